What follows belongs to an exercise in optimizing a design on an open flow for small area, a short achievable clock period and few clock cycles; a production flow would make more cautious choices.
In this exercise RTL edits were held to simulation tests only and were not proved equivalent to the original.
Order is by start time. A run may have started before the one above it ended, and the first run may already hold edits.
Not every run is shown, and edits may drop behaviour that the tests do not exercise.

$ cat flow/design.v
module STA(
	rst_n,
	clk,
	in_valid,
	delay,
	source,
	destination,
	out_valid,
	worst_delay,
	path
);
input				rst_n, clk, in_valid;
input		[3:0]	delay;
input		[3:0]	source;
input		[3:0]	destination;
output reg			out_valid;
output reg	[7:0]	worst_delay;
output reg	[3:0]	path;
localparam IDLE = 4'd0,
		   INPUT = 4'd1,
		   READ_QUEUE = 4'd2,
		   FIND_ZERO_IN_DEGREE = 4'd3,
		   FIND_WORST_DELAY = 4'd4,
		   FIND_LONGEST_PATH = 4'd5,
		   OUTPUT_STATE = 4'd6;
reg [3:0] c_state;
reg [3:0] n_state;
reg 	  no_indegree_is_0;
reg [3:0] node_delay [0:15];
reg [3:0] delay_ff;
reg [3:0] destination_ff;
reg [3:0] source_ff;
reg 	  connection [0:15][0:15];
reg [3:0] input_count;
reg 	  delay_input_done;
reg [3:0] in_degree [1:15];
reg       in_degree_is_0 [1:15];
reg [3:0] scan_count;
reg [3:0] topo_fifo [0:15];
reg [3:0] wrt_ptr;
reg [3:0] rd_ptr;
reg [3:0] wr_data;
reg [3:0] rd_data;
reg		  wr_en;
reg		  rd_en;
reg [7:0] node_value [0:15];
reg [3:0] longest_path [0:15];
reg       path_get;
reg [3:0] depth;
reg [7:0] out_temp;
reg [3:0] path_temp;
reg 	  worst_delay_out_done;
reg go_next_node;
reg [3:0] current_node;
reg can_write_to_fifo[2:15];
reg in_fifo[2:15];
genvar i, j;
integer k;
integer kk;
wire [255:0] conn_flat;                
wire [3:0]   rq_node  = topo_fifo[rd_ptr];
wire [3:0]   tq_node  = topo_fifo[input_count];
wire [15:0]  cur_row  = conn_flat[{current_node, 4'd0} +: 16];
wire [15:0]  rq_row   = conn_flat[{rq_node, 4'd0} +: 16];
wire [15:0]  tq_row   = conn_flat[{tq_node, 4'd0} +: 16];
wire [3:0]   tq_delay = node_delay[tq_node];
wire [7:0]   tq_value = node_value[tq_node];
wire [7:0]   tq_sum   = tq_delay + tq_value;
wire [3:0]   lp_cur   = longest_path[input_count];
wire [7:0]   lp_value = node_value[lp_cur];
reg          pred_found;
reg [3:0]    pred_node;
reg          fifo_sel_found;
reg [3:0]    fifo_sel_node;
generate
	for (i = 0; i < 16; i = i + 1) begin : conn_flat_row
		for (j = 0; j < 16; j = j + 1) begin : conn_flat_col
			assign conn_flat[16 * i + j] = connection[i][j];
		end
	end
endgenerate
always @(*) begin
	pred_found = 1'b0;
	pred_node = 4'd0;
	if (conn_flat[lp_cur] && (node_delay[0] == lp_value)) begin
		pred_found = 1'b1;
		pred_node = 4'd0;
	end
	else begin
		for (kk = 15; kk >= 2; kk = kk - 1) begin
			if (conn_flat[{kk[3:0], lp_cur}] && (node_value[kk] + node_delay[kk] == lp_value)) begin
				pred_found = 1'b1;
				pred_node = kk[3:0];
			end
		end
	end
end
always @(*) begin
	fifo_sel_found = 1'b0;
	fifo_sel_node = 4'd0;
	for (kk = 15; kk >= 2; kk = kk - 1) begin
		if (can_write_to_fifo[kk]) begin
			fifo_sel_found = 1'b1;
			fifo_sel_node = kk[3:0];
		end
	end
end
always @(posedge clk or negedge rst_n) begin
	if (!rst_n)
		c_state <= IDLE;
	else
		c_state <= n_state;
end
always @(*) begin
	case (c_state)
		IDLE : if (in_valid) 
			   		n_state = INPUT;
			   else
					n_state = IDLE;
		INPUT : if (!in_valid)
					n_state = READ_QUEUE;
				else
					n_state = INPUT;
		READ_QUEUE : n_state = FIND_ZERO_IN_DEGREE;
		FIND_ZERO_IN_DEGREE : if (wrt_ptr == 15)
								  n_state = FIND_WORST_DELAY;
							  else if (go_next_node)
							  	  n_state = READ_QUEUE;
							  else
							  	  n_state = FIND_ZERO_IN_DEGREE;
		FIND_WORST_DELAY :  if (input_count == 15)
							   n_state = FIND_LONGEST_PATH;
							else
								n_state = FIND_WORST_DELAY;
		FIND_LONGEST_PATH : if (path_get)
								n_state = OUTPUT_STATE;
							else
								n_state = FIND_LONGEST_PATH;
		OUTPUT_STATE	  : if (depth == 0)
								n_state = IDLE;
							else
								n_state = OUTPUT_STATE;
		default: n_state = IDLE;
	endcase
end
always @(posedge clk or negedge rst_n) begin
	if (!rst_n)
		delay_ff <= 'd0;
	else if (in_valid)
		delay_ff <= delay;
	else
		delay_ff <= 0;
end
always @(posedge clk or negedge rst_n) begin
	if (!rst_n)
		delay_input_done <= 1'b0;
	else if (c_state == IDLE)
		delay_input_done <= 'd0;
	else if ((c_state == INPUT) && (input_count == 15))
		delay_input_done <= 1'b1;
	else
		delay_input_done <= delay_input_done;
end
always @(posedge clk or negedge rst_n) begin
	if (!rst_n)
		destination_ff <= 'd0;
	else if (in_valid)
		destination_ff <= destination;
	else
		destination_ff <= 'd0;
end
always @(posedge clk or negedge rst_n) begin
	if (!rst_n)
		source_ff <= 'd0;
	else if (in_valid)
		source_ff <= source;
	else
		source_ff <= 'd0;
end
always @(posedge clk or negedge rst_n) begin
	if (!rst_n)
		input_count <= 0;
	else if (c_state == IDLE)
		input_count <= 0;
	else if ((c_state == INPUT) || (c_state == FIND_WORST_DELAY) || (c_state == FIND_LONGEST_PATH)) begin
		input_count <= input_count + 1;
	end
	else
		input_count <= input_count;	
end
generate
	for (i = 0; i < 16; i = i + 1) begin:input_loop
		always @(posedge clk or negedge rst_n) begin
			if (!rst_n)
				node_delay[i] <= 'd0;
			else if (c_state == IDLE)
				node_delay[i] <= 'd0;
			else if ((input_count == i) && (c_state == INPUT) && !delay_input_done)
				node_delay[i] <= delay_ff;
			else
				node_delay[i] <= node_delay[i];
		end
	end
endgenerate
generate
	for (i = 0; i < 16; i = i + 1) begin
		for (j = 0; j < 16; j = j + 1) begin
			always @(posedge clk or negedge rst_n) begin
				if (!rst_n)
					connection[i][j] <= 1'b0;
				else if (c_state == IDLE)
					connection[i][j] <= 1'b0;
				else if (c_state == INPUT) begin
					if ((source_ff == i) && (destination_ff == j))
						connection[i][j] <= 1'b1;
					else
						connection[i][j] <= connection[i][j];
				end
				else
					connection[i][j] <= connection[i][j];
			end
		end
	end
endgenerate
always @(posedge clk or negedge rst_n) begin
	if (!rst_n)
		rd_ptr <= 0;
	else if (c_state == IDLE)
		rd_ptr <= 0;
	else if (c_state == READ_QUEUE)
		rd_ptr <= rd_ptr + 1;
	else
		rd_ptr <= rd_ptr;
end
always @(posedge clk or negedge rst_n) begin
	if (!rst_n)
		current_node <= 0;
	else if (c_state == IDLE)
		current_node <= 0;
	else if (c_state ==READ_QUEUE)
		current_node <= rq_node;
	else 
		current_node <= current_node;
end
always @(posedge clk or negedge rst_n) begin
	if (!rst_n)
		go_next_node <= 0;
	else if (c_state == READ_QUEUE)
		go_next_node <= 0;
	else if (c_state == FIND_ZERO_IN_DEGREE) begin
		if (!can_write_to_fifo[2] && !can_write_to_fifo[3] && !can_write_to_fifo[4] && !can_write_to_fifo[5] && !can_write_to_fifo[6] && !can_write_to_fifo[7] && !can_write_to_fifo[8] && !can_write_to_fifo[9] && !can_write_to_fifo[10] && !can_write_to_fifo[11] && !can_write_to_fifo[12] && !can_write_to_fifo[13] && !can_write_to_fifo[14] && !can_write_to_fifo[15])
			go_next_node <= 1;
		else
			go_next_node <= 0;
	end
	else
		go_next_node <= 0;
end
generate
	for (i = 2; i < 16; i = i + 1) begin
		assign can_write_to_fifo[i] = cur_row[i] && (in_degree[i] == 0) && !in_fifo[i];
	end
endgenerate
always @(posedge clk or negedge rst_n) begin
	if (!rst_n) begin
		for (k = 0; k < 15; k = k + 1) begin
			topo_fifo[k] <= 0;
		end
		for (k = 2; k < 16; k = k + 1) begin
			in_fifo[k] <= 0;
		end
		topo_fifo[15] <= 1;
		wrt_ptr <= 1;
	end
	else if (c_state == IDLE) begin
		for (k = 0; k < 15; k = k + 1) begin
			topo_fifo[k] <= 0;
		end
		for (k = 2; k < 16; k = k + 1) begin
			in_fifo[k] <= 0;
		end
		topo_fifo[15] <= 1;
		wrt_ptr <= 1;
	end
	else if (c_state == FIND_ZERO_IN_DEGREE) begin
		if (fifo_sel_found) begin
			topo_fifo[wrt_ptr] <= fifo_sel_node;
			wrt_ptr <= wrt_ptr + 1;
			in_fifo[fifo_sel_node] <= 1;
		end
	end
end
generate
    for (i = 1; i < 16; i = i + 1) begin
		always @(posedge clk or negedge rst_n) begin
			if (!rst_n)
				in_degree[i] <= 'd0;
			else if (c_state == IDLE)
				in_degree[i] <= 'd0;
			else if ((c_state == INPUT) && (destination_ff == i))
				in_degree[i] <= in_degree[i] + 'd1;
			else if ((c_state == READ_QUEUE)) begin
				if (rq_row[i]) begin
					if (in_degree[i] == 0)
						in_degree[i] <= in_degree[i];
					else	
						in_degree[i] <= in_degree[i] - 'd1;
				end
				else
					in_degree[i] <= in_degree[i];
			end
			else
				in_degree[i] <= in_degree[i];
		end
	end
endgenerate
generate
	for (i = 0; i < 16; i = i + 1) begin
		always @(posedge clk or negedge rst_n) begin
			if (!rst_n)
				node_value[i] <= 'd0;
			else if (c_state == IDLE)
				node_value[i] <= 'd0;
			else if (c_state == FIND_WORST_DELAY) begin
				if (tq_row[i]) begin
					if (tq_sum > node_value[i])
						node_value[i] <= tq_sum;
					else
						node_value[i] <= node_value[i];
				end
			end 
			else
				node_value[i] <= node_value[i];
		end
	end
endgenerate
assign longest_path[0] = 'd1;
generate
	for (i = 2; i < 16; i = i + 1) begin
		always @(posedge clk or negedge rst_n) begin
			if (!rst_n)
				longest_path[i] <= 0;
			else if (c_state == IDLE)
				longest_path[i] <= 0;
			else if ((c_state == FIND_LONGEST_PATH) && (input_count == i - 1)) begin
				if (pred_found)
					longest_path[i] <= pred_node;
				else
					longest_path[i] <= longest_path[i];
			end
			else
				longest_path[i] <= longest_path[i];
		end
	end
endgenerate
always @(posedge clk or negedge rst_n) begin
	if (!rst_n)
		longest_path[1] <= 0;
	else if (c_state == IDLE)
		longest_path[1] <= 0;
	else if ((c_state == FIND_LONGEST_PATH) && (input_count == 0)) begin
		if (pred_found)
			longest_path[1] <= pred_node;
		else
			longest_path[1] <= longest_path[1];
	end
	else
		longest_path[1] <= longest_path[1];
end
always @(*) begin
	if ((c_state == FIND_LONGEST_PATH)) begin
		if (((input_count == 1) && (longest_path[1] == 0)) || ((input_count == 2) && (longest_path[2] == 0)) || ((input_count == 3) && (longest_path[3] == 0)) || ((input_count == 4) && (longest_path[4] == 0)) || ((input_count == 5) && (longest_path[5] == 0)) || ((input_count == 6) && (longest_path[6] == 0)) || ((input_count == 7) && (longest_path[7] == 0)) || ((input_count == 8) && (longest_path[8] == 0)) || ((input_count == 9) && (longest_path[9] == 0)) || ((input_count == 10) && (longest_path[10] == 0)) || ((input_count == 11) && (longest_path[11] == 0)) || ((input_count == 12) && (longest_path[12] == 0)) || ((input_count == 13) && (longest_path[13] == 0)) || ((input_count == 14) && (longest_path[14] == 0)) || ((input_count == 15) && (longest_path[15] == 0)))
			path_get <= 1'b1;
		else
			path_get <= 1'b0;
	end
	else
		path_get <= 1'b0;
end
always @(posedge clk or negedge rst_n) begin
	if (!rst_n)
		depth <= 'd0;
	else if (c_state == IDLE)
		depth <= 'd0;
	else if ((c_state == FIND_LONGEST_PATH) && path_get)
			depth <= input_count;
	else if (c_state == OUTPUT_STATE) begin
		if (depth == 0)
			depth <= depth;
		else
			depth <= depth - 1;
	end
	else
		depth <= depth; 
end
always @(posedge clk or negedge rst_n) begin
	if (!rst_n)
		worst_delay_out_done <= 1'b0;
	else if (c_state == IDLE)
		worst_delay_out_done <= 1'b0;
	else if (c_state == OUTPUT_STATE)
		worst_delay_out_done <= 1'b1;
	else
		worst_delay_out_done <= worst_delay_out_done;
end
always @(posedge clk or negedge rst_n) begin
	if (!rst_n)
		out_valid <= 1'b0;
	else if (c_state == IDLE)
		out_valid <= 1'b0;
	else if (c_state == OUTPUT_STATE)
		out_valid <= 1'b1;
	else 
		out_valid <= 1'b0; 
end
always @(posedge clk or negedge rst_n) begin
	if (!rst_n)
		path <= 'd0;
	else if (c_state == OUTPUT_STATE)
		path <= longest_path[depth];
	else
		path <= 'd0;
end
always @(posedge clk or negedge rst_n) begin
	if (!rst_n)
		worst_delay <= 'd0;
	else if (c_state == OUTPUT_STATE && !worst_delay_out_done)
		worst_delay <= node_value[1] + node_delay[1];
	else
		worst_delay <= 'd0;
end
endmodule
$ cat flow/constraint.sdc
create_clock -name core_clock -period 12.0 [get_ports {clk}]
set_input_delay 2.4000 -clock core_clock [delete_from_list [all_inputs] [get_ports {clk}]]
set_output_delay 2.4000 -clock core_clock [all_outputs]
set_load 0.01 [all_outputs]
$ cat flow/run.sh
#!/bin/bash
# synth_recipe.tcl (not shown) runs the flow's synth.tcl, then flattens the netlist and writes it again
# the make line also repeats each setting of config.mk as NAME=value (left out here)
make -C /OpenROAD-flow-scripts/flow DESIGN_CONFIG=/design/flow/config.mk WORK_HOME=/design/flow/orfs CLKGATE_MAP_FILE= SYNTH_SCRIPT=/design/flow/synth_recipe.tcl finish
$ cat flow/config.mk
export PLATFORM = sky130hd
export DESIGN_NAME = STA
export DESIGN_NICKNAME = STA
export VERILOG_FILES = /design/flow/design.v
export SDC_FILE = /design/flow/constraint.sdc
export NUM_CORES = 4
export LEC_CHECK = 0
export CAP_MARGIN = 20
export CORE_MARGIN = 2
export CORE_UTILIZATION = 25
export SLEW_MARGIN = 20
==> results.py, run 1 <==
metrics = {
    "sta": {
        "period_needed_ps": 8640,
        "hold_viol_final": 0,
        "setup_viol_count_final": 0,
        "maxSlewHeadroom": 0.176,
        "tns_ps": 0,
        "fmax_mhz": 116,
        "hold_ws_ps": 484,
        "clock_skew_ps": 39.3,
        "drv_slew": 0,
        "tightest_slew_ps": 1240,
        "fin_crit_sh": 0.720,
        "rsz0062_at_grt": "no",
    },
    "clock_network": {
        "clk_latency_ps": 730,
        "cts_tree": "done",
        "ctsResizeCount": 0,
        "postCtsSetupRepairBufs": 0,
        "clkTransAtPathRegs_ps": 60,
        "cts.htree.levels": 3,
        "cts_hold_repair.buffers": 0,
        "clock-sinks": 693,
        "cts_buffer_depth": 3,
        "cts_root_buf": "clkbuf_16",
        "numCtsBuffers": 83,
    },
    "finish": {
        "fin_util": 0.283,
        "finalNetCount": 5435,
        "layout-drive-gt1-share": 0.138,
        "syn_to_final_growth_pct": 12.4,
    },
    "place": {
        "numPortBuffers": 27,
        "dpl.hpwl_um": 165000,
        "gp_congestion": 1.08,
    },
    "hold_path": {
        "holdPathStages": 1,
        "min_from": "in_degree[3][3]",
        "hold_path_class": "register to register",
        "holdPathEnd": "in_degree[3][3]",
    },
    "global_route": {
        "grt_first_pass_wirelength_um": 332000,
        "antenna_found_initial": 11,
        "grtUsageTotal": 0.221,
        "gr-total-overflow": 0,
        "grt_pass1_vias": 43866,
        "grt_max_degree": 162,
    },
    "logic_synthesis": {
        "ys.flop_type": "dfrtp_1",
        "yosys.area.top_type": "dfrtp_1",
        "syn-num-nets": 5560,
        "ys_types": 111,
        "ys_ff_latch": 693,
        "ys_warn_count": 24,
        "syn_inst": 5278,
        "yosysTopAreaCellShare": 0.344,
        "synth_area_um2": 50200,
        "ys_seq_area_frac": 0.345,
        "synthArstFlopShare": 1.00,
        "synth_area_leaders": "dfrtp_1 (34%), mux4_2 (6.9%), ha_1 (5.9%)",
        "synth_edf_count": 0,
        "synth_area_per_cell_um2": 9.52,
    },
    "critical_path": {
        "critical-path-max-stage-delay_ps": 890,
        "worstPathArrival_ps": 9230,
        "crit_fanout": 59,
        "critPathLaunchType": "register",
        "r2r_cells": 26,
        "r2r-start": "input_count[3]",
        "critPathSlowestCell": "xnor2_4",
        "critPathTopFamily": "simple AND/OR/NAND/NOR gates",
        "crit_path_end_kind": "register",
        "critPathMostFrequentCell": "nand2_1",
        "crit_required_ps": 12590,
        "crit_type": "register to register",
        "r2r_slack_ps": 3360,
        "reg2reg_to": "node_value[1][3]",
        "path_buf_inv": 3,
    },
    "drt": {
        "vias": 45995,
        "viasPerCell": 5.84,
        "drtPass1Iterations": 9,
        "met1_length_um": 94000,
        "antenna_left": 0,
        "wirelength_um": 232000,
        "dr_wl_met2_um": 98000,
        "top_layer_used": "met5",
        "drt_iter0_markers": 6682,
        "route.detailed.drc": 0,
        "wl_per_cell_um": 29.5,
        "met3_length_um": 25300,
    },
    "floorplan": {
        "fp.dieArea_um2": 205000,
        "pin_count": 28,
        "core_um2": 200000,
        "row_count": 164,
        "dieHeight_um": 452,
        "dieWidth_um": 452,
        "start_util": 0.252,
    },
    "status": {
        "status": "finished clean",
    },
    "flow_run": {
        "drv_cap": 0,
    },
}
==> cell usage after synthesis, drive strengths merged (46+ instances only) <==
cell and instances:
dfrtp 691, a31oi 52, nor2 586, o21ai 157, clkbuf 255, a22o 49, ha 237, xnor2 134
and3 49, nand2 378, inv 192, a221oi 54, nand3 158, a311oi 46, nor2b 100, nand4 49
mux4 154, a21oi 468, a22oi 98, mux2i 283, mux2 170, a211oi 99, a21o 73, buf 127
nor3 59
==> worst register-to-register path, delay by kind of cell (launching register included) <==
kind	cells	cell delay [ps]
multiplexers	1	430
AO/OA/AOI/OAI	9	1440
XOR/XNOR	1	890
adder cells (fa/ha/maj)	3	940
buffers and inverters	3	1130
AND/OR/NAND/NOR	9	3320
flip-flops	1	380
==> through the flow <==
step | worst slack (ps) | area [um2] | std cells
floorplan | 5170 | 50200 | 5278
CTS | 3460 | 56400 | 7873
finish | 3360 | 56500 | 7877
global route | 2950 | 56400 | 7874
detailed placement | 3500 | 53700 | 7723
global placement | 3450 | 53600 | 7721
==> layer usage <==
metal  vias up  track usage
met1     23121        0.294
met2      2874        0.327
met3       725       0.0578
met5         -            0
li1      19261            -
met4        14        0.120
==> cells by family (layout without fill, tap and decap cells) <==
logic type	after synthesis	after routing	share of synthesized area
AO/OA/AOI/OAI	1389	1389	0.195
XOR/XNOR	178	178	0.0310
adder cells (fa/ha/maj)	267	267	0.0710
buffers and inverters	576	516	0.0488
flip-flops	693	693	0.345
multiplexers	607	607	0.164
other	0	3	0
AND/OR/NAND/NOR	1568	1568	0.146
==> cells in the final DEF (no fill, tap or decap), types with 95 or more instances in the layout <==
| cell type | n |
|---|---|
| dfrtp_1 | 686 |
| buf_4 | 141 |
| inv_1 | 192 |
| nor2_1 | 574 |
| nand3_1 | 158 |
| xnor2_1 | 130 |
| mux2_2 | 156 |
| nand2_1 | 375 |
| o21ai_0 | 150 |
| mux4_2 | 154 |
| a21oi_1 | 465 |
| a211oi_1 | 95 |
| nor2b_1 | 100 |
| ha_1 | 236 |
| mux2i_1 | 282 |
| a22oi_1 | 96 |
==> layout make-up <==
class,count,area (um2)
Inverter,194,728
Tap cell,2656,3320
Timing Repair Buffer,172,1420
Clock inverter,29,347
Antenna cell,3,7.51
Sequential cell,693,17400
Fill cell,20917,143000
Multi-Input combinational cell,4009,30800
Clock buffer,121,2420
==> sequential cells by signal, summed over array words and instances, names as in the netlist, 8 cells and up <==
register	cells
worst_delay	8
connection	256
node_value	128
node_delay	64
topo_fifo	64
longest_path	60
in_degree	56
in_fifo	14
==> worst max path at each step <==
stage	to	depth (start not counted)	start	slack [ps]
global route	node_value[10][1]	26	input_count[2]	2950
finish	node_value[1][3]	26	input_count[3]	3360
CTS	node_value[10][4]	28	input_count[0]	3460
floorplan	node_value[10][0]	32	input_count[1]	5170
global placement	node_value[10][1]	28	input_count[0]	3450
detailed placement	node_value[10][4]	25	input_count[2]	3500
Testbench counts, summed over its fixed seeds: cycles 145,312.
Power of run 1 is not shown: the default activity estimate is doubtful for this run.
==> inputs of run 2 (changes only) <==
==> flow/design.v (replaced) <==
module STA(
	rst_n,
	clk,
	in_valid,
	delay,
	source,
	destination,
	out_valid,
	worst_delay,
	path
);
input			rst_n, clk, in_valid;
input	[3:0]	delay;
input	[3:0]	source;
input	[3:0]	destination;
output reg			out_valid;
output reg	[7:0]	worst_delay;
output reg	[3:0]	path;
localparam S_IDLE = 2'd0, S_IN = 2'd1, S_COMP = 2'd2, S_OUT = 2'd3;
reg  [1:0]  state;
reg  [4:0]  cnt;
reg  [15:0] adj [0:15];
reg  [7:0]  val [0:15];
reg  [15:0] done;
reg         busy;
reg  [3:0]  cur;
reg  [15:0] rem;
reg  [7:0]  acc;
reg  [3:0]  best;
reg         wr_valid;
reg  [3:0]  wr_cur;
reg  [7:0]  wr_acc;
reg  [3:0]  wr_best;
reg  [15:0] optr;
integer u, v;
wire first = (state == S_IDLE) && in_valid;
wire [15:0] vsel = rem & (~rem + 16'd1);
reg  [7:0]  hv;
reg  [3:0]  venc;
always @(*) begin
	hv = 8'd0;
	venc = 4'd0;
	for (v = 0; v < 16; v = v + 1) begin
		hv = hv | ({8{vsel[v]}} & val[v]);
		venc = venc | ({4{vsel[v]}} & v[3:0]);
	end
end
wire        take   = (hv >= acc);
wire [7:0]  acc_n  = take ? hv : acc;
wire [3:0]  best_n = take ? venc : best;
wire [15:0] rem_n  = rem & ~vsel;
wire        last   = busy && (rem_n == 16'd0);
reg  [15:0] wr_dec;
reg  [15:0] cur_dec;
always @(*) begin
	for (u = 0; u < 16; u = u + 1) begin
		wr_dec[u]  = wr_valid && (wr_cur == u);
		cur_dec[u] = busy && (cur == u);
	end
end
wire [15:0] donex = done | wr_dec | 16'h0002;
reg  [15:0] ready;
always @(*) begin
	for (u = 0; u < 16; u = u + 1)
		ready[u] = !donex[u] && !cur_dec[u] && ((adj[u] & ~donex) == 16'd0);
end
wire [15:0] psel  = ready & (~ready + 16'd1);
wire        pick  = (state == S_COMP) && (!busy || last) && (ready != 16'd0);
reg  [3:0]  penc;
always @(*) begin
	penc = 4'd0;
	for (u = 0; u < 16; u = u + 1)
		penc = penc | ({4{psel[u]}} & u[3:0]);
end
wire [15:0] rsel = (state == S_COMP) ? psel : optr;
reg  [15:0] row;
always @(*) begin
	row = 16'd0;
	for (u = 0; u < 16; u = u + 1)
		row = row | ({16{rsel[u]}} & adj[u]);
end
reg  [3:0] dcur;
always @(*) begin
	dcur = 4'd0;
	for (u = 0; u < 16; u = u + 1)
		dcur = dcur | ({4{wr_dec[u]}} & val[u][3:0]);
end
wire [7:0] hsum = wr_acc + {4'd0, dcur};
reg  [15:0] best_dec;
always @(*) begin
	for (v = 0; v < 16; v = v + 1)
		best_dec[v] = (wr_best == v);
end
wire fin0 = wr_valid && (wr_cur == 4'd0);
always @(posedge clk or negedge rst_n) begin
	if (!rst_n) begin
		state <= S_IDLE;
		cnt <= 5'd0;
		busy <= 1'b0;
		wr_valid <= 1'b0;
		out_valid <= 1'b0;
		worst_delay <= 8'd0;
		path <= 4'd0;
	end else begin
		wr_valid <= last;
		case (state)
		S_IDLE: begin
			cnt <= 5'd0;
			if (in_valid) begin
				state <= S_IN;
				cnt <= 5'd1;
			end
		end
		S_IN: begin
			cnt <= cnt + 5'd1;
			if (cnt == 5'd31) state <= S_COMP;
		end
		S_COMP: begin
			if (pick) busy <= 1'b1;
			else if (last) busy <= 1'b0;
			if (fin0) begin
				state <= S_OUT;
				out_valid <= 1'b1;
				worst_delay <= hsum;
				path <= 4'd0;
			end
		end
		S_OUT: begin
			worst_delay <= 8'd0;
			if (path == 4'd1) begin
				out_valid <= 1'b0;
				path <= 4'd0;
				state <= S_IDLE;
			end else begin
				path <= penc_o;
			end
		end
		endcase
	end
end
reg [3:0] penc_o;
always @(*) begin
	penc_o = 4'd0;
	for (u = 0; u < 16; u = u + 1)
		penc_o = penc_o | ({4{optr[u]}} & u[3:0]);
end
always @(posedge clk) begin
	if (busy) begin
		acc <= acc_n;
		best <= best_n;
		rem <= rem_n;
	end
	if (pick) begin
		cur <= penc;
		rem <= row;
		acc <= 8'd0;
	end
	if (last) begin
		wr_cur <= cur;
		wr_acc <= acc_n;
		wr_best <= best_n;
	end
	if (fin0) optr <= best_dec;
	else if (state == S_OUT) optr <= row;
end
always @(posedge clk) begin
	for (u = 0; u < 16; u = u + 1) begin
		if (first) done[u] <= 1'b0;
		else if (wr_dec[u]) done[u] <= 1'b1;
	end
end
always @(posedge clk) begin
	for (u = 0; u < 16; u = u + 1) begin
		for (v = 0; v < 16; v = v + 1) begin
			if (u != 1 && v != 0 && u != v) begin
				if (in_valid && source == u && destination == v)
					adj[u][v] <= 1'b1;
				else if (first || (wr_dec[u] && !best_dec[v]))
					adj[u][v] <= 1'b0;
			end else
				adj[u][v] <= 1'b0;
		end
	end
end
always @(posedge clk) begin
	for (u = 0; u < 16; u = u + 1) begin
		if (in_valid && !cnt[4] && cnt[3:0] == u)
			val[u] <= {4'd0, delay};
		else if (wr_dec[u] && u != 0 && u != 1)
			val[u] <= hsum;
	end
end
endmodule
==> run 2 against run 1 <==
Net effect: synthesized cell count shrank 53%; setup slack better by 2300 ps; core utilization increased by 0.46 points; cell area down 54%; critical path depth decreased by 3; worst hold slack got worse by 5.6 ps; flip-flop and latch count down 262; area after synthesis fell by 55%; register-to-register slack gained 2300 ps; die area shrank 54%; critical endpoint is now acc[0].
==> results.py, run 2 <==
metrics = {
    "logic_synthesis": {
        "ys_warn_count": 3,
        "synth_area_um2": 22800,
        "synth_area_leaders": "dfxtp_1 (25%), edfxtp_1 (16%), a32o_1 (9.4%)",
        "ys_types": 93,
        "yosysTopAreaCellShare": 0.255,
        "ys_ff_latch": 431,
        "synth_edf_count": 119,
        "ys.flop_type": "dfxtp_1",
        "synth_most_common_cell": "nand2_1",
        "ys_seq_area_frac": 0.436,
        "syn-num-nets": 2494,
        "synth_common_cells": "nand2_1 (388), dfxtp_1 (290), a32o_1 (214)",
        "synthArstFlopShare": 0.0510,
        "synth_area_per_cell_um2": 9.27,
        "syn_inst": 2457,
        "yosys.area.top_type": "dfxtp_1",
    },
    "global_route": {
        "antenna_found_initial": 5,
        "grtUsageTotal": 0.228,
        "grt_first_pass_wirelength_um": 156000,
        "gr-total-overflow": 0,
        "grt_pass1_vias": 20716,
        "grt_max_degree": 98,
    },
    "place": {
        "dpl.hpwl_um": 78900,
        "postPlaceCellArea_um2": 24400,
        "gp_congestion": 1.06,
        "numPortBuffers": 27,
    },
    "finish": {
        "syn_to_final_growth_pct": 13.7,
        "postLayoutCellArea_um2": 25900,
        "finalNetCount": 2424,
        "layout-drive-gt1-share": 0.106,
        "nFillCells": 9405,
        "reg_top3": "adj x211, val x120, optr x16",
        "largest_reg_flops": 211,
        "top_register": "adj",
        "final_cell_mix": "nand2_1 (387), dfxtp_1 (290), a32o_1 (214), nor2_1 (138), a22oi_1 (130)",
        "mostFrequentLayoutCell": "nand2_1",
        "fin_util": 0.287,
    },
    "drt": {
        "route.detailed.drc": 0,
        "wirelength_um": 111000,
        "drt_iter0_markers": 3766,
        "vias": 22525,
        "viasPerCell": 6.26,
        "antenna_left": 0,
        "wl_per_cell_um": 30.7,
        "drtPass1Iterations": 6,
    },
    "hold_path": {
        "hold_path_class": "register to register",
    },
    "critical_path": {
        "critPathLaunchType": "register",
        "worstPathArrival_ps": 6790,
        "crit_required_ps": 12450,
        "crit_path_end_kind": "register",
        "crit_fanout": 23,
        "crit_type": "register to register",
    },
    "sta": {
        "fmax_mhz": 158,
        "hold_ws_ps": 479,
        "rsz0062_at_grt": "no",
        "hold_viol_final": 0,
        "period_needed_ps": 6350,
        "drv_slew": 0,
        "tightest_slew_ps": 1240,
        "maxSlewHeadroom": 0.175,
        "fin_crit_sh": 0.529,
        "tns_ps": 0,
        "clock_skew_ps": 35.7,
        "setup_viol_count_final": 0,
    },
    "floorplan": {
        "dieHeight_um": 306,
        "fp.dieArea_um2": 93500,
        "pin_count": 28,
        "core_um2": 90100,
        "start_util": 0.253,
        "dieWidth_um": 306,
        "row_count": 110,
    },
    "flow_run": {
        "drv_cap": 0,
    },
    "clock_network": {
        "cts_hold_repair.buffers": 0,
        "clkTransAtPathRegs_ps": 60,
        "numCtsBuffers": 45,
        "clk_latency_ps": 620,
        "cts_root_buf": "clkbuf_16",
        "cts_tree": "done",
        "postCtsSetupRepairBufs": 0,
        "ctsResizeCount": 0,
        "cts.htree.levels": 2,
        "cts_buffer_depth": 3,
        "clock-sinks": 431,
    },
    "status": {
        "status": "finished clean",
    },
}
[run 2: changes by cell type after synthesis, sizes merged, moves of 119 or more]
cell / before / now
nor2: 586 / 164
edfxtp: 0 / 119
nand3: 158 / 34
mux2i: 283 / 35
mux4: 154 / 0
a32o: 4 / 214
xnor2: 134 / 0
mux2: 170 / 16
a21oi: 468 / 86
inv: 192 / 42
ha: 237 / 21
dfxtp: 0 / 290
dfrtp: 691 / 22
[run 2: cells by family (layout without fill, tap and decap cells)]
group | after synthesis | after routing | share of synthesized area
buf+inv | 258 | 225 | 0.0458
xor+xnor | 6 | 6 | 0.00231
mux | 51 | 51 | 0.0233
other cells | 0 | 1 | 0
flops | 431 | 431 | 0.436
simple gates | 842 | 842 | 0.179
compound gates | 844 | 844 | 0.300
fa+ha+maj | 25 | 25 | 0.0138
[run 2: final timing paths]
check / cells past startpoint / endpoint / start / slack, ps
worst max-delay path: 23 / acc[0] / rem[1] / 5650
worst min-delay path: 2 / val[5][4] / val[5][4] / 480
worst min register to register: 2 / val[5][4] / val[5][4] / 480
min in group asynchronous: 2 / busy / rst_n / 2240
worst max register to register: 23 / acc[0] / rem[1] / 5650
max in group asynchronous: 2 / worst_delay[6] / rst_n / 9400
[run 2: area by class of cell]
cell class | count | area, um2 | area share
multi-input combinational | 1768 | 12100 | 0.465
sequential | 431 | 9930 | 0.383
tap | 1176 | 1470 | 0.0568
clock buffer | 67 | 1290 | 0.0498
timing repair buffer | 99 | 837 | 0.0323
clock inverter | 17 | 165 | 0.00638
inverter | 42 | 158 | 0.00609
antenna | 1 | 2.50 | 0.0000966
[run 2: metrics by stage]
| stage | worst slack, ps | std cells |
|---|---|---|
| floorplan | 6610 | 2457 |
| global placement | 5810 | 3512 |
| detailed placement | 5670 | 3513 |
| CTS | 5650 | 3597 |
| global route | 5280 | 3601 |
| finish | 5650 | 3601 |
[run 2: worst max-delay path, cell delays in order (launching register included)]
cell	delay (ps)
edfxtp_1	660
or4_1	690
or3_1	420
nand2b_4	200
or3_1	350
nor2_1	170
nand2_1	160
nor3b_2	620
nand2_1	120
nand3_1	140
inv_1	60
ha_1	260
nand2b_1	140
a21o_1	170
a21o_1	170
a21o_1	170
a21o_1	170
a21o_1	170
a21o_1	170
a21oi_1	150
buf_4	260
nand2b_1	480
mux2i_1	240
nor2_1	60
[run 2: routing by layer]
metal  global-route usage  share of wire  vias up
met2                0.337           0.42     1583
met3               0.0614           0.12      373
met4                0.121          0.062        2
met1                0.302           0.40    11173
li1                     -              -     9394
met5                    0        0.00033        -
Testbench counts for the RTL of run 2, summed over its fixed seeds: cycles 94,490.
Power of run 2 is not shown: the default activity estimate is doubtful for this run.
==> inputs of run 3 (changes only) <==
==> flow/design.v (replaced) <==
module STA(
	rst_n,
	clk,
	in_valid,
	delay,
	source,
	destination,
	out_valid,
	worst_delay,
	path
);
input			rst_n, clk, in_valid;
input	[3:0]	delay;
input	[3:0]	source;
input	[3:0]	destination;
output reg			out_valid;
output reg	[7:0]	worst_delay;
output reg	[3:0]	path;
localparam S_IDLE = 2'd0, S_IN = 2'd1, S_COMP = 2'd2, S_OUT = 2'd3;
integer u, v;
reg  [1:0]  state;
reg  [4:0]  cnt;		 
reg  [15:0] adj [0:15];
reg  [7:0]  val [0:15];
reg  [15:0] rdone;		 
reg  [15:0] picked;		 
reg         busy;
reg  [3:0]  cur;
reg  [15:0] rem;
reg         a_first;
reg         b_valid;
reg         b_first;
reg         b_last;
reg  [3:0]  b_cur;
reg  [3:0]  b_d;
reg  [15:0] b_lo;
reg  [15:0] b_hi;
reg  [7:0]  acc;
reg  [3:0]  best;
reg         wr_valid;
reg  [3:0]  wr_cur;
reg  [3:0]  wr_d;
reg  [7:0]  wr_acc;
reg  [3:0]  wr_best;
reg  [15:0] optr;
reg         iv_r;
reg  [3:0]  src_r;
reg  [3:0]  dst_r;
reg  [3:0]  dly_r;
always @(posedge clk or negedge rst_n) begin
	if (!rst_n) iv_r <= 1'b0;
	else        iv_r <= in_valid;
end
always @(posedge clk) begin
	src_r <= source;
	dst_r <= destination;
	dly_r <= delay;
end
wire idle = (state == S_IDLE);
reg  [15:0] rem_rev;
reg  [15:0] hi;
always @(*) begin
	for (v = 0; v < 16; v = v + 1)
		rem_rev[v] = rem[15 - v];
end
wire [15:0] hi_rev = rem_rev & (~rem_rev + 16'd1);
always @(*) begin
	for (v = 0; v < 16; v = v + 1)
		hi[v] = hi_rev[15 - v];
end
wire [15:0] lo     = rem & (~rem + 16'd1);
wire [15:0] rem_n  = rem & ~lo & ~hi;
wire        a_last = busy && (rem_n == 16'd0);
reg  [15:0] cur_dec;
reg  [3:0]  a_d;
always @(*) begin
	a_d = 4'd0;
	for (u = 0; u < 16; u = u + 1) begin
		cur_dec[u] = (cur == u);
		a_d = a_d | ({4{cur_dec[u]}} & val[u][3:0]);
	end
end
reg  [7:0]  hv1, hv2;
reg  [3:0]  e1, e2;
always @(*) begin
	hv1 = 8'd0;
	hv2 = 8'd0;
	e1 = 4'd0;
	e2 = 4'd0;
	for (v = 0; v < 16; v = v + 1) begin
		hv1 = hv1 | ({8{b_lo[v]}} & val[v]);
		hv2 = hv2 | ({8{b_hi[v]}} & val[v]);
		e1 = e1 | ({4{b_lo[v]}} & v[3:0]);
		e2 = e2 | ({4{b_hi[v]}} & v[3:0]);
	end
end
wire        c12    = (hv1 >= hv2);
wire        c1a    = b_first || (hv1 >= acc);
wire        c2a    = b_first || (hv2 >= acc);
wire        t1     = c12 && c1a;
wire        t2     = !c12 && c2a;
wire [7:0]  acc_n  = t1 ? hv1 : t2 ? hv2 : acc;
wire [3:0]  best_n = t1 ? e1 : t2 ? e2 : best;
wire        last   = b_valid && b_last;
wire [15:0] donex = rdone | 16'h0002;
reg  [15:0] ready;
always @(*) begin
	for (u = 0; u < 16; u = u + 1)
		ready[u] = (u != 1) && !picked[u] && ((adj[u] & ~donex) == 16'd0);
end
wire [15:0] psel = ready & (~ready + 16'd1);
wire        pick = (state == S_COMP) && (!busy || a_last) && (ready != 16'd0);
reg  [3:0]  penc;
always @(*) begin
	penc = 4'd0;
	for (u = 0; u < 16; u = u + 1)
		penc = penc | ({4{psel[u]}} & u[3:0]);
end
wire [15:0] rsel = (state == S_COMP) ? psel : optr;
reg  [15:0] row;
always @(*) begin
	row = 16'd0;
	for (u = 0; u < 16; u = u + 1)
		row = row | ({16{rsel[u]}} & adj[u]);
end
reg  [3:0] row_enc;
always @(*) begin
	row_enc = 4'd0;
	for (u = 0; u < 16; u = u + 1)
		row_enc = row_enc | ({4{row[u]}} & u[3:0]);
end
wire [7:0]  hsum = wr_acc + {4'd0, wr_d};
reg  [15:0] wr_dec;
reg  [15:0] best_dec;
always @(*) begin
	for (u = 0; u < 16; u = u + 1) begin
		wr_dec[u]   = wr_valid && (wr_cur == u);
		best_dec[u] = (wr_best == u);
	end
end
wire fin0 = wr_valid && (wr_cur == 4'd0);
always @(posedge clk or negedge rst_n) begin
	if (!rst_n) begin
		state <= S_IDLE;
		cnt <= 5'd0;
		busy <= 1'b0;
		b_valid <= 1'b0;
		wr_valid <= 1'b0;
		out_valid <= 1'b0;
		worst_delay <= 8'd0;
		path <= 4'd0;
	end else begin
		b_valid <= busy;
		wr_valid <= last;
		case (state)
		S_IDLE: begin
			cnt <= 5'd0;
			if (iv_r) begin
				state <= S_IN;
				cnt <= 5'd1;
			end
		end
		S_IN: begin
			cnt <= cnt + 5'd1;
			if (cnt == 5'd31) state <= S_COMP;
		end
		S_COMP: begin
			if (pick) busy <= 1'b1;
			else if (a_last) busy <= 1'b0;
			if (fin0) begin
				state <= S_OUT;
				out_valid <= 1'b1;
				worst_delay <= hsum;
				path <= 4'd0;
			end
		end
		S_OUT: begin
			worst_delay <= 8'd0;
			if (path == 4'd1) begin
				out_valid <= 1'b0;
				path <= 4'd0;
				state <= S_IDLE;
			end else begin
				path <= row_enc;
			end
		end
		endcase
	end
end
always @(posedge clk) begin
	rem <= pick ? row : rem_n;
	b_lo <= lo;
	b_hi <= hi;
	b_last <= a_last;
	b_cur <= cur;
	b_d <= a_d;
	b_first <= a_first;
	a_first <= pick;
	if (pick) cur <= penc;
	acc <= acc_n;
	best <= best_n;
	wr_cur <= b_cur;
	wr_d <= b_d;
	wr_acc <= acc_n;
	wr_best <= best_n;
	if (fin0) optr <= 16'd1;
	else if (state == S_OUT) optr <= row;
end
always @(posedge clk) begin
	for (u = 0; u < 16; u = u + 1) begin
		if (idle) begin
			rdone[u] <= 1'b0;
			picked[u] <= 1'b0;
		end else begin
			if (a_last && cur_dec[u]) rdone[u] <= 1'b1;
			if (pick && psel[u]) picked[u] <= 1'b1;
		end
	end
end
always @(posedge clk) begin
	for (u = 0; u < 16; u = u + 1) begin
		for (v = 0; v < 16; v = v + 1) begin
			if (u != 1 && v != 0 && u != v) begin
				if (iv_r && src_r == u && dst_r == v)
					adj[u][v] <= 1'b1;
				else if (idle || (wr_dec[u] && !best_dec[v]))
					adj[u][v] <= 1'b0;
			end else
				adj[u][v] <= 1'b0;
		end
	end
end
always @(posedge clk) begin
	for (u = 0; u < 16; u = u + 1) begin
		if ((idle && u == 0) || (state == S_IN && !cnt[4] && cnt[3:0] == u))
			val[u] <= {4'd0, dly_r};
		else if (wr_dec[u] && u != 0 && u != 1)
			val[u] <= hsum;
	end
end
endmodule
--- a/flow/config.mk
+++ b/flow/config.mk
@@ -5,7 +5,8 @@
 export SDC_FILE = /design/flow/constraint.sdc
 export NUM_CORES = 4
 export LEC_CHECK = 0
+export ABC_AREA = 1
 export CAP_MARGIN = 20
 export CORE_MARGIN = 2
-export CORE_UTILIZATION = 25
+export CORE_UTILIZATION = 40
 export SLEW_MARGIN = 20
==> run 3 against run 2 <==
Net effect: global-route usage increased by 9.8 points; non-clock buffer count decreased by 34; first-iteration DRC count decreased by 8.0%; critical path type unchanged.
==> results.py, run 3 <==
metrics = {
    "critical_path": {
        "path_cells": "inv_1 -> o22ai_1 -> a2111oi_0 -> buf_4 -> and2_1 -> ha_1 -> a21boi_0 -> o21a_1 -> o21ai_0 -> nand2_1 -> nand3_1 -> nand2_1 -> a21oi_1 -> o21bai_1 -> nand2_1 -> inv_1 -> nor3_1 -> a31oi_1",
        "critPathMostFrequentCell": "nand2_1",
        "path_buf_inv": 3,
        "critPathTopFamily": "compound AO/OA/AOI/OAI gates",
        "crit_path_end_kind": "register",
        "crit_type": "register to register",
        "critPathLaunchType": "register",
        "crit_required_ps": 12330,
        "critPathSlowestCell": "a2111oi_0",
        "critical-path-max-stage-delay_ps": 950,
        "worstPathArrival_ps": 4690,
        "crit_fanout": 20,
        "r2r_slack_ps": 7640,
    },
    "clock_network": {
        "cts_root_buf": "clkbuf_16",
        "cts_tree": "done",
        "cts_buffer_depth": 3,
        "clkTransAtPathRegs_ps": 60,
        "postCtsSetupRepairBufs": 0,
        "clk_latency_ps": 650,
        "ctsResizeCount": 0,
        "numCtsBuffers": 54,
        "clock-sinks": 491,
        "cts_hold_repair.buffers": 0,
        "cts.htree.levels": 2,
    },
    "logic_synthesis": {
        "synth_area_um2": 25100,
        "syn_inst": 3365,
        "ys_seq_area_frac": 0.429,
        "synth_common_cells": "nand2_1 (999), dfxtp_1 (387), nor2_1 (316)",
        "yosys.area.top_type": "dfxtp_1",
        "synth_edf_count": 80,
        "yosysTopAreaCellShare": 0.309,
        "ys_ff_latch": 491,
        "ys.flop_type": "dfxtp_1",
        "ys_types": 65,
        "synth_area_leaders": "dfxtp_1 (31%), nand2_1 (15%), edfxtp_1 (9.6%)",
        "synthArstFlopShare": 0.0489,
        "syn-num-nets": 3418,
        "synth_most_common_cell": "nand2_1",
        "ys_warn_count": 3,
        "synth_area_per_cell_um2": 7.45,
    },
    "finish": {
        "syn_to_final_growth_pct": 11.0,
        "final_cell_mix": "nand2_1 (999), dfxtp_1 (387), inv_1 (300), nor2_1 (296), a32o_1 (211)",
        "finalNetCount": 3359,
        "top_register": "adj",
        "largest_reg_flops": 211,
        "seq_area_um2": 10800,
        "nFillCells": 6268,
        "reg_top3": "adj x211, val x120",
        "diodes": 0,
        "layout-drive-gt1-share": 0.0805,
        "multi_input_area_um2": 12400,
        "mostFrequentLayoutCell": "nand2_1",
        "postLayoutCellArea_um2": 27800,
    },
    "drt": {
        "viasPerCell": 5.99,
        "route.detailed.drc": 0,
        "wirelength_um": 107000,
        "vias": 25095,
        "antenna_left": 0,
        "wl_per_cell_um": 25.5,
        "drtPass1Iterations": 8,
        "drt_iter0_markers": 3463,
    },
    "global_route": {
        "antenna_found_initial": 2,
        "gr-total-overflow": 0,
        "grtUsageTotal": 0.326,
        "grt_pass1_vias": 22892,
        "grt_first_pass_wirelength_um": 155000,
        "grt_max_degree": 127,
    },
    "sta": {
        "fmax_mhz": 229,
        "maxSlewHeadroom": 0.204,
        "hold_viol_final": 0,
        "rsz0062_at_grt": "no",
        "tns_ps": 0,
        "tightest_slew_ps": 1190,
        "setup_viol_count_final": 0,
        "fin_crit_sh": 0.363,
        "clock_skew_ps": 34.3,
        "period_needed_ps": 4360,
        "drv_slew": 0,
        "hold_ws_ps": 327,
    },
    "status": {
        "status": "finished clean",
    },
    "floorplan": {
        "dieWidth_um": 254,
        "core_um2": 61800,
        "pin_count": 28,
        "fp.dieArea_um2": 64700,
        "start_util": 0.406,
        "dieHeight_um": 254,
        "row_count": 91,
    },
    "place": {
        "gp_congestion": 1.00,
        "numPortBuffers": 27,
        "dpl.hpwl_um": 77300,
        "postPlaceCellArea_um2": 25900,
    },
    "flow_run": {
        "drv_cap": 0,
    },
    "hold_path": {
        "hold_path_class": "register to register",
    },
}
[run 3: path summary, 6_finish.rpt]
kind                               start  cells after the start             end
worst max-delay path             b_hi[3]                     18         best[0]
worst min-delay path            b_cur[0]                      0       wr_cur[0]
worst max register to register   b_hi[3]                     18         best[0]
worst min register to register  b_cur[0]                      0       wr_cur[0]
max in group asynchronous          rst_n                      2         b_valid
min in group asynchronous          rst_n                      2  worst_delay[0]
[run 3: cell type report]
class | count | area share
Sequential cell | 491 | 0.386
Multi-Input combinational cell | 2362 | 0.444
Inverter | 332 | 0.0449
Tap cell | 837 | 0.0376
Clock inverter | 33 | 0.0132
Clock buffer | 69 | 0.0545
Timing Repair Buffer | 65 | 0.0201
[run 3: cells by family after synthesis]
kind of cell,count (synthesis),synth area share
xor+xnor,5,0.00175
flops,491,0.429
simple gates,1658,0.278
buf+inv,512,0.0818
fa+ha+maj,38,0.0193
compound gates,661,0.191
[run 3: layer usage]
layer  global-route usage  up-vias  part of all wire  wire [um]
met2                0.456     1594              0.40      43200
met5                    0        -          0.000075          8
li1                     -    11290                 -          -
met3               0.0797      264              0.12      12700
met4                0.131        2             0.043       4600
met1                0.475    11945              0.43      46200
[run 3: stage by stage]
stage / utilization / setup slack, ps / std cells
after global placement: 0.419 / 7710 / 4086
after floorplan: - / 8270 / 3365
after global routing: 0.450 / 7460 / 4189
after detailed placement: 0.420 / 7670 / 4087
after CTS: 0.450 / 7650 / 4189
final: 0.450 / 7640 / 4189
Testbench counts for the RTL of run 3, summed over its fixed seeds: cycles 83,426.
Power of run 3 is not shown: the default activity estimate is doubtful for this run.
==> inputs of run 4 (changes only) <==
--- a/flow/design.v
+++ b/flow/design.v
@@ -23,7 +23,6 @@
 reg  [15:0] adj [0:15];
 reg  [7:0]  val [0:15];
 reg  [15:0] rdone;		 
-reg  [15:0] picked;		 
 reg         busy;
 reg  [3:0]  cur;
 reg  [15:0] rem;
@@ -42,7 +41,6 @@
 reg  [3:0]  wr_d;
 reg  [7:0]  wr_acc;
 reg  [3:0]  wr_best;
-reg  [15:0] optr;
 reg         iv_r;
 reg  [3:0]  src_r;
 reg  [3:0]  dst_r;
@@ -106,7 +104,7 @@
 reg  [15:0] ready;
 always @(*) begin
 	for (u = 0; u < 16; u = u + 1)
-		ready[u] = (u != 1) && !picked[u] && ((adj[u] & ~donex) == 16'd0);
+		ready[u] = (u != 1) && !rdone[u] && !(busy && cur_dec[u]) && ((adj[u] & ~donex) == 16'd0);
 end
 wire [15:0] psel = ready & (~ready + 16'd1);
 wire        pick = (state == S_COMP) && (!busy || a_last) && (ready != 16'd0);
@@ -116,7 +114,7 @@
 	for (u = 0; u < 16; u = u + 1)
 		penc = penc | ({4{psel[u]}} & u[3:0]);
 end
-wire [15:0] rsel = (state == S_COMP) ? psel : optr;
+wire [15:0] rsel = (state == S_COMP) ? psel : rem;
 reg  [15:0] row;
 always @(*) begin
 	row = 16'd0;
@@ -188,7 +186,7 @@
 	end
 end
 always @(posedge clk) begin
-	rem <= pick ? row : rem_n;
+	rem <= (pick || state == S_OUT) ? row : fin0 ? 16'd1 : rem_n;
 	b_lo <= lo;
 	b_hi <= hi;
 	b_last <= a_last;
@@ -203,18 +201,11 @@
 	wr_d <= b_d;
 	wr_acc <= acc_n;
 	wr_best <= best_n;
-	if (fin0) optr <= 16'd1;
-	else if (state == S_OUT) optr <= row;
-end
-always @(posedge clk) begin
-	for (u = 0; u < 16; u = u + 1) begin
-		if (idle) begin
-			rdone[u] <= 1'b0;
-			picked[u] <= 1'b0;
-		end else begin
-			if (a_last && cur_dec[u]) rdone[u] <= 1'b1;
-			if (pick && psel[u]) picked[u] <= 1'b1;
-		end
+end
+always @(posedge clk) begin
+	for (u = 0; u < 16; u = u + 1) begin
+		if (idle) rdone[u] <= 1'b0;
+		else if (a_last && cur_dec[u]) rdone[u] <= 1'b1;
 	end
 end
 always @(posedge clk) begin
==> flow/flow/run.sh (new file) <==
#!/bin/bash
# Standard layout (standard.sh, unchanged synthesis and flow), with
# ORFS's timing repair asked to leave more setup slack than the 12 ns clock
# needs, so that it sizes up the critical paths. Constraints are unchanged.
set -euo pipefail
bash standard.sh SETUP_SLACK_MARGIN=8.4 finish > standard_flow.log 2>&1
==> flow/standard.sh (new file) <==
#!/bin/bash
# synth_recipe.tcl (not shown) runs the flow's synth.tcl, then flattens the netlist and writes it again
# the make line also repeats each setting of config.mk as NAME=value (left out here)
make -C /OpenROAD-flow-scripts/flow DESIGN_CONFIG=/design/flow/config.mk WORK_HOME=/design/flow/orfs CLKGATE_MAP_FILE= SYNTH_SCRIPT=/design/flow/synth_recipe.tcl "${@:-finish}"
removed: flow/run.sh
==> run 4 against run 3 <==
Net effect: still clean; count of clock-buffer cells in the layout did not move; via count rose by 1.6%; area after synthesis fell by 2.2%; critical path type is now register to output pin; largest cell class unchanged.
==> results.py, run 4 <==
metrics = {
    "status": {
        "status": "finished clean",
    },
    "drt": {
        "dr_wl_met2_um": 48600,
        "vias": 25485,
        "route.detailed.drc": 0,
        "wl_per_cell_um": 27.0,
        "drt_iter0_markers": 3438,
        "met3_length_um": 11300,
        "antenna_left": 0,
        "viasPerCell": 6.12,
        "met1_length_um": 43200,
        "wirelength_um": 112000,
        "drtPass1Iterations": 6,
        "top_layer_used": "met4",
    },
    "logic_synthesis": {
        "yosys.area.top_type": "dfxtp_1",
        "synth_area_leaders": "dfxtp_1 (29%), nand2_1 (15%), edfxtp_1 (9.8%)",
        "ys.flop_type": "dfxtp_1",
        "synth_edf_count": 80,
        "syn-num-nets": 3391,
        "synthArstFlopShare": 0.0516,
        "synth_area_um2": 24500,
        "ys_warn_count": 3,
        "yosysTopAreaCellShare": 0.295,
        "ys_seq_area_frac": 0.417,
        "synth_common_cells": "nand2_1 (996), dfxtp_1 (361), nor2_1 (345)",
        "syn_inst": 3338,
        "ys_types": 54,
        "ys_ff_latch": 465,
        "synth_most_common_cell": "nand2_1",
        "synth_area_per_cell_um2": 7.35,
    },
    "place": {
        "place_ws_ps": 8060,
        "numPortBuffers": 27,
        "gp_congestion": 1.03,
        "dpl.hpwl_um": 79900,
    },
    "finish": {
        "finalNetCount": 3397,
        "syn_to_final_growth_pct": 12.8,
        "layout-drive-gt1-share": 0.107,
        "top_register": "adj",
        "diodes": 0,
        "largest_reg_flops": 211,
        "reg_top3": "adj x211, val x120",
        "final_cell_mix": "nand2_1 (989), dfxtp_1 (356), nor2_1 (324), inv_1 (272), nand3_1 (257)",
        "mostFrequentLayoutCell": "nand2_1",
    },
    "hold_path": {
        "hold_path_class": "register to register",
        "holdPathEnd": "wr_cur[3]",
        "holdPathStages": 0,
        "min_from": "b_cur[3]",
    },
    "critical_path": {
        "crit_fanout": 2,
        "critical-path-max-stage-delay_ps": 410,
        "critPathLaunchType": "register",
        "r2r-start": "cur[0]",
        "critPathTopFamily": "flip-flops",
        "critPathSlowestCell": "dfrtp_1",
        "reg2reg_to": "path[0]",
        "path_buf_inv": 1,
        "crit_type": "register to output pin",
        "r2r_slack_ps": 8420,
        "crit_required_ps": 9600,
        "crit_path_end_kind": "output pin",
        "path_cells": "buf_2",
        "r2r_cells": 22,
        "worstPathArrival_ps": 1190,
    },
    "sta": {
        "tns_ps": 0,
        "drv_slew": 0,
        "clock_skew_ps": 45.8,
        "hold_viol_final": 0,
        "hold_ws_ps": 326,
        "fin_crit_sh": 0.299,
        "tightest_slew_ps": 1240,
        "setup_viol_count_final": 0,
        "maxSlewHeadroom": 0.173,
        "setup_ws_ps": 8410,
        "rsz0062_at_grt": "yes",
        "fmax_mhz": 278,
        "period_needed_ps": 3590,
    },
    "clock_network": {
        "cts_root_buf": "clkbuf_16",
        "cts_tree": "done",
        "cts.htree.levels": 2,
        "cts_buffer_depth": 3,
        "numCtsBuffers": 52,
        "clk_latency_ps": 640,
        "cts_hold_repair.buffers": 0,
        "clock-sinks": 465,
        "clkTransAtPathRegs_ps": 60,
    },
    "global_route": {
        "grt_pass1_vias": 23629,
        "antenna_found_initial": 1,
        "grtUsageTotal": 0.346,
        "grt_first_pass_wirelength_um": 162000,
        "grt_max_degree": 81,
        "gr-total-overflow": 0,
    },
    "floorplan": {
        "dieHeight_um": 252,
        "core_um2": 60500,
        "start_util": 0.406,
        "fp.dieArea_um2": 63300,
        "dieWidth_um": 252,
        "pin_count": 28,
        "row_count": 90,
    },
    "flow_run": {
        "drv_cap": 0,
    },
}
## run 4: cell types whose count changed in the layout (fill, tap and decap cells not counted), moves of 28 or more
cell	delta
a21oi_1	-32
buf_4	+43
dfxtp_1	-31
inv_1	-28
nand3_1	+63
nor2_1	+28
## run 4: stage by stage
stage	util	area [um2]	std cells
global route	0.457	27700	4167
CTS	0.452	27300	4148
finish	0.457	27700	4167
global placement	0.420	25400	4027
floorplan	-	24500	3338
detailed placement	0.420	25400	4027
## run 4: worst max path at each step
stage               from      end  slack (ps)  cells past startpoint
3_5_place_dp    b_lo[15]   acc[1]        8060                     16
3_3_place_gp   val[1][1]   acc[1]        8040                     15
6_report         path[1]  path[1]        8410                      1
2_1_floorplan   b_lo[15]   acc[0]        8440                     16
5_1_grt        val[0][0]   acc[1]        8300                     19
4_1_cts          b_lo[7]   acc[1]        8380                     15
## run 4: layout make-up
class,instances,area [um2]
repair buffers,115,910
inverters,306,1190
clock buffers,69,1500
multi-input cells,2402,12600
fillers,6139,32800
repair inverters,2,12.5
clock inverters,26,200
well taps,782,978
flip-flops and latches,465,10200
## run 4: routing by layer
metal  vias to the layer above  GRT usage
met5                         -          0
met4                         0      0.239
met3                       427     0.0605
met2                      1599      0.533
met1                     12059      0.442
li1                      11400          -
## run 4: cells by family after synthesis
| group | Yosys count | share of synthesized area |
|---|---|---|
| adder cells (fa/ha/maj) | 38 | 0.0197 |
| XOR/XNOR | 4 | 0.00143 |
| AND/OR/NAND/NOR | 1746 | 0.300 |
| flip-flops | 465 | 0.417 |
| buffers and inverters | 471 | 0.0777 |
| AO/OA/AOI/OAI | 614 | 0.184 |
## run 4: repair_timing
action                                  CTS  global route
pin swaps                                 4            16
endpoints found under the hold margin     0             0
resized for setup                        76            72
gates cloned                              1             1
setup buffers                            25            16
endpoints found under the setup margin   39            36
Testbench counts for the RTL of run 4, summed over its fixed seeds: cycles 83,426.
Power of run 4 is not shown: the default activity estimate is doubtful for this run.
==> inputs of run 5 (changes only) <==
--- a/flow/design.v
+++ b/flow/design.v
@@ -31,16 +31,12 @@
 reg         b_first;
 reg         b_last;
 reg  [3:0]  b_cur;
-reg  [3:0]  b_d;
-reg  [15:0] b_lo;
-reg  [15:0] b_hi;
+reg  [7:0]  b_h1;
+reg  [7:0]  b_h2;
+reg  [3:0]  b_e1;
+reg  [3:0]  b_e2;
 reg  [7:0]  acc;
 reg  [3:0]  best;
-reg         wr_valid;
-reg  [3:0]  wr_cur;
-reg  [3:0]  wr_d;
-reg  [7:0]  wr_acc;
-reg  [3:0]  wr_best;
 reg         iv_r;
 reg  [3:0]  src_r;
 reg  [3:0]  dst_r;
@@ -71,35 +67,45 @@
 wire        a_last = busy && (rem_n == 16'd0);
 reg  [15:0] cur_dec;
 reg  [3:0]  a_d;
+reg  [7:0]  h1, h2;
+reg  [3:0]  e1, e2;
 always @(*) begin
 	a_d = 4'd0;
+	h1 = 8'd0;
+	h2 = 8'd0;
+	e1 = 4'd0;
+	e2 = 4'd0;
 	for (u = 0; u < 16; u = u + 1) begin
 		cur_dec[u] = (cur == u);
 		a_d = a_d | ({4{cur_dec[u]}} & val[u][3:0]);
-	end
-end
-reg  [7:0]  hv1, hv2;
-reg  [3:0]  e1, e2;
-always @(*) begin
-	hv1 = 8'd0;
-	hv2 = 8'd0;
-	e1 = 4'd0;
-	e2 = 4'd0;
-	for (v = 0; v < 16; v = v + 1) begin
-		hv1 = hv1 | ({8{b_lo[v]}} & val[v]);
-		hv2 = hv2 | ({8{b_hi[v]}} & val[v]);
-		e1 = e1 | ({4{b_lo[v]}} & v[3:0]);
-		e2 = e2 | ({4{b_hi[v]}} & v[3:0]);
-	end
-end
-wire        c12    = (hv1 >= hv2);
-wire        c1a    = b_first || (hv1 >= acc);
-wire        c2a    = b_first || (hv2 >= acc);
+		h1 = h1 | ({8{lo[u]}} & val[u]);
+		h2 = h2 | ({8{hi[u]}} & val[u]);
+	end
+	h1 = h1 + {4'd0, a_d};
+	h2 = h2 + {4'd0, a_d};
+	for (u = 0; u < 16; u = u + 1) begin
+		e1 = e1 | ({4{lo[u]}} & u[3:0]);
+		e2 = e2 | ({4{hi[u]}} & u[3:0]);
+	end
+end
+wire        c12    = (b_h1 >= b_h2);
+wire        c1a    = b_first || (b_h1 >= acc);
+wire        c2a    = b_first || (b_h2 >= acc);
 wire        t1     = c12 && c1a;
 wire        t2     = !c12 && c2a;
-wire [7:0]  acc_n  = t1 ? hv1 : t2 ? hv2 : acc;
-wire [3:0]  best_n = t1 ? e1 : t2 ? e2 : best;
+wire [7:0]  acc_n  = t1 ? b_h1 : t2 ? b_h2 : acc;
+wire [3:0]  best_n = t1 ? b_e1 : t2 ? b_e2 : best;
 wire        last   = b_valid && b_last;
+wire [7:0]  hsum   = acc_n;
+reg  [15:0] wr_dec;
+reg  [15:0] best_dec;
+always @(*) begin
+	for (u = 0; u < 16; u = u + 1) begin
+		wr_dec[u]   = last && (b_cur == u);
+		best_dec[u] = (best_n == u);
+	end
+end
+wire fin0 = last && (b_cur == 4'd0);
 wire [15:0] donex = rdone | 16'h0002;
 reg  [15:0] ready;
 always @(*) begin
@@ -127,29 +133,17 @@
 	for (u = 0; u < 16; u = u + 1)
 		row_enc = row_enc | ({4{row[u]}} & u[3:0]);
 end
-wire [7:0]  hsum = wr_acc + {4'd0, wr_d};
-reg  [15:0] wr_dec;
-reg  [15:0] best_dec;
-always @(*) begin
-	for (u = 0; u < 16; u = u + 1) begin
-		wr_dec[u]   = wr_valid && (wr_cur == u);
-		best_dec[u] = (wr_best == u);
-	end
-end
-wire fin0 = wr_valid && (wr_cur == 4'd0);
 always @(posedge clk or negedge rst_n) begin
 	if (!rst_n) begin
 		state <= S_IDLE;
 		cnt <= 5'd0;
 		busy <= 1'b0;
 		b_valid <= 1'b0;
-		wr_valid <= 1'b0;
 		out_valid <= 1'b0;
 		worst_delay <= 8'd0;
 		path <= 4'd0;
 	end else begin
 		b_valid <= busy;
-		wr_valid <= last;
 		case (state)
 		S_IDLE: begin
 			cnt <= 5'd0;
@@ -187,20 +181,17 @@
 end
 always @(posedge clk) begin
 	rem <= (pick || state == S_OUT) ? row : fin0 ? 16'd1 : rem_n;
-	b_lo <= lo;
-	b_hi <= hi;
+	b_h1 <= h1;
+	b_h2 <= h2;
+	b_e1 <= e1;
+	b_e2 <= e2;
 	b_last <= a_last;
 	b_cur <= cur;
-	b_d <= a_d;
 	b_first <= a_first;
 	a_first <= pick;
 	if (pick) cur <= penc;
 	acc <= acc_n;
 	best <= best_n;
-	wr_cur <= b_cur;
-	wr_d <= b_d;
-	wr_acc <= acc_n;
-	wr_best <= best_n;
 end
 always @(posedge clk) begin
 	for (u = 0; u < 16; u = u + 1) begin
==> run 5 against run 4 <==
Net effect: still clean; cell area increased by 4.2%; first-iteration DRC count decreased by 3.6%; clock skew decreased by 25 ps; die area increased by 3.0%; via count increased by 4.6%; critical path depth unchanged; largest cell class unchanged; highest routed layer unchanged.
==> results.py, run 5 <==
metrics = {
    "flow_run": {
        "drv_cap": 0,
    },
    "logic_synthesis": {
        "synthArstFlopShare": 0.0518,
        "syn-num-nets": 3951,
        "synth_area_per_cell_um2": 6.49,
        "ys_ff_latch": 444,
        "synth_area_um2": 25300,
        "synth_common_cells": "nand2_1 (1,409), nor2_1 (469), inv_1 (414)",
        "yosys.area.top_type": "dfxtp_1",
        "ys_types": 56,
        "synth_most_common_cell": "nand2_1",
        "yosysTopAreaCellShare": 0.280,
        "ys_warn_count": 3,
        "syn_inst": 3893,
        "synth_area_leaders": "dfxtp_1 (28%), nand2_1 (21%), edfxtp_1 (8.1%)",
        "synth_edf_count": 68,
        "ys_seq_area_frac": 0.383,
        "ys.flop_type": "dfxtp_1",
    },
    "drt": {
        "viasPerCell": 5.55,
        "drtPass1Iterations": 6,
        "drt_iter0_markers": 3314,
        "top_layer_used": "met4",
        "wl_per_cell_um": 23.5,
        "route.detailed.drc": 0,
        "vias": 26667,
        "wirelength_um": 113000,
        "antenna_left": 0,
        "met3_length_um": 13200,
        "met1_length_um": 50700,
        "dr_wl_met2_um": 45700,
    },
    "critical_path": {
        "critPathLaunchType": "register",
        "critPathSlowestCell": "dfrtp_1",
        "crit_type": "register to output pin",
        "crit_path_end_kind": "output pin",
        "critPathTopFamily": "flip-flops",
        "path_buf_inv": 1,
        "crit_required_ps": 9600,
        "worstPathArrival_ps": 1200,
        "path_cells": "buf_2",
        "critical-path-max-stage-delay_ps": 420,
        "crit_fanout": 3,
    },
    "sta": {
        "clock_skew_ps": 20.8,
        "drv_slew": 0,
        "fmax_mhz": 278,
        "hold_viol_final": 0,
        "period_needed_ps": 3600,
        "tightest_slew_ps": 1220,
        "rsz0062_at_grt": "yes",
        "maxSlewHeadroom": 0.167,
        "setup_viol_count_final": 0,
        "fin_crit_sh": 0.300,
        "tns_ps": 0,
    },
    "floorplan": {
        "dieWidth_um": 255,
        "row_count": 92,
        "core_um2": 62700,
        "fp.dieArea_um2": 65200,
        "pin_count": 28,
        "dieHeight_um": 255,
        "start_util": 0.403,
    },
    "global_route": {
        "antenna_found_initial": 2,
        "gr-total-overflow": 0,
        "grt_pass1_vias": 24133,
        "grt_max_degree": 80,
        "grt_first_pass_wirelength_um": 164000,
        "grtUsageTotal": 0.336,
    },
    "finish": {
        "syn_to_final_growth_pct": 14.0,
        "diodes": 0,
        "final_cell_mix": "nand2_1 (1,392), nor2_1 (435), inv_1 (406), dfxtp_1 (343), nand3_1 (335)",
        "mostFrequentLayoutCell": "nand2_1",
        "finalNetCount": 3979,
        "top_register": "adj",
        "reg_top3": "adj x211, val x120, rem x16",
        "layout-drive-gt1-share": 0.0997,
        "largest_reg_flops": 211,
    },
    "clock_network": {
        "clk_latency_ps": 620,
        "cts.htree.levels": 2,
        "cts_root_buf": "clkbuf_16",
        "clock-sinks": 444,
        "cts_tree": "done",
        "cts_hold_repair.buffers": 0,
        "numCtsBuffers": 52,
        "cts_buffer_depth": 3,
        "clkTransAtPathRegs_ps": 60,
    },
    "status": {
        "status": "finished clean",
    },
    "hold_path": {
        "hold_path_class": "register to register",
    },
    "place": {
        "numPortBuffers": 27,
        "gp_congestion": 1.02,
        "dpl.hpwl_um": 85400,
    },
}
-- run 5: changes by cell type after synthesis, sizes merged, moves of 16 or more --
cell    previous run  this run
clkbuf           116        74
inv              303       442
nand2           1028      1443
nand3            268       351
o221ai             2        18
buf               49        68
o21ai            165       224
nor2             378       498
a32o             211         0
a21oi             85        68
o22ai             67        36
-- run 5: cell type report --
type | count | area (um2)
tap | 846 | 1060
timing repair inverter | 1 | 7.51
fill | 6584 | 33900
sequential | 444 | 9700
inverter | 451 | 1730
clock inverter | 23 | 231
timing repair buffer | 115 | 982
clock buffer | 72 | 1520
multi-input combinational | 2856 | 13600
-- run 5: path summary, 6_finish.rpt --
check / from / to / slack, ps / depth (start not counted)
setup / recovery: path[1] / path[1] / 8400 / 1
hold / removal: a_first / b_first / 330 / 0
setup reg to reg: rdone[13] / path[2] / 8500 / 20
hold reg to reg: a_first / b_first / 330 / 0
max in group asynchronous: rst_n / busy / 9430 / 2
min in group asynchronous: rst_n / worst_delay[2] / 2200 / 2
-- run 5: metrics by stage --
step	worst slack, ps	hold WS, ps	std cells	util	cell area [um2]
6_report	8400	333	4808	0.459	28800
5_1_grt	8310	342	4808	0.459	28800
2_1_floorplan	9030	310	3893	-	25300
4_1_cts	8270	334	4779	0.449	28200
3_3_place_gp	7860	314	4672	0.419	26300
3_5_place_dp	7830	320	4672	0.419	26300
-- run 5: cell families (layout without fill, tap and decap cells) --
group,count (synthesis),after routing,share of synthesized area
xor+xnor,10,10,0.00346
fa+ha+maj,43,43,0.0219
buf+inv,593,662,0.0945
simple gates,2359,2359,0.391
compound gates,444,444,0.106
flops,444,444,0.383
-- run 5: timing repair --
item                       4_1_cts  5_1_grt
resized for setup               77       92
setup endpoints to repair      175      229
pin swaps                        0       10
cloned                           0        1
buffers inserted                12       28
-- run 5: layer usage --
layer  vias to the layer above  GRT usage
li1                      12484          -
met1                     12494      0.508
met2                      1500      0.478
met3                       189     0.0663
met4                         0     0.0961
met5                         -          0
Testbench counts for the RTL of run 5, summed over its fixed seeds: cycles 82,226.
Power of run 5 is not shown: the default activity estimate is doubtful for this run.
==> inputs of run 6 (changes only) <==
==> flow/design.v: back to that of run 4 <==
==> flow/flow/run.sh (replaced) <==
#!/bin/bash
# Standard layout (standard.sh, unchanged synthesis and flow), with
# ORFS's timing repair asked to leave more setup slack than the 12 ns clock
# needs, so that it sizes up the critical paths. Constraints are unchanged.
set -euo pipefail
bash standard.sh SETUP_SLACK_MARGIN=8.8 finish > standard_flow.log 2>&1
==> run 6 against run 5 <==
Net effect: critical path depth is the same; core utilization up 1.8 points; flip-flop and latch count increased by 21; wire length increased by 1.7%; non-clock buffer count up 46; clock skew is 5.7 ps higher; via count fell by 3.1%; fmax down 0.89%; still clean on timing, DRC and antenna; sequential share of layout area increased by 1.9 points; register-to-register slack better by 50 ps; count of clock-buffer cells in the layout shrank 1; die area fell by 2.9%.
==> results.py, run 6 <==
metrics = {
    "finish": {
        "syn_to_final_growth_pct": 17.7,
        "final_cell_mix": "nand2_1 (973), dfxtp_1 (347), nor2_1 (290), inv_1 (266), nand3_1 (242)",
        "nFillCells": 6085,
        "finalNetCount": 3446,
        "multi_input_area_um2": 13200,
        "mostFrequentLayoutCell": "nand2_1",
        "reg_top3": "adj x211, val x120",
        "seq_area_um2": 10300,
        "top_register": "adj",
        "largest_reg_flops": 211,
        "layout-drive-gt1-share": 0.149,
    },
    "clock_network": {
        "cts_hold_repair.buffers": 0,
        "cts_root_buf": "clkbuf_16",
        "numCtsBuffers": 54,
        "clkTransAtPathRegs_ps": 70,
        "clock-sinks": 465,
        "cts.htree.levels": 2,
        "cts_buffer_depth": 3,
        "cts_tree": "done",
        "clk_latency_ps": 640,
    },
    "status": {
        "status": "finished clean",
    },
    "critical_path": {
        "r2r_slack_ps": 8550,
        "critPathSlowestCell": "dfrtp_1",
        "crit_required_ps": 9600,
        "worstPathArrival_ps": 1230,
        "r2r_cells": 16,
        "critical_path_depth": 1,
        "crit_fanout": 2,
        "path_cells": "buf_2",
        "path_buf_inv": 1,
        "r2r-start": "val[12][0]",
        "reg2reg_to": "acc[6]",
        "crit_path_end_kind": "output pin",
        "critPathTopFamily": "flip-flops",
        "crit_type": "register to output pin",
        "critical-path-max-stage-delay_ps": 430,
        "crit_start": "path[2]",
        "critPathLaunchType": "register",
        "endpoint": "path[2]",
    },
    "drt": {
        "vias": 25838,
        "drt_iter0_markers": 3358,
        "route.detailed.drc": 0,
        "antenna_left": 0,
        "wl_per_cell_um": 27.2,
        "drtPass1Iterations": 6,
        "wirelength_um": 115000,
        "viasPerCell": 6.12,
    },
    "logic_synthesis": {
        "ys_warn_count": 3,
        "syn-num-nets": 3391,
        "synthArstFlopShare": 0.0516,
        "synth_area_per_cell_um2": 7.35,
        "synth_edf_count": 80,
        "synth_common_cells": "nand2_1 (996), dfxtp_1 (361), nor2_1 (345)",
        "ys_ff_latch": 465,
        "syn_inst": 3338,
        "yosys.area.top_type": "dfxtp_1",
        "yosysTopAreaCellShare": 0.295,
        "synth_area_um2": 24500,
        "synth_most_common_cell": "nand2_1",
        "ys.flop_type": "dfxtp_1",
        "ys_types": 54,
        "synth_area_leaders": "dfxtp_1 (29%), nand2_1 (15%), edfxtp_1 (9.8%)",
        "ys_seq_area_frac": 0.417,
    },
    "floorplan": {
        "row_count": 90,
        "dieWidth_um": 252,
        "dieHeight_um": 252,
        "start_util": 0.406,
        "pin_count": 28,
        "core_um2": 60500,
        "fp.dieArea_um2": 63300,
    },
    "place": {
        "gp_congestion": 1.07,
        "numPortBuffers": 27,
        "dpl.hpwl_um": 81100,
    },
    "global_route": {
        "grt_pass1_vias": 24114,
        "grt_max_degree": 87,
        "gr-total-overflow": 0,
        "antenna_found_initial": 0,
        "grtUsageTotal": 0.353,
        "grt_first_pass_wirelength_um": 164000,
    },
    "sta": {
        "drv_slew": 0,
        "setup_viol_count_final": 0,
        "fmax_mhz": 276,
        "period_needed_ps": 3630,
        "hold_viol_final": 0,
        "tns_ps": 0,
        "fin_crit_sh": 0.302,
        "rsz0062_at_grt": "yes",
        "maxSlewHeadroom": 0.142,
        "tightest_slew_ps": 1290,
        "clock_skew_ps": 26.5,
    },
    "hold_path": {
        "hold_path_class": "register to register",
    },
    "flow_run": {
        "drv_cap": 0,
    },
}
run 6: changes by cell type after synthesis, moves of 11 or more:
| cell | before | now |
|---|---|---|
| a21oi_1 | 68 | 85 |
| a32o_1 | 0 | 211 |
| buf_2 | 38 | 18 |
| clkbuf_1 | 74 | 116 |
| edfxtp_1 | 68 | 80 |
| inv_1 | 414 | 286 |
| inv_2 | 28 | 17 |
| nand2_1 | 1409 | 996 |
| nand3_1 | 339 | 260 |
| nor2_1 | 469 | 345 |
| o21ai_0 | 182 | 154 |
| o21ai_1 | 41 | 11 |
| o221ai_1 | 18 | 2 |
| o22ai_1 | 36 | 67 |
run 6: stage by stage:
stage	cell area (um2)	worst slack [ps]	instances	util	hold WS (ps)
3_3_place_gp	25400	8200	4028	0.420	310
6_report	28900	8370	4221	0.478	326
3_5_place_dp	25400	8160	4028	0.421	312
4_1_cts	27900	8360	4171	0.462	325
5_1_grt	28900	8360	4220	0.477	332
2_1_floorplan	24600	8820	3338	-	310
run 6: kinds of logic (layout without fill, tap and decap cells):
group           Yosys count  after routing  share of synthesized area
flops                   465            465                      0.417
xor+xnor                  4              4                    0.00143
compound gates          614            614                      0.184
buf+inv                 471            570                     0.0777
fa+ha+maj                38             38                     0.0197
simple gates           1746           1747                      0.300
other cells               0              1                          0
run 6: worst min-delay path by stage:
stage / startpoint / slack [ps] / depth (start not counted) / end
final: b_cur[2] / 330 / 0 / wr_cur[2]
after global placement: b_d[2] / 310 / 0 / wr_d[2]
after detailed placement: b_cur[0] / 310 / 0 / wr_cur[0]
after floorplan: a_first / 310 / 0 / b_first
after CTS: b_cur[2] / 330 / 0 / wr_cur[2]
after global routing: b_cur[2] / 330 / 0 / wr_cur[2]
run 6: final cells by class:
type / count / share of cell area
inverters: 306 / 0.0416
repair buffers: 161 / 0.0473
clock buffers: 71 / 0.0525
multi-input cells: 2403 / 0.457
diodes: 1 / 0.0000867
well taps: 782 / 0.0339
clock inverters: 30 / 0.0122
repair inverters: 2 / 0.000520
flip-flops and latches: 465 / 0.355
run 6: what timing repair did:
action / CTS / global route
resized for setup: 164 / 154
pin swaps: 26 / 40
setup endpoints to repair: 63 / 83
cloned: 4 / 2
hold endpoints to repair: 0 / 0
buffers inserted: 38 / 47
run 6: layer usage:
metal,up-vias,wire length [um],track usage
li1,11534,-,-
met1,12110,42700,0.437
met2,1721,50300,0.551
met3,473,12500,0.0723
met4,0,9160,0.242
met5,-,0,0
Testbench counts for the RTL of run 6, summed over its fixed seeds: cycles 83,426.
Power of run 6 is not shown: the default activity estimate is doubtful for this run.
==> inputs of run 7 (changes only) <==
--- a/flow/design.v
+++ b/flow/design.v
@@ -31,16 +31,12 @@
 reg         b_first;
 reg         b_last;
 reg  [3:0]  b_cur;
-reg  [3:0]  b_d;
-reg  [15:0] b_lo;
-reg  [15:0] b_hi;
+reg  [7:0]  b_h1;
+reg  [7:0]  b_h2;
+reg  [3:0]  b_e1;
+reg  [3:0]  b_e2;
 reg  [7:0]  acc;
 reg  [3:0]  best;
-reg         wr_valid;
-reg  [3:0]  wr_cur;
-reg  [3:0]  wr_d;
-reg  [7:0]  wr_acc;
-reg  [3:0]  wr_best;
 reg         iv_r;
 reg  [3:0]  src_r;
 reg  [3:0]  dst_r;
@@ -71,35 +67,45 @@
 wire        a_last = busy && (rem_n == 16'd0);
 reg  [15:0] cur_dec;
 reg  [3:0]  a_d;
+reg  [7:0]  h1, h2;
+reg  [3:0]  e1, e2;
 always @(*) begin
 	a_d = 4'd0;
+	h1 = 8'd0;
+	h2 = 8'd0;
+	e1 = 4'd0;
+	e2 = 4'd0;
 	for (u = 0; u < 16; u = u + 1) begin
 		cur_dec[u] = (cur == u);
 		a_d = a_d | ({4{cur_dec[u]}} & val[u][3:0]);
-	end
-end
-reg  [7:0]  hv1, hv2;
-reg  [3:0]  e1, e2;
-always @(*) begin
-	hv1 = 8'd0;
-	hv2 = 8'd0;
-	e1 = 4'd0;
-	e2 = 4'd0;
-	for (v = 0; v < 16; v = v + 1) begin
-		hv1 = hv1 | ({8{b_lo[v]}} & val[v]);
-		hv2 = hv2 | ({8{b_hi[v]}} & val[v]);
-		e1 = e1 | ({4{b_lo[v]}} & v[3:0]);
-		e2 = e2 | ({4{b_hi[v]}} & v[3:0]);
-	end
-end
-wire        c12    = (hv1 >= hv2);
-wire        c1a    = b_first || (hv1 >= acc);
-wire        c2a    = b_first || (hv2 >= acc);
+		h1 = h1 | ({8{lo[u]}} & val[u]);
+		h2 = h2 | ({8{hi[u]}} & val[u]);
+	end
+	h1 = h1 + {4'd0, a_d};
+	h2 = h2 + {4'd0, a_d};
+	for (u = 0; u < 16; u = u + 1) begin
+		e1 = e1 | ({4{lo[u]}} & u[3:0]);
+		e2 = e2 | ({4{hi[u]}} & u[3:0]);
+	end
+end
+wire        c12    = (b_h1 >= b_h2);
+wire        c1a    = b_first || (b_h1 >= acc);
+wire        c2a    = b_first || (b_h2 >= acc);
 wire        t1     = c12 && c1a;
 wire        t2     = !c12 && c2a;
-wire [7:0]  acc_n  = t1 ? hv1 : t2 ? hv2 : acc;
-wire [3:0]  best_n = t1 ? e1 : t2 ? e2 : best;
+wire [7:0]  acc_n  = t1 ? b_h1 : t2 ? b_h2 : acc;
+wire [3:0]  best_n = t1 ? b_e1 : t2 ? b_e2 : best;
 wire        last   = b_valid && b_last;
+wire [7:0]  hsum   = acc_n;
+reg  [15:0] wr_dec;
+reg  [15:0] best_dec;
+always @(*) begin
+	for (u = 0; u < 16; u = u + 1) begin
+		wr_dec[u]   = last && (b_cur == u);
+		best_dec[u] = (best_n == u);
+	end
+end
+wire fin0 = last && (b_cur == 4'd0);
 wire [15:0] donex = rdone | 16'h0002;
 reg  [15:0] ready;
 always @(*) begin
@@ -127,29 +133,17 @@
 	for (u = 0; u < 16; u = u + 1)
 		row_enc = row_enc | ({4{row[u]}} & u[3:0]);
 end
-wire [7:0]  hsum = wr_acc + {4'd0, wr_d};
-reg  [15:0] wr_dec;
-reg  [15:0] best_dec;
-always @(*) begin
-	for (u = 0; u < 16; u = u + 1) begin
-		wr_dec[u]   = wr_valid && (wr_cur == u);
-		best_dec[u] = (wr_best == u);
-	end
-end
-wire fin0 = wr_valid && (wr_cur == 4'd0);
 always @(posedge clk or negedge rst_n) begin
 	if (!rst_n) begin
 		state <= S_IDLE;
 		cnt <= 5'd0;
 		busy <= 1'b0;
 		b_valid <= 1'b0;
-		wr_valid <= 1'b0;
 		out_valid <= 1'b0;
 		worst_delay <= 8'd0;
 		path <= 4'd0;
 	end else begin
 		b_valid <= busy;
-		wr_valid <= last;
 		case (state)
 		S_IDLE: begin
 			cnt <= 5'd0;
@@ -187,20 +181,17 @@
 end
 always @(posedge clk) begin
 	rem <= (pick || state == S_OUT) ? row : fin0 ? 16'd1 : rem_n;
-	b_lo <= lo;
-	b_hi <= hi;
+	b_h1 <= h1;
+	b_h2 <= h2;
+	b_e1 <= e1;
+	b_e2 <= e2;
 	b_last <= a_last;
 	b_cur <= cur;
-	b_d <= a_d;
 	b_first <= a_first;
 	a_first <= pick;
 	if (pick) cur <= penc;
 	acc <= acc_n;
 	best <= best_n;
-	wr_cur <= b_cur;
-	wr_d <= b_d;
-	wr_acc <= acc_n;
-	wr_best <= best_n;
 end
 always @(posedge clk) begin
 	for (u = 0; u < 16; u = u + 1) begin
@@ -208,25 +199,33 @@
 		else if (a_last && cur_dec[u]) rdone[u] <= 1'b1;
 	end
 end
+reg  [15:0] rw_sel, cl_sel, rw_keep;
+always @(*) begin
+	for (u = 0; u < 16; u = u + 1) begin
+		rw_sel[u]  = (state == S_COMP) ? wr_dec[u] : (iv_r && src_r == u);
+		cl_sel[u]  = (state == S_COMP) ? best_dec[u] : (dst_r == u);
+		rw_keep[u] = !idle && !wr_dec[u];
+	end
+end
 always @(posedge clk) begin
 	for (u = 0; u < 16; u = u + 1) begin
 		for (v = 0; v < 16; v = v + 1) begin
-			if (u != 1 && v != 0 && u != v) begin
-				if (iv_r && src_r == u && dst_r == v)
-					adj[u][v] <= 1'b1;
-				else if (idle || (wr_dec[u] && !best_dec[v]))
-					adj[u][v] <= 1'b0;
-			end else
+			if (u != 1 && v != 0 && u != v)
+				adj[u][v] <= (rw_sel[u] && cl_sel[v]) || (rw_keep[u] && adj[u][v]);
+			else
 				adj[u][v] <= 1'b0;
 		end
 	end
 end
-always @(posedge clk) begin
-	for (u = 0; u < 16; u = u + 1) begin
-		if ((idle && u == 0) || (state == S_IN && !cnt[4] && cnt[3:0] == u))
-			val[u] <= {4'd0, dly_r};
-		else if (wr_dec[u] && u != 0 && u != 1)
-			val[u] <= hsum;
-	end
+wire [7:0]  vw_data = (state == S_COMP) ? hsum : {4'd0, dly_r};
+reg  [15:0] vw_en;
+always @(*) begin
+	for (u = 0; u < 16; u = u + 1)
+		vw_en[u] = (state == S_COMP) ? (wr_dec[u] && u != 0 && u != 1)
+		                             : ((idle && u == 0) || (state == S_IN && !cnt[4] && cnt[3:0] == u));
+end
+always @(posedge clk) begin
+	for (u = 0; u < 16; u = u + 1)
+		if (vw_en[u]) val[u] <= vw_data;
 end
 endmodule
==> flow/flow/run.sh (replaced) <==
#!/bin/bash
# Standard layout (standard.sh, unchanged synthesis and flow), with
# ORFS's timing repair asked to leave more setup slack than the 12 ns clock
# needs, so that it sizes up the critical paths. Constraints are unchanged.
set -euo pipefail
bash standard.sh SETUP_SLACK_MARGIN=8.4 finish > standard_flow.log 2>&1
--- a/flow/config.mk
+++ b/flow/config.mk
@@ -9,4 +9,6 @@
 export CAP_MARGIN = 20
 export CORE_MARGIN = 2
 export CORE_UTILIZATION = 40
+export CTS_CLUSTER_DIAMETER = 100
+export CTS_CLUSTER_SIZE = 20
 export SLEW_MARGIN = 20
==> run 7 against run 6 <==
Net effect: worst hold slack better by 17 ps; wire length is 15% lower; cell area is 9.5% lower; register-to-register slack worse by 60 ps; flip-flop and latch count is 13 lower; via count is 7.0% lower; sequential share of layout area is 4.6 points higher; critical path type unchanged; setup slack better by 4.9 ps.
==> results.py, run 7 <==
metrics = {
    "sta": {
        "maxSlewHeadroom": 0.191,
        "period_needed_ps": 3620,
        "fmax_mhz": 276,
        "drv_slew": 0,
        "fin_crit_sh": 0.302,
        "tightest_slew_ps": 1210,
        "tns_ps": 0,
        "setup_viol_count_final": 0,
        "clock_skew_ps": 55.1,
        "hold_viol_final": 0,
        "rsz0062_at_grt": "yes",
    },
    "logic_synthesis": {
        "ys_seq_area_frac": 0.434,
        "synth_common_cells": "nand2_1 (1,130), nand3_1 (489), inv_1 (330)",
        "synthArstFlopShare": 0.0509,
        "synth_most_common_cell": "nand2_1",
        "yosys.area.top_type": "dfxtp_1",
        "ys_types": 61,
        "syn_inst": 3393,
        "ys.flop_type": "dfxtp_1",
        "ys_ff_latch": 452,
        "ys_warn_count": 3,
        "yosysTopAreaCellShare": 0.246,
        "synth_area_leaders": "dfxtp_1 (25%), nand2_1 (18%), edfxtp_1 (16%)",
        "synth_area_um2": 24100,
        "synth_area_per_cell_um2": 7.12,
        "syn-num-nets": 3451,
        "synth_edf_count": 132,
    },
    "drt": {
        "wl_per_cell_um": 23.5,
        "dr_wl_met2_um": 40000,
        "viasPerCell": 5.77,
        "drtPass1Iterations": 6,
        "met1_length_um": 43000,
        "vias": 24019,
        "met3_length_um": 11600,
        "drt_iter0_markers": 3348,
        "antenna_left": 0,
        "route.detailed.drc": 0,
        "top_layer_used": "met5",
        "wirelength_um": 97800,
    },
    "hold_path": {
        "holdPathEnd": "b_first",
        "holdPathStages": 0,
        "min_from": "a_first",
        "hold_path_class": "register to register",
    },
    "global_route": {
        "grtUsageTotal": 0.304,
        "antenna_found_initial": 1,
        "grt_pass1_vias": 21547,
        "grt_first_pass_wirelength_um": 144000,
        "gr-total-overflow": 0,
        "grt_max_degree": 61,
    },
    "finish": {
        "final_cell_mix": "nand2_1 (1,126), nand3_1 (488), inv_1 (325), nor2_1 (302), dfxtp_1 (289)",
        "diodes": 0,
        "top_register": "adj",
        "mostFrequentLayoutCell": "nand2_1",
        "layout-drive-gt1-share": 0.0790,
        "nFillCells": 6242,
        "finalNetCount": 3426,
        "syn_to_final_growth_pct": 8.23,
        "seq_area_um2": 10500,
        "largest_reg_flops": 211,
        "reg_top3": "adj x211, val x128, rem x16",
        "multi_input_area_um2": 11800,
    },
    "critical_path": {
        "r2r_slack_ps": 8490,
        "worstPathArrival_ps": 1220,
        "path_cells": "buf_6",
        "critPathLaunchType": "register",
        "critPathTopFamily": "flip-flops",
        "crit_required_ps": 9600,
        "crit_path_end_kind": "output pin",
        "path_buf_inv": 1,
        "r2r-start": "rem[7]",
        "r2r_cells": 16,
        "crit_fanout": 3,
        "critical-path-max-stage-delay_ps": 440,
        "critPathSlowestCell": "dfrtp_1",
        "critical_path_depth": 1,
        "reg2reg_to": "b_h1[7]",
        "crit_type": "register to output pin",
    },
    "clock_network": {
        "cts_root_buf": "clkbuf_16",
        "cts_buffer_depth": 3,
        "clkTransAtPathRegs_ps": 90,
        "cts_tree": "done",
        "clock-sinks": 452,
        "clk_latency_ps": 630,
        "cts.htree.levels": 1,
        "numCtsBuffers": 27,
    },
    "place": {
        "dpl.hpwl_um": 70800,
        "numPortBuffers": 27,
        "gp_congestion": 1.01,
    },
    "floorplan": {
        "fp.dieArea_um2": 62400,
        "core_um2": 60000,
        "row_count": 90,
        "start_util": 0.402,
        "dieWidth_um": 250,
        "dieHeight_um": 250,
        "pin_count": 28,
    },
    "flow_run": {
        "drv_cap": 0,
    },
    "status": {
        "status": "finished clean",
    },
}
## run 7: changes by cell type after synthesis, moves of 22 or more
cell      previous run  this run
a32o_1             211         0
nor2_1             345       318
clkbuf_1           116        53
inv_1              286       330
nand2_1            996      1130
buf_2               18        40
dfxtp_1            361       297
o21ai_0            154        78
nand3_1            260       489
edfxtp_1            80       132
a21oi_1             85        62
## run 7: layer usage
metal / vias to the layer above / GRT usage
li1: 11043 / -
met1: 11250 / 0.457
met2: 1506 / 0.438
met3: 218 / 0.0554
met4: 2 / 0.0919
met5: - / 0
## run 7: what timing repair did
item | CTS | global route
resized for setup | 70 | 58
endpoints found under the setup margin | 235 | 302
hold buffers | 0 | 0
buffers inserted | 5 | 11
pin swaps | 0 | 2
## run 7: worst max path at each step
stage,start,end
after floorplan,b_h2[7],val[0][1]
after global placement,b_h2[5],val[0][2]
after detailed placement,rem[0],b_h1[7]
after CTS,path[3],path[3]
after global routing,rem[7],b_h1[7]
final,path[0],path[0]
## run 7: stage by stage
step	hold slack, ps	util	worst slack, ps	instances	cell area (um2)
5_1_grt	354	0.435	8360	4163	26100
2_1_floorplan	310	-	8960	3393	24100
3_3_place_gp	321	0.417	8190	4104	25000
4_1_cts	343	0.431	8230	4152	25900
3_5_place_dp	318	0.417	8130	4105	25000
6_report	344	0.435	8380	4163	26100
## run 7: area by class of cell
cell class | count | area share
Inverter | 355 | 0.0517
Clock inverter | 5 | 0.00182
Clock buffer | 37 | 0.0281
Multi-Input combinational cell | 2452 | 0.453
Tap cell | 782 | 0.0374
Sequential cell | 452 | 0.402
Timing Repair Buffer | 80 | 0.0263
## run 7: logic make-up (layout without fill, tap and decap cells)
kind of cell / Yosys count / count (layout) / synth area share
AO/OA/AOI/OAI: 314 / 314 / 0.0817
adder cells (fa/ha/maj): 43 / 43 / 0.0229
buffers and inverters: 489 / 477 / 0.0862
AND/OR/NAND/NOR: 2084 / 2084 / 0.371
flip-flops: 452 / 452 / 0.434
XOR/XNOR: 11 / 11 / 0.00399
Testbench counts for the RTL of run 7, summed over its fixed seeds: cycles 82,226.
Power of run 7 is not shown: the default activity estimate is doubtful for this run.
==> inputs of run 8 (changes only) <==
==> flow/flow/run.sh (replaced) <==
#!/bin/bash
# Standard layout (standard.sh, unchanged synthesis and flow), with
# ORFS's timing repair asked to leave more setup slack than the 12 ns clock
# needs, so that it sizes up the critical paths. Constraints are unchanged.
set -euo pipefail
bash standard.sh SETUP_SLACK_MARGIN=8.0 finish > standard_flow.log 2>&1
==> run 8 against run 7 <==
Net effect: count of clock-buffer cells in the layout stayed put; critical path depth stayed put; area after synthesis stayed put; global-route usage is 0.059 points lower; fmax is 8.8% lower; via count hardly changed; worst hold slack better by 1.3 ps; critical path type unchanged; critical endpoint is now worst_delay[3].
==> results.py, run 8 <==
metrics = {
    "drt": {
        "drtPass1Iterations": 6,
        "vias": 24018,
        "viasPerCell": 5.79,
        "drt_iter0_markers": 3573,
        "wirelength_um": 97600,
        "route.detailed.drc": 0,
        "antenna_left": 0,
        "wl_per_cell_um": 23.5,
    },
    "logic_synthesis": {
        "synth_common_cells": "nand2_1 (1,130), nand3_1 (489), inv_1 (330)",
        "synth_edf_count": 132,
        "synth_area_per_cell_um2": 7.12,
        "ys_ff_latch": 452,
        "yosys.area.top_type": "dfxtp_1",
        "synth_area_leaders": "dfxtp_1 (25%), nand2_1 (18%), edfxtp_1 (16%)",
        "yosysTopAreaCellShare": 0.246,
        "ys_types": 61,
        "ys_seq_area_frac": 0.434,
        "synth_area_um2": 24100,
        "syn-num-nets": 3451,
        "synthArstFlopShare": 0.0509,
        "synth_most_common_cell": "nand2_1",
        "syn_inst": 3393,
        "ys.flop_type": "dfxtp_1",
        "ys_warn_count": 3,
    },
    "hold_path": {
        "min_from": "a_first",
        "holdPathEnd": "b_first",
        "holdPathStages": 0,
        "hold_path_class": "register to register",
    },
    "finish": {
        "finalNetCount": 3411,
        "postLayoutCellArea_um2": 25900,
        "final_cell_mix": "nand2_1 (1,130), nand3_1 (489), inv_1 (329), nor2_1 (312), dfxtp_1 (297)",
        "top_register": "adj",
        "post_layout_nonfiller_instances": 4148,
        "layout-drive-gt1-share": 0.0606,
        "syn_to_final_growth_pct": 7.21,
        "diodes": 0,
        "largest_reg_flops": 211,
        "mostFrequentLayoutCell": "nand2_1",
        "reg_top3": "adj x211, val x128, rem x16",
    },
    "place": {
        "postPlaceCellArea_um2": 25000,
        "place_ws_ps": 8130,
        "dpl.hpwl_um": 70800,
        "dpl.cell_count": 4105,
        "gp_congestion": 1.01,
        "numPortBuffers": 27,
    },
    "global_route": {
        "antenna_found_initial": 1,
        "grt_first_pass_wirelength_um": 143000,
        "grtUsageTotal": 0.303,
        "grt_max_degree": 61,
        "gr-total-overflow": 0,
        "grt_pass1_vias": 21489,
    },
    "critical_path": {
        "r2r_cells": 16,
        "crit_fanout": 2,
        "r2r_slack_ps": 8110,
        "crit_type": "register to output pin",
        "critPathLaunchType": "register",
        "reg2reg_to": "b_h1[6]",
        "crit_required_ps": 9600,
        "critPathSlowestCell": "clkdlybuf4s50_1",
        "path_buf_inv": 1,
        "path_cells": "clkdlybuf4s50_1",
        "crit_path_end_kind": "output pin",
        "critPathTopFamily": "buffers and inverters",
        "critical-path-max-stage-delay_ps": 580,
        "worstPathArrival_ps": 1570,
        "r2r-start": "rem[2]",
    },
    "clock_network": {
        "cts.htree.levels": 1,
        "cts_hold_repair.buffers": 0,
        "cts_buffer_depth": 3,
        "cts_root_buf": "clkbuf_16",
        "clock-sinks": 452,
        "clkTransAtPathRegs_ps": 90,
        "numCtsBuffers": 27,
        "cts_tree": "done",
        "clk_latency_ps": 630,
    },
    "sta": {
        "hold_viol_final": 0,
        "maxSlewHeadroom": 0.215,
        "rsz0062_at_grt": "yes",
        "setup_viol_count_final": 0,
        "period_needed_ps": 3970,
        "drv_slew": 0,
        "fmax_mhz": 252,
        "tightest_slew_ps": 1180,
        "setup_ws_ps": 8030,
        "clock_skew_ps": 49.6,
        "tns_ps": 0,
        "fin_crit_sh": 0.331,
    },
    "floorplan": {
        "core_um2": 60000,
        "start_util": 0.402,
        "pin_count": 28,
        "row_count": 90,
        "dieWidth_um": 250,
        "fp.dieArea_um2": 62400,
        "dieHeight_um": 250,
    },
    "status": {
        "status": "finished clean",
    },
    "flow_run": {
        "drv_cap": 0,
    },
}
[run 8: cell counts after synthesis]
Identical to the previous run, type by type.
[run 8: logic make-up (layout without fill, tap and decap cells)]
logic type                 Yosys count  in the layout  share of synthesized area
AOI/OAI and AO/OA                  314            314                     0.0817
xor gates and xnor gates            11             11                    0.00399
adders and majority gates           43             43                     0.0229
buffers and inverters              489            462                     0.0862
DFF                                452            452                      0.434
and+or+nand+nor                   2084           2084                      0.371
[run 8: area by class of cell]
type,instances,area [um2]
Sequential cell,452,10500
Timing Repair Buffer,65,567
Clock buffer,37,733
Tap cell,782,978
Clock inverter,5,47.5
Inverter,355,1330
Fill cell,6277,34100
Multi-Input combinational cell,2452,11700
[run 8: worst max-delay path by stage]
stage / startpoint / to / slack [ps] / cells after the start
5_1_grt: rem[0] / b_h1[7] / 7940 / 19
6_report: worst_delay[3] / worst_delay[3] / 8030 / 1
3_3_place_gp: b_h2[5] / val[0][2] / 8190 / 12
3_5_place_dp: rem[0] / b_h1[7] / 8130 / 19
4_1_cts: path[3] / path[3] / 7980 / 1
2_1_floorplan: b_h2[7] / val[0][1] / 8960 / 16
[run 8: layer usage]
layer	track usage	up-vias	routed length (um)
li1	-	11012	-
met1	0.456	11326	43000
met2	0.439	1478	40000
met3	0.0543	200	11400
met4	0.0912	2	3160
met5	0	-	11
[run 8: worst register-to-register path: cells and delay by family (launching register included)]
family                   cells  cell delay (ps)
AND/OR/NAND/NOR              8             1490
AO/OA/AOI/OAI                2              650
adder cells (fa/ha/maj)      2              660
flip-flops                   1              470
buffers and inverters        3              400
XOR/XNOR                     1              140
[run 8: timing repair]
action                                  CTS  global route
endpoints found under the setup margin    5           138
buffers inserted                          1             0
resized for setup                         4             9
[run 8: per-stage QoR]
step,hold slack [ps],utilization
floorplan,310,-
global placement,321,0.417
detailed placement,318,0.417
CTS,343,0.430
global route,354,0.431
finish,345,0.431
Power of run 8 is not shown: the default activity estimate is doubtful for this run.
==> inputs of run 9 (changes only) <==
--- a/flow/design.v
+++ b/flow/design.v
@@ -31,12 +31,18 @@
 reg         b_first;
 reg         b_last;
 reg  [3:0]  b_cur;
-reg  [7:0]  b_h1;
-reg  [7:0]  b_h2;
-reg  [3:0]  b_e1;
-reg  [3:0]  b_e2;
+reg  [3:0]  b_d;
+reg  [15:0] b_lo;
+reg  [15:0] b_hi;
+reg         b_fw1;		 
+reg         b_fw2;
 reg  [7:0]  acc;
 reg  [3:0]  best;
+reg         wr_valid;
+reg  [3:0]  wr_cur;
+reg  [3:0]  wr_d;
+reg  [7:0]  wr_acc;
+reg  [3:0]  wr_best;
 reg         iv_r;
 reg  [3:0]  src_r;
 reg  [3:0]  dst_r;
@@ -51,66 +57,68 @@
 	dly_r <= delay;
 end
 wire idle = (state == S_IDLE);
+wire        last   = b_valid && b_last;
+reg  [15:0] bl_dec;		 
+always @(*) begin
+	for (u = 0; u < 16; u = u + 1)
+		bl_dec[u] = last && (b_cur == u);
+end
+wire [15:0] eff    = rem;
+wire        issue  = busy;
 reg  [15:0] rem_rev;
 reg  [15:0] hi;
 always @(*) begin
 	for (v = 0; v < 16; v = v + 1)
-		rem_rev[v] = rem[15 - v];
+		rem_rev[v] = eff[15 - v];
 end
 wire [15:0] hi_rev = rem_rev & (~rem_rev + 16'd1);
 always @(*) begin
 	for (v = 0; v < 16; v = v + 1)
 		hi[v] = hi_rev[15 - v];
 end
-wire [15:0] lo     = rem & (~rem + 16'd1);
+wire [15:0] lo     = eff & (~eff + 16'd1);
 wire [15:0] rem_n  = rem & ~lo & ~hi;
 wire        a_last = busy && (rem_n == 16'd0);
 reg  [15:0] cur_dec;
 reg  [3:0]  a_d;
-reg  [7:0]  h1, h2;
+always @(*) begin
+	a_d = 4'd0;
+	for (u = 0; u < 16; u = u + 1) begin
+		cur_dec[u] = (cur == u);
+		a_d = a_d | ({4{cur_dec[u]}} & val[u][3:0]);
+	end
+end
+wire [4:0]  hs_lo  = {1'b0, wr_acc[3:0]} + {1'b0, wr_d};
+wire [3:0]  hs_hi1 = wr_acc[7:4] + 4'd1;
+wire [7:0]  hsum   = {hs_lo[4] ? hs_hi1 : wr_acc[7:4], hs_lo[3:0]};
+reg  [7:0]  hv1, hv2;
 reg  [3:0]  e1, e2;
 always @(*) begin
-	a_d = 4'd0;
-	h1 = 8'd0;
-	h2 = 8'd0;
+	hv1 = 8'd0;
+	hv2 = 8'd0;
 	e1 = 4'd0;
 	e2 = 4'd0;
-	for (u = 0; u < 16; u = u + 1) begin
-		cur_dec[u] = (cur == u);
-		a_d = a_d | ({4{cur_dec[u]}} & val[u][3:0]);
-		h1 = h1 | ({8{lo[u]}} & val[u]);
-		h2 = h2 | ({8{hi[u]}} & val[u]);
-	end
-	h1 = h1 + {4'd0, a_d};
-	h2 = h2 + {4'd0, a_d};
-	for (u = 0; u < 16; u = u + 1) begin
-		e1 = e1 | ({4{lo[u]}} & u[3:0]);
-		e2 = e2 | ({4{hi[u]}} & u[3:0]);
-	end
-end
-wire        c12    = (b_h1 >= b_h2);
-wire        c1a    = b_first || (b_h1 >= acc);
-wire        c2a    = b_first || (b_h2 >= acc);
+	for (v = 0; v < 16; v = v + 1) begin
+		hv1 = hv1 | ({8{b_lo[v]}} & val[v]);
+		hv2 = hv2 | ({8{b_hi[v]}} & val[v]);
+		e1 = e1 | ({4{b_lo[v]}} & v[3:0]);
+		e2 = e2 | ({4{b_hi[v]}} & v[3:0]);
+	end
+end
+wire [7:0]  hx1    = b_fw1 ? hsum : hv1;
+wire [7:0]  hx2    = b_fw2 ? hsum : hv2;
+wire        c12    = (hx1 >= hx2);
+wire        c1a    = b_first || (hx1 >= acc);
+wire        c2a    = b_first || (hx2 >= acc);
 wire        t1     = c12 && c1a;
 wire        t2     = !c12 && c2a;
-wire [7:0]  acc_n  = t1 ? b_h1 : t2 ? b_h2 : acc;
-wire [3:0]  best_n = t1 ? b_e1 : t2 ? b_e2 : best;
-wire        last   = b_valid && b_last;
-wire [7:0]  hsum   = acc_n;
-reg  [15:0] wr_dec;
-reg  [15:0] best_dec;
-always @(*) begin
-	for (u = 0; u < 16; u = u + 1) begin
-		wr_dec[u]   = last && (b_cur == u);
-		best_dec[u] = (best_n == u);
-	end
-end
-wire fin0 = last && (b_cur == 4'd0);
+wire [7:0]  acc_n  = t1 ? hx1 : t2 ? hx2 : acc;
+wire [3:0]  best_n = t1 ? e1 : t2 ? e2 : best;
 wire [15:0] donex = rdone | 16'h0002;
 reg  [15:0] ready;
 always @(*) begin
 	for (u = 0; u < 16; u = u + 1)
-		ready[u] = (u != 1) && !rdone[u] && !(busy && cur_dec[u]) && ((adj[u] & ~donex) == 16'd0);
+		ready[u] = (u != 1) && !rdone[u] && ((adj[u] & ~donex) == 16'd0);
 end
 wire [15:0] psel = ready & (~ready + 16'd1);
 wire        pick = (state == S_COMP) && (!busy || a_last) && (ready != 16'd0);
@@ -133,17 +141,28 @@
 	for (u = 0; u < 16; u = u + 1)
 		row_enc = row_enc | ({4{row[u]}} & u[3:0]);
 end
+reg  [15:0] wr_dec;
+reg  [15:0] best_dec;
+always @(*) begin
+	for (u = 0; u < 16; u = u + 1) begin
+		wr_dec[u]   = wr_valid && (wr_cur == u);
+		best_dec[u] = (wr_best == u);
+	end
+end
+wire fin0 = wr_valid && (wr_cur == 4'd0);
 always @(posedge clk or negedge rst_n) begin
 	if (!rst_n) begin
 		state <= S_IDLE;
 		cnt <= 5'd0;
 		busy <= 1'b0;
 		b_valid <= 1'b0;
+		wr_valid <= 1'b0;
 		out_valid <= 1'b0;
 		worst_delay <= 8'd0;
 		path <= 4'd0;
 	end else begin
-		b_valid <= busy;
+		b_valid <= issue;
+		wr_valid <= last;
 		case (state)
 		S_IDLE: begin
 			cnt <= 5'd0;
@@ -181,22 +200,28 @@
 end
 always @(posedge clk) begin
 	rem <= (pick || state == S_OUT) ? row : fin0 ? 16'd1 : rem_n;
-	b_h1 <= h1;
-	b_h2 <= h2;
-	b_e1 <= e1;
-	b_e2 <= e2;
+	b_lo <= lo;
+	b_hi <= hi;
+	b_fw1 <= ((lo & bl_dec) != 16'd0);
+	b_fw2 <= ((hi & bl_dec) != 16'd0);
 	b_last <= a_last;
 	b_cur <= cur;
+	b_d <= a_d;
 	b_first <= a_first;
-	a_first <= pick;
+	if (pick) a_first <= 1'b1;
+	else if (issue) a_first <= 1'b0;
 	if (pick) cur <= penc;
 	acc <= acc_n;
 	best <= best_n;
+	wr_cur <= b_cur;
+	wr_d <= b_d;
+	wr_acc <= acc_n;
+	wr_best <= best_n;
 end
 always @(posedge clk) begin
 	for (u = 0; u < 16; u = u + 1) begin
 		if (idle) rdone[u] <= 1'b0;
-		else if (a_last && cur_dec[u]) rdone[u] <= 1'b1;
+		else if (pick && psel[u]) rdone[u] <= 1'b1;
 	end
 end
 reg  [15:0] rw_sel, cl_sel, rw_keep;
==> flow/flow/run.sh (replaced) <==
#!/bin/bash
# Standard layout (standard.sh, unchanged synthesis and flow), with
# ORFS's timing repair asked to leave more setup slack than the 12 ns clock
# needs, so that it sizes up the critical paths. Constraints are unchanged.
set -euo pipefail
bash standard.sh SETUP_SLACK_MARGIN=8.4 finish > standard_flow.log 2>&1
==> run 9 against run 8 <==
Net effect: first-iteration DRC count is 24% lower; highest routed layer is now met4; largest cell class is now flip-flops and latches; setup slack improved by 410 ps; still clean on timing, DRC and antenna; cell area down 1.6%; critical path type is now register to register; area after synthesis decreased by 3.0%; core utilization grew 0.91 points.
==> results.py, run 9 <==
metrics = {
    "drt": {
        "vias": 22507,
        "drtPass1Iterations": 6,
        "wl_per_cell_um": 25.9,
        "wirelength_um": 98100,
        "viasPerCell": 5.94,
        "drt_iter0_markers": 2699,
        "route.detailed.drc": 0,
        "antenna_left": 0,
    },
    "logic_synthesis": {
        "synth_area_leaders": "dfxtp_1 (26%), edfxtp_1 (18%), nand2_1 (11%)",
        "ys_seq_area_frac": 0.473,
        "syn-num-nets": 3109,
        "ys_types": 55,
        "syn_inst": 3055,
        "yosysTopAreaCellShare": 0.262,
        "ys.flop_type": "dfxtp_1",
        "yosys.area.top_type": "dfxtp_1",
        "synth_common_cells": "nand2_1 (707), nand3_1 (375), dfxtp_1 (307)",
        "ys_ff_latch": 475,
        "synth_area_um2": 23400,
        "synth_most_common_cell": "nand2_1",
        "synthArstFlopShare": 0.0505,
        "synth_area_per_cell_um2": 7.67,
        "ys_warn_count": 3,
        "synth_edf_count": 144,
    },
    "sta": {
        "tightest_slew_ps": 1140,
        "maxSlewHeadroom": 0.238,
        "period_needed_ps": 3560,
        "fmax_mhz": 281,
        "setup_viol_count_final": 0,
        "drv_slew": 0,
        "fin_crit_sh": 0.297,
        "tns_ps": 0,
        "hold_viol_final": 0,
        "clock_skew_ps": 51.8,
        "rsz0062_at_grt": "yes",
    },
    "floorplan": {
        "dieWidth_um": 246,
        "start_util": 0.405,
        "fp.dieArea_um2": 60500,
        "core_um2": 57800,
        "pin_count": 28,
        "row_count": 88,
        "dieHeight_um": 246,
    },
    "place": {
        "gp_congestion": 1.03,
        "dpl.hpwl_um": 70700,
        "numPortBuffers": 27,
    },
    "critical_path": {
        "critPathSlowestCell": "edfxtp_1",
        "critical-path-max-stage-delay_ps": 460,
        "crit_path_end_kind": "register",
        "path_cells": "nand2_1 -> o21ai_0 -> a21oi_1 -> nand4_1 -> o21ai_0 -> ha_1 -> o21a_1 -> o21a_1 -> o211ai_1 -> nand2_1 -> a21oi_2 -> o21bai_2 -> nand2_4 -> clkinvlp_4 -> buf_6 -> o31ai_1 -> o21ai_0",
        "r2r_cells": 17,
        "crit_type": "register to register",
        "reg2reg_to": "best[3]",
        "worstPathArrival_ps": 3890,
        "r2r-start": "val[13][2]",
        "critPathLaunchType": "register",
        "path_buf_inv": 2,
        "critPathTopFamily": "compound AO/OA/AOI/OAI gates",
        "crit_required_ps": 12330,
        "critPathMostFrequentCell": "o21ai_0",
        "r2r_slack_ps": 8440,
        "crit_fanout": 5,
    },
    "finish": {
        "nFillCells": 5881,
        "syn_to_final_growth_pct": 8.70,
        "final_cell_mix": "nand2_1 (685), nand3_1 (373), inv_1 (282), dfxtp_1 (282), nor2_1 (274)",
        "finalNetCount": 3065,
        "mostFrequentLayoutCell": "nand2_1",
        "top_register": "adj",
        "largest_reg_flops": 211,
        "reg_top3": "adj x211, val x128",
        "layout-drive-gt1-share": 0.100,
    },
    "hold_path": {
        "min_from": "b_d[2]",
        "hold_path_class": "register to register",
        "holdPathEnd": "wr_d[2]",
        "holdPathStages": 0,
    },
    "clock_network": {
        "numCtsBuffers": 27,
        "cts_root_buf": "clkbuf_16",
        "cts_tree": "done",
        "cts.htree.levels": 1,
        "cts_hold_repair.buffers": 0,
        "clk_latency_ps": 640,
        "cts_buffer_depth": 3,
        "clock-sinks": 475,
        "clkTransAtPathRegs_ps": 90,
    },
    "global_route": {
        "antenna_found_initial": 1,
        "grtUsageTotal": 0.319,
        "gr-total-overflow": 0,
        "grt_pass1_vias": 21637,
        "grt_first_pass_wirelength_um": 142000,
        "grt_max_degree": 71,
    },
    "status": {
        "status": "finished clean",
    },
    "flow_run": {
        "drv_cap": 0,
    },
}
run 9: cell type report:
class | instances | area, um2 | share of cell area
Tap cell | 765 | 957 | 0.0376
Sequential cell | 475 | 11100 | 0.436
Timing Repair Buffer | 72 | 582 | 0.0228
Inverter | 319 | 1230 | 0.0483
Multi-Input combinational cell | 2116 | 10800 | 0.426
Clock inverter | 2 | 16.3 | 0.000639
Clock buffer | 41 | 728 | 0.0286
Antenna cell | 1 | 2.50 | 0.0000983
run 9: cells by family after synthesis:
family | Yosys count | share of synthesized area
buffers and inverters | 464 | 0.0816
and+or+nand+nor | 1523 | 0.283
AOI/OAI and AO/OA | 549 | 0.139
adders and majority gates | 39 | 0.0212
xor gates and xnor gates | 5 | 0.00187
DFF | 475 | 0.473
run 9: repair_timing:
| action | in CTS | in global routing |
|---|---|---|
| setup buffers | 12 | 9 |
| gates cloned | 0 | 0 |
| resized for setup | 88 | 106 |
| setup endpoints to repair | 197 | 176 |
| pin swaps | 3 | 15 |
run 9: worst register-to-register path, cell delays in order, from the launching register on:
cell	delay (ps)
edfxtp_1	460
nand2_1	240
o21ai_0	150
a21oi_1	340
nand4_1	240
o21ai_0	230
ha_1	300
o21a_1	100
o21a_1	160
o211ai_1	160
nand2_1	120
a21oi_2	170
o21bai_2	110
nand2_4	120
clkinvlp_4	110
buf_6	130
o31ai_1	50
o21ai_0	110
run 9: per-layer routing:
| metal | wire length (um) | GRT usage |
|---|---|---|
| met5 | 0 | 0 |
| met4 | 8280 | 0.224 |
| met3 | 7750 | 0.0436 |
| met2 | 45300 | 0.528 |
| met1 | 36700 | 0.384 |
run 9: stage by stage:
| stage | instance area [um2] | util | instances | setup WS (ps) | hold WS (ps) |
|---|---|---|---|---|---|
| after detailed placement | 24100 | 0.418 | 3726 | 7610 | 316 |
| after floorplan | 23400 | - | 3055 | 8430 | 310 |
| after global placement | 24100 | 0.417 | 3725 | 7600 | 311 |
| final | 25500 | 0.441 | 3791 | 8440 | 335 |
| after global routing | 25500 | 0.440 | 3790 | 8240 | 352 |
| after CTS | 25000 | 0.433 | 3781 | 8370 | 336 |
run 9: how the worst max path moves through the flow:
| stage | startpoint | to | slack [ps] | depth (start not counted) |
|---|---|---|---|---|
| 6_report | val[13][2] | best[3] | 8440 | 17 |
| 3_5_place_dp | acc[0] | best[3] | 7610 | 18 |
| 3_3_place_gp | acc[0] | best[3] | 7600 | 18 |
| 4_1_cts | acc[1] | best[3] | 8370 | 17 |
| 2_1_floorplan | acc[0] | acc[0] | 8430 | 17 |
| 5_1_grt | state[0] | adj[9][13] | 8240 | 11 |
Testbench counts for the RTL of run 9, summed over its fixed seeds: cycles 77,816.
Power of run 9 is not shown: the default activity estimate is doubtful for this run.
==> inputs of run 10 (changes only) <==
==> flow/flow/run.sh (replaced) <==
#!/bin/bash
# Standard layout (standard.sh, unchanged synthesis and flow), with
# ORFS's timing repair asked to leave more setup slack than the 12 ns clock
# needs, so that it sizes up the critical paths. Constraints are unchanged.
set -euo pipefail
bash standard.sh SETUP_SLACK_MARGIN=8.6 finish > standard_flow.log 2>&1
==> run 10 against run 9 <==
Net effect: cell area up 1.7%; critical path depth down 16; fmax about the same; register-to-register slack better by 40 ps; area after synthesis unchanged; synthesized cell count unchanged; critical endpoint is now path[2]; highest routed layer unchanged.
==> results.py, run 10 <==
metrics = {
    "critical_path": {
        "crit_type": "register to output pin",
        "worstPathArrival_ps": 1160,
        "crit_path_end_kind": "output pin",
        "critPathSlowestCell": "dfrtp_1",
        "critPathLaunchType": "register",
        "path_buf_inv": 1,
        "crit_fanout": 2,
        "critPathTopFamily": "flip-flops",
        "crit_required_ps": 9600,
        "critical-path-max-stage-delay_ps": 390,
        "path_cells": "buf_2",
    },
    "sta": {
        "fin_crit_sh": 0.296,
        "tightest_slew_ps": 1230,
        "maxSlewHeadroom": 0.180,
        "setup_viol_count_final": 0,
        "period_needed_ps": 3560,
        "drv_slew": 0,
        "clock_skew_ps": 30.5,
        "rsz0062_at_grt": "yes",
        "hold_viol_final": 0,
        "tns_ps": 0,
        "fmax_mhz": 281,
    },
    "finish": {
        "syn_to_final_growth_pct": 10.6,
        "largest_reg_flops": 211,
        "multi_input_area_um2": 10900,
        "top_register": "adj",
        "nFillCells": 5836,
        "seq_area_um2": 11100,
        "mostFrequentLayoutCell": "nand2_1",
        "final_cell_mix": "nand2_1 (692), nand3_1 (371), inv_1 (279), dfxtp_1 (278), nor2_1 (269)",
        "reg_top3": "adj x211, val x128",
        "layout-drive-gt1-share": 0.110,
        "finalNetCount": 3089,
        "diodes": 0,
    },
    "drt": {
        "wl_per_cell_um": 25.7,
        "drt_iter0_markers": 2453,
        "route.detailed.drc": 0,
        "viasPerCell": 5.92,
        "drtPass1Iterations": 6,
        "vias": 22608,
        "antenna_left": 0,
        "wirelength_um": 97900,
    },
    "global_route": {
        "grt_pass1_vias": 21930,
        "antenna_found_initial": 0,
        "gr-total-overflow": 0,
        "grt_first_pass_wirelength_um": 142000,
        "grt_max_degree": 91,
        "grtUsageTotal": 0.317,
    },
    "floorplan": {
        "dieWidth_um": 246,
        "core_um2": 57800,
        "start_util": 0.405,
        "pin_count": 28,
        "dieHeight_um": 246,
        "fp.dieArea_um2": 60500,
        "row_count": 88,
    },
    "logic_synthesis": {
        "synthArstFlopShare": 0.0505,
        "ys_warn_count": 3,
        "synth_common_cells": "nand2_1 (707), nand3_1 (375), dfxtp_1 (307)",
        "ys_types": 55,
        "ys_ff_latch": 475,
        "synth_edf_count": 144,
        "ys_seq_area_frac": 0.473,
        "syn-num-nets": 3109,
        "ys.flop_type": "dfxtp_1",
        "synth_area_um2": 23400,
        "syn_inst": 3055,
        "synth_area_per_cell_um2": 7.67,
        "yosys.area.top_type": "dfxtp_1",
        "synth_most_common_cell": "nand2_1",
        "synth_area_leaders": "dfxtp_1 (26%), edfxtp_1 (18%), nand2_1 (11%)",
        "yosysTopAreaCellShare": 0.262,
    },
    "clock_network": {
        "cts_root_buf": "clkbuf_16",
        "cts_tree": "done",
        "numCtsBuffers": 28,
        "clock-sinks": 475,
        "clkTransAtPathRegs_ps": 90,
        "clk_latency_ps": 620,
        "cts_hold_repair.buffers": 0,
        "cts.htree.levels": 1,
        "cts_buffer_depth": 3,
    },
    "place": {
        "numPortBuffers": 27,
        "gp_congestion": 1.04,
        "dpl.hpwl_um": 71300,
    },
    "hold_path": {
        "hold_path_class": "register to register",
    },
    "status": {
        "status": "finished clean",
    },
    "flow_run": {
        "drv_cap": 0,
    },
}
==> run 10: cell count changes in the layout (fill, tap and decap cells not counted), sizes merged <==
cell / previous run / this run
clkinvlp: 3 / 1
bufinv: 0 / 2
buf: 58 / 81
inv: 317 / 318
clkbuf: 41 / 43
diode: 1 / 0
==> run 10: area by class of cell <==
type	count	area share
Clock inverter	3	0.00275
Inverter	319	0.0480
Timing Repair Buffer	95	0.0314
Clock buffer	43	0.0317
Tap cell	765	0.0370
Multi-Input combinational cell	2116	0.420
Sequential cell	475	0.429
==> run 10: path summary, 6_finish.rpt <==
check / start / end / slack (ps) / cells after the start
worst min-delay path: b_d[3] / wr_d[3] / 340 / 0
worst min register to register: b_d[3] / wr_d[3] / 340 / 0
worst max register to register: acc[0] / acc[2] / 8480 / 20
worst max-delay path: path[2] / path[2] / 8440 / 1
max in group asynchronous: rst_n / cnt[3] / 9570 / 2
min in group asynchronous: rst_n / cnt[1] / 2150 / 2
==> run 10: routing by layer <==
layer / track usage / routed length (um) / up-vias
met5: 0 / 0 / -
met4: 0.220 / 8040 / 0
met3: 0.0451 / 7330 / 329
met2: 0.528 / 45600 / 1221
met1: 0.378 / 36900 / 10821
li1: - / - / 10237
==> run 10: cells by family (layout without fill, tap and decap cells) <==
group,Yosys count,in the layout,share of synthesized area
simple gates,1523,1523,0.283
compound gates,549,549,0.139
xor+xnor,5,5,0.00187
buf+inv,464,460,0.0816
flops,475,475,0.473
fa+ha+maj,39,39,0.0212
==> run 10: repair_timing <==
item                                    4_1_cts  5_1_grt
setup buffers                                32        9
endpoints found under the hold margin         0        0
resized for setup                           168       65
pin swaps                                    19        7
endpoints found under the setup margin      102       86
==> run 10: stage by stage <==
| step | area (um2) | worst slack (ps) | hold WS (ps) | instances | util |
|---|---|---|---|---|---|
| 2_1_floorplan | 23400 | 8630 | 310 | 3055 | - |
| 4_1_cts | 25600 | 8420 | 338 | 3807 | 0.444 |
| 5_1_grt | 25900 | 8310 | 342 | 3816 | 0.448 |
| 3_3_place_gp | 24100 | 7600 | 313 | 3727 | 0.418 |
| 3_5_place_dp | 24200 | 7520 | 316 | 3729 | 0.418 |
| 6_report | 25900 | 8440 | 335 | 3816 | 0.448 |
Power of run 10 is not shown: the default activity estimate is doubtful for this run.
==> inputs of run 11 (changes only) <==
--- a/flow/design.v
+++ b/flow/design.v
@@ -88,6 +88,11 @@
 		a_d = a_d | ({4{cur_dec[u]}} & val[u][3:0]);
 	end
 end
+reg  [7:0]  hrd [0:15];
+always @(*) begin
+	for (v = 0; v < 16; v = v + 1)
+		hrd[v] = (v == 0) ? 8'd0 : (v == 1) ? {4'd0, val[1][3:0]} : val[v];
+end
 wire [4:0]  hs_lo  = {1'b0, wr_acc[3:0]} + {1'b0, wr_d};
 wire [3:0]  hs_hi1 = wr_acc[7:4] + 4'd1;
 wire [7:0]  hsum   = {hs_lo[4] ? hs_hi1 : wr_acc[7:4], hs_lo[3:0]};
@@ -99,8 +104,8 @@
 	e1 = 4'd0;
 	e2 = 4'd0;
 	for (v = 0; v < 16; v = v + 1) begin
-		hv1 = hv1 | ({8{b_lo[v]}} & val[v]);
-		hv2 = hv2 | ({8{b_hi[v]}} & val[v]);
+		hv1 = hv1 | ({8{b_lo[v]}} & hrd[v]);
+		hv2 = hv2 | ({8{b_hi[v]}} & hrd[v]);
 		e1 = e1 | ({4{b_lo[v]}} & v[3:0]);
 		e2 = e2 | ({4{b_hi[v]}} & v[3:0]);
 	end
@@ -115,20 +120,26 @@
 wire [7:0]  acc_n  = t1 ? hx1 : t2 ? hx2 : acc;
 wire [3:0]  best_n = t1 ? e1 : t2 ? e2 : best;
 wire [15:0] donex = rdone | 16'h0002;
+wire        scan = (state == S_COMP) || (state == S_IN && cnt == 5'd31);
+reg  [15:0] esrc;
+always @(*) begin
+	for (u = 0; u < 16; u = u + 1)
+		esrc[u] = iv_r && (src_r == u);
+end
 reg  [15:0] ready;
 always @(*) begin
 	for (u = 0; u < 16; u = u + 1)
-		ready[u] = (u != 1) && !rdone[u] && ((adj[u] & ~donex) == 16'd0);
+		ready[u] = (u != 1) && !rdone[u] && !esrc[u] && ((adj[u] & ~donex) == 16'd0);
 end
 wire [15:0] psel = ready & (~ready + 16'd1);
-wire        pick = (state == S_COMP) && (!busy || a_last) && (ready != 16'd0);
+wire        pick = scan && (!busy || a_last) && (ready != 16'd0);
 reg  [3:0]  penc;
 always @(*) begin
 	penc = 4'd0;
 	for (u = 0; u < 16; u = u + 1)
 		penc = penc | ({4{psel[u]}} & u[3:0]);
 end
-wire [15:0] rsel = (state == S_COMP) ? psel : rem;
+wire [15:0] rsel = scan ? psel : rem;
 reg  [15:0] row;
 always @(*) begin
 	row = 16'd0;
@@ -163,6 +174,8 @@
 	end else begin
 		b_valid <= issue;
 		wr_valid <= last;
+		if (pick) busy <= 1'b1;
+		else if (a_last) busy <= 1'b0;
 		case (state)
 		S_IDLE: begin
 			cnt <= 5'd0;
@@ -176,8 +189,6 @@
 			if (cnt == 5'd31) state <= S_COMP;
 		end
 		S_COMP: begin
-			if (pick) busy <= 1'b1;
-			else if (a_last) busy <= 1'b0;
 			if (fin0) begin
 				state <= S_OUT;
 				out_valid <= 1'b1;
@@ -227,7 +238,7 @@
 reg  [15:0] rw_sel, cl_sel, rw_keep;
 always @(*) begin
 	for (u = 0; u < 16; u = u + 1) begin
-		rw_sel[u]  = (state == S_COMP) ? wr_dec[u] : (iv_r && src_r == u);
+		rw_sel[u]  = (state == S_COMP) ? wr_dec[u] : esrc[u];
 		cl_sel[u]  = (state == S_COMP) ? best_dec[u] : (dst_r == u);
 		rw_keep[u] = !idle && !wr_dec[u];
 	end
@@ -251,6 +262,9 @@
 end
 always @(posedge clk) begin
 	for (u = 0; u < 16; u = u + 1)
-		if (vw_en[u]) val[u] <= vw_data;
+		if (vw_en[u]) begin
+			if (u < 2) val[u][3:0] <= vw_data[3:0];
+			else val[u] <= vw_data;
+		end
 end
 endmodule
==> flow/flow/run.sh (replaced) <==
#!/bin/bash
# Standard layout (standard.sh, unchanged synthesis and flow), with
# ORFS's timing repair asked to leave more setup slack than the 12 ns clock
# needs, so that it sizes up the critical paths. Constraints are unchanged.
set -euo pipefail
bash standard.sh SETUP_SLACK_MARGIN=8.4 finish > standard_flow.log 2>&1
==> run 11 against run 10 <==
Net effect: critical path type is now register to register; non-clock buffer count rose by 10; largest cell class is now multi-input gates; global-route usage increased by 1.3 points; synthesized cell count up 1.1%; first-iteration DRC count increased by 6.1%; clock skew increased by 12 ps; core utilization about the same; wire length rose by 3.9%; fmax shrank 6.0%; setup slack worse by 230 ps; sequential share of layout area shrank 1.0 points.
==> results.py, run 11 <==
metrics = {
    "status": {
        "status": "finished clean",
    },
    "logic_synthesis": {
        "synth_area_per_cell_um2": 7.53,
        "synth_area_um2": 23300,
        "synthArstFlopShare": 0.0516,
        "synth_top_family_by_area": "simple AND/OR/NAND/NOR gates",
        "yosys.area.top_type": "dfxtp_1",
        "yosysTopAreaCellShare": 0.263,
        "yosys.area_share.simple": 0.306,
        "ys.flop_type": "dfxtp_1",
        "synth_area_leaders": "dfxtp_1 (26%), edfxtp_1 (18%), nand2_1 (12%)",
        "ys_seq_area_frac": 0.464,
        "ys_ff_latch": 465,
        "synth_xor_area_frac": 0.00226,
        "ys_warn_count": 4,
        "synth-compound-area-share": 0.127,
        "synth.area.mux_share": 0,
        "ys_types": 61,
        "syn-num-nets": 3144,
        "synth_edf_count": 136,
        "synth_common_cells": "nand2_1 (753), nand3_1 (424), dfxtp_1 (305), nor2_1 (305), inv_1 (279)",
        "synth_fa_ha_area_frac": 0.0213,
        "synth_most_common_cell": "nand2_1",
        "syn_inst": 3090,
    },
    "clock_network": {
        "clkTransAtPathRegs_ps": 100,
        "cts_hold_repair.buffers": 0,
        "numCtsBuffers": 28,
        "cts.htree.levels": 1,
        "cts_tree": "done",
        "cts_buffer_depth": 3,
        "cts_root_buf": "clkbuf_16",
        "clk_latency_ps": 630,
        "clock-sinks": 465,
    },
    "place": {
        "numPortBuffers": 27,
        "dpl.hpwl_um": 73700,
        "gp_congestion": 1.05,
        "dpl.cell_count": 3767,
        "place_ws_ps": 7450,
    },
    "sta": {
        "tightest_slew_ps": 1200,
        "setup_ws_ps": 8220,
        "maxSlewHeadroom": 0.199,
        "rsz0062_at_grt": "yes",
        "hold_viol_final": 0,
        "setup_viol_count_final": 0,
        "fmax_mhz": 264,
        "fin_crit_sh": 0.315,
        "clock_skew_ps": 42.1,
        "tns_ps": 0,
        "drv_slew": 0,
        "period_needed_ps": 3780,
    },
    "finish": {
        "seq_area_um2": 10800,
        "top_register": "adj",
        "finalNetCount": 3139,
        "nFillCells": 5802,
        "fin_util": 0.448,
        "reg_top3": "adj x211, val x116, rem x16",
        "layout-drive-gt1-share": 0.104,
        "post_layout_nonfiller_instances": 3867,
        "final_cell_mix": "nand2_1 (726), nand3_1 (423), dfxtp_1 (292), nor2_1 (285), inv_1 (273)",
        "largest_reg_flops": 211,
        "multi_input_area_um2": 11100,
        "mostFrequentLayoutCell": "nand2_1",
        "syn_to_final_growth_pct": 11.0,
    },
    "global_route": {
        "grt_first_pass_wirelength_um": 146000,
        "grt_max_degree": 69,
        "gr-total-overflow": 0,
        "grt_pass1_vias": 22293,
        "antenna_found_initial": 2,
        "met3_usage": 0.0406,
        "grtUsageTotal": 0.331,
        "busiest_layer": "met2",
        "gr-usage-met2": 0.556,
        "met1_usage": 0.382,
    },
    "critical_path": {
        "crit_path_end_kind": "register",
        "worstPathArrival_ps": 4280,
        "crit_fanout": 35,
        "reg2reg_to": "adj[4][5]",
        "crit_type": "register to register",
        "critPathLaunchType": "register",
        "crit_required_ps": 12500,
        "r2r_slack_ps": 8220,
        "r2r-start": "state[0]",
        "r2r_cells": 10,
    },
    "floorplan": {
        "dieHeight_um": 245,
        "fp.dieArea_um2": 60100,
        "dieWidth_um": 245,
        "row_count": 88,
        "pin_count": 28,
        "core_um2": 57600,
        "start_util": 0.404,
    },
    "hold_path": {
        "holdPathEnd": "wr_d[1]",
        "min_from": "b_d[1]",
        "holdPathStages": 0,
        "hold_path_class": "register to register",
    },
    "drt": {
        "vias": 23141,
        "route.detailed.drc": 0,
        "drtPass1Iterations": 6,
        "viasPerCell": 5.98,
        "wirelength_um": 102000,
        "antenna_left": 0,
        "wl_per_cell_um": 26.3,
        "drt_iter0_markers": 2602,
    },
    "flow_run": {
        "drv_cap": 0,
    },
}
-- run 11: changes by cell type after synthesis, sizes merged, moves of 5 or more --
| cell | previous run | this run |
|---|---|---|
| nand3 | 384 | 435 |
| nand2 | 732 | 770 |
| inv | 317 | 298 |
| a21oi | 78 | 65 |
| a22o | 23 | 11 |
| nor2 | 318 | 330 |
| clkbuf | 109 | 101 |
| edfxtp | 144 | 136 |
| o2111ai | 0 | 8 |
| a211oi | 11 | 4 |
| o21ai | 256 | 249 |
| buf | 36 | 41 |
| nor4 | 11 | 16 |
-- run 11: cell type report --
| cell class | count | share of cell area |
|---|---|---|
| repair buffers | 105 | 0.0349 |
| inverters | 301 | 0.0459 |
| clock buffers | 42 | 0.0312 |
| flip-flops and latches | 465 | 0.419 |
| clock inverters | 4 | 0.00145 |
| well taps | 765 | 0.0371 |
| multi-input cells | 2182 | 0.430 |
| repair inverters | 2 | 0.000485 |
| diodes | 1 | 0.0000969 |
-- run 11: worst max-delay path, cell delays in order, from the launching register on --
cell	delay, ps
dfrtp_1	470
inv_1	110
ha_1	280
buf_4	470
inv_1	190
or2_2	320
o21ai_0	160
inv_1	110
nor2_1	300
nand2_1	800
o21ai_0	440
-- run 11: logic make-up (layout without fill, tap and decap cells) --
| group | count (synthesis) | in the layout |
|---|---|---|
| AND/OR/NAND/NOR | 1633 | 1633 |
| AO/OA/AOI/OAI | 504 | 504 |
| flip-flops | 465 | 465 |
| buffers and inverters | 443 | 454 |
| adder cells (fa/ha/maj) | 39 | 39 |
| XOR/XNOR | 6 | 6 |
| other | 0 | 1 |
-- run 11: worst max path at each step --
stage          startpoint    endpoint  cells after the start
3_5_place_dp       acc[0]      acc[0]                     13
4_1_cts          state[0]   adj[5][8]                     10
3_3_place_gp       acc[0]      acc[0]                     13
5_1_grt          state[0]  adj[5][10]                     10
6_report         state[0]   adj[4][5]                     10
2_1_floorplan      acc[0]      acc[0]                     13
-- run 11: per-stage QoR --
step | area (um2) | hold WS, ps
after floorplan | 23300 | 310
after global placement | 24000 | 313
after detailed placement | 24000 | 315
after CTS | 25300 | 335
after global routing | 25800 | 343
final | 25800 | 335
-- run 11: what timing repair did --
action | CTS | global route
pin swaps | 5 | 24
cloned | 0 | 2
endpoints found under the hold margin | 0 | 0
gates resized for setup | 103 | 106
setup buffers | 26 | 23
setup endpoints to repair | 60 | 181
-- run 11: metal layers --
metal	vias up	wire, um
met5	-	13
met4	2	9350
met3	414	7440
met2	1252	47600
met1	11047	37300
li1	10426	-
Testbench counts for the RTL of run 11, summed over its fixed seeds: cycles 76,625.
Power of run 11 is not shown: the default activity estimate is doubtful for this run.
==> inputs of run 12 (changes only) <==
==> flow/flow/run.sh (replaced) <==
#!/bin/bash
# Standard layout (standard.sh, unchanged synthesis and flow), with
# ORFS's timing repair asked to leave more setup slack than the 12 ns clock
# needs, so that it sizes up the critical paths. Constraints are unchanged.
set -euo pipefail
bash standard.sh SETUP_SLACK_MARGIN=8.3 finish > standard_flow.log 2>&1
==> run 12 against run 11 <==
Net effect: non-clock buffer count down 15; sequential share of layout area up 0.43 points; count of clock-buffer cells in the layout unchanged; core utilization down 0.49 points; critical endpoint is now worst_delay[0]; largest cell class unchanged.
==> results.py, run 12 <==
metrics = {
    "finish": {
        "top_register": "adj",
        "postLayoutCellArea_um2": 25500,
        "final_cell_mix": "nand2_1 (735), nand3_1 (424), dfxtp_1 (296), nor2_1 (287), inv_1 (274)",
        "largest_reg_flops": 211,
        "mostFrequentLayoutCell": "nand2_1",
        "syn_to_final_growth_pct": 9.80,
        "layout-drive-gt1-share": 0.0872,
        "nFillCells": 5795,
        "reg_top3": "adj x211, val x116, rem x16",
        "finalNetCount": 3124,
    },
    "clock_network": {
        "cts.htree.levels": 1,
        "cts_tree": "done",
        "cts_root_buf": "clkbuf_16",
        "clkTransAtPathRegs_ps": 90,
        "clk_latency_ps": 630,
        "cts_buffer_depth": 3,
        "cts_hold_repair.buffers": 0,
        "numCtsBuffers": 28,
        "clock-sinks": 465,
    },
    "critical_path": {
        "crit_required_ps": 9600,
        "crit_path_end_kind": "output pin",
        "crit_type": "register to output pin",
        "path_buf_inv": 1,
        "critPathLaunchType": "register",
        "critPathSlowestCell": "dfrtp_1",
        "critPathTopFamily": "flip-flops",
        "critical-path-max-stage-delay_ps": 400,
        "worstPathArrival_ps": 1260,
        "crit_fanout": 2,
        "path_cells": "clkdlybuf4s15_1",
    },
    "place": {
        "gp_congestion": 1.05,
        "postPlaceCellArea_um2": 24000,
        "numPortBuffers": 27,
        "place_ws_ps": 7450,
        "dpl.hpwl_um": 73700,
    },
    "sta": {
        "setup_ws_ps": 8340,
        "setup_viol_count_final": 0,
        "fmax_mhz": 273,
        "fin_crit_sh": 0.305,
        "hold_viol_final": 0,
        "drv_slew": 0,
        "tns_ps": 0,
        "rsz0062_at_grt": "yes",
        "period_needed_ps": 3660,
        "tightest_slew_ps": 1190,
        "clock_skew_ps": 40.3,
        "maxSlewHeadroom": 0.205,
    },
    "logic_synthesis": {
        "yosys.area.top_type": "dfxtp_1",
        "synth_common_cells": "nand2_1 (753), nand3_1 (424), dfxtp_1 (305), nor2_1 (305), inv_1 (279)",
        "synth_edf_count": 136,
        "synthArstFlopShare": 0.0516,
        "ys.flop_type": "dfxtp_1",
        "syn_inst": 3090,
        "ys_warn_count": 4,
        "ys_types": 61,
        "syn-num-nets": 3144,
        "synth_area_leaders": "dfxtp_1 (26%), edfxtp_1 (18%), nand2_1 (12%)",
        "yosysTopAreaCellShare": 0.263,
        "ys_ff_latch": 465,
        "synth_most_common_cell": "nand2_1",
        "synth_area_um2": 23300,
        "ys_seq_area_frac": 0.464,
        "synth_area_per_cell_um2": 7.53,
    },
    "drt": {
        "vias": 23042,
        "drtPass1Iterations": 8,
        "drt_iter0_markers": 2567,
        "antenna_left": 0,
        "wirelength_um": 101000,
        "route.detailed.drc": 0,
        "viasPerCell": 5.98,
        "wl_per_cell_um": 26.3,
    },
    "global_route": {
        "grt_max_degree": 69,
        "grt_pass1_vias": 22257,
        "grt_first_pass_wirelength_um": 146000,
        "grtUsageTotal": 0.331,
        "gr-total-overflow": 0,
        "antenna_found_initial": 1,
    },
    "floorplan": {
        "pin_count": 28,
        "start_util": 0.404,
        "dieHeight_um": 245,
        "core_um2": 57600,
        "dieWidth_um": 245,
        "row_count": 88,
        "fp.dieArea_um2": 60100,
    },
    "hold_path": {
        "hold_path_class": "register to register",
    },
    "flow_run": {
        "drv_cap": 0,
    },
    "status": {
        "status": "finished clean",
    },
}
## run 12: routing by layer
layer / share of wire / vias up / GRT usage
li1: - / 10379 / -
met1: 0.37 / 10974 / 0.383
met2: 0.47 / 1316 / 0.562
met3: 0.072 / 371 / 0.0408
met4: 0.086 / 2 / 0.242
met5: 0.00013 / - / 0
## run 12: logic make-up after synthesis
group                      share of synthesized area
AOI/OAI and AO/OA                              0.127
xor gates and xnor gates                     0.00226
adders and majority gates                     0.0213
buffers and inverters                         0.0791
DFF                                            0.464
and+or+nand+nor                                0.306
## run 12: worst reg2reg max path, cell delays in order (launching register included)
cell     delay [ps]
dfxtp_1         580
inv_4           240
nand2_1         180
o21ai_0         110
nor2_1          120
nand3_1         220
nand2_1         200
nor2_4          100
nand2_2         100
nand2_2         190
nand3_1         160
nand2_1         100
nor2_1          360
nand3_1         210
nor2_2          250
nand2_2          80
nor2_1          140
nand2_1         120
nand2_1          80
nand2_1          40
## run 12: cell type report
class	count	area, um2	area share
multi-input combinational	2182	10900	0.429
sequential	465	10800	0.423
inverter	301	1160	0.0455
tap	765	957	0.0375
timing repair buffer	90	811	0.0317
clock buffer	42	806	0.0316
clock inverter	4	37.5	0.00147
timing repair inverter	2	12.5	0.000490
antenna	1	2.50	0.0000980
## run 12: repair_timing
| action | 4_1_cts | 5_1_grt |
|---|---|---|
| buffers inserted | 24 | 10 |
| setup endpoints to repair | 41 | 130 |
| hold endpoints to repair | 0 | 0 |
| pin swaps | 4 | 6 |
| cloned | 0 | 2 |
| gates resized for setup | 56 | 71 |
## run 12: through the flow
step / utilization / hold WS [ps] / cells
after global routing: 0.443 / 343 / 3851
after global placement: 0.416 / 313 / 3765
after detailed placement: 0.417 / 315 / 3767
after floorplan: - / 310 / 3090
final: 0.444 / 335 / 3852
after CTS: 0.438 / 335 / 3837
## run 12: final timing paths
kind,from,to,slack (ps),depth (start not counted)
worst min register to register,b_d[1],wr_d[1],340,0
min in group asynchronous,rst_n,worst_delay[7],2150,2
worst min-delay path,b_d[1],wr_d[1],340,0
worst max-delay path,worst_delay[0],worst_delay[0],8340,1
worst max register to register,rdone[2],path[2],8350,19
max in group asynchronous,rst_n,iv_r,9540,2
Power of run 12 is not shown: the default activity estimate is doubtful for this run.
==> inputs of run 13 (changes only) <==
--- a/flow/design.v
+++ b/flow/design.v
@@ -16,9 +16,12 @@
 output reg			out_valid;
 output reg	[7:0]	worst_delay;
 output reg	[3:0]	path;
-localparam S_IDLE = 2'd0, S_IN = 2'd1, S_COMP = 2'd2, S_OUT = 2'd3;
 integer u, v;
-reg  [1:0]  state;
+reg         s_idle;		 
+reg         s_in;		 
+reg         s_comp;		 
+reg         s_out;		 
+reg         s_last;		 
 reg  [4:0]  cnt;		 
 reg  [15:0] adj [0:15];
 reg  [7:0]  val [0:15];
@@ -56,7 +59,7 @@
 	dst_r <= destination;
 	dly_r <= delay;
 end
-wire idle = (state == S_IDLE);
+wire idle = s_idle;
 wire        last   = b_valid && b_last;
 reg  [15:0] bl_dec;		 
 always @(*) begin
@@ -120,7 +123,7 @@
 wire [7:0]  acc_n  = t1 ? hx1 : t2 ? hx2 : acc;
 wire [3:0]  best_n = t1 ? e1 : t2 ? e2 : best;
 wire [15:0] donex = rdone | 16'h0002;
-wire        scan = (state == S_COMP) || (state == S_IN && cnt == 5'd31);
+wire        scan = s_comp || s_last;
 reg  [15:0] esrc;
 always @(*) begin
 	for (u = 0; u < 16; u = u + 1)
@@ -163,7 +166,11 @@
 wire fin0 = wr_valid && (wr_cur == 4'd0);
 always @(posedge clk or negedge rst_n) begin
 	if (!rst_n) begin
-		state <= S_IDLE;
+		s_idle <= 1'b1;
+		s_in <= 1'b0;
+		s_comp <= 1'b0;
+		s_out <= 1'b0;
+		s_last <= 1'b0;
 		cnt <= 5'd0;
 		busy <= 1'b0;
 		b_valid <= 1'b0;
@@ -176,41 +183,44 @@
 		wr_valid <= last;
 		if (pick) busy <= 1'b1;
 		else if (a_last) busy <= 1'b0;
-		case (state)
-		S_IDLE: begin
+		if (s_idle) begin
 			cnt <= 5'd0;
 			if (iv_r) begin
-				state <= S_IN;
+				s_idle <= 1'b0;
+				s_in <= 1'b1;
 				cnt <= 5'd1;
 			end
 		end
-		S_IN: begin
+		if (s_in) begin
 			cnt <= cnt + 5'd1;
-			if (cnt == 5'd31) state <= S_COMP;
-		end
-		S_COMP: begin
-			if (fin0) begin
-				state <= S_OUT;
-				out_valid <= 1'b1;
-				worst_delay <= hsum;
-				path <= 4'd0;
+			s_last <= (cnt == 5'd30);
+			if (s_last) begin
+				s_in <= 1'b0;
+				s_comp <= 1'b1;
 			end
 		end
-		S_OUT: begin
+		if (s_comp && fin0) begin
+			s_comp <= 1'b0;
+			s_out <= 1'b1;
+			out_valid <= 1'b1;
+			worst_delay <= hsum;
+			path <= 4'd0;
+		end
+		if (s_out) begin
 			worst_delay <= 8'd0;
 			if (path == 4'd1) begin
 				out_valid <= 1'b0;
 				path <= 4'd0;
-				state <= S_IDLE;
+				s_out <= 1'b0;
+				s_idle <= 1'b1;
 			end else begin
 				path <= row_enc;
 			end
 		end
-		endcase
-	end
-end
-always @(posedge clk) begin
-	rem <= (pick || state == S_OUT) ? row : fin0 ? 16'd1 : rem_n;
+	end
+end
+always @(posedge clk) begin
+	rem <= (pick || s_out) ? row : fin0 ? 16'd1 : rem_n;
 	b_lo <= lo;
 	b_hi <= hi;
 	b_fw1 <= ((lo & bl_dec) != 16'd0);
@@ -238,8 +248,8 @@
 reg  [15:0] rw_sel, cl_sel, rw_keep;
 always @(*) begin
 	for (u = 0; u < 16; u = u + 1) begin
-		rw_sel[u]  = (state == S_COMP) ? wr_dec[u] : esrc[u];
-		cl_sel[u]  = (state == S_COMP) ? best_dec[u] : (dst_r == u);
+		rw_sel[u]  = s_comp ? wr_dec[u] : esrc[u];
+		cl_sel[u]  = s_comp ? best_dec[u] : (dst_r == u);
 		rw_keep[u] = !idle && !wr_dec[u];
 	end
 end
@@ -253,12 +263,12 @@
 		end
 	end
 end
-wire [7:0]  vw_data = (state == S_COMP) ? hsum : {4'd0, dly_r};
+wire [7:0]  vw_data = s_comp ? hsum : {4'd0, dly_r};
 reg  [15:0] vw_en;
 always @(*) begin
 	for (u = 0; u < 16; u = u + 1)
-		vw_en[u] = (state == S_COMP) ? (wr_dec[u] && u != 0 && u != 1)
-		                             : ((idle && u == 0) || (state == S_IN && !cnt[4] && cnt[3:0] == u));
+		vw_en[u] = s_comp ? (wr_dec[u] && u != 0 && u != 1)
+		                  : ((s_idle && u == 0) || (s_in && !cnt[4] && cnt[3:0] == u));
 end
 always @(posedge clk) begin
 	for (u = 0; u < 16; u = u + 1)
==> flow/flow/run.sh (replaced) <==
#!/bin/bash
# Standard layout (standard.sh, unchanged synthesis and flow), with
# ORFS's timing repair asked to leave more setup slack than the 12 ns clock
# needs, so that it sizes up the critical paths. Constraints are unchanged.
set -euo pipefail
bash standard.sh SETUP_SLACK_MARGIN=8.4 finish > standard_flow.log 2>&1
==> run 13 against run 12 <==
Net effect: wire length down 3.6%; die area fell by 1.4%; clock skew fell by 10 ps; synthesized cell count shrank 2.5%; non-clock buffer count shrank 6; critical endpoint is now adj[14][9]; first-iteration DRC count is 4.3% higher; core utilization up 0.098 points; worst hold slack got worse by 2.4 ps; count of clock-buffer cells in the layout is 1 lower; global-route usage fell by 0.97 points; largest cell class is now flip-flops and latches.
==> results.py, run 13 <==
metrics = {
    "drt": {
        "vias": 22682,
        "antenna_left": 0,
        "wirelength_um": 97900,
        "viasPerCell": 6.03,
        "drt_iter0_markers": 2677,
        "route.detailed.drc": 0,
        "wl_per_cell_um": 26.0,
        "drtPass1Iterations": 6,
    },
    "finish": {
        "post_layout_nonfiller_instances": 3759,
        "nFillCells": 5634,
        "finalNetCount": 3039,
        "reg_top3": "adj x211, val x116, rem x16",
        "largest_reg_flops": 211,
        "final_cell_mix": "nand2_1 (687), nand3_1 (430), dfxtp_1 (292), nor2_1 (288), inv_1 (246)",
        "syn_to_final_growth_pct": 9.50,
        "diodes": 0,
        "mostFrequentLayoutCell": "nand2_1",
        "fin_util": 0.444,
        "top_register": "adj",
        "layout-drive-gt1-share": 0.0899,
    },
    "floorplan": {
        "fp.dieArea_um2": 59300,
        "pin_count": 28,
        "start_util": 0.406,
        "dieHeight_um": 243,
        "core_um2": 56500,
        "row_count": 87,
        "dieWidth_um": 243,
    },
    "critical_path": {
        "path_buf_inv": 4,
        "critPathLaunchType": "register",
        "critical-path-max-stage-delay_ps": 500,
        "critPathTopFamily": "simple AND/OR/NAND/NOR gates",
        "worstPathArrival_ps": 4120,
        "crit_fanout": 36,
        "critPathSlowestCell": "nand2_2",
        "crit_required_ps": 12520,
        "crit_path_end_kind": "register",
        "crit_type": "register to register",
        "path_cells": "buf_6 -> inv_1 -> buf_4 -> or2_2 -> o21ai_0 -> inv_1 -> nor2_1 -> nand2_2 -> o21ai_0",
    },
    "logic_synthesis": {
        "synth_common_cells": "nand2_1 (706), nand3_1 (432), dfxtp_1 (305)",
        "synthArstFlopShare": 0.0577,
        "synth_most_common_cell": "nand2_1",
        "synth_edf_count": 136,
        "synth_area_um2": 22900,
        "ys_types": 56,
        "syn-num-nets": 3063,
        "ys.flop_type": "dfxtp_1",
        "ys_seq_area_frac": 0.474,
        "yosysTopAreaCellShare": 0.266,
        "syn_inst": 3014,
        "yosys.area.top_type": "dfxtp_1",
        "ys_warn_count": 4,
        "ys_ff_latch": 468,
        "synth_area_leaders": "dfxtp_1 (27%), edfxtp_1 (18%), nand2_1 (12%)",
        "synth_area_per_cell_um2": 7.61,
    },
    "sta": {
        "maxSlewHeadroom": 0.212,
        "rsz0062_at_grt": "yes",
        "period_needed_ps": 3600,
        "clock_skew_ps": 30.0,
        "hold_viol_final": 0,
        "setup_viol_count_final": 0,
        "fin_crit_sh": 0.300,
        "drv_slew": 0,
        "fmax_mhz": 278,
        "tightest_slew_ps": 1170,
        "tns_ps": 0,
    },
    "global_route": {
        "gr-total-overflow": 0,
        "grt_max_degree": 89,
        "antenna_found_initial": 0,
        "grt_pass1_vias": 21427,
        "grt_first_pass_wirelength_um": 142000,
        "grtUsageTotal": 0.321,
    },
    "status": {
        "status": "finished clean",
    },
    "place": {
        "gp_congestion": 1.01,
        "dpl.cell_count": 3696,
        "numPortBuffers": 27,
        "dpl.hpwl_um": 70600,
    },
    "clock_network": {
        "cts_hold_repair.buffers": 0,
        "cts_buffer_depth": 3,
        "clkTransAtPathRegs_ps": 90,
        "cts_tree": "done",
        "clk_latency_ps": 620,
        "numCtsBuffers": 27,
        "clock-sinks": 468,
        "cts_root_buf": "clkbuf_16",
        "cts.htree.levels": 1,
    },
    "flow_run": {
        "drv_cap": 0,
    },
    "hold_path": {
        "hold_path_class": "register to register",
    },
}
==> run 13: final cells by class <==
cell class,count,area (um2),area share
Tap cell,756,946,0.0377
Inverter,275,1080,0.0432
Clock inverter,1,6.26,0.000249
Sequential cell,468,10900,0.434
Clock buffer,41,761,0.0303
Multi-Input combinational cell,2134,10700,0.428
Timing Repair Buffer,84,691,0.0275
==> run 13: path summary, 6_finish.rpt <==
check / startpoint / endpoint / cells after the start / slack [ps]
worst max-delay path: s_comp / adj[14][9] / 9 / 8400
max in group asynchronous: rst_n / s_idle / 2 / 9460
worst max register to register: s_comp / adj[14][9] / 9 / 8400
worst min register to register: b_d[3] / wr_d[3] / 0 / 330
worst min-delay path: b_d[3] / wr_d[3] / 0 / 330
min in group asynchronous: rst_n / iv_r / 2 / 2180
==> run 13: cells by family after synthesis <==
group / synth area share
compound gates: 0.126
simple gates: 0.306
fa+ha+maj: 0.0189
buf+inv: 0.0733
flops: 0.474
xor+xnor: 0.00191
==> run 13: timing repair <==
| item | CTS | global route |
|---|---|---|
| gates cloned | 0 | 1 |
| resized for setup | 95 | 76 |
| setup buffers | 13 | 6 |
| pin swaps | 2 | 17 |
| setup endpoints to repair | 144 | 215 |
==> run 13: metal layers <==
| metal | routed length (um) | track usage |
|---|---|---|
| met5 | 0 | 0 |
| met3 | 8740 | 0.0491 |
| met4 | 7420 | 0.206 |
| met1 | 37800 | 0.407 |
| met2 | 43900 | 0.511 |
==> run 13: worst reg2reg max path: stages (launching register included) <==
cell and delay [ps]:
dfrtp_1 420, buf_6 360, inv_1 360, buf_4 330, or2_2 340, o21ai_0 340
inv_1 140, nor2_1 370, nand2_2 500, o21ai_0 370
==> run 13: per-stage QoR <==
step                hold WS, ps  worst slack [ps]  instance area (um2)
floorplan                   310              8460                22900
global placement            310              7750                23800
detailed placement          312              7840                23800
CTS                         332              8250                24800
global route                342              8310                25100
finish                      333              8400                25100
Testbench counts for the RTL of run 13, summed over its fixed seeds: cycles 76,625.
Power of run 13 is not shown: the default activity estimate is doubtful for this run.
==> inputs of run 14 (changes only) <==
==> flow/flow/run.sh (replaced) <==
#!/bin/bash
# Standard layout (standard.sh, unchanged synthesis and flow), with
# ORFS's timing repair asked to leave more setup slack than the 12 ns clock
# needs, so that it sizes up the critical paths. Constraints are unchanged.
set -euo pipefail
bash standard.sh SETUP_SLACK_MARGIN=8.5 finish > standard_flow.log 2>&1
==> run 14 against run 13 <==
Net effect: still clean; fmax up 1.5%; cell area up 2.0%; area after synthesis unchanged; global-route usage rose by 0.26 points; first-iteration DRC count increased by 2.2%; register-to-register slack improved by 100 ps; worst hold slack lost 0.86 ps; wire length is 1.5% higher; setup slack better by 52 ps; count of clock-buffer cells in the layout is 1 lower; clock skew down 3.7 ps.
==> results.py, run 14 <==
metrics = {
    "sta": {
        "period_needed_ps": 3550,
        "fmax_mhz": 282,
        "hold_viol_final": 0,
        "drv_slew": 0,
        "clock_skew_ps": 26.3,
        "rsz0062_at_grt": "yes",
        "tightest_slew_ps": 1210,
        "tns_ps": 0,
        "fin_crit_sh": 0.296,
        "setup_viol_count_final": 0,
        "maxSlewHeadroom": 0.193,
    },
    "logic_synthesis": {
        "ys_ff_latch": 468,
        "synth_common_cells": "nand2_1 (706), nand3_1 (432), dfxtp_1 (305)",
        "yosysTopAreaCellShare": 0.266,
        "syn_inst": 3014,
        "syn-num-nets": 3063,
        "ys.flop_type": "dfxtp_1",
        "synth_area_um2": 22900,
        "synthArstFlopShare": 0.0577,
        "synth_area_leaders": "dfxtp_1 (27%), edfxtp_1 (18%), nand2_1 (12%)",
        "ys_warn_count": 4,
        "ys_seq_area_frac": 0.474,
        "synth_area_per_cell_um2": 7.61,
        "synth_edf_count": 136,
        "synth_most_common_cell": "nand2_1",
        "ys_types": 56,
        "yosys.area.top_type": "dfxtp_1",
    },
    "critical_path": {
        "crit_required_ps": 9600,
        "critPathSlowestCell": "dfrtp_1",
        "crit_type": "register to output pin",
        "critPathTopFamily": "flip-flops",
        "path_cells": "buf_2",
        "critical-path-max-stage-delay_ps": 380,
        "path_buf_inv": 1,
        "critPathLaunchType": "register",
        "crit_path_end_kind": "output pin",
        "worstPathArrival_ps": 1150,
        "crit_fanout": 2,
    },
    "flow_run": {
        "drv_cap": 0,
    },
    "global_route": {
        "grt_max_degree": 90,
        "grt_first_pass_wirelength_um": 142000,
        "grtUsageTotal": 0.323,
        "gr-total-overflow": 0,
        "grt_pass1_vias": 21430,
        "antenna_found_initial": 4,
    },
    "floorplan": {
        "core_um2": 56500,
        "dieWidth_um": 243,
        "start_util": 0.406,
        "row_count": 87,
        "dieHeight_um": 243,
        "fp.dieArea_um2": 59300,
        "pin_count": 28,
    },
    "finish": {
        "mostFrequentLayoutCell": "nand2_1",
        "top_register": "adj",
        "nFillCells": 5761,
        "reg_top3": "adj x211, val x116, rem x16",
        "layout-drive-gt1-share": 0.104,
        "diodes": 0,
        "final_cell_mix": "nand2_1 (700), nand3_1 (429), dfxtp_1 (288), nor2_1 (281), inv_1 (245)",
        "largest_reg_flops": 211,
        "finalNetCount": 3064,
        "syn_to_final_growth_pct": 11.7,
    },
    "hold_path": {
        "hold_path_class": "register to register",
    },
    "drt": {
        "drt_iter0_markers": 2735,
        "vias": 22631,
        "viasPerCell": 5.98,
        "wl_per_cell_um": 26.2,
        "wirelength_um": 99300,
        "drtPass1Iterations": 6,
        "antenna_left": 0,
        "route.detailed.drc": 0,
    },
    "clock_network": {
        "numCtsBuffers": 29,
        "cts_buffer_depth": 3,
        "cts.htree.levels": 1,
        "clkTransAtPathRegs_ps": 90,
        "cts_root_buf": "clkbuf_16",
        "cts_tree": "done",
        "clock-sinks": 468,
        "clk_latency_ps": 640,
    },
    "place": {
        "numPortBuffers": 27,
        "dpl.hpwl_um": 71300,
        "gp_congestion": 1.01,
    },
    "status": {
        "status": "finished clean",
    },
}
-- run 14: cell counts after synthesis --
Identical to the previous run, type by type.
-- run 14: final cells by class --
cell class,count,area [um2],share of cell area
clock inverter,5,52.6,0.00205
sequential,468,10900,0.425
inverter,275,1090,0.0426
timing repair inverter,1,7.51,0.000293
clock buffer,40,820,0.0320
timing repair buffer,105,870,0.0340
tap,756,946,0.0369
multi-input combinational,2135,10900,0.427
-- run 14: worst paths after layout --
check / startpoint / endpoint / slack (ps) / cells past startpoint
max reg2reg: rdone[13] / path[0] / 8500 / 20
min: b_d[2] / wr_d[2] / 330 / 0
min reg2reg: b_d[2] / wr_d[2] / 330 / 0
min in group asynchronous: rst_n / s_out / 2160 / 2
max: out_valid / out_valid / 8450 / 1
max in group asynchronous: rst_n / s_idle / 9500 / 2
-- run 14: logic make-up (layout without fill, tap and decap cells) --
kind of cell | Yosys count | after routing | share of synthesized area
compound gates | 497 | 498 | 0.126
xor+xnor | 5 | 5 | 0.00191
fa+ha+maj | 34 | 34 | 0.0189
buf+inv | 412 | 426 | 0.0733
flops | 468 | 468 | 0.474
simple gates | 1598 | 1598 | 0.306
-- run 14: metrics by stage --
stage | util | setup slack (ps) | instance area [um2] | hold WS, ps | instances
finish | 0.453 | 8450 | 25600 | 332 | 3785
global route | 0.453 | 8390 | 25600 | 339 | 3785
floorplan | - | 8580 | 22900 | 310 | 3014
detailed placement | 0.421 | 7550 | 23800 | 314 | 3696
global placement | 0.421 | 7550 | 23800 | 311 | 3696
CTS | 0.446 | 8410 | 25200 | 334 | 3773
-- run 14: routing by layer --
metal / vias up / global-route usage / wire, um
met5: - / 0 / 11
met4: 2 / 0.211 / 7510
met3: 340 / 0.0471 / 7750
met2: 1264 / 0.526 / 45300
met1: 10805 / 0.401 / 38700
li1: 10220 / - / -
-- run 14: timing repair --
action,in CTS,in global routing
hold buffers,0,0
endpoints found under the setup margin,55,45
gates cloned,1,1
hold endpoints to repair,0,0
pin swaps,10,27
gates resized for setup,125,95
buffers inserted,31,11
Power of run 14 is not shown: the default activity estimate is doubtful for this run.
==> inputs of run 15 (changes only) <==
--- a/flow/config.mk
+++ b/flow/config.mk
@@ -11,4 +11,5 @@
 export CORE_UTILIZATION = 40
 export CTS_CLUSTER_DIAMETER = 100
 export CTS_CLUSTER_SIZE = 20
+export PLACE_DENSITY = 0.75
 export SLEW_MARGIN = 20
==> run 15 against run 14 <==
Net effect: still clean on timing, DRC and antenna; fmax down 1.9%; wire length down 9.4%; sequential share of layout area increased by 0.70 points; area after synthesis is the same; core utilization is 0.81 points lower; global-route usage shrank 3.0 points; final cell count down 0.29%; setup slack got worse by 68 ps; via count is 0.39% higher; critical endpoint unchanged.
==> results.py, run 15 <==
metrics = {
    "status": {
        "status": "finished clean",
    },
    "sta": {
        "fmax_mhz": 276,
        "tightest_slew_ps": 1120,
        "rsz0062_at_grt": "yes",
        "clock_skew_ps": 31.6,
        "fin_crit_sh": 0.302,
        "tns_ps": 0,
        "drv_slew": 0,
        "period_needed_ps": 3620,
        "hold_viol_final": 0,
        "setup_viol_count_final": 0,
        "maxSlewHeadroom": 0.253,
    },
    "logic_synthesis": {
        "ys_warn_count": 4,
        "ys_types": 56,
        "syn-num-nets": 3063,
        "synth_area_per_cell_um2": 7.61,
        "ys_ff_latch": 468,
        "syn_inst": 3014,
        "synth_most_common_cell": "nand2_1",
        "synth_common_cells": "nand2_1 (706), nand3_1 (432), dfxtp_1 (305)",
        "ys.flop_type": "dfxtp_1",
        "yosysTopAreaCellShare": 0.266,
        "synth_edf_count": 136,
        "synth_area_leaders": "dfxtp_1 (27%), edfxtp_1 (18%), nand2_1 (12%)",
        "synthArstFlopShare": 0.0577,
        "ys_seq_area_frac": 0.474,
        "yosys.area.top_type": "dfxtp_1",
        "synth_area_um2": 22900,
    },
    "critical_path": {
        "worstPathArrival_ps": 1220,
        "crit_path_end_kind": "output pin",
        "r2r_slack_ps": 8390,
        "path_buf_inv": 1,
        "critPathTopFamily": "flip-flops",
        "critPathLaunchType": "register",
        "critical-path-max-stage-delay_ps": 450,
        "path_cells": "buf_2",
        "r2r_cells": 8,
        "crit_type": "register to output pin",
        "r2r-start": "s_comp",
        "crit_fanout": 2,
        "crit_required_ps": 9600,
        "critPathSlowestCell": "dfrtp_1",
        "reg2reg_to": "adj[5][9]",
    },
    "global_route": {
        "antenna_found_initial": 2,
        "grt_pass1_vias": 20556,
        "grt_max_degree": 72,
        "grtUsageTotal": 0.293,
        "gr-total-overflow": 0,
        "grt_first_pass_wirelength_um": 132000,
    },
    "clock_network": {
        "clock-sinks": 468,
        "cts_buffer_depth": 3,
        "cts_root_buf": "clkbuf_16",
        "clk_latency_ps": 620,
        "cts_tree": "done",
        "cts.htree.levels": 1,
        "clkTransAtPathRegs_ps": 90,
        "numCtsBuffers": 29,
    },
    "floorplan": {
        "dieHeight_um": 243,
        "core_um2": 56500,
        "start_util": 0.406,
        "pin_count": 28,
        "fp.dieArea_um2": 59300,
        "row_count": 87,
        "dieWidth_um": 243,
    },
    "finish": {
        "reg_top3": "adj x211, val x116, rem x16",
        "seq_area_um2": 10900,
        "mostFrequentLayoutCell": "nand2_1",
        "multi_input_area_um2": 10600,
        "finalNetCount": 3048,
        "layout-drive-gt1-share": 0.0855,
        "post_layout_nonfiller_instances": 3774,
        "final_cell_mix": "nand2_1 (693), nand3_1 (431), dfxtp_1 (300), nor2_1 (297), inv_1 (246)",
        "top_register": "adj",
        "nFillCells": 5629,
        "largest_reg_flops": 211,
        "syn_to_final_growth_pct": 9.68,
    },
    "drt": {
        "vias": 22719,
        "route.detailed.drc": 0,
        "wirelength_um": 90000,
        "antenna_left": 0,
        "viasPerCell": 6.02,
        "drtPass1Iterations": 9,
        "wl_per_cell_um": 23.8,
        "drt_iter0_markers": 3646,
    },
    "place": {
        "dpl.cell_count": 3691,
        "gp_congestion": 1.06,
        "numPortBuffers": 27,
        "dpl.hpwl_um": 64700,
    },
    "hold_path": {
        "holdPathEnd": "wr_d[2]",
        "hold_path_class": "register to register",
        "min_from": "b_d[2]",
        "holdPathStages": 0,
    },
    "flow_run": {
        "drv_cap": 0,
    },
}
[run 15: cell counts after synthesis]
No cell type changed its count.
[run 15: repair_timing]
action | CTS | global route
hold buffers | 0 | 0
resized for setup | 94 | 75
pin swaps | 8 | 16
setup endpoints to repair | 146 | 190
cloned | 2 | 1
buffers inserted | 18 | 11
[run 15: worst max path at each step]
stage                          from        end  cells after the start  slack [ps]
after floorplan              acc[0]     acc[0]                     16        8580
after global placement       acc[0]     acc[6]                     17        7940
after detailed placement     acc[0]     acc[6]                     17        7830
after CTS                 out_valid  out_valid                      1        8350
after global routing         s_comp  adj[6][9]                      8        8320
final                     out_valid  out_valid                      1        8380
[run 15: cell families after synthesis]
group,Yosys count,synth area share
simple gates,1598,0.306
compound gates,497,0.126
flops,468,0.474
buf+inv,412,0.0733
fa+ha+maj,34,0.0189
xor+xnor,5,0.00191
[run 15: metal layers]
metal	vias up	wire length, um	track usage
li1	10194	-	-
met1	10530	35000	0.396
met2	1694	38800	0.449
met3	299	11200	0.0616
met4	2	4940	0.133
met5	-	12	0
[run 15: final cells by class]
| type | instances | area share |
|---|---|---|
| repair buffers | 88 | 0.0295 |
| clock buffers | 45 | 0.0312 |
| multi-input cells | 2135 | 0.423 |
| repair inverters | 2 | 0.000448 |
| flip-flops and latches | 468 | 0.433 |
| well taps | 756 | 0.0376 |
| clock inverters | 4 | 0.00229 |
| inverters | 275 | 0.0430 |
| diodes | 1 | 0.0000995 |
[run 15: through the flow]
stage	instance area [um2]	util	worst slack, ps	hold WS (ps)
2_1_floorplan	22900	-	8580	310
3_3_place_gp	23700	0.420	7940	314
3_5_place_dp	23700	0.420	7830	312
4_1_cts	24800	0.440	8350	332
5_1_grt	25200	0.445	8320	347
6_report	25200	0.445	8380	331
Power of run 15 is not shown: the default activity estimate is doubtful for this run.
==> inputs of run 16 (changes only) <==
--- a/flow/design.v
+++ b/flow/design.v
@@ -248,8 +248,8 @@
 reg  [15:0] rw_sel, cl_sel, rw_keep;
 always @(*) begin
 	for (u = 0; u < 16; u = u + 1) begin
-		rw_sel[u]  = s_comp ? wr_dec[u] : esrc[u];
-		cl_sel[u]  = s_comp ? best_dec[u] : (dst_r == u);
+		rw_sel[u]  = wr_dec[u] || esrc[u];
+		cl_sel[u]  = (wr_valid && best_dec[u]) || (iv_r && dst_r == u);
 		rw_keep[u] = !idle && !wr_dec[u];
 	end
 end
@@ -263,12 +263,12 @@
 		end
 	end
 end
-wire [7:0]  vw_data = s_comp ? hsum : {4'd0, dly_r};
+wire [7:0]  vw_data = wr_valid ? hsum : {4'd0, dly_r};
 reg  [15:0] vw_en;
 always @(*) begin
 	for (u = 0; u < 16; u = u + 1)
-		vw_en[u] = s_comp ? (wr_dec[u] && u != 0 && u != 1)
-		                  : ((s_idle && u == 0) || (s_in && !cnt[4] && cnt[3:0] == u));
+		vw_en[u] = (wr_dec[u] && u != 0 && u != 1)
+		        || (s_idle && u == 0) || (s_in && !cnt[4] && cnt[3:0] == u);
 end
 always @(posedge clk) begin
 	for (u = 0; u < 16; u = u + 1)
==> run 16 against run 15 <==
Net effect: worst hold slack better by 3.1 ps; final cell count increased by 2.6%; area after synthesis up 1.7%; largest cell class is now multi-input gates.
==> results.py, run 16 <==
metrics = {
    "finish": {
        "mostFrequentLayoutCell": "nand2_1",
        "final_cell_mix": "nand2_1 (760), nor2_1 (341), nand3_1 (325), dfxtp_1 (289), inv_1 (284)",
        "syn_to_final_growth_pct": 9.69,
        "layout-drive-gt1-share": 0.0955,
        "diodes": 0,
        "fin_util": 0.443,
        "largest_reg_flops": 211,
        "reg_top3": "adj x211, val x116, rem x16",
        "finalNetCount": 3144,
        "top_register": "adj",
        "nFillCells": 5903,
        "seq_area_um2": 10900,
        "multi_input_area_um2": 10900,
    },
    "logic_synthesis": {
        "synth_edf_count": 136,
        "synth_area_per_cell_um2": 7.53,
        "syn_inst": 3097,
        "synth_common_cells": "nand2_1 (761), nor2_1 (348), nand3_1 (327)",
        "yosysTopAreaCellShare": 0.262,
        "ys_ff_latch": 468,
        "syn-num-nets": 3146,
        "synth_area_um2": 23300,
        "ys_types": 58,
        "synthArstFlopShare": 0.0577,
        "synth_area_leaders": "dfxtp_1 (26%), edfxtp_1 (18%), nand2_1 (12%)",
        "yosys.area.top_type": "dfxtp_1",
        "synth_most_common_cell": "nand2_1",
        "ys.flop_type": "dfxtp_1",
        "ys_seq_area_frac": 0.466,
        "ys_warn_count": 4,
    },
    "critical_path": {
        "crit_required_ps": 9600,
        "r2r-start": "acc[0]",
        "critPathTopFamily": "flip-flops",
        "critical_path_depth": 1,
        "endpoint": "worst_delay[2]",
        "worstPathArrival_ps": 1190,
        "crit_fanout": 2,
        "reg2reg_to": "best[0]",
        "r2r_slack_ps": 8510,
        "path_cells": "buf_2",
        "crit_start": "worst_delay[2]",
        "critPathSlowestCell": "dfrtp_1",
        "critical-path-max-stage-delay_ps": 440,
        "crit_type": "register to output pin",
        "crit_path_end_kind": "output pin",
        "path_buf_inv": 1,
        "critPathLaunchType": "register",
        "r2r_cells": 17,
    },
    "clock_network": {
        "cts_buffer_depth": 3,
        "clock-sinks": 468,
        "clk_latency_ps": 610,
        "clkTransAtPathRegs_ps": 90,
        "cts_tree": "done",
        "cts.htree.levels": 1,
        "cts_hold_repair.buffers": 0,
        "cts_root_buf": "clkbuf_16",
        "numCtsBuffers": 27,
    },
    "flow_run": {
        "drv_cap": 0,
    },
    "global_route": {
        "met3_usage": 0.0406,
        "grt_first_pass_wirelength_um": 130000,
        "grtUsageTotal": 0.282,
        "met1_usage": 0.368,
        "grt_pass1_vias": 21339,
        "gr-usage-met2": 0.437,
        "gr-total-overflow": 0,
        "busiest_layer": "met2",
        "antenna_found_initial": 1,
        "grt_max_degree": 71,
    },
    "drt": {
        "drt_iter0_markers": 3096,
        "wl_per_cell_um": 22.4,
        "wirelength_um": 86900,
        "drtPass1Iterations": 8,
        "antenna_left": 0,
        "vias": 22738,
        "route.detailed.drc": 0,
        "viasPerCell": 5.87,
    },
    "sta": {
        "rsz0062_at_grt": "yes",
        "setup_ws_ps": 8410,
        "tns_ps": 0,
        "hold_ws_ps": 334,
        "fmax_mhz": 278,
        "hold_viol_final": 0,
        "clock_skew_ps": 25.0,
        "tightest_slew_ps": 1090,
        "setup_viol_count_final": 0,
        "fin_crit_sh": 0.299,
        "maxSlewHeadroom": 0.275,
        "drv_slew": 0,
        "period_needed_ps": 3590,
    },
    "floorplan": {
        "dieHeight_um": 245,
        "fp.dieArea_um2": 60300,
        "row_count": 88,
        "pin_count": 28,
        "dieWidth_um": 245,
        "start_util": 0.404,
        "core_um2": 57700,
    },
    "place": {
        "gp_congestion": 1.03,
        "place_ws_ps": 7890,
        "dpl.hpwl_um": 63400,
        "numPortBuffers": 27,
    },
    "hold_path": {
        "hold_path_class": "register to register",
    },
    "status": {
        "status": "finished clean",
    },
}
-- run 16: changes by cell type after synthesis, sizes merged, moves of 7 or more --
cell	before	now
nand3	442	342
o21ai	267	260
nand2	727	797
inv	271	312
clkbuf	105	92
nor3	24	40
nor2	323	381
a32oi	1	10
-- run 16: through the flow --
| step | cells | cell area [um2] |
|---|---|---|
| CTS | 3852 | 25100 |
| global placement | 3795 | 24200 |
| floorplan | 3097 | 23300 |
| detailed placement | 3795 | 24200 |
| finish | 3874 | 25600 |
| global route | 3874 | 25600 |
-- run 16: worst reg2reg max path, delay by kind of cell (launching register included) --
kind / cells / cell delay (ps)
adders and majority gates: 3 / 1050
AOI/OAI and AO/OA: 6 / 910
and+or+nand+nor: 5 / 490
DFF: 1 / 430
buffers and inverters: 3 / 330
-- run 16: worst min path at each step --
stage,from,to,depth (start not counted)
detailed placement,b_d[0],wr_d[0],0
global route,b_d[1],wr_d[1],0
floorplan,b_d[0],wr_d[0],0
global placement,b_d[2],wr_d[2],0
finish,b_d[1],wr_d[1],0
CTS,b_d[1],wr_d[1],0
-- run 16: timing repair --
item / 4_1_cts / 5_1_grt
pin swaps: 10 / 15
setup endpoints to repair: 41 / 57
gates cloned: 0 / 2
buffers inserted: 14 / 20
resized for setup: 84 / 73
endpoints found under the hold margin: 0 / 0
-- run 16: final cells by class --
cell class	instances	area share
Multi-Input combinational cell	2185	0.426
Timing Repair Buffer	94	0.0319
Tap cell	765	0.0374
Sequential cell	468	0.426
Timing Repair inverter	2	0.000489
Inverter	317	0.0482
Clock inverter	2	0.000489
Clock buffer	41	0.0293
-- run 16: kinds of logic after synthesis --
group | count (synthesis) | share of synthesized area
flops | 468 | 0.466
fa+ha+maj | 34 | 0.0186
simple gates | 1638 | 0.308
buf+inv | 444 | 0.0772
xor+xnor | 5 | 0.00188
compound gates | 508 | 0.128
-- run 16: metal layers --
| metal | vias up | part of all wire |
|---|---|---|
| li1 | 10365 | - |
| met5 | - | 0 |
| met3 | 356 | 0.11 |
| met2 | 1502 | 0.43 |
| met1 | 10515 | 0.39 |
| met4 | 0 | 0.083 |
Testbench counts for the RTL of run 16, summed over its fixed seeds: cycles 76,625.
Power of run 16 is not shown: the default activity estimate is doubtful for this run.
==> inputs of run 17 (changes only) <==
==> flow/run.sh (new file) <==
#!/bin/bash
# synth_recipe.tcl (not shown) runs the flow's synth.tcl, then flattens the netlist and writes it again
# the make line also repeats each setting of config.mk as NAME=value (left out here)
make -C /OpenROAD-flow-scripts/flow DESIGN_CONFIG=/design/flow/config.mk WORK_HOME=/design/flow/orfs CLKGATE_MAP_FILE= SYNTH_SCRIPT=/design/flow/synth_recipe.tcl finish
--- a/flow/config.mk
+++ b/flow/config.mk
@@ -12,4 +12,5 @@
 export CTS_CLUSTER_DIAMETER = 100
 export CTS_CLUSTER_SIZE = 20
 export PLACE_DENSITY = 0.75
+export SETUP_SLACK_MARGIN = 5
 export SLEW_MARGIN = 20
removed: flow/flow/run.sh
removed: flow/standard.sh
==> run 17 against run 16 <==
Net effect: setup slack got worse by 660 ps; synthesized cell count did not move; die area did not move; sequential share of layout area rose by 0.95 points; wire length rose by 0.99%; fmax fell by 16%; cell area fell by 2.4%; first-iteration DRC count fell by 14%; flip-flop and latch count did not move; register-to-register slack got worse by 770 ps; core utilization fell by 1.1 points; critical path type is now register to register; still clean on timing, DRC and antenna.
==> results.py, run 17 <==
metrics = {
    "status": {
        "status": "finished clean",
    },
    "logic_synthesis": {
        "syn-num-nets": 3146,
        "syn_inst": 3097,
        "synth_common_cells": "nand2_1 (761), nor2_1 (348), nand3_1 (327)",
        "ys_ff_latch": 468,
        "synth_edf_count": 136,
        "ys_types": 58,
        "synth_most_common_cell": "nand2_1",
        "ys_warn_count": 4,
        "yosys.area.top_type": "dfxtp_1",
        "synth_area_leaders": "dfxtp_1 (26%), edfxtp_1 (18%), nand2_1 (12%)",
        "ys.flop_type": "dfxtp_1",
        "synthArstFlopShare": 0.0577,
        "yosysTopAreaCellShare": 0.262,
        "synth_area_um2": 23300,
        "synth_area_per_cell_um2": 7.53,
        "ys_seq_area_frac": 0.466,
    },
    "sta": {
        "setup_ws_ps": 7740,
        "hold_viol_final": 0,
        "fin_crit_sh": 0.355,
        "rsz0062_at_grt": "no",
        "drv_slew": 0,
        "period_needed_ps": 4260,
        "tns_ps": 0,
        "tightest_slew_ps": 1120,
        "fmax_mhz": 235,
        "maxSlewHeadroom": 0.251,
        "hold_ws_ps": 332,
        "setup_viol_count_final": 0,
        "clock_skew_ps": 36.2,
    },
    "critical_path": {
        "worstPathArrival_ps": 4610,
        "reg2reg_to": "acc[1]",
        "critPathLaunchType": "register",
        "r2r_cells": 16,
        "crit_type": "register to register",
        "path_cells": "ha_1 -> fa_1 -> a21oi_1 -> o21bai_1 -> xor2_1 -> inv_1 -> o21ai_0 -> inv_1 -> ha_1 -> o21ai_0 -> nand2_1 -> a21oi_1 -> nor2_1 -> a2111oi_0 -> o21ai_1 -> buf_4",
        "crit_path_end_kind": "register",
        "critPathSlowestCell": "a2111oi_0",
        "critical-path-max-stage-delay_ps": 450,
        "r2r-start": "acc[0]",
        "crit_fanout": 7,
        "r2r_slack_ps": 7740,
        "crit_required_ps": 12360,
    },
    "place": {
        "gp_congestion": 1.04,
        "dpl.hpwl_um": 64000,
        "place_ws_ps": 7820,
        "numPortBuffers": 27,
    },
    "finish": {
        "final_cell_mix": "nand2_1 (761), nor2_1 (348), nand3_1 (327), dfxtp_1 (305), inv_1 (293)",
        "largest_reg_flops": 211,
        "finalNetCount": 3110,
        "top_register": "adj",
        "diodes": 0,
        "mostFrequentLayoutCell": "nand2_1",
        "reg_top3": "adj x211, val x116, rem x16",
        "syn_to_final_growth_pct": 7.02,
        "fin_util": 0.433,
        "layout-drive-gt1-share": 0.0586,
    },
    "floorplan": {
        "fp.dieArea_um2": 60300,
        "row_count": 88,
        "pin_count": 28,
        "dieHeight_um": 245,
        "core_um2": 57700,
        "start_util": 0.404,
        "dieWidth_um": 245,
    },
    "hold_path": {
        "holdPathStages": 0,
        "min_from": "b_d[1]",
        "holdPathEnd": "wr_d[1]",
        "hold_path_class": "register to register",
    },
    "clock_network": {
        "ctsResizeCount": 0,
        "cts.htree.levels": 1,
        "cts_root_buf": "clkbuf_16",
        "cts_buffer_depth": 3,
        "clkTransAtPathRegs_ps": 100,
        "postCtsSetupRepairBufs": 0,
        "numCtsBuffers": 27,
        "cts_hold_repair.buffers": 0,
        "clk_latency_ps": 620,
        "cts_tree": "done",
        "clock-sinks": 468,
    },
    "drt": {
        "wirelength_um": 87700,
        "antenna_left": 0,
        "drt_iter0_markers": 2663,
        "route.detailed.drc": 0,
        "drtPass1Iterations": 8,
        "vias": 22622,
        "viasPerCell": 5.89,
        "wl_per_cell_um": 22.8,
    },
    "flow_run": {
        "drv_cap": 0,
    },
    "global_route": {
        "grt_pass1_vias": 21571,
        "grtUsageTotal": 0.287,
        "antenna_found_initial": 1,
        "grt_max_degree": 80,
        "grt_first_pass_wirelength_um": 131000,
        "gr-total-overflow": 0,
    },
}
==> run 17: cell counts after synthesis <==
No cell type changed its count.
==> run 17: critical path: cells and delay by family, from the launching register on <==
family / cells / cell delay, ps
AO/OA/AOI/OAI: 7 / 1710
XOR/XNOR: 1 / 340
adder cells (fa/ha/maj): 3 / 930
buffers and inverters: 3 / 450
flip-flops: 1 / 440
AND/OR/NAND/NOR: 2 / 140
==> run 17: worst max path at each step <==
stage,startpoint,end,slack [ps],cells after the start
after floorplan,acc[0],acc[0],8260,14
after global placement,acc[0],acc[0],7900,16
after detailed placement,acc[0],acc[0],7820,16
after CTS,acc[0],acc[3],7810,16
after global routing,acc[0],acc[3],7430,16
final,acc[0],acc[1],7740,16
==> run 17: layer usage <==
| metal | track usage | routed length, um |
|---|---|---|
| met5 | 0 | 0 |
| met2 | 0.449 | 38500 |
| met4 | 0.198 | 7040 |
| met1 | 0.361 | 33300 |
| met3 | 0.0507 | 8890 |
==> run 17: cell families after synthesis <==
logic type	count (synthesis)	share of synthesized area
flip-flops	468	0.466
AO/OA/AOI/OAI	508	0.128
AND/OR/NAND/NOR	1638	0.308
adder cells (fa/ha/maj)	34	0.0186
buffers and inverters	444	0.0772
XOR/XNOR	5	0.00188
==> run 17: final cells by class <==
class / count / area (um2)
Fill cell: 5914 / 32700
Inverter: 317 / 1200
Clock inverter: 1 / 16.3
Clock buffer: 41 / 728
Timing Repair Buffer: 62 / 531
Tap cell: 765 / 957
Multi-Input combinational cell: 2185 / 10700
Sequential cell: 468 / 10900
==> run 17: per-stage QoR <==
step	area [um2]	std cells
after floorplan	23300	3097
after global placement	24200	3796
after detailed placement	24200	3797
after CTS	25000	3839
after global routing	25000	3839
final	25000	3839
Power of run 17 is not shown: the default activity estimate is doubtful for this run.

[port drivers added, routing unchanged]
Ports are ideal in the flow. The routed layouts listed here were re-timed in OpenROAD.
Step 1 (the two cells are an assumption about what drives the block):
set clk [get_ports {clk}]
set_driving_cell -lib_cell sky130_fd_sc_hd__clkbuf_16 $clk
set_driving_cell -lib_cell sky130_fd_sc_hd__buf_2 [delete_from_list [all_inputs] $clk]
Step 2, shift: input delay + t, output delay - t, t = (earliest + latest rising clock arrival at the registers) / 2. This alone moves slack from input paths to output paths.
Slacks: ideal ports / drivers / drivers and shift; pairs: ideal ports / drivers.
| run | shift t [ns] | slack for setup (ns) | worst slew at a driven data input, ns |
|---|---|---|---|
| run 1 | 0.799 | 3.359 / 3.359 / 3.359 | 0.07 |
| run 2 | 0.673 | 5.655 / 5.655 / 5.655 | 0.03 |
| run 3 | 0.694 | 7.640 / 7.640 / 7.640 | 0.06 |
| run 4 | 0.680 | 8.407 / 8.346 / 8.423 | 0.04 |
| run 5 | 0.677 | 8.404 / 8.336 / 8.496 | 0.03 |
| run 6 | 0.692 | 8.372 / 8.311 / 8.548 | 0.05 |
| run 7 | 0.666 | 8.377 / 8.314 / 8.492 | 0.04 |
| run 8 | 0.664 | 8.028 / 7.965 / 8.112 | 0.04 |
| run 9 | 0.674 | 8.441 / 8.379 / 8.441 | 0.07 |
| run 10 | 0.669 | 8.444 / 8.379 / 8.480 | 0.07 |
| run 11 | 0.675 | 8.215 / 8.215 / 8.215 | 0.05 |
| run 12 | 0.676 | 8.343 / 8.279 / 8.349 | 0.05 |
| run 13 | 0.666 | 8.398 / 8.391 / 8.398 | 0.04 |
| run 14 | 0.689 | 8.450 / 8.379 / 8.499 | 0.05 |
| run 15 | 0.669 | 8.382 / 8.321 / 8.392 | 0.03 |
| run 16 | 0.655 | 8.407 / 8.350 / 8.515 | 0.05 |
| run 17 | 0.655 | 7.744 / 7.744 / 7.744 | 0.03 |
After both steps setup and hold are still met in every run listed.
